What follows belongs to an exercise in optimizing a design on an open flow for a short achievable clock period and few clock cycles; a production flow would make more cautious choices. At most, simulation tests tie the RTL to the original design; equivalence was not proved. The runs stand in the order in which they began. Some may have run side by side, so a run need not build on the results above it, and the first need not be the original design. The series may have gaps, and a smaller design here may also do less where the tests do not look. Function not checked in runs 2 to 8, 10 to 12, 15, 17, 18 and 20 to 22: the RTL went through the layout flow alone. The flow treats the clock pin as an ideal source, which a real chip does not have.

[design/flow/run.sh]
#!/bin/bash
# synth_recipe.tcl (not shown) runs the flow's synth.tcl, then flattens the netlist and writes it again
# the make line also repeats each setting of config.mk as NAME=value (left out here)
make -C /OpenROAD-flow-scripts/flow DESIGN_CONFIG=/design/flow/config.mk WORK_HOME=/design/flow/orfs CLKGATE_MAP_FILE= SYNTH_SCRIPT=/design/flow/synth_recipe.tcl finish
[design/flow/config.mk]
export PLATFORM = sky130hd
export DESIGN_NAME = cpu
export DESIGN_NICKNAME = cpu
export VERILOG_FILES = /design/flow/design.v
export SDC_FILE = /design/flow/constraint.sdc
export NUM_CORES = 4
export LEC_CHECK = 0
export CAP_MARGIN = 20
export CORE_MARGIN = 2
export CORE_UTILIZATION = 40
export PLACE_DENSITY = 0.6
export SLEW_MARGIN = 20
[design/flow/constraint.sdc]
create_clock -name core_clock -period 5.5 [get_ports {clk}]
set_input_delay 1.1000 -clock core_clock [delete_from_list [all_inputs] [get_ports {clk}]]
set_output_delay 1.1000 -clock core_clock [all_outputs]
set_load 0.01 [all_outputs]
[design/flow/design.v]
module DFFe_16(input clk, input en, input [15:0] D, output reg[15:0] Q);
  always @(posedge clk) begin
    if (en) begin
      Q <= D;
    end
  end
endmodule
module DFFe_3(input clk, input en, input [2:0] D, output reg [2:0]Q);
  always @(posedge clk) begin
    if (en) begin
      Q <= D;
    end
  end
endmodule
module DFFe_8(input clk, input en, input [7:0] D, output reg [7:0]Q);
  always @(posedge clk) begin
    if (en) begin
      Q <= D;
    end
  end
endmodule
module mux_16(input [15:0] option_1, input [15:0] option_2, input selection, output reg[15:0] out);
   always @(*) begin  
   case(selection) 
        1'b0: out <= option_2;
        1'b1: out <= option_1;
        default: out <= 16'bx;
   endcase
  end
endmodule
module mux_8(input [7:0] option_1, input [7:0] option_2, input selection, output reg[7:0] out);
   always @(*) begin  
   case(selection) 
        1'b0: out <= option_2;
        1'b1: out <= option_1;
        default: out <= 8'bx;
   endcase
  end
endmodule
module mux_writeback(input [15:0] option_1, input [15:0] option_2, input [15:0] option_3, input [15:0] option_4, input [1:0] selection, output reg [15:0] out);
 always @(*) begin  
   case(selection) 
        2'b00: out <= option_1;
        2'b01: out <= option_2;
        2'b10: out <= option_3;
        2'b11: out <= option_4;
        default: out <= 16'bx;
   endcase
  end
endmodule
module regfile(input logic clk, input logic [15:0] w_data, input logic [2:0] w_addr, input logic w_en, input logic [2:0] r_addr, output logic [15:0] r_data);
    logic [15:0] m[0:7];
    assign r_data = m[r_addr];
    always_ff @(posedge clk) if (w_en) m[w_addr] <= w_data;
endmodule
module shifter( input [15:0] shift_in, input [1:0] shift_op, output [15:0] shift_out);
  reg signed [15:0] shift_out_reg;
  reg signed [15:0] shift_in_reg;
  assign shift_out = shift_out_reg;
always_comb begin
  if (shift_op == 2'b00) begin
    shift_in_reg = shift_in;
    shift_out_reg = shift_in;
  end 
  else if (shift_op == 2'b01) begin
    shift_in_reg = shift_in;
    shift_out_reg = shift_in << 1;
  end
  else if (shift_op == 2'b10) begin
    shift_in_reg = shift_in;
    shift_out_reg = shift_in >> 1;
  end
  else if (shift_op == 2'b11) begin
    shift_in_reg = shift_in;
    shift_out_reg = shift_in_reg >>> 1;
  end
  else begin
    shift_out_reg = 16'bx;
    shift_in_reg = 16'bx;
  end
end
endmodule
module ALU(input [15:0] val_A, input [15:0] val_B, input [1:0] ALU_op, output [15:0] ALU_out, output [2:0] Z);
  reg signed [15:0] ALU_out_reg;
  reg signed [15:0] val_B_reg;
  reg signed [15:0] val_A_reg;
  reg [2:0] Z_reg;
  assign ALU_out = ALU_out_reg;
  assign Z = Z_reg;
 always_comb begin
    ALU_out_reg = 16'bx;
     val_B_reg = ~val_B + 1'b1;
  if (ALU_op == 2'b00) begin
    ALU_out_reg = val_A + val_B;
  end 
  else if (ALU_op == 2'b01) begin
    ALU_out_reg = val_A + val_B_reg;
  end
  else if (ALU_op == 2'b10) begin
   ALU_out_reg = val_A & val_B;
  end
  else if (ALU_op == 2'b11) begin
    ALU_out_reg = ~val_B;
  end
  else begin
    ALU_out_reg = 16'bx;
  end
end
always_comb begin
  Z_reg[2] = (ALU_out_reg == 16'b0);
  Z_reg[1] = ALU_out_reg[15];
  Z_reg[0] = (val_A[15] != val_B[15]) && (ALU_out_reg[15] != val_A[15]);
end
endmodule
module idecoder(input [15:0] ir, input [1:0] reg_sel,
                output [2:0] opcode, output [1:0] ALU_op, output [1:0] shift_op,
		output [15:0] sximm5, output [15:0] sximm8,
                output [2:0] r_addr, output [2:0] w_addr);
        reg [2:0] out;
        assign opcode = ir[15:13];
        assign ALU_op = ir[12:11];
        assign shift_op = (ir[15:13] == 3'b011 || ir[15:13] == 3'b100) ? 2'b00 : ir[4:3];  
        mux_3 regselmux(ir[10:8], ir[7:5], ir[2:0], reg_sel, out);
        assign r_addr = out;
        assign w_addr = out;
        assign sximm5 = {{11{ir[4]}},ir[4:0]};
        assign sximm8 = {{8{ir[7]}},ir[7:0]};
endmodule
module mux_3(input wire [2:0] Rn_in, input wire [2:0] Rd_in, input wire [2:0] Rm_in, input wire [1:0] selection_FSM, output reg [2:0] out);
  always @(*) begin  
   case(selection_FSM) 
        2'b00: out <= Rm_in;
        2'b01: out <= Rd_in;
        2'b10: out <= Rn_in;
        default: out <= 3'bx;
   endcase
  end
endmodule
module datapath(input clk, input [15:0] mdata, input [7:0] pc, input [1:0] wb_sel,
                input [2:0] w_addr, input w_en, input [2:0] r_addr, input en_A,
                input en_B, input [1:0] shift_op, input sel_A, input sel_B,
                input [1:0] ALU_op, input en_C, input en_status,
		            input [15:0] sximm8, input [15:0] sximm5,
                output [15:0] datapath_out, output [15:0] out,output Z_out, output N_out, output V_out);
  reg [15:0] w_data;
  reg [15:0] shift_in;
  reg [15:0] val_A;
  reg [15:0] val_B;
  assign out = datapath_out;
  reg [15:0] r_data;
  reg [15:0] shift_out;
  reg [15:0] ALU_out;
  reg [2:0] Z;
  wire [15:0] A_out; 
  DFFe_16 A(clk, en_A, r_data, A_out);
  DFFe_16 B(clk, en_B, r_data, shift_in);
  DFFe_16 C(clk, en_C, ALU_out, datapath_out);
  DFFe_3 status(clk, en_status, Z, {Z_out,N_out,V_out});
  mux_16 a_select(16'b0, A_out, sel_A, val_A);
  mux_16 b_select(sximm5, shift_out, sel_B, val_B);
  mux_writeback writeback(datapath_out, {8'b0,pc}, sximm8, mdata, wb_sel, w_data); 
  regfile U0(clk, w_data, w_addr, w_en, r_addr, r_data); 
  shifter U1(shift_in, shift_op, shift_out);
  ALU U2(val_A, val_B, ALU_op, ALU_out, Z);
endmodule
module controller7(input clk, input rst_n,
                  input [2:0] opcode, input [1:0] ALU_op, input [1:0] shift_op,
                  output waiting,
                  output [1:0] reg_sel, output [1:0] wb_sel, output w_en,
                  output en_A, output en_B, output en_C, output en_status,
                  output sel_A, output sel_B,
                  output load_ir, output load_addr, output sel_addr, output load_pc, output clear_pc,
                  output ram_w_en);
  localparam [4:0] S_RST     = 5'd0,
                   S_IF1     = 5'd1,    
                   S_IF2     = 5'd2,    
                   S_DEC     = 5'd3,
                   S_MOVI    = 5'd4,
                   S_LA      = 5'd5,
                   S_LB      = 5'd6,
                   S_ALU     = 5'd7,
                   S_CMP     = 5'd8,
                   S_WB      = 5'd9,
                   S_ADDR    = 5'd10,   
                   S_DAR     = 5'd11,   
                   S_LDR1    = 5'd12,   
                   S_LDR2    = 5'd13,   
                   S_STR1    = 5'd14,   
                   S_STR2    = 5'd15,   
                   S_STR3    = 5'd16,   
                   S_HALT    = 5'd17;
  reg [4:0] State;
  reg [4:0] NextState;
  wire is_movi = (opcode == 3'b110) && (ALU_op == 2'b10);
  wire is_movr = (opcode == 3'b110) && (ALU_op == 2'b00);
  wire is_alu  = (opcode == 3'b101);
  wire is_ldr  = (opcode == 3'b011);
  wire is_str  = (opcode == 3'b100);
  always @(*) begin
    case (State)
      S_RST:  NextState = S_IF1;
      S_IF1:  NextState = S_IF2;
      S_IF2:  NextState = S_DEC;
      S_DEC: begin
        if (is_movi)                              NextState = S_MOVI;
        else if (is_movr || (is_alu && ALU_op == 2'b11)) NextState = S_LB;
        else if (is_alu || is_ldr || is_str)      NextState = S_LA;
        else                                      NextState = S_HALT;
      end
      S_MOVI: NextState = S_IF1;
      S_LA:   NextState = (is_ldr || is_str) ? S_ADDR : S_LB;
      S_LB:   NextState = (is_alu && ALU_op == 2'b01) ? S_CMP : S_ALU;
      S_ALU:  NextState = S_WB;
      S_CMP:  NextState = S_IF1;
      S_WB:   NextState = S_IF1;
      S_ADDR: NextState = S_DAR;
      S_DAR:  NextState = is_ldr ? S_LDR1 : S_STR1;
      S_LDR1: NextState = S_LDR2;
      S_LDR2: NextState = S_IF1;
      S_STR1: NextState = S_STR2;
      S_STR2: NextState = S_STR3;
      S_STR3: NextState = S_IF1;
      default: NextState = S_HALT;
    endcase
  end
  always_ff @(posedge clk) begin
    if (~rst_n) State <= S_RST;
    else        State <= NextState;
  end
  assign waiting   = (State == S_HALT);
  assign reg_sel   = (State == S_MOVI || State == S_LA) ? 2'b10 :
                     (State == S_WB || State == S_LDR2 || State == S_STR1) ? 2'b01 : 2'b00;
  assign wb_sel    = (State == S_MOVI) ? 2'b10 : (State == S_LDR2) ? 2'b11 : 2'b00;
  assign w_en      = (State == S_MOVI) || (State == S_WB) || (State == S_LDR2);
  assign en_A      = (State == S_LA);
  assign en_B      = (State == S_LB) || (State == S_STR1);
  assign en_C      = (State == S_ALU) || (State == S_ADDR) || (State == S_STR2);
  assign en_status = (State == S_CMP);
  assign sel_A     = (State == S_STR2) || (State == S_ALU && (is_movr || ALU_op == 2'b11));
  assign sel_B     = (State == S_ADDR);
  assign load_ir   = (State == S_IF2);
  assign load_addr = (State == S_DAR);
  assign sel_addr  = !(State == S_LDR1 || State == S_STR3);
  assign load_pc   = (State == S_RST) || (State == S_IF1);
  assign clear_pc  = (State == S_RST);
  assign ram_w_en  = (State == S_STR3);
endmodule
module cpu(input clk, input rst_n, input [7:0] start_pc, input [15:0] ram_r_data,
           output waiting, output [15:0] out, output [15:0] ram_w_data, output N, output V, output Z, output [7:0] ram_addr, output ram_w_en);
reg [15:0] ir;
reg [1:0] reg_sel;
reg [2:0] opcode;
reg [1:0] ALU_op;
reg [15:0] sximm5;
reg [15:0] sximm8;
reg [2:0] r_addr;
reg [2:0] w_addr;
reg [1:0] shift_op;
reg [1:0] wb_sel;
reg w_en;
reg en_A;
reg en_B;
reg en_C;
reg en_status;
reg sel_A;
reg sel_B;
reg [15:0] mdata;
reg [7:0] pc;
reg load_ir;
reg sel_addr;
reg load_pc;
reg clear_pc;
reg [15:0] datapath_out;
reg load_addr;
reg [7:0] data_addr;
reg [7:0] next_pc;
reg [7:0] pc_addr;
assign ram_w_data = datapath_out;
idecoder U0(ir, reg_sel, 
            opcode, ALU_op, shift_op, sximm5, sximm8, r_addr, w_addr);
controller7 U1(clk, rst_n, opcode, ALU_op, shift_op,
              waiting, reg_sel, wb_sel, w_en, en_A, en_B, en_C, en_status, sel_A, sel_B,
              load_ir, load_addr, sel_addr, load_pc, clear_pc, ram_w_en);
datapath U2( clk, ram_r_data, pc, wb_sel, w_addr,  w_en, r_addr,  en_A, en_B, shift_op, sel_A, sel_B, ALU_op, en_C, en_status, sximm8, sximm5,
            datapath_out, out, Z, N, V);
DFFe_16 inst_reg(clk, load_ir, ram_r_data, ir);
DFFe_8 DAR(clk, load_addr, datapath_out[7:0], data_addr);
DFFe_8 PC(clk, load_pc, next_pc, pc);
mux_8 PC_control(start_pc, {pc + 1'b1}, clear_pc, next_pc);
mux_8 ram_AddrControl(pc, data_addr, sel_addr, ram_addr);
endmodule
==> results of run 1 <==
-- worst max-delay path by stage --
stage,end,slack [ps],cells after the start
detailed placement,U2.status.Q[2],420,16
global placement,U2.status.Q[2],560,16
floorplan,U2.status.Q[2],1210,19
global route,U2.status.Q[2],60,16
finish,U2.status.Q[2],400,16
CTS,U2.status.Q[2],380,16
-- flip-flops by register name, summed over array words and instances, names as in the netlist --
name,count
PC.Q,8
U1.State,5
DAR.Q,8
U2.status.Q,3
U2.C.Q,16
U2.U0.m,128
U2.B.Q,16
U2.A.Q,16
inst_reg.Q,16
-- timing repair --
item / 4_1_cts / 5_1_grt
setup buffers: 0 / 0
resized for setup: 0 / 1
hold buffers: 0 / 0
setup endpoints to repair: 0 / 1
-- worst reg2reg max path, cell delays in order, from the launching register on --
cell	delay, ps
edfxtp_1	610
or3b_1	620
a41oi_1	280
nor2_1	50
o21ai_0	410
inv_1	210
ha_1	240
o21ba_2	240
o211ai_1	120
a31oi_1	310
o31ai_2	150
a211o_1	380
and4_4	210
a311o_1	290
nor4_2	370
o2111ai_1	190
nor4b_2	240
-- final cells by class --
| type | instances | area [um^2] | share of cell area |
|---|---|---|---|
| inverter | 37 | 138.9 | 0.01022 |
| multi-input combinational | 806 | 4876 | 0.3588 |
| sequential | 216 | 6436 | 0.4737 |
| timing repair buffer | 100 | 925.9 | 0.06814 |
| clock buffer | 28 | 636.9 | 0.04687 |
| tap | 384 | 480.5 | 0.03536 |
| clock inverter | 12 | 93.84 | 0.006906 |
-- layer usage --
layer,global-route usage,vias up
li1,-,4278
met1,0.2744,4307
met2,0.3451,277
met3,0.02511,44
met4,0.04511,0
met5,0,-
-- Yosys cell counts (7+ instances only) --
master    count  area (um^2)
nand2_1     224        840.8
mux2_2       10        112.6
a21oi_1      40        200.2
o21a_1        9        67.56
a21o_1        8        60.06
o22ai_1       7        43.79
nand2b_1     10        62.56
and2_1       23        143.9
a221o_1      11        110.1
xnor2_1      11        96.34
nor3_1       23        115.1
nor2b_1      21        131.4
buf_1         8        30.03
nor2_1       48        180.2
inv_1        37        138.9
a31oi_1      14        87.58
a22oi_1      13        97.59
or3_1        10        62.56
buf_4        17        127.6
xor2_1        7        61.31
o21ai_0      64        320.3
edfxtp_1    211         6336
a211oi_1      8        60.06
ha_1         30        375.4
nand3_1      88        440.4
clkbuf_1     57        214.0
-- stage by stage --
stage	area, um^2	hold slack [ps]	setup WS [ps]	util	instances
after floorplan	11810	542.9	1215	-	1147
after global placement	12850	593.0	558.1	0.4455	1543
after detailed placement	12850	599.6	417.1	0.4455	1543
after CTS	13590	607.3	380.8	0.4708	1583
after global routing	13590	620.1	62.96	0.4709	1583
final	13590	575.0	402.4	0.4709	1583
-- cells by family after synthesis --
family | after synthesis | synth area share
AND/OR/NAND/NOR | 499 | 0.2046
AO/OA/AOI/OAI | 240 | 0.1383
flip-flops | 216 | 0.5451
buffers and inverters | 125 | 0.04684
adder cells (fa/ha/maj) | 32 | 0.03518
XOR/XNOR | 18 | 0.01335
multiplexers | 17 | 0.01653
==> results.json, run 1 <==
{
  "clock_latency_ps": 520,
  "ys_types": 87,
  "drive_above_1_share": 0.08924,
  "drt_pass1_iterations": 5,
  "worstHoldStart": "U2.C.Q[1]",
  "start_kind": "flip-flop",
  "syn2layout_area_growth_pct": 15.09,
  "fin_skew_ps": 11.46,
  "syn_area_um2": 11810,
  "h-tree-depth": 1,
  "fp.coreArea_um2": 28860,
  "ys.flop_type": "edfxtp_1",
  "die_h_um": 175.8,
  "grt_pass1_vias": 8381,
  "cpMaxStageDelayCell": "or3b_1",
  "reg2reg_to": "U2.status.Q[2]",
  "fillers": 2713,
  "fin_crit_ps": 5098,
  "synth_edf_count": 211,
  "cts_tree": "done",
  "seq_area_frac_synth": 0.5451,
  "tns_ps": 0,
  "grt_pass1_wl_um": 48490,
  "overflow": 0,
  "max_stage_delay_ps": 620,
  "num_antenna_cells": 0,
  "nNetsFinal": 1244,
  "grt_max_degree": 64,
  "wl_met2_um": 15280,
  "numClockSinks": 216,
  "hold_end": "DAR.Q[1]",
  "hold_depth": 0,
  "status": "complete, no violations",
  "io_pins": 71,
  "synth.yosys.warnings": 11,
  "rsz0062_at_grt": "no",
  "path_class": "reg2reg",
  "start_util": 0.4091,
  "cts-buffers-inserted": 25,
  "hpwl_um": 21620,
  "r2r-start": "inst_reg.Q[13]",
  "slew_viol_final": 0,
  "clk_pin_slew_ps": 60,
  "wl_met3_um": 1808,
  "hp-class": "reg2reg",
  "path_cells": "or3b_1, a41oi_1, nor2_1, o21ai_0, inv_1, ha_1, o21ba_2, o211ai_1, a31oi_1, o31ai_2, a211o_1, and4_4, a311o_1, nor4_2, o2111ai_1, nor4b_2",
  "via_per_inst": 5.626,
  "drt-wirelength-per-cell_um": 19.80,
  "die_area_um2": 30910,
  "tightest_slew_ps": 1089,
  "r2r_slack_ps": 400,
  "synth_nets": 1205,
  "synth-seq-cells": 216,
  "synth_cells": 1147,
  "cp_data_required_time_ps": 5840,
  "synth-async-reset-ratio": 0,
  "m1WireLength_um": 13680,
  "drt_iter0_drc": 841,
  "highest_layer": "met4",
  "track_usage": 0.2015,
  "via_count": 8906,
  "drc": 0,
  "worst-path-max-fanout": 14,
  "worstSetupStartpoint": "inst_reg.Q[13]",
  "wirelength_um": 31350,
  "antenna_found_initial": 0,
  "avgSynthCellArea_um2": 10.29,
  "max_cap_viol_count": 0,
  "numPortBuffers": 70,
  "end_kind": "flip-flop",
  "path_buf_inv": 1,
  "relSlewSlack": 0.2710,
  "ant_nets": 0,
  "critPathTopFamily": "compound AO/OA/AOI/OAI gates",
  "die_w_um": 175.8,
  "place_congestion": 0.9002,
  "final_common_cell": "nand2_1",
  "cts-root-buf": "clkbuf_16",
  "arrival_ps": 5440,
  "hold_viol": 0,
  "layout_common_cells": "nand2_1 (223), edfxtp_1 (211), nand3_1 (88)",
  "timing.final.crit_share": 0.9268,
  "rows": 62,
  "setup_violations": 0,
  "max_freq_mhz": 196.2,
  "r2r_cells": 16,
  "clockBufferDepth": 3
}
Testbench counts, summed over its fixed seeds: cycles 67,531.
Power of run 1 is not shown: the default activity estimate is doubtful for this run.
==> run 2: changes to the inputs <==
==> design/flow/design.v (replaced) <==
module cpu(input clk, input rst_n, input [7:0] start_pc, input [15:0] ram_r_data,
           output waiting, output [15:0] out, output [15:0] ram_w_data, output N, output V, output Z, output [7:0] ram_addr, output ram_w_en);
  localparam D = 6;                
  reg [15:0] rf [0:7];
  reg [7:0]  addr_q, pc_q;
  reg        wen_q;
  reg [15:0] wdata_q;
  reg        fetch_q;              
  reg        arr_q;                
  reg        ld1_q;                
  reg [2:0]  ld1_rd;
  reg        ld2_q;                
  reg [2:0]  ld2_rd;
  reg [15:0] q [0:D-1];            
  reg [2:0]  cnt;
  reg        ex_v, ex_wr, ex_out, ex_cmp;
  reg        ex_add, ex_and, ex_notb;    
  reg [2:0]  ex_rd;
  reg [15:0] a_q, b_q;
  reg [15:0] out_q;
  reg        z_q, n_q, v_q;
  reg        wait_q;
  assign waiting    = wait_q;
  assign out        = out_q;
  assign ram_w_data = wdata_q;
  assign ram_addr   = addr_q;
  assign ram_w_en   = wen_q;
  assign Z = z_q;
  assign N = n_q;
  assign V = v_q;
  wire [15:0] sum  = a_q + b_q;
  wire [15:0] diff = a_q - b_q;
  wire [15:0] ex_res = ex_add ? sum : ex_and ? (a_q & b_q) : ex_notb ? ~b_q : b_q;
  wire        ex_fw  = ex_v & ex_wr;
  wire [15:0] ir = q[0];
  wire        ir_v = (cnt != 3'd0);
  wire [2:0]  opc = ir[15:13];
  wire [1:0]  op  = ir[12:11];
  wire [2:0]  rn  = ir[10:8];
  wire [2:0]  rd  = ir[7:5];
  wire [1:0]  sh  = ir[4:3];
  wire [2:0]  rm  = ir[2:0];
  wire is_movi = (opc == 3'b110) & (op == 2'b10);
  wire is_mov  = (opc == 3'b110) & (op == 2'b00);
  wire is_alu  = (opc == 3'b101);
  wire is_ldr  = (opc == 3'b011);
  wire is_str  = (opc == 3'b100);
  wire is_mem  = is_ldr | is_str;
  wire is_halt = ~(is_movi | is_mov | is_alu | is_mem);
  wire reads_a = (is_alu & (op != 2'b11)) | is_mem;
  wire reads_b = is_mov | is_alu | is_str;
  wire [2:0] rb = is_str ? rd : rm;
  wire stall = (ld1_q & ((reads_a & (rn == ld1_rd)) | (reads_b & (rb == ld1_rd)))) |
               (is_mem & ex_fw & (ex_rd == rn)) |
               (is_mem & ld2_q & (ld2_rd == rn));
  wire consume = ir_v & ~is_halt & ~stall;
  wire [15:0] rf_a = rf[rn];
  wire [15:0] rf_b = rf[rb];
  wire [15:0] va = (ex_fw & (ex_rd == rn)) ? ex_res :
                   (ld2_q & (ld2_rd == rn)) ? ram_r_data : rf_a;
  wire [15:0] vb = (ex_fw & (ex_rd == rb)) ? ex_res :
                   (ld2_q & (ld2_rd == rb)) ? ram_r_data : rf_b;
  wire [1:0]  shb = is_str ? 2'b00 : sh;
  wire [15:0] vb_sh = (shb == 2'b00) ? vb :
                      (shb == 2'b01) ? {vb[14:0], 1'b0} :
                      (shb == 2'b10) ? {1'b0, vb[15:1]} : {vb[15], vb[15:1]};
  wire [15:0] sximm5 = {{11{ir[4]}}, ir[4:0]};
  wire [15:0] sximm8 = {{8{ir[7]}}, ir[7:0]};
  wire [15:0] b_d = is_movi ? sximm8 : is_ldr ? sximm5 : vb_sh;
  wire [7:0]  da = rf_a[7:0] + sximm5[7:0];
  wire [2:0] pos   = cnt - {2'b00, consume};
  wire [2:0] cnt_d = pos + {2'b00, arr_q};
  wire fetch_ok = ({1'b0, cnt_d} + {3'b000, fetch_q}) < D;
  integer i;
  always @(posedge clk) begin
    for (i = 0; i < D; i = i + 1) begin
      if (arr_q && pos == i)
        q[i] <= ram_r_data;
      else if (consume)
        q[i] <= (i == D - 1) ? q[i] : q[(i == D - 1) ? i : i + 1];
    end
  end
  always @(posedge clk) begin
    if (!rst_n) cnt <= 3'd0;
    else        cnt <= cnt_d;
  end
  always @(posedge clk) begin
    if (!rst_n) begin
      addr_q  <= start_pc;
      pc_q    <= start_pc + 8'd1;
      fetch_q <= 1'b1;
      wen_q   <= 1'b0;
      ld1_q   <= 1'b0;
      arr_q   <= 1'b0;
      ld2_q   <= 1'b0;
    end else begin
      arr_q  <= fetch_q;
      ld2_q  <= ld1_q;
      ld2_rd <= ld1_rd;
      if (consume & is_mem) begin
        addr_q  <= da;
        fetch_q <= 1'b0;
        wen_q   <= is_str;
        ld1_q   <= is_ldr;
        ld1_rd  <= rd;
      end else begin
        wen_q   <= 1'b0;
        ld1_q   <= 1'b0;
        fetch_q <= fetch_ok;
        if (fetch_ok) begin
          addr_q <= pc_q;
          pc_q   <= pc_q + 8'd1;
        end
      end
    end
    wdata_q <= vb;
  end
  always @(posedge clk) begin
    if (!rst_n) ex_v <= 1'b0;
    else        ex_v <= consume;
    a_q     <= va;
    b_q     <= b_d;
    ex_wr   <= is_movi | is_mov | (is_alu & (op != 2'b01));
    ex_out  <= is_mov | (is_alu & (op != 2'b01)) | is_mem;
    ex_cmp  <= is_alu & (op == 2'b01);
    ex_add  <= (is_alu & (op == 2'b00)) | is_ldr;
    ex_and  <= is_alu & (op == 2'b10);
    ex_notb <= is_alu & (op == 2'b11);
    ex_rd   <= is_movi ? rn : rd;
  end
  integer k;
  always @(posedge clk) begin
    for (k = 0; k < 8; k = k + 1) begin
      if (ex_fw && ex_rd == k)
        rf[k] <= ex_res;
      else if (ld2_q && ld2_rd == k)
        rf[k] <= ram_r_data;
    end
    if (ex_v & ex_out) out_q <= ex_res;
    if (ex_v & ex_cmp) begin
      z_q <= (a_q == b_q);
      n_q <= diff[15];
      v_q <= (a_q[15] != b_q[15]) & (diff[15] != a_q[15]);
    end
  end
  always @(posedge clk) begin
    if (!rst_n) wait_q <= 1'b0;
    else if (ir_v & is_halt) wait_q <= 1'b1;
  end
endmodule
==> results.json, run 2 <==
{
  "status": "complete, no violations",
  "timing.final.crit_share": 0.9065,
  "die_w_um": 219.6,
  "fin_crit_ps": 4986,
  "top_regs": "rf: 128 flops, q: 96 flops",
  "synth.yosys.warnings": 3,
  "synth_area_leaders": "edfxtp_1 (43%), mux2_2 (7.3%), dfxtp_1 (7.2%)",
  "cts_tree": "done",
  "cts_post_setup_buffers_inserted": 0,
  "seq_area_frac_synth": 0.5001,
  "dp.cells": 2411,
  "path_cells": "or3b_1, mux2i_4, xnor2_1, o41ai_1, a2111o_1, inv_1, ha_1, ha_1, inv_1, ha_1, ha_1, xor2_1, a32oi_1, nor2_1, nor2_1",
  "fillers": 4215,
  "arrival_ps": 5170,
  "drt_iter0_drc": 1691,
  "synth-seq-cells": 332,
  "relSlewSlack": 0.1508,
  "layout_common_cells": "nand2_1 (318), edfxtp_1 (265), mux2_2 (121)",
  "max_stage_delay_ps": 570,
  "die_h_um": 219.6,
  "slew_viol_final": 0,
  "via_per_inst": 5.937,
  "hold_viol": 0,
  "m1WireLength_um": 25070,
  "clockBufferDepth": 3,
  "nNetsFinal": 1921,
  "yosys.area.top_type": "edfxtp_1",
  "hpwl_um": 40800,
  "fin_skew_ps": 20.89,
  "hold_buffers": 0,
  "fin_cells": 2479,
  "tns_ps": 0,
  "ant_nets": 0,
  "cp_data_required_time_ps": 5690,
  "io_pins": 71,
  "die_area_um2": 48220,
  "top_register": "rf",
  "drive_above_1_share": 0.1554,
  "hp-class": "reg2reg",
  "start_kind": "flip-flop",
  "drt-wirelength-per-cell_um": 24.27,
  "clock_latency_ps": 570,
  "overflow": 0,
  "cts-buffers-inserted": 37,
  "max_cap_viol_count": 0,
  "place_area_um2": 20160,
  "synth_top_area_frac": 0.4280,
  "synth.most_common_cell": "nand2_1",
  "numPortBuffers": 70,
  "cpMaxStageDelayCell": "edfxtp_1",
  "synth_common_cells": "nand2_1 (319), edfxtp_1 (265), o21ai_0 (126)",
  "grt_pass1_vias": 14222,
  "synth_nets": 1868,
  "path_class": "reg2reg",
  "wl_met2_um": 27040,
  "fp.coreArea_um2": 45670,
  "antenna_found_initial": 1,
  "start_util": 0.4071,
  "highest_layer": "met4",
  "syn2layout_area_growth_pct": 14.66,
  "cts-root-buf": "clkbuf_16",
  "num_antenna_cells": 0,
  "wl_met3_um": 5787,
  "ys.flop_type": "edfxtp_1",
  "final_common_cell": "nand2_1",
  "syn_area_um2": 18590,
  "numClockSinks": 332,
  "grt_max_degree": 43,
  "rows": 78,
  "final_cell_area_um2": 21320,
  "ys_types": 78,
  "synth-async-reset-ratio": 0,
  "tightest_slew_ps": 1274,
  "max_freq_mhz": 200.6,
  "crit_top_cell": "ha_1",
  "setup_violations": 0,
  "via_count": 14719,
  "synth_edf_count": 265,
  "largest_reg_flops": 128,
  "wirelength_um": 60160,
  "track_usage": 0.2501,
  "post_cts_resized": 0,
  "clk_pin_slew_ps": 60,
  "h-tree-depth": 2,
  "end_kind": "flip-flop",
  "avgSynthCellArea_um2": 10.35,
  "drc": 0,
  "worst-path-max-fanout": 13,
  "drt_pass1_iterations": 6,
  "place_congestion": 0.9336,
  "rsz0062_at_grt": "no",
  "synth_cells": 1797,
  "grt_pass1_wl_um": 89270
}
-- run 2: cell type report --
| cell class | instances | area, um^2 | area share |
|---|---|---|---|
| inverter | 56 | 210.2 | 0.009860 |
| tap | 600 | 750.7 | 0.03522 |
| clock buffer | 41 | 940.9 | 0.04414 |
| multi-input combinational | 1275 | 8617 | 0.4042 |
| clock inverter | 27 | 214.0 | 0.01004 |
| timing repair buffer | 148 | 1286 | 0.06034 |
| sequential | 332 | 9299 | 0.4362 |
-- run 2: final timing paths --
| check | to | slack, ps | from | cells past startpoint |
|---|---|---|---|---|
| setup / recovery | pc_q[6] | 510 | q[0][13] | 15 |
| hold reg to reg | wait_q | 470 | wait_q | 1 |
| setup reg to reg | pc_q[6] | 510 | q[0][13] | 15 |
| hold / removal | wait_q | 470 | wait_q | 1 |
-- run 2: worst max-delay path: cells and delay by family (launching register included) --
family | cells | cell delay, ps
buffers and inverters | 2 | 200
flip-flops | 1 | 570
AO/OA/AOI/OAI | 3 | 810
XOR/XNOR | 2 | 280
AND/OR/NAND/NOR | 3 | 1210
adder cells (fa/ha/maj) | 4 | 1080
multiplexers | 1 | 470
-- run 2: cells by family after synthesis --
group | share of synthesized area
compound gates | 0.1432
xor+xnor | 0.02779
fa+ha+maj | 0.03109
buf+inv | 0.03943
flops | 0.5001
mux | 0.1170
simple gates | 0.1413
-- run 2: stage by stage --
stage          setup WS [ps]  utilization  hold slack [ps]
2_1_floorplan           1055            -            426.4
3_3_place_gp           637.4       0.4409            447.6
3_5_place_dp           526.0       0.4413            459.1
4_1_cts                516.4       0.4666            472.6
5_1_grt                223.2       0.4667            482.8
6_report               514.0       0.4667            467.1
-- run 2: metal layers --
layer / up-vias / GRT usage
met5: - / 0
met2: 810 / 0.3937
met3: 146 / 0.05535
met4: 0 / 0.1009
met1: 7078 / 0.3347
li1: 6685 / -
Power of run 2 is not shown: the default activity estimate is doubtful for this run.
==> run 3: changes to the inputs <==
--- a/design/flow/config.mk
+++ b/design/flow/config.mk
@@ -5,8 +5,10 @@
 export SDC_FILE = /design/flow/constraint.sdc
 export NUM_CORES = 4
 export LEC_CHECK = 0
+export ABC_CLOCK_PERIOD_IN_PS = 2000
 export CAP_MARGIN = 20
 export CORE_MARGIN = 2
 export CORE_UTILIZATION = 40
 export PLACE_DENSITY = 0.6
+export SETUP_SLACK_MARGIN = 3.4
 export SLEW_MARGIN = 20
==> results.json, run 3 <==
{
  "status": "complete, no violations",
  "syn_area_um2": 18590,
  "synth_cells": 1797,
  "ys.flop_type": "edfxtp_1",
  "tns_ps": 0,
  "die_h_um": 219.6,
  "fp.coreArea_um2": 45670,
  "start_util": 0.4071,
  "largest_reg_flops": 128,
  "cts-buffers-inserted": 38,
  "worst-path-max-fanout": 8,
  "via_per_inst": 5.972,
  "overflow": 0,
  "final_common_cell": "nand2_1",
  "cts_tree": "done",
  "rsz0062_at_grt": "yes",
  "synth-compound-area-share": 0.1432,
  "ys_types": 78,
  "end_kind": "flip-flop",
  "timing.final.crit_share": 0.7085,
  "via_count": 16185,
  "drt-wirelength-per-cell_um": 24.76,
  "die_w_um": 219.6,
  "clk_pin_slew_ps": 60,
  "synth_area_leaders": "edfxtp_1 (43%), mux2_2 (7.3%), dfxtp_1 (7.2%)",
  "wirelength_um": 67110,
  "grt_pass1_vias": 15628,
  "r2r_cells": 16,
  "fin_skew_ps": 27.62,
  "numClockSinks": 332,
  "numPortBuffers": 70,
  "fin_crit_ps": 3897,
  "h-tree-depth": 2,
  "cts-root-buf": "clkbuf_16",
  "yosys.area_share.simple": 0.1413,
  "rows": 78,
  "antenna_found_initial": 0,
  "final_cell_area_um2": 25910,
  "ant_nets": 0,
  "synth_xor_area_frac": 0.02779,
  "synth_nets": 1868,
  "hold_depth": 1,
  "cp_data_required_time_ps": 5720,
  "synth_top_family_by_area": "compound AO/OA/AOI/OAI gates",
  "clockBufferDepth": 3,
  "yosys.area.top_type": "edfxtp_1",
  "synth_top_area_frac": 0.4280,
  "avgSynthCellArea_um2": 10.35,
  "syn2layout_area_growth_pct": 39.38,
  "drc": 0,
  "top_regs": "rf: 128 flops, q: 96 flops",
  "grt_max_degree": 31,
  "grt_pass1_wl_um": 98500,
  "synth_mux_area_frac": 0.1170,
  "path_class": "reg2reg",
  "max_cap_viol_count": 0,
  "arrival_ps": 4120,
  "num_antenna_cells": 0,
  "seq_area_frac_synth": 0.5001,
  "top_register": "rf",
  "io_pins": 71,
  "synth-seq-cells": 332,
  "synth.most_common_cell": "nand2_1",
  "slew_viol_final": 0,
  "place_congestion": 0.9581,
  "hpwl_um": 41250,
  "synth_common_cells": "nand2_1 (319), edfxtp_1 (265), o21ai_0 (126)",
  "relSlewSlack": 0.2198,
  "setup_violations": 0,
  "clock_latency_ps": 560,
  "track_usage": 0.2741,
  "start_kind": "flip-flop",
  "hp-class": "reg2reg",
  "tightest_slew_ps": 1170,
  "synth_edf_count": 265,
  "layout_common_cells": "nand2_1 (276), edfxtp_1 (265), buf_4 (184)",
  "die_area_um2": 48220,
  "synth-async-reset-ratio": 0,
  "nNetsFinal": 2151,
  "synth.yosys.warnings": 3,
  "place_area_um2": 20710,
  "hold_buffers": 0,
  "synthAdderAreaFrac": 0.03109,
  "hold_viol": 0,
  "drt_iter0_drc": 2149,
  "max_freq_mhz": 256.6,
  "drive_above_1_share": 0.4289,
  "drt_pass1_iterations": 6
}
-- run 3: cells by family (layout without fill, tap and decap cells) --
logic type      count (synthesis)  in the layout
buf+inv                       190            497
mux                           181            183
xor+xnor                       59             59
compound gates                404            404
flops                         332            332
fa+ha+maj                      45             45
simple gates                  586            590
-- run 3: final timing paths --
check,startpoint,endpoint,slack (ps)
worst max-delay path,q[0][13],pc_q[1],1600
worst min-delay path,wait_q,wait_q,470
worst max register to register,q[0][13],pc_q[1],1600
worst min register to register,wait_q,wait_q,470
-- run 3: timing repair --
| item | 4_1_cts | 5_1_grt |
|---|---|---|
| pin swaps | 104 | 104 |
| cloned | 15 | 1 |
| setup buffers | 149 | 75 |
| setup endpoints to repair | 473 | 485 |
| gates resized for setup | 507 | 207 |
| hold endpoints to repair | 0 | 0 |
-- run 3: cell type report --
type	instances	area (um^2)
timing repair buffer	371	3496
fill	3713	19760
multi-input combinational	1281	10840
inverter	56	247.7
clock buffer	43	991.0
clock inverter	27	254.0
tap	600	750.7
sequential	332	9333
-- run 3: worst max-delay path: stages (launching register included) --
cell and delay [ps]:
edfxtp_1 400, or3b_4 470, mux2i_1 140, buf_4 160, xnor2_2 130, o41ai_2 360
a2111o_1 280, inv_2 70, ha_4 160, ha_4 270, inv_2 50, ha_4 230
ha_4 160, xor2_2 170, a32oi_2 190, nor2_2 90, nor2_4 240
-- run 3: routing by layer --
layer	share of wire	wire, um	up-vias	global-route usage
met4	0.048	3244	0	0.1152
li1	-	-	7171	-
met1	0.39	26290	7928	0.3514
met2	0.46	30850	889	0.4446
met5	0	0	-	0
met3	0.10	6726	197	0.06432
-- run 3: per-stage QoR --
stage | util | instances | worst slack, ps | hold slack, ps
2_1_floorplan | - | 1797 | 1695 | 426.4
3_3_place_gp | 0.4528 | 2400 | 976.3 | 448.3
3_5_place_dp | 0.4534 | 2400 | 893.1 | 462.3
4_1_cts | 0.5360 | 2634 | 1554 | 458.9
5_1_grt | 0.5674 | 2710 | 1487 | 499.0
6_report | 0.5674 | 2710 | 1603 | 468.3
Power of run 3 is not shown: the default activity estimate is doubtful for this run.
==> run 4: changes to the inputs <==
==> design/flow/design.v (replaced) <==
module cpu(input clk, input rst_n, input [7:0] start_pc, input [15:0] ram_r_data,
           output waiting, output [15:0] out, output [15:0] ram_w_data, output N, output V, output Z, output [7:0] ram_addr, output ram_w_en);
  localparam K = 4;                
  localparam KB = 2;               
  localparam FWDADD = 0;           
  reg [15:0] rf [0:7];
  reg [7:0]  addr_q, pc_q;
  reg        wen_q;
  reg [15:0] wdata_q;
  reg        fetch_q;              
  reg        arr_q;                
  reg        ld1_q;                
  reg [2:0]  ld1_rd;
  reg [7:0]  ld2_oh;               
  reg [15:0] bq [0:K-1];
  reg [KB-1:0] rp, wp;
  reg [KB:0] nb;
  reg [15:0] ir;
  reg        ir_v;
  reg        d_movi, d_ldr, d_str, d_halt, d_wr, d_add, d_out, d_cmp, d_and, d_notb;
  reg [2:0]  d_dest;
  reg [7:0]  d_rn_oh, d_rb_oh;
  reg [1:0]  d_sh;
  reg        fa_ex, fb_ex, fa_ld, fb_ld, stall_q;
  reg        ex_wr, ex_out, ex_cmp;
  reg [7:0]  ex_wr_oh;
  reg        ex_add, ex_and, ex_notb;    
  reg [15:0] a_q, b_q;
  reg [15:0] out_q;
  reg        z_q, n_q, v_q;
  reg        wait_q;
  assign waiting    = wait_q;
  assign out        = out_q;
  assign ram_w_data = wdata_q;
  assign ram_addr   = addr_q;
  assign ram_w_en   = wen_q;
  assign Z = z_q;
  assign N = n_q;
  assign V = v_q;
  wire [15:0] sum    = a_q + b_q;
  wire [15:0] diff   = a_q - b_q;
  wire [15:0] ex_lres = ex_and ? (a_q & b_q) : ex_notb ? ~b_q : b_q;
  wire [15:0] ex_res  = ex_add ? sum : ex_lres;
  wire [15:0] ex_fwd  = FWDADD ? ex_res : ex_lres;
  wire consume = ir_v & ~d_halt & ~stall_q;
  wire d_mem   = d_ldr | d_str;
  reg [15:0] rf_a, rf_b;
  integer j;
  always @(*) begin
    rf_a = 16'h0;
    rf_b = 16'h0;
    for (j = 0; j < 8; j = j + 1) begin
      rf_a = rf_a | ({16{d_rn_oh[j]}} & rf[j]);
      rf_b = rf_b | ({16{d_rb_oh[j]}} & rf[j]);
    end
  end
  wire [15:0] va = fa_ex ? ex_fwd : fa_ld ? ram_r_data : rf_a;
  wire [15:0] vb = fb_ex ? ex_fwd : fb_ld ? ram_r_data : rf_b;
  wire [15:0] vb_sh = (d_sh == 2'b00) ? vb :
                      (d_sh == 2'b01) ? {vb[14:0], 1'b0} :
                      (d_sh == 2'b10) ? {1'b0, vb[15:1]} : {vb[15], vb[15:1]};
  wire [15:0] sximm5 = {{11{ir[4]}}, ir[4:0]};
  wire [15:0] sximm8 = {{8{ir[7]}}, ir[7:0]};
  wire [15:0] b_d = d_movi ? sximm8 : d_ldr ? sximm5 : vb_sh;
  wire [7:0]  da  = rf_a[7:0] + sximm5[7:0];
  wire take = ~ir_v | consume;
  wire [15:0] bhead = bq[rp];
  wire [15:0] w  = ~take ? ir : (nb != 0) ? bhead : ram_r_data;
  wire        wv = ~take | (nb != 0) | arr_q;
  wire [2:0] opc = w[15:13];
  wire [1:0] op  = w[12:11];
  wire [2:0] rn  = w[10:8];
  wire [2:0] rd  = w[7:5];
  wire [2:0] rm  = w[2:0];
  wire w_movi = (opc == 3'b110) & (op == 2'b10);
  wire w_mov  = (opc == 3'b110) & (op == 2'b00);
  wire w_alu  = (opc == 3'b101);
  wire w_ldr  = (opc == 3'b011);
  wire w_str  = (opc == 3'b100);
  wire w_mem  = w_ldr | w_str;
  wire w_halt = ~(w_movi | w_mov | w_alu | w_mem);
  wire w_ra   = (w_alu & (op != 2'b11)) | w_mem;
  wire w_rb   = w_mov | w_alu | w_str;
  wire [2:0] rb = w_str ? rd : rm;
  wire       nx_ex_wr = consume & d_wr;
  wire       nx_ld1   = consume & d_ldr;
  wire       a_ex  = nx_ex_wr & (d_dest == rn);
  wire       b_ex  = nx_ex_wr & (d_dest == rb);
  wire       a_ld1 = nx_ld1 & (ir[7:5] == rn);
  wire       b_ld1 = nx_ld1 & (ir[7:5] == rb);
  wire       a_ld2 = ld1_q & (ld1_rd == rn);
  wire       b_ld2 = ld1_q & (ld1_rd == rb);
  wire       ex_noadd = FWDADD ? 1'b1 : ~d_add;
  wire       stall_d = (w_ra & a_ld1) | (w_rb & b_ld1) |
                       (w_mem & (a_ex | a_ld2)) |
                       (~ex_noadd & ((w_ra & a_ex) | (w_rb & b_ex)));
  always @(posedge clk) begin
    if (take) ir <= w;
    d_movi <= w_movi;
    d_ldr  <= w_ldr;
    d_str  <= w_str;
    d_halt <= w_halt;
    d_wr   <= w_movi | w_mov | (w_alu & (op != 2'b01));
    d_out  <= w_mov | (w_alu & (op != 2'b01)) | w_mem;
    d_cmp  <= w_alu & (op == 2'b01);
    d_add  <= (w_alu & (op == 2'b00)) | w_ldr;
    d_and  <= w_alu & (op == 2'b10);
    d_notb <= w_alu & (op == 2'b11);
    d_dest <= w_movi ? rn : rd;
    d_rn_oh <= 8'b1 << rn;
    d_rb_oh <= 8'b1 << rb;
    d_sh   <= w_mem ? 2'b00 : w[4:3];
    fa_ex  <= a_ex;
    fb_ex  <= b_ex;
    fa_ld  <= a_ld2 & ~a_ex;
    fb_ld  <= b_ld2 & ~b_ex;
    if (!rst_n) begin
      ir_v    <= 1'b0;
      stall_q <= 1'b0;
    end else begin
      ir_v    <= wv;
      stall_q <= stall_d;
    end
  end
  wire from_b = take & (nb != 0);
  wire to_b   = arr_q & ~(take & (nb == 0));
  always @(posedge clk) begin
    if (to_b) bq[wp] <= ram_r_data;
    if (!rst_n) begin
      rp <= 0;
      wp <= 0;
      nb <= 0;
    end else begin
      if (from_b) rp <= rp + 1'b1;
      if (to_b)   wp <= wp + 1'b1;
      nb <= nb + {{KB{1'b0}}, to_b} - {{KB{1'b0}}, from_b};
    end
  end
  wire fetch_ok = ({2'b00, nb} + {{KB+1{1'b0}}, ir_v} + {{KB+1{1'b0}}, arr_q} +
                   {{KB+1{1'b0}}, fetch_q}) <= K;
  always @(posedge clk) begin
    if (!rst_n) begin
      addr_q  <= start_pc;
      pc_q    <= start_pc + 8'd1;
      fetch_q <= 1'b1;
      wen_q   <= 1'b0;
      ld1_q   <= 1'b0;
      arr_q   <= 1'b0;
      ld2_oh  <= 8'h00;
    end else begin
      arr_q  <= fetch_q;
      ld2_oh <= ld1_q ? (8'b1 << ld1_rd) : 8'h00;
      if (consume & d_mem) begin
        addr_q  <= da;
        fetch_q <= 1'b0;
        wen_q   <= d_str;
        ld1_q   <= d_ldr;
        ld1_rd  <= ir[7:5];
      end else begin
        wen_q   <= 1'b0;
        ld1_q   <= 1'b0;
        fetch_q <= fetch_ok;
        if (fetch_ok) begin
          addr_q <= pc_q;
          pc_q   <= pc_q + 8'd1;
        end
      end
    end
    wdata_q <= vb;
  end
  always @(posedge clk) begin
    if (!rst_n) begin
      ex_wr_oh <= 8'h00;
      ex_out   <= 1'b0;
      ex_cmp   <= 1'b0;
    end else begin
      ex_wr_oh <= (consume & d_wr) ? (8'b1 << d_dest) : 8'h00;
      ex_out   <= consume & d_out;
      ex_cmp   <= consume & d_cmp;
    end
    a_q     <= va;
    b_q     <= b_d;
    ex_add  <= d_add;
    ex_and  <= d_and;
    ex_notb <= d_notb;
  end
  integer k;
  always @(posedge clk) begin
    for (k = 0; k < 8; k = k + 1) begin
      if (ex_wr_oh[k])
        rf[k] <= ex_res;
      else if (ld2_oh[k])
        rf[k] <= ram_r_data;
    end
    if (ex_out) out_q <= ex_res;
    if (ex_cmp) begin
      z_q <= (a_q == b_q);
      n_q <= diff[15];
      v_q <= (a_q[15] != b_q[15]) & (diff[15] != a_q[15]);
    end
  end
  always @(posedge clk) begin
    if (!rst_n) wait_q <= 1'b0;
    else if (ir_v & d_halt) wait_q <= 1'b1;
  end
endmodule
==> results.json, run 4 <==
{
  "status": "complete, no violations",
  "syn_area_um2": 18260,
  "multiInputGateArea_um2": 9318,
  "max_stage_delay_ps": 430,
  "synth.yosys.warnings": 2,
  "seq_area_frac_synth": 0.5363,
  "fin_crit_ps": 2834,
  "cts_tree": "done",
  "path_class": "in2reg",
  "relSlewSlack": 0.2058,
  "numClockSinks": 366,
  "via_count": 15098,
  "clockBufferDepth": 3,
  "hold_viol": 0,
  "drt_pass1_iterations": 7,
  "arrival_ps": 3310,
  "regArea_um2": 9873,
  "timing.final.crit_share": 0.5153,
  "r2r_slack_ps": 2690,
  "synth_area_leaders": "edfxtp_1 (40%), dfxtp_1 (13%), a22oi_1 (5.3%)",
  "cpMaxStageDelayCell": "clkdlybuf4s50_1",
  "cts-buffers-inserted": 42,
  "grt_pass1_wl_um": 92410,
  "avgSynthCellArea_um2": 10.90,
  "synth-seq-cells": 366,
  "h-tree-depth": 2,
  "grt_pass1_vias": 14743,
  "numPortBuffers": 70,
  "grt_max_degree": 46,
  "end_kind": "flip-flop",
  "r2r_cells": 14,
  "path_cells": "clkdlybuf4s50_1, buf_8, a221oi_4, inv_2, nand3_4, mux2_4, mux2i_1, and3_4, o2111ai_1, a31oi_1",
  "io_pins": 71,
  "clk_pin_slew_ps": 60,
  "fillers": 3760,
  "wirelength_um": 63540,
  "synth-async-reset-ratio": 0,
  "drive_above_1_share": 0.3853,
  "final_common_cell": "edfxtp_1",
  "max_cap_viol_count": 0,
  "rsz0062_at_grt": "yes",
  "r2r-start": "b_q[0]",
  "synth_common_cells": "edfxtp_1 (246), nor2_1 (157), a21oi_1 (132)",
  "yosys.area.top_type": "edfxtp_1",
  "drt_iter0_drc": 1795,
  "rows": 78,
  "ant_nets": 0,
  "hpwl_um": 38140,
  "largest_reg_flops": 128,
  "tightest_slew_ps": 1190,
  "place_congestion": 0.9151,
  "synth_nets": 1754,
  "clock_latency_ps": 580,
  "antenna_found_initial": 0,
  "die_w_um": 217.6,
  "overflow": 0,
  "start_util": 0.4040,
  "layout_common_cells": "edfxtp_1 (246), nor2_1 (138), buf_4 (131)",
  "die_h_um": 217.6,
  "start_kind": "primary input",
  "die_area_um2": 47360,
  "cp_data_required_time_ps": 5980,
  "synth_top_area_frac": 0.4047,
  "hold_depth": 0,
  "drt-wirelength-per-cell_um": 25.16,
  "track_usage": 0.2631,
  "top_register": "rf",
  "synth.most_common_cell": "edfxtp_1",
  "worstHoldStart": "d_and",
  "cts-root-buf": "clkbuf_16",
  "top_regs": "rf: 128 flops, bq: 64 flops",
  "max_freq_mhz": 352.8,
  "via_per_inst": 5.977,
  "worst-path-max-fanout": 8,
  "slew_viol_final": 0,
  "synth_cells": 1675,
  "fp.coreArea_um2": 45190,
  "nNetsFinal": 1971,
  "hp-class": "reg2reg",
  "drc": 0,
  "ys.flop_type": "edfxtp_1",
  "hold_end": "ex_and",
  "hold_buffers": 0,
  "num_antenna_cells": 0,
  "ys_types": 68,
  "reg2reg_to": "out_q[14]",
  "fin_skew_ps": 32.16,
  "syn2layout_area_growth_pct": 34.27,
  "tns_ps": 0,
  "setup_violations": 0,
  "synth_edf_count": 246
}
-- run 4: changes by cell type in the layout (fill, tap and decap cells not counted), moves of 39 or more --
cell and change:
dfxtp_1 +39, nor2_1 +64, nand2_1 -169, a22oi_1 +65, a21oi_1 +42, buf_4 -53
-- run 4: final cells by class --
class	instances	share of cell area
Sequential cell	366	0.4028
Tap cell	600	0.03063
Inverter	62	0.01149
Clock buffer	58	0.04875
Multi-Input combinational cell	1122	0.3801
Timing Repair Buffer	298	0.1200
Clock inverter	20	0.006228
-- run 4: cell families (layout without fill, tap and decap cells) --
| logic type | count (synthesis) | after routing | synth area share |
|---|---|---|---|
| adders and majority gates | 53 | 53 | 0.03838 |
| buffers and inverters | 189 | 438 | 0.03982 |
| DFF | 366 | 366 | 0.5363 |
| and+or+nand+nor | 431 | 431 | 0.1094 |
| AOI/OAI and AO/OA | 433 | 434 | 0.1513 |
| muxes | 143 | 143 | 0.09609 |
| xor gates and xnor gates | 60 | 61 | 0.02879 |
-- run 4: worst max-delay path: cells and delay by family --
kind                   cells  cell delay, ps
AND/OR/NAND/NOR            2             400
AO/OA/AOI/OAI              3             590
buffers and inverters      3             720
multiplexers               2             480
-- run 4: timing repair --
action	in CTS	in global routing
gates resized for setup	471	205
gates cloned	3	2
pin swaps	70	102
setup endpoints to repair	365	317
setup buffers	128	60
-- run 4: how the worst max path moves through the flow --
stage | cells after the start | to | start
floorplan | 8 | stall_q | ram_r_data[15]
global placement | 10 | stall_q | ram_r_data[14]
detailed placement | 10 | stall_q | ram_r_data[14]
CTS | 14 | rf[1][14] | b_q[0]
global route | 14 | out_q[14] | b_q[0]
finish | 10 | stall_q | ram_r_data[15]
-- run 4: routing by layer --
layer  track usage  part of all wire  vias to the layer above
met5             0                 0                        -
met4        0.1416             0.053                        0
met3       0.04630             0.093                      194
met2        0.4245              0.47                      872
met1        0.3371              0.39                     7405
li1              -                 -                     6627
-- run 4: metrics by stage --
stage               cells  utilization  setup slack (ps)  area (um^2)  hold WS (ps)
floorplan            1675            -              2863        18820         309.6
global placement     2255       0.4412              1929        19930         313.0
detailed placement   2255       0.4412              1909        19940         318.2
CTS                  2464       0.5139              2794        23220         332.8
global route         2526       0.5424              2553        24510         328.5
finish               2526       0.5424              2666        24510         323.1
Power of run 4 is not shown: the default activity estimate is doubtful for this run.
==> run 5: changes to the inputs <==
==> design/flow/design.v (replaced) <==
module idecoder(input [15:0] w, input [2:0] xd, input [2:0] wd,
                output movi, output ldr, output str, output halt,
                output ra, output rbu, output wr, output add, output lop_and,
                output lop_notb, output cmp, output outv,
                output [2:0] dest, output [7:0] rn_oh, output [7:0] rb_oh, output [1:0] sh,
                output rn_x, output rb_x, output rn_w, output rb_w);
  wire [2:0] opc = w[15:13];
  wire [1:0] op  = w[12:11];
  wire [2:0] rn  = w[10:8];
  wire [2:0] rd  = w[7:5];
  wire [2:0] rm  = w[2:0];
  wire mv  = (opc == 3'b110) & (op == 2'b00);
  wire alu = (opc == 3'b101);
  wire mem;
  assign movi = (opc == 3'b110) & (op == 2'b10);
  assign ldr  = (opc == 3'b011);
  assign str  = (opc == 3'b100);
  assign mem  = ldr | str;
  assign halt = ~(movi | mv | alu | mem);
  assign ra   = (alu & (op != 2'b11)) | mem;
  assign rbu  = mv | alu | str;
  assign wr   = movi | mv | (alu & (op != 2'b01)) | ldr;
  assign add  = (alu & (op == 2'b00)) | ldr;
  assign lop_and  = alu & (op == 2'b10);
  assign lop_notb = alu & (op == 2'b11);
  assign cmp  = alu & (op == 2'b01);
  assign outv = mv | (alu & (op != 2'b01)) | mem;
  wire [2:0] rb = str ? rd : rm;
  assign dest  = movi ? rn : rd;
  assign rn_oh = 8'b1 << rn;
  assign rb_oh = 8'b1 << rb;
  assign sh    = mem ? 2'b00 : w[4:3];
  assign rn_x  = (rn == xd);
  assign rb_x  = (rb == xd);
  assign rn_w  = (rn == wd);
  assign rb_w  = (rb == wd);
endmodule
module cpu(input clk, input rst_n, input [7:0] start_pc, input [15:0] ram_r_data,
           output waiting, output [15:0] out, output [15:0] ram_w_data, output N, output V, output Z, output [7:0] ram_addr, output ram_w_en);
  localparam K = 4;                
  localparam KB = 2;               
  reg [15:0] rf [0:7];
  reg [7:0]  addr_q, pc_q;
  reg        wen_q;
  reg [15:0] wdata_q;
  reg        fetch_q;              
  reg        arr_q;                
  reg [15:0] bq [0:K-1];
  reg [KB-1:0] rp, wp;
  reg [KB:0] nb;
  reg [15:0] ir;
  reg        ir_v;
  reg        d_movi, d_ldr, d_str, d_halt, d_wr, d_add, d_out, d_cmp, d_and, d_notb;
  reg [2:0]  d_dest;
  reg [7:0]  d_rn_oh, d_rb_oh;
  reg [1:0]  d_sh;
  reg        fa_ex, fb_ex, fa_wb, fb_wb, stall_q;
  reg [15:0] a_q, b_q;
  reg        ex_add, ex_and, ex_notb;    
  reg        ex_wr, ex_out, ex_cmp, ex_ldr;
  reg [2:0]  ex_dest;
  reg [15:0] wb_res;
  reg [7:0]  wb_wr_oh;
  reg        wb_ldr;
  reg [15:0] out_q;
  reg        z_q, n_q, v_q;
  reg        wait_q;
  assign waiting    = wait_q;
  assign out        = out_q;
  assign ram_w_data = wdata_q;
  assign ram_addr   = addr_q;
  assign ram_w_en   = wen_q;
  assign Z = z_q;
  assign N = n_q;
  assign V = v_q;
  wire [8:0]  lo  = {1'b0, a_q[7:0]} + {1'b0, b_q[7:0]};
  wire [7:0]  h0  = a_q[15:8] + b_q[15:8];
  wire [7:0]  h1  = a_q[15:8] - ~b_q[15:8];         
  wire [15:0] sum = {lo[8] ? h1 : h0, lo[7:0]};
  wire [8:0]  dlo = {1'b0, a_q[7:0]} - {1'b0, b_q[7:0]};
  wire [7:0]  dh0 = a_q[15:8] - b_q[15:8];
  wire [7:0]  dh1 = a_q[15:8] + ~b_q[15:8];         
  wire        dn  = dlo[8] ? dh1[7] : dh0[7];
  wire [15:0] ex_lres = ex_and ? (a_q & b_q) : ex_notb ? ~b_q : b_q;
  wire [15:0] ex_res  = ex_add ? sum : ex_lres;
  wire [15:0] wb_val  = wb_ldr ? ram_r_data : wb_res;
  wire consume = ir_v & ~d_halt & ~stall_q;
  wire d_mem   = d_ldr | d_str;
  reg [15:0] rf_a, rf_b;
  integer j;
  always @(*) begin
    rf_a = 16'h0;
    rf_b = 16'h0;
    for (j = 0; j < 8; j = j + 1) begin
      rf_a = rf_a | ({16{d_rn_oh[j]}} & rf[j]);
      rf_b = rf_b | ({16{d_rb_oh[j]}} & rf[j]);
    end
  end
  wire [15:0] va = fa_ex ? ex_lres : fa_wb ? wb_val : rf_a;
  wire [15:0] vb = fb_ex ? ex_lres : fb_wb ? wb_val : rf_b;
  wire [15:0] vb_sh = (d_sh == 2'b00) ? vb :
                      (d_sh == 2'b01) ? {vb[14:0], 1'b0} :
                      (d_sh == 2'b10) ? {1'b0, vb[15:1]} : {vb[15], vb[15:1]};
  wire [15:0] sximm5 = {{11{ir[4]}}, ir[4:0]};
  wire [15:0] sximm8 = {{8{ir[7]}}, ir[7:0]};
  wire [15:0] b_d = d_movi ? sximm8 : d_ldr ? sximm5 : vb_sh;
  wire [7:0]  base = fa_wb ? wb_res[7:0] : rf_a[7:0];
  wire [7:0]  da   = base + sximm5[7:0];
  wire take   = ~ir_v | consume;
  wire from_b = take & (nb != 3'd0);
  wire [15:0] bhead = bq[rp];
  wire cx = consume & d_wr;
  wire cw = ex_wr;
  wire i_movi, i_ldr, i_str, i_halt, i_ra, i_rbu, i_wr, i_add, i_and, i_notb, i_cmp, i_out;
  wire [2:0] i_dest; wire [7:0] i_rn, i_rb; wire [1:0] i_sh;
  wire i_rnx, i_rbx, i_rnw, i_rbw;
  idecoder DI(ir, d_dest, ex_dest, i_movi, i_ldr, i_str, i_halt, i_ra, i_rbu, i_wr, i_add,
              i_and, i_notb, i_cmp, i_out, i_dest, i_rn, i_rb, i_sh, i_rnx, i_rbx, i_rnw, i_rbw);
  wire h_movi, h_ldr, h_str, h_halt, h_ra, h_rbu, h_wr, h_add, h_and, h_notb, h_cmp, h_out;
  wire [2:0] h_dest; wire [7:0] h_rn, h_rb; wire [1:0] h_sh;
  wire h_rnx, h_rbx, h_rnw, h_rbw;
  idecoder DH(bhead, d_dest, ex_dest, h_movi, h_ldr, h_str, h_halt, h_ra, h_rbu, h_wr, h_add,
              h_and, h_notb, h_cmp, h_out, h_dest, h_rn, h_rb, h_sh, h_rnx, h_rbx, h_rnw, h_rbw);
  wire r_movi, r_ldr, r_str, r_halt, r_ra, r_rbu, r_wr, r_add, r_and, r_notb, r_cmp, r_out;
  wire [2:0] r_dest; wire [7:0] r_rn, r_rb; wire [1:0] r_sh;
  wire r_rnx, r_rbx, r_rnw, r_rbw;
  idecoder DR(ram_r_data, d_dest, ex_dest, r_movi, r_ldr, r_str, r_halt, r_ra, r_rbu, r_wr, r_add,
              r_and, r_notb, r_cmp, r_out, r_dest, r_rn, r_rb, r_sh, r_rnx, r_rbx, r_rnw, r_rbw);
  wire i_aw = cw & i_rnw;
  wire i_st = (i_ldr | i_str) & i_aw & ex_ldr;
  wire i_fa_wb = i_aw;
  wire i_fb_wb = cw & i_rbw;
  wire h_ax = cx & h_rnx, h_bx = cx & h_rbx, h_aw = cw & h_rnw, h_bw = cw & h_rbw;
  wire h_st = (d_add & ((h_ra & h_ax) | (h_rbu & h_bx))) |
              ((h_ldr | h_str) & (h_ax | (h_aw & ex_ldr)));
  wire r_ax = cx & r_rnx, r_bx = cx & r_rbx, r_aw = cw & r_rnw, r_bw = cw & r_rbw;
  wire r_st = (d_add & ((r_ra & r_ax) | (r_rbu & r_bx))) |
              ((r_ldr | r_str) & (r_ax | (r_aw & ex_ldr)));
  always @(posedge clk) begin
    if (take) ir <= from_b ? bhead : ram_r_data;
    if (!take) begin
      d_movi <= i_movi; d_ldr <= i_ldr; d_str <= i_str; d_halt <= i_halt;
      d_wr <= i_wr; d_add <= i_add; d_and <= i_and; d_notb <= i_notb;
      d_cmp <= i_cmp; d_out <= i_out; d_dest <= i_dest;
      d_rn_oh <= i_rn; d_rb_oh <= i_rb; d_sh <= i_sh;
      fa_ex <= 1'b0; fb_ex <= 1'b0; fa_wb <= i_fa_wb; fb_wb <= i_fb_wb;
    end else if (from_b) begin
      d_movi <= h_movi; d_ldr <= h_ldr; d_str <= h_str; d_halt <= h_halt;
      d_wr <= h_wr; d_add <= h_add; d_and <= h_and; d_notb <= h_notb;
      d_cmp <= h_cmp; d_out <= h_out; d_dest <= h_dest;
      d_rn_oh <= h_rn; d_rb_oh <= h_rb; d_sh <= h_sh;
      fa_ex <= h_ax; fb_ex <= h_bx; fa_wb <= h_aw & ~h_ax; fb_wb <= h_bw & ~h_bx;
    end else begin
      d_movi <= r_movi; d_ldr <= r_ldr; d_str <= r_str; d_halt <= r_halt;
      d_wr <= r_wr; d_add <= r_add; d_and <= r_and; d_notb <= r_notb;
      d_cmp <= r_cmp; d_out <= r_out; d_dest <= r_dest;
      d_rn_oh <= r_rn; d_rb_oh <= r_rb; d_sh <= r_sh;
      fa_ex <= r_ax; fb_ex <= r_bx; fa_wb <= r_aw & ~r_ax; fb_wb <= r_bw & ~r_bx;
    end
    if (!rst_n) begin
      ir_v    <= 1'b0;
      stall_q <= 1'b0;
    end else begin
      ir_v    <= ~take | (nb != 3'd0) | arr_q;
      stall_q <= ~take ? i_st : from_b ? h_st : r_st;
    end
  end
  wire to_b = arr_q & ~(take & (nb == 3'd0));
  always @(posedge clk) begin
    if (to_b) bq[wp] <= ram_r_data;
    if (!rst_n) begin
      rp <= 0;
      wp <= 0;
      nb <= 0;
    end else begin
      if (from_b) rp <= rp + 1'b1;
      if (to_b)   wp <= wp + 1'b1;
      nb <= nb + {{KB{1'b0}}, to_b} - {{KB{1'b0}}, from_b};
    end
  end
  wire fetch_ok = ({2'b00, nb} + {{KB+1{1'b0}}, ir_v} + {{KB+1{1'b0}}, arr_q} +
                   {{KB+1{1'b0}}, fetch_q}) <= K;
  always @(posedge clk) begin
    if (!rst_n) begin
      addr_q  <= start_pc;
      pc_q    <= start_pc + 8'd1;
      fetch_q <= 1'b1;
      wen_q   <= 1'b0;
      arr_q   <= 1'b0;
    end else begin
      arr_q <= fetch_q;
      if (consume & d_mem) begin
        addr_q  <= da;
        fetch_q <= 1'b0;
        wen_q   <= d_str;
      end else begin
        wen_q   <= 1'b0;
        fetch_q <= fetch_ok;
        if (fetch_ok) begin
          addr_q <= pc_q;
          pc_q   <= pc_q + 8'd1;
        end
      end
    end
    wdata_q <= vb;
  end
  always @(posedge clk) begin
    if (!rst_n) begin
      ex_wr  <= 1'b0;
      ex_out <= 1'b0;
      ex_cmp <= 1'b0;
      ex_ldr <= 1'b0;
    end else begin
      ex_wr  <= consume & d_wr;
      ex_out <= consume & d_out;
      ex_cmp <= consume & d_cmp;
      ex_ldr <= consume & d_ldr;
    end
    a_q     <= va;
    b_q     <= b_d;
    ex_add  <= d_add;
    ex_and  <= d_and;
    ex_notb <= d_notb;
    ex_dest <= d_dest;
  end
  always @(posedge clk) begin
    if (!rst_n) begin
      wb_wr_oh <= 8'h00;
      wb_ldr   <= 1'b0;
    end else begin
      wb_wr_oh <= ex_wr ? (8'b1 << ex_dest) : 8'h00;
      wb_ldr   <= ex_ldr;
    end
    wb_res <= ex_res;
    if (ex_out) out_q <= ex_res;
    if (ex_cmp) begin
      z_q <= (a_q == b_q);
      n_q <= dn;
      v_q <= (a_q[15] != b_q[15]) & (dn != a_q[15]);
    end
  end
  integer k;
  always @(posedge clk) begin
    for (k = 0; k < 8; k = k + 1)
      if (wb_wr_oh[k]) rf[k] <= wb_val;
  end
  always @(posedge clk) begin
    if (!rst_n) wait_q <= 1'b0;
    else if (ir_v & d_halt) wait_q <= 1'b1;
  end
endmodule
==> results.json, run 5 <==
{
  "r2r_slack_ps": 1970,
  "fin_skew_ps": 18.39,
  "cp_data_required_time_ps": 5790,
  "syn2layout_area_growth_pct": 25.83,
  "h-tree-depth": 2,
  "hold_depth": 0,
  "synth_cells": 1598,
  "clk_pin_slew_ps": 60,
  "fin_hold_ws_ps": 331.3,
  "worst-path-max-fanout": 5,
  "start_kind": "flip-flop",
  "hpwl_um": 34990,
  "final_util": 0.5104,
  "path_class": "reg2reg",
  "setup_violations": 0,
  "die_w_um": 215.8,
  "seq_area_frac_synth": 0.5552,
  "via_per_inst": 5.775,
  "ys.flop_type": "edfxtp_1",
  "r2r_cells": 19,
  "post-place-ws_ps": 1595,
  "final.setup.worst_slack_ps": 1971,
  "drc": 0,
  "timing.final.crit_share": 0.6416,
  "synth_top_area_frac": 0.4068,
  "grt_pass1_wl_um": 80980,
  "io_pins": 71,
  "reg2reg_to": "out_q[14]",
  "slew_viol_final": 0,
  "antenna_found_initial": 1,
  "hp-class": "reg2reg",
  "ant_nets": 0,
  "numClockSinks": 376,
  "cts-buffers-inserted": 42,
  "die_h_um": 215.8,
  "synth_area_leaders": "edfxtp_1 (41%), dfxtp_1 (15%), a22oi_1 (4.8%)",
  "hold_viol": 0,
  "via_count": 13600,
  "syn_area_um2": 17940,
  "yosys.area.top_type": "edfxtp_1",
  "layout_common_cells": "edfxtp_1 (243), nor2_1 (112), nand2_1 (111), a22oi_1 (111), buf_4 (91)",
  "cts_tree": "done",
  "tns_ps": 0,
  "end_kind": "flip-flop",
  "num_antenna_cells": 0,
  "r2r-start": "b_q[0]",
  "fp.coreArea_um2": 44220,
  "fin_crit_ps": 3529,
  "grt_pass1_vias": 13428,
  "grt_max_degree": 53,
  "clockBufferDepth": 3,
  "track_usage": 0.2296,
  "fillers": 3815,
  "synth-async-reset-ratio": 0,
  "numPortBuffers": 70,
  "top_register": "rf",
  "avgSynthCellArea_um2": 11.22,
  "top_regs": "rf: 128 flops, bq: 64 flops",
  "hold_end": "ex_notb",
  "overflow": 0,
  "regArea_um2": 10060,
  "die_area_um2": 46550,
  "multiInputGateArea_um2": 8564,
  "drt-wirelength-per-cell_um": 23.07,
  "ys_types": 71,
  "max_freq_mhz": 283.4,
  "wirelength_um": 54340,
  "synth_common_cells": "edfxtp_1 (243), dfxtp_1 (133), nand2_1 (120)",
  "rsz0062_at_grt": "yes",
  "drt_pass1_iterations": 8,
  "synth.most_common_cell": "edfxtp_1",
  "final_common_cell": "edfxtp_1",
  "synth_edf_count": 243,
  "max_cap_viol_count": 0,
  "synth-seq-cells": 376,
  "relSlewSlack": 0.2436,
  "arrival_ps": 3820,
  "rows": 77,
  "cts-root-buf": "clkbuf_16",
  "largest_reg_flops": 128,
  "place_congestion": 0.8935,
  "synth_nets": 1685,
  "drive_above_1_share": 0.2853,
  "clock_latency_ps": 570,
  "status": "complete, no violations",
  "worstHoldStart": "d_notb",
  "synth.yosys.warnings": 2,
  "nNetsFinal": 1817,
  "start_util": 0.4056,
  "drt_iter0_drc": 1433,
  "tightest_slew_ps": 1133
}
## run 5: changes by cell type after synthesis, sizes merged, moves of 23 or more
cell,delta
clkbuf,-30
mux2i,+40
mux2,-82
xnor2,+23
o21ai,-28
nor2,-40
## run 5: area by class of cell
type | count | share of cell area
clock buffers | 60 | 0.05455
clock inverters | 17 | 0.004546
inverters | 67 | 0.01186
multi-input cells | 1054 | 0.3795
flip-flops and latches | 376 | 0.4459
well taps | 592 | 0.03282
repair buffers | 189 | 0.07085
## run 5: cells by family (layout without fill, tap and decap cells)
family	after synthesis	in the layout	synth area share
AO/OA/AOI/OAI	387	388	0.1408
XOR/XNOR	85	85	0.04150
adder cells (fa/ha/maj)	61	61	0.04506
buffers and inverters	170	333	0.03704
flip-flops	376	376	0.5552
multiplexers	102	102	0.06941
AND/OR/NAND/NOR	417	418	0.1109
## run 5: how the worst max path moves through the flow
stage / startpoint / to / slack (ps) / cells past startpoint
finish: b_q[0] / out_q[14] / 1970 / 19
global route: b_q[0] / out_q[15] / 1860 / 18
CTS: b_q[0] / out_q[15] / 1970 / 17
global placement: ram_r_data[15] / stall_q / 1650 / 8
detailed placement: ram_r_data[15] / stall_q / 1590 / 8
floorplan: b_q[0] / out_q[15] / 1980 / 18
## run 5: per-layer routing
metal / part of all wire / vias to the layer above / track usage
met5: 0.00022 / - / 0
met4: 0.046 / 2 / 0.1106
met3: 0.083 / 151 / 0.04778
met2: 0.46 / 614 / 0.3554
met1: 0.42 / 6641 / 0.3080
li1: - / 6192 / -
## run 5: stage by stage
| step | instance area (um^2) | std cells |
|---|---|---|
| 6_report | 22570 | 2355 |
| 5_1_grt | 22570 | 2355 |
| 4_1_cts | 21770 | 2317 |
| 3_5_place_dp | 19360 | 2166 |
| 3_3_place_gp | 19360 | 2166 |
| 2_1_floorplan | 18410 | 1598 |
## run 5: repair_timing
| item | 4_1_cts | 5_1_grt |
|---|---|---|
| hold buffers | 0 | 0 |
| pin swaps | 55 | 54 |
| gates resized for setup | 413 | 132 |
| endpoints found under the setup margin | 365 | 178 |
| gates cloned | 4 | 0 |
| buffers inserted | 70 | 38 |
## run 5: worst max-delay path, cell delays in order (launching register included)
cell      delay [ps]
dfxtp_4          360
ha_4             130
inv_2             30
fa_2             340
o21ba_4          210
o21ai_4          130
a21oi_2           70
a221o_2          470
nand2_2          130
o21ai_4           70
buf_6            120
buf_6            100
fa_2             350
nor2b_2          140
o21ai_1           80
nand2b_1         100
a21o_1           140
a21oi_2           50
xor2_1           140
mux2i_1          100
Power of run 5 is not shown: the default activity estimate is doubtful for this run.
==> run 6: changes to the inputs <==
--- a/design/flow/design.v
+++ b/design/flow/design.v
@@ -38,16 +38,14 @@
 module cpu(input clk, input rst_n, input [7:0] start_pc, input [15:0] ram_r_data,
            output waiting, output [15:0] out, output [15:0] ram_w_data, output N, output V, output Z, output [7:0] ram_addr, output ram_w_en);
   localparam K = 4;                
-  localparam KB = 2;               
   reg [15:0] rf [0:7];
   reg [7:0]  addr_q, pc_q;
   reg        wen_q;
   reg [15:0] wdata_q;
   reg        fetch_q;              
   reg        arr_q;                
-  reg [15:0] bq [0:K-1];
-  reg [KB-1:0] rp, wp;
-  reg [KB:0] nb;
+  reg [15:0] bq [0:K-1];           
+  reg [K-1:0] bv;                  
   reg [15:0] ir;
   reg        ir_v;
   reg        d_movi, d_ldr, d_str, d_halt, d_wr, d_add, d_out, d_cmp, d_and, d_notb;
@@ -55,13 +53,17 @@
   reg [7:0]  d_rn_oh, d_rb_oh;
   reg [1:0]  d_sh;
   reg        fa_ex, fb_ex, fa_wb, fb_wb, stall_q;
+  reg        cons_q;               
   reg [15:0] a_q, b_q;
   reg        ex_add, ex_and, ex_notb;    
   reg        ex_wr, ex_out, ex_cmp, ex_ldr;
   reg [2:0]  ex_dest;
-  reg [15:0] wb_res;
+  reg [7:0]  wb_lo, wb_h0, wb_h1;
+  reg        wb_c;
+  reg [15:0] wb_l;
+  reg        wb_add, wb_ldr, wb_outadd, wb_cmp;
   reg [7:0]  wb_wr_oh;
-  reg        wb_ldr;
+  reg        wb_z, wb_db, wb_dh0, wb_dh1, wb_a15, wb_b15;
   reg [15:0] out_q;
   reg        z_q, n_q, v_q;
   reg        wait_q;
@@ -76,15 +78,15 @@
   wire [8:0]  lo  = {1'b0, a_q[7:0]} + {1'b0, b_q[7:0]};
   wire [7:0]  h0  = a_q[15:8] + b_q[15:8];
   wire [7:0]  h1  = a_q[15:8] - ~b_q[15:8];         
-  wire [15:0] sum = {lo[8] ? h1 : h0, lo[7:0]};
   wire [8:0]  dlo = {1'b0, a_q[7:0]} - {1'b0, b_q[7:0]};
   wire [7:0]  dh0 = a_q[15:8] - b_q[15:8];
   wire [7:0]  dh1 = a_q[15:8] + ~b_q[15:8];         
-  wire        dn  = dlo[8] ? dh1[7] : dh0[7];
-  wire [15:0] ex_lres = ex_and ? (a_q & b_q) : ex_notb ? ~b_q : b_q;
-  wire [15:0] ex_res  = ex_add ? sum : ex_lres;
-  wire [15:0] wb_val  = wb_ldr ? ram_r_data : wb_res;
-  wire consume = ir_v & ~d_halt & ~stall_q;
+  wire [15:0] ex_l = ex_and ? (a_q & b_q) : ex_notb ? ~b_q : b_q;
+  wire [15:0] wb_sum = {(wb_h0 & {8{~wb_c}}) | (wb_h1 & {8{wb_c}}), wb_lo};
+  wire [15:0] wb_res = wb_add ? wb_sum : wb_l;
+  wire [15:0] wb_val = wb_ldr ? ram_r_data : wb_res;
+  wire        wb_n   = (wb_dh0 & ~wb_db) | (wb_dh1 & wb_db);
+  wire consume = cons_q;
   wire d_mem   = d_ldr | d_str;
   reg [15:0] rf_a, rf_b;
   integer j;
@@ -96,19 +98,26 @@
       rf_b = rf_b | ({16{d_rb_oh[j]}} & rf[j]);
     end
   end
-  wire [15:0] va = fa_ex ? ex_lres : fa_wb ? wb_val : rf_a;
-  wire [15:0] vb = fb_ex ? ex_lres : fb_wb ? wb_val : rf_b;
+  wire [15:0] va = fa_ex ? ex_l : fa_wb ? wb_val : rf_a;
+  wire [15:0] vb = fb_ex ? ex_l : fb_wb ? wb_val : rf_b;
   wire [15:0] vb_sh = (d_sh == 2'b00) ? vb :
                       (d_sh == 2'b01) ? {vb[14:0], 1'b0} :
                       (d_sh == 2'b10) ? {1'b0, vb[15:1]} : {vb[15], vb[15:1]};
   wire [15:0] sximm5 = {{11{ir[4]}}, ir[4:0]};
   wire [15:0] sximm8 = {{8{ir[7]}}, ir[7:0]};
   wire [15:0] b_d = d_movi ? sximm8 : d_ldr ? sximm5 : vb_sh;
-  wire [7:0]  base = fa_wb ? wb_res[7:0] : rf_a[7:0];
-  wire [7:0]  da   = base + sximm5[7:0];
+  reg [7:0] da_rf;
+  integer m;
+  always @(*) begin
+    da_rf = 8'h00;
+    for (m = 0; m < 8; m = m + 1)
+      da_rf = da_rf | ({8{d_rn_oh[m]}} & (rf[m][7:0] + sximm5[7:0]));
+  end
+  wire [7:0] da_wl = wb_lo + sximm5[7:0];
+  wire [7:0] da_wo = wb_l[7:0] + sximm5[7:0];
+  wire [7:0] da = ~fa_wb ? da_rf : wb_add ? da_wl : da_wo;
   wire take   = ~ir_v | consume;
-  wire from_b = take & (nb != 3'd0);
-  wire [15:0] bhead = bq[rp];
+  wire from_b = take & bv[0];
   wire cx = consume & d_wr;
   wire cw = ex_wr;
   wire i_movi, i_ldr, i_str, i_halt, i_ra, i_rbu, i_wr, i_add, i_and, i_notb, i_cmp, i_out;
@@ -119,7 +128,7 @@
   wire h_movi, h_ldr, h_str, h_halt, h_ra, h_rbu, h_wr, h_add, h_and, h_notb, h_cmp, h_out;
   wire [2:0] h_dest; wire [7:0] h_rn, h_rb; wire [1:0] h_sh;
   wire h_rnx, h_rbx, h_rnw, h_rbw;
-  idecoder DH(bhead, d_dest, ex_dest, h_movi, h_ldr, h_str, h_halt, h_ra, h_rbu, h_wr, h_add,
+  idecoder DH(bq[0], d_dest, ex_dest, h_movi, h_ldr, h_str, h_halt, h_ra, h_rbu, h_wr, h_add,
               h_and, h_notb, h_cmp, h_out, h_dest, h_rn, h_rb, h_sh, h_rnx, h_rbx, h_rnw, h_rbw);
   wire r_movi, r_ldr, r_str, r_halt, r_ra, r_rbu, r_wr, r_add, r_and, r_notb, r_cmp, r_out;
   wire [2:0] r_dest; wire [7:0] r_rn, r_rb; wire [1:0] r_sh;
@@ -128,22 +137,21 @@
               r_and, r_notb, r_cmp, r_out, r_dest, r_rn, r_rb, r_sh, r_rnx, r_rbx, r_rnw, r_rbw);
   wire i_aw = cw & i_rnw;
   wire i_st = (i_ldr | i_str) & i_aw & ex_ldr;
-  wire i_fa_wb = i_aw;
-  wire i_fb_wb = cw & i_rbw;
   wire h_ax = cx & h_rnx, h_bx = cx & h_rbx, h_aw = cw & h_rnw, h_bw = cw & h_rbw;
   wire h_st = (d_add & ((h_ra & h_ax) | (h_rbu & h_bx))) |
               ((h_ldr | h_str) & (h_ax | (h_aw & ex_ldr)));
   wire r_ax = cx & r_rnx, r_bx = cx & r_rbx, r_aw = cw & r_rnw, r_bw = cw & r_rbw;
   wire r_st = (d_add & ((r_ra & r_ax) | (r_rbu & r_bx))) |
               ((r_ldr | r_str) & (r_ax | (r_aw & ex_ldr)));
-  always @(posedge clk) begin
-    if (take) ir <= from_b ? bhead : ram_r_data;
+  wire nx_v = ~take | bv[0] | arr_q;
+  always @(posedge clk) begin
+    if (take) ir <= from_b ? bq[0] : ram_r_data;
     if (!take) begin
       d_movi <= i_movi; d_ldr <= i_ldr; d_str <= i_str; d_halt <= i_halt;
       d_wr <= i_wr; d_add <= i_add; d_and <= i_and; d_notb <= i_notb;
       d_cmp <= i_cmp; d_out <= i_out; d_dest <= i_dest;
       d_rn_oh <= i_rn; d_rb_oh <= i_rb; d_sh <= i_sh;
-      fa_ex <= 1'b0; fb_ex <= 1'b0; fa_wb <= i_fa_wb; fb_wb <= i_fb_wb;
+      fa_ex <= 1'b0; fb_ex <= 1'b0; fa_wb <= i_aw; fb_wb <= cw & i_rbw;
     end else if (from_b) begin
       d_movi <= h_movi; d_ldr <= h_ldr; d_str <= h_str; d_halt <= h_halt;
       d_wr <= h_wr; d_add <= h_add; d_and <= h_and; d_notb <= h_notb;
@@ -160,26 +168,38 @@
     if (!rst_n) begin
       ir_v    <= 1'b0;
       stall_q <= 1'b0;
-    end else begin
-      ir_v    <= ~take | (nb != 3'd0) | arr_q;
+      cons_q  <= 1'b0;
+    end else begin
+      ir_v    <= nx_v;
       stall_q <= ~take ? i_st : from_b ? h_st : r_st;
-    end
-  end
-  wire to_b = arr_q & ~(take & (nb == 3'd0));
-  always @(posedge clk) begin
-    if (to_b) bq[wp] <= ram_r_data;
-    if (!rst_n) begin
-      rp <= 0;
-      wp <= 0;
-      nb <= 0;
-    end else begin
-      if (from_b) rp <= rp + 1'b1;
-      if (to_b)   wp <= wp + 1'b1;
-      nb <= nb + {{KB{1'b0}}, to_b} - {{KB{1'b0}}, from_b};
-    end
-  end
-  wire fetch_ok = ({2'b00, nb} + {{KB+1{1'b0}}, ir_v} + {{KB+1{1'b0}}, arr_q} +
-                   {{KB+1{1'b0}}, fetch_q}) <= K;
+      cons_q  <= ~take ? (~i_halt & ~i_st) :
+                 from_b ? (~h_halt & ~h_st) : (arr_q & ~r_halt & ~r_st);
+    end
+  end
+  wire pop  = from_b;
+  wire push = arr_q & ~(take & ~bv[0]);
+  reg [15:0] sh_q [0:K-1];
+  reg [K-1:0] sh_v;
+  integer f;
+  always @(*) begin
+    for (f = 0; f < K; f = f + 1) begin
+      sh_q[f] = (pop && f < K - 1) ? bq[(f < K - 1) ? f + 1 : f] : bq[f];
+      sh_v[f] = pop ? ((f < K - 1) ? bv[(f < K - 1) ? f + 1 : f] : 1'b0) : bv[f];
+    end
+  end
+  always @(posedge clk) begin
+    for (f = 0; f < K; f = f + 1) begin
+      if (push && !sh_v[f] && (f == 0 || sh_v[(f == 0) ? 0 : f - 1]))
+        bq[f] <= ram_r_data;
+      else
+        bq[f] <= sh_q[f];
+    end
+    if (!rst_n) bv <= {K{1'b0}};
+    else        bv <= sh_v | (push ? (sh_v + 1'b1) & ~sh_v : {K{1'b0}});
+  end
+  wire [1:0] xin = {1'b0, ir_v} + {1'b0, arr_q} + {1'b0, fetch_q};
+  wire fetch_ok = (xin == 2'd0) | ((xin == 2'd1) & ~bv[3]) |
+                  ((xin == 2'd2) & ~bv[2]) | ((xin == 2'd3) & ~bv[1]);
   always @(posedge clk) begin
     if (!rst_n) begin
       addr_q  <= start_pc;
@@ -225,18 +245,36 @@
   end
   always @(posedge clk) begin
     if (!rst_n) begin
-      wb_wr_oh <= 8'h00;
-      wb_ldr   <= 1'b0;
-    end else begin
-      wb_wr_oh <= ex_wr ? (8'b1 << ex_dest) : 8'h00;
-      wb_ldr   <= ex_ldr;
-    end
-    wb_res <= ex_res;
-    if (ex_out) out_q <= ex_res;
-    if (ex_cmp) begin
-      z_q <= (a_q == b_q);
-      n_q <= dn;
-      v_q <= (a_q[15] != b_q[15]) & (dn != a_q[15]);
+      wb_wr_oh  <= 8'h00;
+      wb_ldr    <= 1'b0;
+      wb_outadd <= 1'b0;
+      wb_cmp    <= 1'b0;
+    end else begin
+      wb_wr_oh  <= ex_wr ? (8'b1 << ex_dest) : 8'h00;
+      wb_ldr    <= ex_ldr;
+      wb_outadd <= ex_out & ex_add;
+      wb_cmp    <= ex_cmp;
+    end
+    wb_lo  <= lo[7:0];
+    wb_c   <= lo[8];
+    wb_h0  <= h0;
+    wb_h1  <= h1;
+    wb_l   <= ex_l;
+    wb_add <= ex_add;
+    wb_z   <= (a_q == b_q);
+    wb_db  <= dlo[8];
+    wb_dh0 <= dh0[7];
+    wb_dh1 <= dh1[7];
+    wb_a15 <= a_q[15];
+    wb_b15 <= b_q[15];
+  end
+  always @(posedge clk) begin
+    if (ex_out & ~ex_add) out_q <= ex_l;
+    else if (wb_outadd)   out_q <= wb_sum;
+    if (wb_cmp) begin
+      z_q <= wb_z;
+      n_q <= wb_n;
+      v_q <= (wb_a15 != wb_b15) & (wb_n != wb_a15);
     end
   end
   integer k;
@@ -246,6 +284,6 @@
   end
   always @(posedge clk) begin
     if (!rst_n) wait_q <= 1'b0;
-    else if (ir_v & d_halt) wait_q <= 1'b1;
+    else if (ir_v & d_halt & ~(ex_out & ex_add) & ~ex_cmp) wait_q <= 1'b1;
   end
 endmodule
==> results.json, run 6 <==
{
  "fin_crit_ps": 2893,
  "h-tree-depth": 2,
  "synth-async-reset-ratio": 0,
  "synth_area_leaders": "edfxtp_1 (34%), dfxtp_1 (15%), ha_1 (5.6%)",
  "synth_nets": 2189,
  "syn_area_um2": 21590,
  "ys_types": 85,
  "cts_tree": "done",
  "cp_data_required_time_ps": 5800,
  "ant_nets": 0,
  "r2r_cells": 7,
  "end_kind": "flip-flop",
  "clockBufferDepth": 3,
  "avgSynthCellArea_um2": 10.51,
  "start_util": 0.4027,
  "final_common_cell": "edfxtp_1",
  "worstSetupStartpoint": "ir[4]",
  "arrival_ps": 3190,
  "clk_pin_slew_ps": 60,
  "syn2layout_area_growth_pct": 21.47,
  "grt_max_degree": 48,
  "hold_viol": 0,
  "synth_cells": 2053,
  "fin_skew_ps": 20.19,
  "status": "complete, no violations",
  "nNetsFinal": 2287,
  "drt-wirelength-per-cell_um": 24.94,
  "tns_ps": 0,
  "numPortBuffers": 70,
  "top_regs": "rf: 128 flops, bq: 64 flops",
  "synth_top_area_frac": 0.3380,
  "worst-path-max-fanout": 12,
  "synth.most_common_cell": "edfxtp_1",
  "grt_pass1_wl_um": 104900,
  "rows": 85,
  "path_class": "reg2reg",
  "drc": 0,
  "yosys.area.top_type": "edfxtp_1",
  "drt_iter0_drc": 1910,
  "fp.coreArea_um2": 53600,
  "cts-root-buf": "clkbuf_16",
  "tightest_slew_ps": 1197,
  "max_freq_mhz": 345.7,
  "timing.final.crit_share": 0.5259,
  "r2r_slack_ps": 2610,
  "clock_latency_ps": 570,
  "slew_viol_final": 0,
  "overflow": 0,
  "synth-seq-cells": 405,
  "place_congestion": 0.8977,
  "start_kind": "flip-flop",
  "grt_pass1_vias": 16594,
  "hold_buffers": 0,
  "cts-buffers-inserted": 43,
  "ys.flop_type": "edfxtp_1",
  "seq_area_frac_synth": 0.4883,
  "layout_common_cells": "edfxtp_1 (243), nand2_1 (143), dfxtp_1 (127)",
  "numClockSinks": 405,
  "hpwl_um": 48300,
  "fillers": 4839,
  "die_w_um": 236.3,
  "die_area_um2": 55840,
  "antenna_found_initial": 1,
  "io_pins": 71,
  "largest_reg_flops": 128,
  "top_register": "rf",
  "hp-class": "reg2reg",
  "max_cap_viol_count": 0,
  "die_h_um": 236.3,
  "via_per_inst": 6.024,
  "critPathCapture": "addr_q[6]",
  "reg2reg_to": "addr_q[6]",
  "r2r-start": "ir[4]",
  "synth.yosys.warnings": 7,
  "drive_above_1_share": 0.2390,
  "via_count": 17350,
  "setup_violations": 0,
  "num_antenna_cells": 0,
  "wirelength_um": 71820,
  "track_usage": 0.2469,
  "synth_common_cells": "edfxtp_1 (243), dfxtp_1 (162), nand2_1 (151)",
  "drt_pass1_iterations": 6,
  "relSlewSlack": 0.2006,
  "rsz0062_at_grt": "yes",
  "synth_edf_count": 243
}
-- run 6: cell count changes after synthesis, moves of 29 or more --
cell and delta:
o21ai_0 +44, inv_1 +30, a221oi_1 +29, dfxtp_1 +29
ha_1 +42, nand2_1 +31, mux2_2 +60, a21oi_1 +31
-- run 6: how the worst min path moves through the flow --
| stage | startpoint | endpoint | cells after the start |
|---|---|---|---|
| final | d_notb | ex_notb | 0 |
| after detailed placement | d_notb | ex_notb | 0 |
| after global placement | d_notb | ex_notb | 0 |
| after global routing | d_notb | ex_notb | 0 |
| after CTS | d_notb | ex_notb | 0 |
| after floorplan | d_and | ex_and | 0 |
-- run 6: cell families after synthesis --
family / count (synthesis) / synth area share
AND/OR/NAND/NOR: 464 / 0.1022
multiplexers: 126 / 0.06283
buffers and inverters: 231 / 0.04521
XOR/XNOR: 111 / 0.04504
flip-flops: 405 / 0.4883
AO/OA/AOI/OAI: 606 / 0.1882
adder cells (fa/ha/maj): 110 / 0.06828
-- run 6: through the flow --
step	instances	setup slack [ps]	cell area [um^2]	util	hold slack (ps)
after CTS	2847	2655	25440	0.4746	334.2
after global placement	2713	1244	22950	0.4282	322.5
final	2880	2607	26220	0.4892	330.4
after detailed placement	2713	1490	22950	0.4282	322.0
after global routing	2880	2559	26220	0.4892	348.9
after floorplan	2053	2794	21870	-	309.6
-- run 6: final cells by class --
cell class / instances / area, um^2 / share of cell area
Tap cell: 696 / 870.8 / 0.03321
Clock inverter: 20 / 171.4 / 0.006538
Inverter: 97 / 371.6 / 0.01417
Multi-Input combinational cell: 1419 / 11110 / 0.4238
Clock buffer: 58 / 1290 / 0.04920
Timing Repair Buffer: 185 / 1805 / 0.06886
Sequential cell: 405 / 10600 / 0.4042
-- run 6: critical path, stage by stage (launching register included) --
cell and delay (ps):
edfxtp_1 490, buf_12 210, ha_4 290, mux2_2 340, a222oi_1 440, nand4_1 240, a2111oi_4 490, a2bb2oi_2 120
-- run 6: layer usage --
| layer | global-route usage | vias to the layer above | wire length (um) |
|---|---|---|---|
| met5 | 0 | - | 0 |
| met4 | 0.1013 | 0 | 2834 |
| met3 | 0.02926 | 146 | 4887 |
| met2 | 0.4001 | 817 | 33640 |
| met1 | 0.3360 | 8546 | 30470 |
| li1 | - | 7841 | - |
-- run 6: timing repair --
| item | in CTS | in global routing |
|---|---|---|
| gates resized for setup | 397 | 111 |
| setup buffers | 52 | 26 |
| endpoints found under the setup margin | 397 | 191 |
| hold endpoints to repair | 0 | 0 |
| gates cloned | 4 | 7 |
| pin swaps | 40 | 34 |
Power of run 6 is not shown: the default activity estimate is doubtful for this run.
==> run 7: changes to the inputs <==
--- a/design/flow/design.v
+++ b/design/flow/design.v
@@ -1,9 +1,9 @@
-module idecoder(input [15:0] w, input [2:0] xd, input [2:0] wd,
+module idecoder(input [15:0] w, input [2:0] xd, input [2:0] wd, input [2:0] ld,
                 output movi, output ldr, output str, output halt,
                 output ra, output rbu, output wr, output add, output lop_and,
                 output lop_notb, output cmp, output outv,
                 output [2:0] dest, output [7:0] rn_oh, output [7:0] rb_oh, output [1:0] sh,
-                output rn_x, output rb_x, output rn_w, output rb_w);
+                output rn_x, output rb_x, output rn_w, output rb_w, output rn_l, output rb_l);
   wire [2:0] opc = w[15:13];
   wire [1:0] op  = w[12:11];
   wire [2:0] rn  = w[10:8];
@@ -34,6 +34,8 @@
   assign rb_x  = (rb == xd);
   assign rn_w  = (rn == wd);
   assign rb_w  = (rb == wd);
+  assign rn_l  = (rn == ld);
+  assign rb_l  = (rb == ld);
 endmodule
 module cpu(input clk, input rst_n, input [7:0] start_pc, input [15:0] ram_r_data,
            output waiting, output [15:0] out, output [15:0] ram_w_data, output N, output V, output Z, output [7:0] ram_addr, output ram_w_en);
@@ -52,17 +54,20 @@
   reg [2:0]  d_dest;
   reg [7:0]  d_rn_oh, d_rb_oh;
   reg [1:0]  d_sh;
-  reg        fa_ex, fb_ex, fa_wb, fb_wb, stall_q;
+  reg        fa_ex, fb_ex, fa_wb, fb_wb, fa_ld, fb_ld, stall_q;
   reg        cons_q;               
   reg [15:0] a_q, b_q;
   reg        ex_add, ex_and, ex_notb;    
-  reg        ex_wr, ex_out, ex_cmp, ex_ldr;
+  reg        ex_wr, ex_out, ex_cmp, ex_ldr, ex_str;
   reg [2:0]  ex_dest;
+  reg [7:0]  ex_imm;
   reg [7:0]  wb_lo, wb_h0, wb_h1;
   reg        wb_c;
   reg [15:0] wb_l;
   reg        wb_add, wb_ldr, wb_outadd, wb_cmp;
   reg [7:0]  wb_wr_oh;
+  reg [2:0]  wb_dest;
+  reg [7:0]  w2_oh;                
   reg        wb_z, wb_db, wb_dh0, wb_dh1, wb_a15, wb_b15;
   reg [15:0] out_q;
   reg        z_q, n_q, v_q;
@@ -84,10 +89,8 @@
   wire [15:0] ex_l = ex_and ? (a_q & b_q) : ex_notb ? ~b_q : b_q;
   wire [15:0] wb_sum = {(wb_h0 & {8{~wb_c}}) | (wb_h1 & {8{wb_c}}), wb_lo};
   wire [15:0] wb_res = wb_add ? wb_sum : wb_l;
-  wire [15:0] wb_val = wb_ldr ? ram_r_data : wb_res;
   wire        wb_n   = (wb_dh0 & ~wb_db) | (wb_dh1 & wb_db);
   wire consume = cons_q;
-  wire d_mem   = d_ldr | d_str;
   reg [15:0] rf_a, rf_b;
   integer j;
   always @(*) begin
@@ -98,51 +101,44 @@
       rf_b = rf_b | ({16{d_rb_oh[j]}} & rf[j]);
     end
   end
-  wire [15:0] va = fa_ex ? ex_l : fa_wb ? wb_val : rf_a;
-  wire [15:0] vb = fb_ex ? ex_l : fb_wb ? wb_val : rf_b;
+  wire [15:0] va = fa_ex ? ex_l : fa_wb ? wb_res : fa_ld ? ram_r_data : rf_a;
+  wire [15:0] vb = fb_ex ? ex_l : fb_wb ? wb_res : fb_ld ? ram_r_data : rf_b;
   wire [15:0] vb_sh = (d_sh == 2'b00) ? vb :
                       (d_sh == 2'b01) ? {vb[14:0], 1'b0} :
                       (d_sh == 2'b10) ? {1'b0, vb[15:1]} : {vb[15], vb[15:1]};
   wire [15:0] sximm5 = {{11{ir[4]}}, ir[4:0]};
   wire [15:0] sximm8 = {{8{ir[7]}}, ir[7:0]};
   wire [15:0] b_d = d_movi ? sximm8 : d_ldr ? sximm5 : vb_sh;
-  reg [7:0] da_rf;
-  integer m;
-  always @(*) begin
-    da_rf = 8'h00;
-    for (m = 0; m < 8; m = m + 1)
-      da_rf = da_rf | ({8{d_rn_oh[m]}} & (rf[m][7:0] + sximm5[7:0]));
-  end
-  wire [7:0] da_wl = wb_lo + sximm5[7:0];
-  wire [7:0] da_wo = wb_l[7:0] + sximm5[7:0];
-  wire [7:0] da = ~fa_wb ? da_rf : wb_add ? da_wl : da_wo;
   wire take   = ~ir_v | consume;
   wire from_b = take & bv[0];
   wire cx = consume & d_wr;
   wire cw = ex_wr;
+  wire cl = wb_ldr;
   wire i_movi, i_ldr, i_str, i_halt, i_ra, i_rbu, i_wr, i_add, i_and, i_notb, i_cmp, i_out;
   wire [2:0] i_dest; wire [7:0] i_rn, i_rb; wire [1:0] i_sh;
-  wire i_rnx, i_rbx, i_rnw, i_rbw;
-  idecoder DI(ir, d_dest, ex_dest, i_movi, i_ldr, i_str, i_halt, i_ra, i_rbu, i_wr, i_add,
-              i_and, i_notb, i_cmp, i_out, i_dest, i_rn, i_rb, i_sh, i_rnx, i_rbx, i_rnw, i_rbw);
+  wire i_rnx, i_rbx, i_rnw, i_rbw, i_rnl, i_rbl;
+  idecoder DI(ir, d_dest, ex_dest, wb_dest, i_movi, i_ldr, i_str, i_halt, i_ra, i_rbu, i_wr, i_add,
+              i_and, i_notb, i_cmp, i_out, i_dest, i_rn, i_rb, i_sh, i_rnx, i_rbx, i_rnw, i_rbw, i_rnl, i_rbl);
   wire h_movi, h_ldr, h_str, h_halt, h_ra, h_rbu, h_wr, h_add, h_and, h_notb, h_cmp, h_out;
   wire [2:0] h_dest; wire [7:0] h_rn, h_rb; wire [1:0] h_sh;
-  wire h_rnx, h_rbx, h_rnw, h_rbw;
-  idecoder DH(bq[0], d_dest, ex_dest, h_movi, h_ldr, h_str, h_halt, h_ra, h_rbu, h_wr, h_add,
-              h_and, h_notb, h_cmp, h_out, h_dest, h_rn, h_rb, h_sh, h_rnx, h_rbx, h_rnw, h_rbw);
+  wire h_rnx, h_rbx, h_rnw, h_rbw, h_rnl, h_rbl;
+  idecoder DH(bq[0], d_dest, ex_dest, wb_dest, h_movi, h_ldr, h_str, h_halt, h_ra, h_rbu, h_wr, h_add,
+              h_and, h_notb, h_cmp, h_out, h_dest, h_rn, h_rb, h_sh, h_rnx, h_rbx, h_rnw, h_rbw, h_rnl, h_rbl);
   wire r_movi, r_ldr, r_str, r_halt, r_ra, r_rbu, r_wr, r_add, r_and, r_notb, r_cmp, r_out;
   wire [2:0] r_dest; wire [7:0] r_rn, r_rb; wire [1:0] r_sh;
-  wire r_rnx, r_rbx, r_rnw, r_rbw;
-  idecoder DR(ram_r_data, d_dest, ex_dest, r_movi, r_ldr, r_str, r_halt, r_ra, r_rbu, r_wr, r_add,
-              r_and, r_notb, r_cmp, r_out, r_dest, r_rn, r_rb, r_sh, r_rnx, r_rbx, r_rnw, r_rbw);
-  wire i_aw = cw & i_rnw;
-  wire i_st = (i_ldr | i_str) & i_aw & ex_ldr;
+  wire r_rnx, r_rbx, r_rnw, r_rbw, r_rnl, r_rbl;
+  idecoder DR(ram_r_data, d_dest, ex_dest, wb_dest, r_movi, r_ldr, r_str, r_halt, r_ra, r_rbu, r_wr, r_add,
+              r_and, r_notb, r_cmp, r_out, r_dest, r_rn, r_rb, r_sh, r_rnx, r_rbx, r_rnw, r_rbw, r_rnl, r_rbl);
+  wire i_aw = cw & i_rnw, i_bw = cw & i_rbw, i_al = cl & i_rnl, i_bl = cl & i_rbl;
+  wire i_st = ex_ldr & ((i_ra & i_aw) | (i_rbu & i_bw));
   wire h_ax = cx & h_rnx, h_bx = cx & h_rbx, h_aw = cw & h_rnw, h_bw = cw & h_rbw;
+  wire h_al = cl & h_rnl, h_bl = cl & h_rbl;
   wire h_st = (d_add & ((h_ra & h_ax) | (h_rbu & h_bx))) |
-              ((h_ldr | h_str) & (h_ax | (h_aw & ex_ldr)));
+              (ex_ldr & ((h_ra & h_aw) | (h_rbu & h_bw)));
   wire r_ax = cx & r_rnx, r_bx = cx & r_rbx, r_aw = cw & r_rnw, r_bw = cw & r_rbw;
+  wire r_al = cl & r_rnl, r_bl = cl & r_rbl;
   wire r_st = (d_add & ((r_ra & r_ax) | (r_rbu & r_bx))) |
-              ((r_ldr | r_str) & (r_ax | (r_aw & ex_ldr)));
+              (ex_ldr & ((r_ra & r_aw) | (r_rbu & r_bw)));
   wire nx_v = ~take | bv[0] | arr_q;
   always @(posedge clk) begin
     if (take) ir <= from_b ? bq[0] : ram_r_data;
@@ -151,19 +147,22 @@
       d_wr <= i_wr; d_add <= i_add; d_and <= i_and; d_notb <= i_notb;
       d_cmp <= i_cmp; d_out <= i_out; d_dest <= i_dest;
       d_rn_oh <= i_rn; d_rb_oh <= i_rb; d_sh <= i_sh;
-      fa_ex <= 1'b0; fb_ex <= 1'b0; fa_wb <= i_aw; fb_wb <= cw & i_rbw;
+      fa_ex <= 1'b0; fb_ex <= 1'b0; fa_wb <= i_aw; fb_wb <= i_bw;
+      fa_ld <= i_al & ~i_aw; fb_ld <= i_bl & ~i_bw;
     end else if (from_b) begin
       d_movi <= h_movi; d_ldr <= h_ldr; d_str <= h_str; d_halt <= h_halt;
       d_wr <= h_wr; d_add <= h_add; d_and <= h_and; d_notb <= h_notb;
       d_cmp <= h_cmp; d_out <= h_out; d_dest <= h_dest;
       d_rn_oh <= h_rn; d_rb_oh <= h_rb; d_sh <= h_sh;
       fa_ex <= h_ax; fb_ex <= h_bx; fa_wb <= h_aw & ~h_ax; fb_wb <= h_bw & ~h_bx;
+      fa_ld <= h_al & ~h_aw & ~h_ax; fb_ld <= h_bl & ~h_bw & ~h_bx;
     end else begin
       d_movi <= r_movi; d_ldr <= r_ldr; d_str <= r_str; d_halt <= r_halt;
       d_wr <= r_wr; d_add <= r_add; d_and <= r_and; d_notb <= r_notb;
       d_cmp <= r_cmp; d_out <= r_out; d_dest <= r_dest;
       d_rn_oh <= r_rn; d_rb_oh <= r_rb; d_sh <= r_sh;
       fa_ex <= r_ax; fb_ex <= r_bx; fa_wb <= r_aw & ~r_ax; fb_wb <= r_bw & ~r_bx;
+      fa_ld <= r_al & ~r_aw & ~r_ax; fb_ld <= r_bl & ~r_bw & ~r_bx;
     end
     if (!rst_n) begin
       ir_v    <= 1'b0;
@@ -209,10 +208,10 @@
       arr_q   <= 1'b0;
     end else begin
       arr_q <= fetch_q;
-      if (consume & d_mem) begin
-        addr_q  <= da;
+      if (ex_ldr | ex_str) begin
+        addr_q  <= a_q[7:0] + ex_imm;
         fetch_q <= 1'b0;
-        wen_q   <= d_str;
+        wen_q   <= ex_str;
       end else begin
         wen_q   <= 1'b0;
         fetch_q <= fetch_ok;
@@ -222,7 +221,7 @@
         end
       end
     end
-    wdata_q <= vb;
+    wdata_q <= b_q;
   end
   always @(posedge clk) begin
     if (!rst_n) begin
@@ -230,11 +229,13 @@
       ex_out <= 1'b0;
       ex_cmp <= 1'b0;
       ex_ldr <= 1'b0;
+      ex_str <= 1'b0;
     end else begin
       ex_wr  <= consume & d_wr;
       ex_out <= consume & d_out;
       ex_cmp <= consume & d_cmp;
       ex_ldr <= consume & d_ldr;
+      ex_str <= consume & d_str;
     end
     a_q     <= va;
     b_q     <= b_d;
@@ -242,19 +243,23 @@
     ex_and  <= d_and;
     ex_notb <= d_notb;
     ex_dest <= d_dest;
+    ex_imm  <= sximm5[7:0];
   end
   always @(posedge clk) begin
     if (!rst_n) begin
       wb_wr_oh  <= 8'h00;
+      w2_oh     <= 8'h00;
       wb_ldr    <= 1'b0;
       wb_outadd <= 1'b0;
       wb_cmp    <= 1'b0;
     end else begin
-      wb_wr_oh  <= ex_wr ? (8'b1 << ex_dest) : 8'h00;
+      wb_wr_oh  <= (ex_wr & ~ex_ldr) ? (8'b1 << ex_dest) : 8'h00;
+      w2_oh     <= wb_ldr ? (8'b1 << wb_dest) : 8'h00;
       wb_ldr    <= ex_ldr;
       wb_outadd <= ex_out & ex_add;
       wb_cmp    <= ex_cmp;
     end
+    wb_dest <= ex_dest;
     wb_lo  <= lo[7:0];
     wb_c   <= lo[8];
     wb_h0  <= h0;
@@ -280,10 +285,11 @@
   integer k;
   always @(posedge clk) begin
     for (k = 0; k < 8; k = k + 1)
-      if (wb_wr_oh[k]) rf[k] <= wb_val;
+      if (wb_wr_oh[k])   rf[k] <= wb_res;
+      else if (w2_oh[k]) rf[k] <= ram_r_data;
   end
   always @(posedge clk) begin
     if (!rst_n) wait_q <= 1'b0;
-    else if (ir_v & d_halt & ~(ex_out & ex_add) & ~ex_cmp) wait_q <= 1'b1;
+    else if (ir_v & d_halt & ~(ex_out & ex_add) & ~ex_cmp & ~ex_str) wait_q <= 1'b1;
   end
 endmodule
==> results.json, run 7 <==
{
  "rows": 83,
  "status": "complete, no violations",
  "fp.coreArea_um2": 51510,
  "cp_data_required_time_ps": 5980,
  "timing.final.crit_share": 0.4750,
  "grt_pass1_vias": 16345,
  "setup_violations": 0,
  "synth_common_cells": "edfxtp_1 (243), nor2_1 (204), a21oi_1 (187)",
  "layout_common_cells": "edfxtp_1 (243), nor2_1 (191), a21oi_1 (170)",
  "track_usage": 0.2487,
  "die_area_um2": 54170,
  "grt_max_degree": 38,
  "relSlewSlack": 0.2346,
  "start_util": 0.4063,
  "syn2layout_area_growth_pct": 24.15,
  "top_register": "rf",
  "synth_top_area_frac": 0.3487,
  "tns_ps": 0,
  "drc": 0,
  "synth_nets": 2098,
  "numClockSinks": 423,
  "slew_viol_final": 0,
  "max_cap_viol_count": 0,
  "r2r-start": "bq[0][1]",
  "cts-root-buf": "clkbuf_16",
  "overflow": 0,
  "nNetsFinal": 2222,
  "synth_area_leaders": "edfxtp_1 (35%), dfxtp_1 (17%), mux2_2 (6.0%)",
  "drive_above_1_share": 0.2690,
  "arrival_ps": 3090,
  "via_per_inst": 5.898,
  "synth_cells": 2026,
  "cts_tree": "done",
  "yosys.area.top_type": "edfxtp_1",
  "synth-seq-cells": 423,
  "top_regs": "rf: 128 flops, bq: 64 flops",
  "avgSynthCellArea_um2": 10.33,
  "largest_reg_flops": 128,
  "ys_types": 67,
  "synth-async-reset-ratio": 0,
  "end_kind": "flip-flop",
  "worst-path-max-fanout": 4,
  "place_congestion": 0.9151,
  "antenna_found_initial": 0,
  "path_class": "in2reg",
  "num_antenna_cells": 0,
  "drt_iter0_drc": 1949,
  "h-tree-depth": 2,
  "cts-buffers-inserted": 46,
  "hold_viol": 0,
  "hold_end": "ex_and",
  "synth_edf_count": 243,
  "hpwl_um": 42330,
  "drt-wirelength-per-cell_um": 24.02,
  "ys.flop_type": "edfxtp_1",
  "seq_area_frac_synth": 0.5209,
  "start_kind": "primary input",
  "synth.most_common_cell": "edfxtp_1",
  "fillers": 4611,
  "r2r_slack_ps": 3150,
  "grt_pass1_wl_um": 101100,
  "numPortBuffers": 70,
  "clockBufferDepth": 3,
  "max_freq_mhz": 382.8,
  "hp-class": "reg2reg",
  "hold_buffers": 0,
  "worstHoldStart": "d_and",
  "die_w_um": 232.7,
  "multiInputGateArea_um2": 9990,
  "wirelength_um": 68850,
  "hold_depth": 0,
  "ant_nets": 0,
  "fin_skew_ps": 19.98,
  "clk_pin_slew_ps": 70,
  "final_common_cell": "edfxtp_1",
  "r2r_cells": 6,
  "reg2reg_to": "fb_wb",
  "synth.yosys.warnings": 7,
  "io_pins": 71,
  "regArea_um2": 10960,
  "via_count": 16903,
  "clock_latency_ps": 590,
  "tightest_slew_ps": 1147,
  "die_h_um": 232.7,
  "drt_pass1_iterations": 8,
  "fin_crit_ps": 2612,
  "rsz0062_at_grt": "yes",
  "syn_area_um2": 20930
}
run 7: cell types whose count changed in the layout (fill, tap and decap cells not counted), moves of 27 or more:
cell,delta
nor2_1,+69
inv_1,-32
nand2_1,-30
buf_4,+36
a22oi_1,-27
ha_1,-38
a21oi_1,+47
mux2_2,+48
run 7: worst max path at each step:
stage,start,endpoint,slack [ps],depth (start not counted)
finish,ram_r_data[14],fb_wb,2890,10
global route,ram_r_data[14],fb_wb,2820,10
CTS,ram_r_data[14],fb_wb,2920,10
detailed placement,ram_r_data[13],fb_wb,1540,9
global placement,ram_r_data[13],fb_wb,1600,9
floorplan,ram_r_data[13],fb_wb,2450,7
run 7: metal layers:
metal / wire length [um] / track usage / vias to the layer above
met1: 27800 / 0.3275 / 8111
met2: 30960 / 0.3912 / 927
met4: 3196 / 0.1071 / 4
met5: 140 / 0 / -
met3: 6750 / 0.05821 / 241
li1: - / - / 7620
run 7: cell families (layout without fill, tap and decap cells):
group	after synthesis	count (layout)	share of synthesized area
buf+inv	235	395	0.04269
xor+xnor	97	97	0.04060
compound gates	543	543	0.1627
flops	423	423	0.5209
fa+ha+maj	46	46	0.02930
mux	171	171	0.08920
simple gates	511	511	0.1146
run 7: repair_timing:
action                                  4_1_cts  5_1_grt
buffers inserted                             65       47
endpoints found under the setup margin      300      192
gates cloned                                  8        2
pin swaps                                    34       68
gates resized for setup                     379      171
run 7: layout make-up:
| class | instances | area share |
|---|---|---|
| Sequential cell | 423 | 0.4219 |
| Multi-Input combinational cell | 1368 | 0.3845 |
| Timing Repair Buffer | 242 | 0.09260 |
| Clock buffer | 59 | 0.04897 |
| Tap cell | 680 | 0.03275 |
| Inverter | 69 | 0.01108 |
| Clock inverter | 25 | 0.008186 |
run 7: metrics by stage:
step                      std cells  hold slack [ps]  setup slack, ps  area (um^2)    util
after global routing           2866            330.4             2820        25980  0.5044
after detailed placement       2660            314.3             1536        22370  0.4343
after CTS                      2817            328.8             2916        24990  0.4852
after floorplan                2026            309.6             2450        21190       -
final                          2866            327.8             2888        25980  0.5044
after global placement         2660            320.2             1601        22370  0.4343
run 7: critical path: stages:
cell and delay [ps]:
buf_8 100, buf_12 110, nor3b_4 180, buf_6 170
mux2i_4 280, xnor2_2 110, or3_4 400, o21a_1 180
and3_1 150, or3_1 300
Power of run 7 is not shown: the default activity estimate is doubtful for this run.
==> run 8: changes to the inputs <==
--- a/design/flow/design.v
+++ b/design/flow/design.v
@@ -31,15 +31,15 @@
   assign rb_oh = 8'b1 << rb;
   assign sh    = mem ? 2'b00 : w[4:3];
   assign rn_x  = (rn == xd);
-  assign rb_x  = (rb == xd);
+  assign rb_x  = str ? (rd == xd) : (rm == xd);
   assign rn_w  = (rn == wd);
-  assign rb_w  = (rb == wd);
+  assign rb_w  = str ? (rd == wd) : (rm == wd);
   assign rn_l  = (rn == ld);
-  assign rb_l  = (rb == ld);
+  assign rb_l  = str ? (rd == ld) : (rm == ld);
 endmodule
 module cpu(input clk, input rst_n, input [7:0] start_pc, input [15:0] ram_r_data,
            output waiting, output [15:0] out, output [15:0] ram_w_data, output N, output V, output Z, output [7:0] ram_addr, output ram_w_en);
-  localparam K = 4;                
+  localparam K = 6;                
   reg [15:0] rf [0:7];
   reg [7:0]  addr_q, pc_q;
   reg        wen_q;
@@ -197,8 +197,8 @@
     else        bv <= sh_v | (push ? (sh_v + 1'b1) & ~sh_v : {K{1'b0}});
   end
   wire [1:0] xin = {1'b0, ir_v} + {1'b0, arr_q} + {1'b0, fetch_q};
-  wire fetch_ok = (xin == 2'd0) | ((xin == 2'd1) & ~bv[3]) |
-                  ((xin == 2'd2) & ~bv[2]) | ((xin == 2'd3) & ~bv[1]);
+  wire fetch_ok = (xin == 2'd0) | ((xin == 2'd1) & ~bv[K-1]) |
+                  ((xin == 2'd2) & ~bv[K-2]) | ((xin == 2'd3) & ~bv[K-3]);
   always @(posedge clk) begin
     if (!rst_n) begin
       addr_q  <= start_pc;
==> results.json, run 8 <==
{
  "status": "complete, no violations",
  "cpMaxStageDelayCell": "a21oi_2",
  "wirelength_um": 72500,
  "synth_nets": 2217,
  "synth.most_common_cell": "edfxtp_1",
  "cp_data_required_time_ps": 6020,
  "reg2reg_to": "cons_q",
  "synth_top_area_frac": 0.3709,
  "via_per_inst": 5.914,
  "drt-wirelength-per-cell_um": 23.77,
  "seq_area_frac_synth": 0.5345,
  "nNetsFinal": 2332,
  "final_common_cell": "edfxtp_1",
  "ys.flop_type": "edfxtp_1",
  "synth_area_leaders": "edfxtp_1 (37%), dfxtp_1 (16%), mux2_2 (4.8%)",
  "numPortBuffers": 70,
  "path_cells": "buf_4, buf_12, nor3b_4, buf_6, mux2i_4, buf_4, buf_6, mux2i_1, nor2_1, a21oi_2, buf_4, nand2b_4, nor2_1",
  "start_util": 0.4041,
  "worstSetupStartpoint": "ram_r_data[15]",
  "track_usage": 0.2449,
  "timing.final.crit_share": 0.4449,
  "grt_max_degree": 37,
  "hpwl_um": 44830,
  "rsz0062_at_grt": "yes",
  "cts_tree": "done",
  "overflow": 0,
  "num_antenna_cells": 0,
  "fin_skew_ps": 14.51,
  "die_area_um2": 57570,
  "antenna_found_initial": 1,
  "top_register": "rf",
  "clockBufferDepth": 3,
  "slew_viol_final": 0,
  "relSlewSlack": 0.3717,
  "hp-class": "reg2reg",
  "worst-path-max-fanout": 5,
  "r2r_slack_ps": 3160,
  "place_congestion": 0.8903,
  "ys_types": 73,
  "critPathTopFamily": "buffers and inverters",
  "largest_reg_flops": 128,
  "drc": 0,
  "start_kind": "primary input",
  "numClockSinks": 457,
  "cts-buffers-inserted": 50,
  "max_stage_delay_ps": 250,
  "end_kind": "flip-flop",
  "arrival_ps": 2970,
  "die_h_um": 239.9,
  "ant_nets": 0,
  "r2r-start": "bq[0][15]",
  "synth_common_cells": "edfxtp_1 (275), nand2_1 (192), nor2_1 (192)",
  "critPathCapture": "d_rb_oh[1]",
  "synth_cells": 2145,
  "path_depth": 13,
  "setup_violations": 0,
  "synth_edf_count": 275,
  "drt_pass1_iterations": 6,
  "io_pins": 71,
  "top_regs": "rf: 128 flops, bq: 96 flops",
  "fp.coreArea_um2": 55090,
  "synth-seq-cells": 457,
  "final_util": 0.4958,
  "grt_pass1_vias": 17168,
  "drive_above_1_share": 0.2572,
  "max_cap_viol_count": 0,
  "hold_viol": 0,
  "avgSynthCellArea_um2": 10.38,
  "max_freq_mhz": 408.6,
  "path_buf_inv": 6,
  "syn2layout_area_growth_pct": 22.69,
  "drt_iter0_drc": 2205,
  "die_w_um": 239.9,
  "synth-async-reset-ratio": 0,
  "layout_common_cells": "edfxtp_1 (275), nor2_1 (189), nand2_1 (184)",
  "synth.yosys.warnings": 7,
  "h-tree-depth": 2,
  "rows": 86,
  "syn_area_um2": 22270,
  "cts-root-buf": "clkbuf_16",
  "yosys.area.top_type": "edfxtp_1",
  "tns_ps": 0,
  "clock_latency_ps": 590,
  "via_count": 18037,
  "grt_pass1_wl_um": 106200,
  "fin_crit_ps": 2447,
  "crit_top_cell": "buf_4",
  "r2r_cells": 8,
  "path_class": "in2reg",
  "tightest_slew_ps": 935.2,
  "clk_pin_slew_ps": 70
}
## run 8: cell types whose count changed in the layout (fill, tap and decap cells not counted), sizes merged, moves of 9 or more
cell / delta
buf: -15
a22oi: +11
mux2: -20
edfxtp: +32
clkbuf: +12
o21ai: +28
nand3: +10
a221oi: -9
nor2: -11
nand2: +73
and3: -10
## run 8: cells by family (layout without fill, tap and decap cells)
logic type                 count (synthesis)  in the layout  share of synthesized area
buffers and inverters                    242            394                    0.04350
adders and majority gates                 46             46                    0.02754
AOI/OAI and AO/OA                        584            584                     0.1644
muxes                                    154            154                    0.07575
xor gates and xnor gates                  95             95                    0.03737
DFF                                      457            457                     0.5345
and+or+nand+nor                          567            572                     0.1169
## run 8: cell type report
type                            count  area (um^2)
Fill cell                        4966        27780
Sequential cell                   457        11970
Multi-Input combinational cell   1451        10250
Timing Repair Buffer              228         2093
Clock buffer                       70         1505
Tap cell                          748        935.9
Inverter                           72        299.0
Clock inverter                     24        260.3
## run 8: worst min path at each step
| stage | cells after the start | start | slack (ps) | to |
|---|---|---|---|---|
| 2_1_floorplan | 0 | d_and | 310 | ex_and |
| 3_3_place_gp | 0 | d_and | 320 | ex_and |
| 3_5_place_dp | 0 | d_and | 310 | ex_and |
| 4_1_cts | 0 | d_and | 320 | ex_and |
| 5_1_grt | 0 | d_notb | 330 | ex_notb |
| 6_report | 0 | d_and | 320 | ex_and |
## run 8: repair_timing
item,in CTS,in global routing
setup buffers,62,47
endpoints found under the setup margin,394,279
resized for setup,392,113
hold buffers,0,0
pin swaps,37,48
gates cloned,10,2
## run 8: through the flow
stage | cells | area [um^2] | setup WS, ps | hold WS [ps]
4_1_cts | 3001 | 26530 | 3163 | 324.0
5_1_grt | 3050 | 27320 | 3014 | 328.9
2_1_floorplan | 2145 | 22530 | 2717 | 309.6
3_5_place_dp | 2835 | 23640 | 1783 | 312.1
6_report | 3050 | 27320 | 3053 | 322.3
3_3_place_gp | 2835 | 23640 | 1831 | 315.4
## run 8: worst reg2reg max path, delay by kind of cell, from the launching register on
family          cells  cell delay (ps)
simple gates        2              520
mux                 1              380
buf+inv             1              210
flops               1              510
xor+xnor            1              130
compound gates      3              480
## run 8: layer usage
layer	vias to the layer above	part of all wire	track usage	routed length [um]
met3	237	0.098	0.03995	7082
met1	8737	0.39	0.3253	28560
met5	-	0	0	0
met4	0	0.049	0.1105	3527
met2	1030	0.46	0.3937	33330
li1	8033	-	-	-
Power of run 8 is not shown: the default activity estimate is doubtful for this run.
==> run 9: changes to the inputs <==
--- a/design/flow/design.v
+++ b/design/flow/design.v
@@ -124,24 +124,15 @@
   wire h_rnx, h_rbx, h_rnw, h_rbw, h_rnl, h_rbl;
   idecoder DH(bq[0], d_dest, ex_dest, wb_dest, h_movi, h_ldr, h_str, h_halt, h_ra, h_rbu, h_wr, h_add,
               h_and, h_notb, h_cmp, h_out, h_dest, h_rn, h_rb, h_sh, h_rnx, h_rbx, h_rnw, h_rbw, h_rnl, h_rbl);
-  wire r_movi, r_ldr, r_str, r_halt, r_ra, r_rbu, r_wr, r_add, r_and, r_notb, r_cmp, r_out;
-  wire [2:0] r_dest; wire [7:0] r_rn, r_rb; wire [1:0] r_sh;
-  wire r_rnx, r_rbx, r_rnw, r_rbw, r_rnl, r_rbl;
-  idecoder DR(ram_r_data, d_dest, ex_dest, wb_dest, r_movi, r_ldr, r_str, r_halt, r_ra, r_rbu, r_wr, r_add,
-              r_and, r_notb, r_cmp, r_out, r_dest, r_rn, r_rb, r_sh, r_rnx, r_rbx, r_rnw, r_rbw, r_rnl, r_rbl);
   wire i_aw = cw & i_rnw, i_bw = cw & i_rbw, i_al = cl & i_rnl, i_bl = cl & i_rbl;
   wire i_st = ex_ldr & ((i_ra & i_aw) | (i_rbu & i_bw));
   wire h_ax = cx & h_rnx, h_bx = cx & h_rbx, h_aw = cw & h_rnw, h_bw = cw & h_rbw;
   wire h_al = cl & h_rnl, h_bl = cl & h_rbl;
   wire h_st = (d_add & ((h_ra & h_ax) | (h_rbu & h_bx))) |
               (ex_ldr & ((h_ra & h_aw) | (h_rbu & h_bw)));
-  wire r_ax = cx & r_rnx, r_bx = cx & r_rbx, r_aw = cw & r_rnw, r_bw = cw & r_rbw;
-  wire r_al = cl & r_rnl, r_bl = cl & r_rbl;
-  wire r_st = (d_add & ((r_ra & r_ax) | (r_rbu & r_bx))) |
-              (ex_ldr & ((r_ra & r_aw) | (r_rbu & r_bw)));
-  wire nx_v = ~take | bv[0] | arr_q;
-  always @(posedge clk) begin
-    if (take) ir <= from_b ? bq[0] : ram_r_data;
+  wire nx_v = ~take | bv[0];
+  always @(posedge clk) begin
+    if (take) ir <= bq[0];
     if (!take) begin
       d_movi <= i_movi; d_ldr <= i_ldr; d_str <= i_str; d_halt <= i_halt;
       d_wr <= i_wr; d_add <= i_add; d_and <= i_and; d_notb <= i_notb;
@@ -149,20 +140,13 @@
       d_rn_oh <= i_rn; d_rb_oh <= i_rb; d_sh <= i_sh;
       fa_ex <= 1'b0; fb_ex <= 1'b0; fa_wb <= i_aw; fb_wb <= i_bw;
       fa_ld <= i_al & ~i_aw; fb_ld <= i_bl & ~i_bw;
-    end else if (from_b) begin
+    end else begin
       d_movi <= h_movi; d_ldr <= h_ldr; d_str <= h_str; d_halt <= h_halt;
       d_wr <= h_wr; d_add <= h_add; d_and <= h_and; d_notb <= h_notb;
       d_cmp <= h_cmp; d_out <= h_out; d_dest <= h_dest;
       d_rn_oh <= h_rn; d_rb_oh <= h_rb; d_sh <= h_sh;
       fa_ex <= h_ax; fb_ex <= h_bx; fa_wb <= h_aw & ~h_ax; fb_wb <= h_bw & ~h_bx;
       fa_ld <= h_al & ~h_aw & ~h_ax; fb_ld <= h_bl & ~h_bw & ~h_bx;
-    end else begin
-      d_movi <= r_movi; d_ldr <= r_ldr; d_str <= r_str; d_halt <= r_halt;
-      d_wr <= r_wr; d_add <= r_add; d_and <= r_and; d_notb <= r_notb;
-      d_cmp <= r_cmp; d_out <= r_out; d_dest <= r_dest;
-      d_rn_oh <= r_rn; d_rb_oh <= r_rb; d_sh <= r_sh;
-      fa_ex <= r_ax; fb_ex <= r_bx; fa_wb <= r_aw & ~r_ax; fb_wb <= r_bw & ~r_bx;
-      fa_ld <= r_al & ~r_aw & ~r_ax; fb_ld <= r_bl & ~r_bw & ~r_bx;
     end
     if (!rst_n) begin
       ir_v    <= 1'b0;
@@ -170,13 +154,12 @@
       cons_q  <= 1'b0;
     end else begin
       ir_v    <= nx_v;
-      stall_q <= ~take ? i_st : from_b ? h_st : r_st;
-      cons_q  <= ~take ? (~i_halt & ~i_st) :
-                 from_b ? (~h_halt & ~h_st) : (arr_q & ~r_halt & ~r_st);
+      stall_q <= ~take ? i_st : h_st;
+      cons_q  <= ~take ? (~i_halt & ~i_st) : (from_b & ~h_halt & ~h_st);
     end
   end
   wire pop  = from_b;
-  wire push = arr_q & ~(take & ~bv[0]);
+  wire push = arr_q;
   reg [15:0] sh_q [0:K-1];
   reg [K-1:0] sh_v;
   integer f;
==> results.json, run 9 <==
{
  "grt_max_degree": 34,
  "start_kind": "flip-flop",
  "synth_nets": 1952,
  "yosys.area.top_type": "edfxtp_1",
  "critPathTopFamily": "flip-flops",
  "fin_skew_ps": 23.35,
  "worst-path-max-fanout": 1,
  "max_freq_mhz": 451.0,
  "nNetsFinal": 2058,
  "wirelength_um": 62620,
  "hpwl_um": 39490,
  "die_area_um2": 55460,
  "drt_pass1_iterations": 6,
  "grt_pass1_wl_um": 92460,
  "relSlewSlack": 0.2432,
  "path_class": "reg2out",
  "ys.flop_type": "edfxtp_1",
  "synth_top_area_frac": 0.3852,
  "synth.most_common_cell": "edfxtp_1",
  "synth.yosys.warnings": 7,
  "max_stage_delay_ps": 380,
  "rsz0062_at_grt": "yes",
  "grt_pass1_vias": 15195,
  "slew_viol_final": 0,
  "clockBufferDepth": 3,
  "avgSynthCellArea_um2": 11.40,
  "tightest_slew_ps": 1134,
  "timing.final.crit_share": 0.4031,
  "die_w_um": 235.5,
  "antenna_found_initial": 0,
  "drt-wirelength-per-cell_um": 23.06,
  "clock_latency_ps": 600,
  "max_cap_viol_count": 0,
  "largest_reg_flops": 128,
  "cts_tree": "done",
  "cts-root-buf": "clkbuf_16",
  "clk_pin_slew_ps": 60,
  "numPortBuffers": 70,
  "ant_nets": 0,
  "setup_violations": 0,
  "path_buf_inv": 1,
  "synth-seq-cells": 457,
  "start_util": 0.4063,
  "syn_area_um2": 21440,
  "r2r-start": "bq[0][13]",
  "rows": 84,
  "cpMaxStageDelayCell": "edfxtp_1",
  "layout_common_cells": "edfxtp_1 (275), nor2_1 (161), dfxtp_1 (161)",
  "die_h_um": 235.5,
  "synth-async-reset-ratio": 0,
  "r2r_cells": 7,
  "cp_data_required_time_ps": 4400,
  "fillers": 4682,
  "critPathCapture": "ram_addr[7]",
  "drt_iter0_drc": 1894,
  "via_count": 15831,
  "fin_crit_ps": 2217,
  "end_kind": "output pin",
  "arrival_ps": 1120,
  "path_cells": "buf_2",
  "synth_cells": 1880,
  "status": "complete, no violations",
  "place_congestion": 0.8680,
  "worstHoldStart": "d_notb",
  "hold_buffers": 0,
  "final_common_cell": "edfxtp_1",
  "hp-class": "reg2reg",
  "numClockSinks": 457,
  "tns_ps": 0,
  "path_depth": 1,
  "synth_common_cells": "edfxtp_1 (275), dfxtp_1 (182), nor2_1 (164)",
  "top_register": "rf",
  "hold_viol": 0,
  "track_usage": 0.2166,
  "worstSetupStartpoint": "addr_q[7]",
  "cts-buffers-inserted": 49,
  "seq_area_frac_synth": 0.5552,
  "syn2layout_area_growth_pct": 21.04,
  "synth_area_leaders": "edfxtp_1 (39%), dfxtp_1 (17%), mux2_2 (8.1%)",
  "io_pins": 71,
  "drc": 0,
  "r2r_slack_ps": 3300,
  "ys_types": 75,
  "fp.coreArea_um2": 52760,
  "drive_above_1_share": 0.2704,
  "synth_edf_count": 275,
  "overflow": 0,
  "reg2reg_to": "fb_ld",
  "top_regs": "rf: 128 flops, bq: 96 flops",
  "h-tree-depth": 2,
  "via_per_inst": 5.829
}
-- run 9: per-stage QoR --
stage	cell area, um^2	hold WS (ps)	setup WS [ps]	instances	util
floorplan	21550	309.6	3247	1880	-
global placement	22760	324.2	2337	2530	0.4313
detailed placement	22760	319.9	2248	2530	0.4313
CTS	25130	334.3	3239	2660	0.4764
global route	25950	339.8	3230	2715	0.4918
finish	25950	331.1	3283	2716	0.4918
-- run 9: kinds of logic (layout without fill, tap and decap cells) --
| kind of cell | after synthesis | in the layout | synth area share |
|---|---|---|---|
| XOR/XNOR | 80 | 80 | 0.03268 |
| AO/OA/AOI/OAI | 455 | 455 | 0.1393 |
| adder cells (fa/ha/maj) | 46 | 46 | 0.02860 |
| multiplexers | 220 | 220 | 0.1122 |
| other | 0 | 1 | 0 |
| buffers and inverters | 202 | 348 | 0.03759 |
| flip-flops | 457 | 457 | 0.5552 |
| AND/OR/NAND/NOR | 420 | 421 | 0.09443 |
-- run 9: area by class of cell --
cell class | instances | area [um^2] | area share
clock inverters | 29 | 239.0 | 0.009210
diodes | 1 | 2.502 | 0.00009644
multi-input cells | 1222 | 9397 | 0.3621
clock buffers | 63 | 1445 | 0.05569
inverters | 59 | 234.0 | 0.009017
well taps | 688 | 860.8 | 0.03317
repair buffers | 197 | 1833 | 0.07064
flip-flops and latches | 457 | 11940 | 0.4601
-- run 9: per-layer routing --
layer | vias to the layer above | GRT usage | part of all wire
met5 | - | 0 | 0
met4 | 0 | 0.08550 | 0.038
met3 | 179 | 0.03928 | 0.086
met2 | 836 | 0.3512 | 0.46
met1 | 7635 | 0.2876 | 0.42
li1 | 7181 | - | -
-- run 9: repair_timing --
| action | 4_1_cts | 5_1_grt |
|---|---|---|
| gates cloned | 4 | 5 |
| setup endpoints to repair | 301 | 180 |
| resized for setup | 305 | 88 |
| pin swaps | 17 | 26 |
| hold endpoints to repair | 0 | 0 |
| buffers inserted | 34 | 50 |
-- run 9: how the worst min path moves through the flow --
stage               endpoint  slack [ps]  depth (start not counted)
floorplan             ex_and         310                          0
global placement     ex_notb         320                          0
detailed placement   ex_notb         320                          0
CTS                  ex_notb         330                          0
global route         ex_notb         340                          0
finish               ex_notb         330                          0
Testbench counts for the RTL of run 9, summed over its fixed seeds: cycles 13,981.
Power of run 9 is not shown: the default activity estimate is doubtful for this run.
==> run 10: changes to the inputs <==
--- a/design/flow/design.v
+++ b/design/flow/design.v
@@ -1,9 +1,10 @@
 module idecoder(input [15:0] w, input [2:0] xd, input [2:0] wd, input [2:0] ld,
                 output movi, output ldr, output str, output halt,
-                output ra, output rbu, output wr, output add, output lop_and,
+                output ra, output rbu, output rcu, output wr, output add, output lop_and,
                 output lop_notb, output cmp, output outv,
-                output [2:0] dest, output [7:0] rn_oh, output [7:0] rb_oh, output [1:0] sh,
-                output rn_x, output rb_x, output rn_w, output rb_w, output rn_l, output rb_l);
+                output [2:0] dest, output [7:0] rn_oh, output [7:0] rm_oh, output [7:0] rd_oh,
+                output [1:0] sh,
+                output [2:0] x, output [2:0] wb, output [2:0] l);
   wire [2:0] opc = w[15:13];
   wire [1:0] op  = w[12:11];
   wire [2:0] rn  = w[10:8];
@@ -18,24 +19,22 @@
   assign mem  = ldr | str;
   assign halt = ~(movi | mv | alu | mem);
   assign ra   = (alu & (op != 2'b11)) | mem;
-  assign rbu  = mv | alu | str;
+  assign rbu  = mv | alu;
+  assign rcu  = str;
   assign wr   = movi | mv | (alu & (op != 2'b01)) | ldr;
   assign add  = (alu & (op == 2'b00)) | ldr;
   assign lop_and  = alu & (op == 2'b10);
   assign lop_notb = alu & (op == 2'b11);
   assign cmp  = alu & (op == 2'b01);
   assign outv = mv | (alu & (op != 2'b01)) | mem;
-  wire [2:0] rb = str ? rd : rm;
   assign dest  = movi ? rn : rd;
   assign rn_oh = 8'b1 << rn;
-  assign rb_oh = 8'b1 << rb;
+  assign rm_oh = 8'b1 << rm;
+  assign rd_oh = 8'b1 << rd;
   assign sh    = mem ? 2'b00 : w[4:3];
-  assign rn_x  = (rn == xd);
-  assign rb_x  = str ? (rd == xd) : (rm == xd);
-  assign rn_w  = (rn == wd);
-  assign rb_w  = str ? (rd == wd) : (rm == wd);
-  assign rn_l  = (rn == ld);
-  assign rb_l  = str ? (rd == ld) : (rm == ld);
+  assign x  = {rn == xd, rm == xd, rd == xd};
+  assign wb = {rn == wd, rm == wd, rd == wd};
+  assign l  = {rn == ld, rm == ld, rd == ld};
 endmodule
 module cpu(input clk, input rst_n, input [7:0] start_pc, input [15:0] ram_r_data,
            output waiting, output [15:0] out, output [15:0] ram_w_data, output N, output V, output Z, output [7:0] ram_addr, output ram_w_en);
@@ -52,9 +51,10 @@
   reg        ir_v;
   reg        d_movi, d_ldr, d_str, d_halt, d_wr, d_add, d_out, d_cmp, d_and, d_notb;
   reg [2:0]  d_dest;
-  reg [7:0]  d_rn_oh, d_rb_oh;
+  reg [7:0]  d_rn_oh, d_rm_oh, d_rd_oh;
   reg [1:0]  d_sh;
-  reg        fa_ex, fb_ex, fa_wb, fb_wb, fa_ld, fb_ld, stall_q;
+  reg [2:0]  f_ex, f_wb, f_ld;
+  reg        stall_q;
   reg        cons_q;               
   reg [15:0] a_q, b_q;
   reg        ex_add, ex_and, ex_notb;    
@@ -91,62 +91,80 @@
   wire [15:0] wb_res = wb_add ? wb_sum : wb_l;
   wire        wb_n   = (wb_dh0 & ~wb_db) | (wb_dh1 & wb_db);
   wire consume = cons_q;
-  reg [15:0] rf_a, rf_b;
+  reg [15:0] rf_a, rf_b, rf_c;
   integer j;
   always @(*) begin
     rf_a = 16'h0;
     rf_b = 16'h0;
+    rf_c = 16'h0;
     for (j = 0; j < 8; j = j + 1) begin
       rf_a = rf_a | ({16{d_rn_oh[j]}} & rf[j]);
-      rf_b = rf_b | ({16{d_rb_oh[j]}} & rf[j]);
-    end
-  end
-  wire [15:0] va = fa_ex ? ex_l : fa_wb ? wb_res : fa_ld ? ram_r_data : rf_a;
-  wire [15:0] vb = fb_ex ? ex_l : fb_wb ? wb_res : fb_ld ? ram_r_data : rf_b;
+      rf_b = rf_b | ({16{d_rm_oh[j]}} & rf[j]);
+      rf_c = rf_c | ({16{d_rd_oh[j]}} & rf[j]);
+    end
+  end
+  wire [15:0] va = f_ex[2] ? ex_l : f_wb[2] ? wb_res : f_ld[2] ? ram_r_data : rf_a;
+  wire [15:0] vb = f_ex[1] ? ex_l : f_wb[1] ? wb_res : f_ld[1] ? ram_r_data : rf_b;
+  wire [15:0] vc = f_ex[0] ? ex_l : f_wb[0] ? wb_res : f_ld[0] ? ram_r_data : rf_c;
   wire [15:0] vb_sh = (d_sh == 2'b00) ? vb :
                       (d_sh == 2'b01) ? {vb[14:0], 1'b0} :
                       (d_sh == 2'b10) ? {1'b0, vb[15:1]} : {vb[15], vb[15:1]};
   wire [15:0] sximm5 = {{11{ir[4]}}, ir[4:0]};
   wire [15:0] sximm8 = {{8{ir[7]}}, ir[7:0]};
-  wire [15:0] b_d = d_movi ? sximm8 : d_ldr ? sximm5 : vb_sh;
+  wire [15:0] b_d = d_movi ? sximm8 : d_ldr ? sximm5 : d_str ? vc : vb_sh;
   wire take   = ~ir_v | consume;
   wire from_b = take & bv[0];
   wire cx = consume & d_wr;
   wire cw = ex_wr;
   wire cl = wb_ldr;
-  wire i_movi, i_ldr, i_str, i_halt, i_ra, i_rbu, i_wr, i_add, i_and, i_notb, i_cmp, i_out;
-  wire [2:0] i_dest; wire [7:0] i_rn, i_rb; wire [1:0] i_sh;
-  wire i_rnx, i_rbx, i_rnw, i_rbw, i_rnl, i_rbl;
-  idecoder DI(ir, d_dest, ex_dest, wb_dest, i_movi, i_ldr, i_str, i_halt, i_ra, i_rbu, i_wr, i_add,
-              i_and, i_notb, i_cmp, i_out, i_dest, i_rn, i_rb, i_sh, i_rnx, i_rbx, i_rnw, i_rbw, i_rnl, i_rbl);
-  wire h_movi, h_ldr, h_str, h_halt, h_ra, h_rbu, h_wr, h_add, h_and, h_notb, h_cmp, h_out;
-  wire [2:0] h_dest; wire [7:0] h_rn, h_rb; wire [1:0] h_sh;
-  wire h_rnx, h_rbx, h_rnw, h_rbw, h_rnl, h_rbl;
-  idecoder DH(bq[0], d_dest, ex_dest, wb_dest, h_movi, h_ldr, h_str, h_halt, h_ra, h_rbu, h_wr, h_add,
-              h_and, h_notb, h_cmp, h_out, h_dest, h_rn, h_rb, h_sh, h_rnx, h_rbx, h_rnw, h_rbw, h_rnl, h_rbl);
-  wire i_aw = cw & i_rnw, i_bw = cw & i_rbw, i_al = cl & i_rnl, i_bl = cl & i_rbl;
-  wire i_st = ex_ldr & ((i_ra & i_aw) | (i_rbu & i_bw));
-  wire h_ax = cx & h_rnx, h_bx = cx & h_rbx, h_aw = cw & h_rnw, h_bw = cw & h_rbw;
-  wire h_al = cl & h_rnl, h_bl = cl & h_rbl;
-  wire h_st = (d_add & ((h_ra & h_ax) | (h_rbu & h_bx))) |
-              (ex_ldr & ((h_ra & h_aw) | (h_rbu & h_bw)));
-  wire nx_v = ~take | bv[0];
-  always @(posedge clk) begin
-    if (take) ir <= bq[0];
+  wire i_movi, i_ldr, i_str, i_halt, i_ra, i_rbu, i_rcu, i_wr, i_add, i_and, i_notb, i_cmp, i_out;
+  wire [2:0] i_dest; wire [7:0] i_rn, i_rm, i_rd; wire [1:0] i_sh;
+  wire [2:0] i_x, i_w, i_l;
+  idecoder DI(ir, d_dest, ex_dest, wb_dest, i_movi, i_ldr, i_str, i_halt, i_ra, i_rbu, i_rcu,
+              i_wr, i_add, i_and, i_notb, i_cmp, i_out, i_dest, i_rn, i_rm, i_rd, i_sh,
+              i_x, i_w, i_l);
+  wire h_movi, h_ldr, h_str, h_halt, h_ra, h_rbu, h_rcu, h_wr, h_add, h_and, h_notb, h_cmp, h_out;
+  wire [2:0] h_dest; wire [7:0] h_rn, h_rm, h_rd; wire [1:0] h_sh;
+  wire [2:0] h_x, h_w, h_l;
+  idecoder DH(bq[0], d_dest, ex_dest, wb_dest, h_movi, h_ldr, h_str, h_halt, h_ra, h_rbu, h_rcu,
+              h_wr, h_add, h_and, h_notb, h_cmp, h_out, h_dest, h_rn, h_rm, h_rd, h_sh,
+              h_x, h_w, h_l);
+  wire r_movi, r_ldr, r_str, r_halt, r_ra, r_rbu, r_rcu, r_wr, r_add, r_and, r_notb, r_cmp, r_out;
+  wire [2:0] r_dest; wire [7:0] r_rn, r_rm, r_rd; wire [1:0] r_sh;
+  wire [2:0] r_x, r_w, r_l;
+  idecoder DR(ram_r_data, d_dest, ex_dest, wb_dest, r_movi, r_ldr, r_str, r_halt, r_ra, r_rbu, r_rcu,
+              r_wr, r_add, r_and, r_notb, r_cmp, r_out, r_dest, r_rn, r_rm, r_rd, r_sh,
+              r_x, r_w, r_l);
+  wire [2:0] i_fw = {3{cw}} & i_w, i_fl = {3{cl}} & i_l;
+  wire [2:0] i_use = {i_ra, i_rbu, i_rcu};
+  wire i_st = ex_ldr & |(i_use & i_fw);
+  wire [2:0] h_fx = {3{cx}} & h_x, h_fw = {3{cw}} & h_w, h_fl = {3{cl}} & h_l;
+  wire [2:0] h_use = {h_ra, h_rbu, h_rcu};
+  wire h_st = (d_add & |(h_use & h_fx)) | (ex_ldr & |(h_use & h_fw));
+  wire [2:0] r_fx = {3{cx}} & r_x, r_fw = {3{cw}} & r_w, r_fl = {3{cl}} & r_l;
+  wire [2:0] r_use = {r_ra, r_rbu, r_rcu};
+  wire r_st = (d_add & |(r_use & r_fx)) | (ex_ldr & |(r_use & r_fw));
+  wire nx_v = ~take | bv[0] | arr_q;
+  always @(posedge clk) begin
+    if (take) ir <= from_b ? bq[0] : ram_r_data;
     if (!take) begin
       d_movi <= i_movi; d_ldr <= i_ldr; d_str <= i_str; d_halt <= i_halt;
       d_wr <= i_wr; d_add <= i_add; d_and <= i_and; d_notb <= i_notb;
       d_cmp <= i_cmp; d_out <= i_out; d_dest <= i_dest;
-      d_rn_oh <= i_rn; d_rb_oh <= i_rb; d_sh <= i_sh;
-      fa_ex <= 1'b0; fb_ex <= 1'b0; fa_wb <= i_aw; fb_wb <= i_bw;
-      fa_ld <= i_al & ~i_aw; fb_ld <= i_bl & ~i_bw;
-    end else begin
+      d_rn_oh <= i_rn; d_rm_oh <= i_rm; d_rd_oh <= i_rd; d_sh <= i_sh;
+      f_ex <= 3'b000; f_wb <= i_fw; f_ld <= i_fl & ~i_fw;
+    end else if (from_b) begin
       d_movi <= h_movi; d_ldr <= h_ldr; d_str <= h_str; d_halt <= h_halt;
       d_wr <= h_wr; d_add <= h_add; d_and <= h_and; d_notb <= h_notb;
       d_cmp <= h_cmp; d_out <= h_out; d_dest <= h_dest;
-      d_rn_oh <= h_rn; d_rb_oh <= h_rb; d_sh <= h_sh;
-      fa_ex <= h_ax; fb_ex <= h_bx; fa_wb <= h_aw & ~h_ax; fb_wb <= h_bw & ~h_bx;
-      fa_ld <= h_al & ~h_aw & ~h_ax; fb_ld <= h_bl & ~h_bw & ~h_bx;
+      d_rn_oh <= h_rn; d_rm_oh <= h_rm; d_rd_oh <= h_rd; d_sh <= h_sh;
+      f_ex <= h_fx; f_wb <= h_fw & ~h_fx; f_ld <= h_fl & ~h_fw & ~h_fx;
+    end else begin
+      d_movi <= r_movi; d_ldr <= r_ldr; d_str <= r_str; d_halt <= r_halt;
+      d_wr <= r_wr; d_add <= r_add; d_and <= r_and; d_notb <= r_notb;
+      d_cmp <= r_cmp; d_out <= r_out; d_dest <= r_dest;
+      d_rn_oh <= r_rn; d_rm_oh <= r_rm; d_rd_oh <= r_rd; d_sh <= r_sh;
+      f_ex <= r_fx; f_wb <= r_fw & ~r_fx; f_ld <= r_fl & ~r_fw & ~r_fx;
     end
     if (!rst_n) begin
       ir_v    <= 1'b0;
@@ -154,12 +172,13 @@
       cons_q  <= 1'b0;
     end else begin
       ir_v    <= nx_v;
-      stall_q <= ~take ? i_st : h_st;
-      cons_q  <= ~take ? (~i_halt & ~i_st) : (from_b & ~h_halt & ~h_st);
+      stall_q <= ~take ? i_st : from_b ? h_st : r_st;
+      cons_q  <= ~take ? (~i_halt & ~i_st) :
+                 from_b ? (~h_halt & ~h_st) : (arr_q & ~r_halt & ~r_st);
     end
   end
   wire pop  = from_b;
-  wire push = arr_q;
+  wire push = arr_q & ~(take & ~bv[0]);
   reg [15:0] sh_q [0:K-1];
   reg [K-1:0] sh_v;
   integer f;
==> results.json, run 10 <==
{
  "status": "complete, no violations",
  "layout_common_cells": "edfxtp_1 (275), nor2_1 (232), a21oi_1 (221)",
  "synth_xor_area_frac": 0.04331,
  "ys.flop_type": "edfxtp_1",
  "max_stage_delay_ps": 460,
  "regArea_um2": 12200,
  "synth-async-reset-ratio": 0,
  "drc": 0,
  "syn2layout_area_growth_pct": 17.91,
  "hp-class": "reg2reg",
  "final_common_cell": "edfxtp_1",
  "numClockSinks": 468,
  "fp.coreArea_um2": 59240,
  "place_congestion": 0.9518,
  "clk_pin_slew_ps": 60,
  "hold_viol": 0,
  "synth_top_area_frac": 0.3431,
  "numPortBuffers": 70,
  "top_register": "rf",
  "io_pins": 71,
  "synth-seq-cells": 468,
  "top_regs": "rf: 128 flops, bq: 96 flops",
  "num_antenna_cells": 0,
  "synth_area_leaders": "edfxtp_1 (34%), dfxtp_1 (16%), a21oi_1 (4.9%)",
  "cpMaxStageDelayCell": "or3_4",
  "clock_latency_ps": 620,
  "synth_common_cells": "edfxtp_1 (275), a21oi_1 (238), nor2_1 (235)",
  "max_cap_viol_count": 0,
  "critPathTopFamily": "compound AO/OA/AOI/OAI gates",
  "fin_cells": 3266,
  "ys_types": 71,
  "timing.final.crit_share": 0.4260,
  "die_w_um": 249.3,
  "arrival_ps": 2840,
  "synth.most_common_cell": "edfxtp_1",
  "drt-wirelength-per-cell_um": 25.11,
  "tns_ps": 0,
  "via_per_inst": 6.129,
  "slew_viol_final": 0,
  "synth_mux_area_frac": 0.06644,
  "fillers": 5443,
  "antenna_found_initial": 0,
  "cts-buffers-inserted": 51,
  "drive_above_1_share": 0.1837,
  "seq_area_frac_synth": 0.5037,
  "syn_area_um2": 24070,
  "avgSynthCellArea_um2": 9.875,
  "grt_max_degree": 58,
  "synth_nets": 2509,
  "grt_pass1_wl_um": 122100,
  "synth-compound-area-share": 0.1883,
  "die_area_um2": 62140,
  "drt_iter0_drc": 2952,
  "wirelength_um": 82020,
  "hpwl_um": 52930,
  "nNetsFinal": 2523,
  "die_h_um": 249.3,
  "h-tree-depth": 2,
  "synth_top_family_by_area": "compound AO/OA/AOI/OAI gates",
  "ant_nets": 0,
  "rows": 89,
  "synth_cells": 2437,
  "path_buf_inv": 2,
  "yosys.area.top_type": "edfxtp_1",
  "grt_pass1_vias": 19001,
  "cp_data_required_time_ps": 5990,
  "largest_reg_flops": 128,
  "via_count": 20017,
  "overflow": 0,
  "start_kind": "flip-flop",
  "setup_violations": 0,
  "max_freq_mhz": 426.8,
  "fin_crit_ps": 2343,
  "drt_pass1_iterations": 10,
  "synth_edf_count": 275,
  "relSlewSlack": 0.2829,
  "rsz0062_at_grt": "yes",
  "end_kind": "flip-flop",
  "fin_skew_ps": 22.60,
  "dp.cells": 3108,
  "start_util": 0.4062,
  "track_usage": 0.2567,
  "worst-path-max-fanout": 6,
  "path_class": "reg2reg",
  "yosys.area_share.simple": 0.1225,
  "tightest_slew_ps": 1074,
  "path_cells": "buf_12, or3_4, buf_6, a221oi_2, and3_4, a211o_1, mux2_4, o21ai_2, a221o_1",
  "multiInputGateArea_um2": 11350,
  "synth.yosys.warnings": 7,
  "cts-root-buf": "clkbuf_16",
  "cts_tree": "done",
  "clockBufferDepth": 3,
  "synthAdderAreaFrac": 0.02548
}
## run 10: worst reg2reg max path: cells and delay by family, from the launching register on
kind,cells,cell delay [ps]
AOI/OAI and AO/OA,4,730
and+or+nand+nor,2,710
DFF,1,350
buffers and inverters,2,270
muxes,1,160
## run 10: worst paths after layout
| kind | endpoint | slack [ps] | startpoint | depth (start not counted) |
|---|---|---|---|---|
| max | b_q[7] | 3160 | f_ex[1] | 9 |
| min | ex_notb | 320 | d_notb | 0 |
| max reg2reg | b_q[7] | 3160 | f_ex[1] | 9 |
| min reg2reg | ex_notb | 320 | d_notb | 0 |
## run 10: logic make-up (layout without fill, tap and decap cells)
family | count (synthesis) | after routing
AOI/OAI and AO/OA | 710 | 710
and+or+nand+nor | 636 | 637
DFF | 468 | 468
buffers and inverters | 309 | 364
muxes | 149 | 149
xor gates and xnor gates | 119 | 119
adders and majority gates | 46 | 46
## run 10: layer usage
layer / share of wire / track usage / routed length (um)
met1: 0.41 / 0.3481 / 33400
met2: 0.44 / 0.3916 / 35880
met3: 0.12 / 0.06991 / 9524
met4: 0.039 / 0.09501 / 3218
met5: 0 / 0 / 0
## run 10: final cells by class
class                           count  area share
Sequential cell                   468      0.4300
Timing Repair Buffer              189     0.06327
Clock inverter                     27     0.01058
Clock buffer                       68     0.05084
Tap cell                          773     0.03408
Multi-Input combinational cell   1661      0.3998
Inverter                           80     0.01142
## run 10: what timing repair did
item,CTS,global route
gates cloned,6,0
setup endpoints to repair,408,152
setup buffers,45,12
hold buffers,0,0
gates resized for setup,365,98
pin swaps,31,33
hold endpoints to repair,0,0
## run 10: through the flow
stage	util	worst slack, ps	area [um^2]	hold slack, ps
6_report	0.4790	3157	28380	324.6
5_1_grt	0.4790	3086	28380	331.4
4_1_cts	0.4714	3149	27930	326.7
3_5_place_dp	0.4286	1893	25390	316.1
3_3_place_gp	0.4285	1987	25380	316.2
2_1_floorplan	-	3232	24320	309.6
Power of run 10 is not shown: the default activity estimate is doubtful for this run.
==> run 11: changes to the inputs <==
--- a/design/flow/design.v
+++ b/design/flow/design.v
@@ -69,8 +69,8 @@
   reg [2:0]  wb_dest;
   reg [7:0]  w2_oh;                
   reg        wb_z, wb_db, wb_dh0, wb_dh1, wb_a15, wb_b15;
-  reg [15:0] out_q;
-  reg        z_q, n_q, v_q;
+  reg [15:0] out_q, out_s;
+  reg        z_q, n_q, v_q, z_s, n_s, v_s;
   reg        wait_q;
   assign waiting    = wait_q;
   assign out        = out_q;
@@ -215,12 +215,10 @@
         fetch_q <= 1'b0;
         wen_q   <= ex_str;
       end else begin
+        addr_q  <= pc_q;
         wen_q   <= 1'b0;
         fetch_q <= fetch_ok;
-        if (fetch_ok) begin
-          addr_q <= pc_q;
-          pc_q   <= pc_q + 8'd1;
-        end
+        if (fetch_ok) pc_q <= pc_q + 8'd1;
       end
     end
     wdata_q <= b_q;
@@ -275,13 +273,20 @@
     wb_a15 <= a_q[15];
     wb_b15 <= b_q[15];
   end
-  always @(posedge clk) begin
-    if (ex_out & ~ex_add) out_q <= ex_l;
-    else if (wb_outadd)   out_q <= wb_sum;
+  wire [15:0] out_d = (ex_out & ~ex_add) ? ex_l : wb_outadd ? wb_sum : out_s;
+  wire        z_d = wb_cmp ? wb_z : z_s;
+  wire        n_d = wb_cmp ? wb_n : n_s;
+  wire        v_d = wb_cmp ? ((wb_a15 != wb_b15) & (wb_n != wb_a15)) : v_s;
+  always @(posedge clk) begin
+    out_q <= out_d;
+    z_q   <= z_d;
+    n_q   <= n_d;
+    v_q   <= v_d;
+    if ((ex_out & ~ex_add) | wb_outadd) out_s <= out_d;
     if (wb_cmp) begin
-      z_q <= wb_z;
-      n_q <= wb_n;
-      v_q <= (wb_a15 != wb_b15) & (wb_n != wb_a15);
+      z_s <= z_d;
+      n_s <= n_d;
+      v_s <= v_d;
     end
   end
   integer k;
==> results.json, run 11 <==
{
  "status": "complete, no violations",
  "synth_mux_area_frac": 0.07012,
  "largest_reg_flops": 128,
  "overflow": 0,
  "path_cells": "buf_12, or3_4, a221o_1, a221oi_2, a221oi_2, mux2i_1, o21ai_1, a221o_1",
  "synth_top_family_by_area": "compound AO/OA/AOI/OAI gates",
  "arrival_ps": 2850,
  "synth.yosys.warnings": 7,
  "synth.most_common_cell": "edfxtp_1",
  "antenna_found_initial": 2,
  "drive_above_1_share": 0.1771,
  "synth-async-reset-ratio": 0,
  "fin_crit_ps": 2352,
  "grt_max_degree": 49,
  "clockBufferDepth": 3,
  "cp_data_required_time_ps": 5990,
  "synth_edf_count": 267,
  "rows": 90,
  "cts_tree": "done",
  "layout_common_cells": "edfxtp_1 (267), nor2_1 (224), a21oi_1 (215)",
  "nNetsFinal": 2531,
  "grt_pass1_wl_um": 124400,
  "synth_nets": 2537,
  "max_cap_viol_count": 0,
  "avgSynthCellArea_um2": 9.924,
  "top_register": "rf",
  "clk_pin_slew_ps": 60,
  "synth-seq-cells": 487,
  "worst-path-max-fanout": 17,
  "max_freq_mhz": 425.2,
  "io_pins": 71,
  "synth_common_cells": "edfxtp_1 (267), a21oi_1 (231), nor2_1 (226)",
  "die_h_um": 251.3,
  "numPortBuffers": 70,
  "track_usage": 0.2602,
  "setup_violations": 0,
  "numClockSinks": 487,
  "hpwl_um": 53960,
  "synth_xor_area_frac": 0.04260,
  "tns_ps": 0,
  "worstSetupStartpoint": "f_ex[1]",
  "hp-class": "reg2reg",
  "ys_types": 72,
  "syn_area_um2": 24460,
  "drt-wirelength-per-cell_um": 25.54,
  "tightest_slew_ps": 960.0,
  "yosys.area.top_type": "edfxtp_1",
  "end_kind": "flip-flop",
  "slew_viol_final": 0,
  "synth_cells": 2465,
  "clock_latency_ps": 620,
  "drt_pass1_iterations": 9,
  "via_count": 20193,
  "num_antenna_cells": 0,
  "seq_area_frac_synth": 0.5078,
  "cts-buffers-inserted": 52,
  "relSlewSlack": 0.3600,
  "fp.coreArea_um2": 60360,
  "place_congestion": 0.9233,
  "synthAdderAreaFrac": 0.02506,
  "die_area_um2": 63150,
  "worstHoldStart": "d_notb",
  "path_class": "reg2reg",
  "drt_iter0_drc": 2873,
  "fin_skew_ps": 20.23,
  "h-tree-depth": 2,
  "top_regs": "rf: 128 flops, bq: 96 flops",
  "cts-root-buf": "clkbuf_16",
  "synth_top_area_frac": 0.3277,
  "ant_nets": 0,
  "final_common_cell": "edfxtp_1",
  "rsz0062_at_grt": "yes",
  "hold_viol": 0,
  "final_util": 0.4756,
  "die_w_um": 251.3,
  "path_buf_inv": 1,
  "start_util": 0.4053,
  "drc": 0,
  "via_per_inst": 6.149,
  "yosys.area_share.simple": 0.1203,
  "synth-compound-area-share": 0.1847,
  "grt_pass1_vias": 19188,
  "timing.final.crit_share": 0.4276,
  "max_stage_delay_ps": 450,
  "wirelength_um": 83880,
  "r2r-start": "f_ex[1]",
  "critPathTopFamily": "compound AO/OA/AOI/OAI gates",
  "start_kind": "flip-flop",
  "cpMaxStageDelayCell": "or3_4",
  "syn2layout_area_growth_pct": 17.35,
  "synth_area_leaders": "edfxtp_1 (33%), dfxtp_1 (18%), a21oi_1 (4.7%)",
  "ys.flop_type": "edfxtp_1"
}
run 11: logic make-up after synthesis:
logic type	count (synthesis)
XOR/XNOR	119
adder cells (fa/ha/maj)	46
multiplexers	159
buffers and inverters	311
flip-flops	487
AND/OR/NAND/NOR	638
AO/OA/AOI/OAI	705
run 11: area by class of cell:
| class | count | area (um^2) |
|---|---|---|
| fillers | 5521 | 31650 |
| flip-flops and latches | 487 | 12540 |
| multi-input cells | 1670 | 11450 |
| repair buffers | 173 | 1719 |
| clock buffers | 72 | 1458 |
| well taps | 782 | 978.4 |
| inverters | 75 | 300.3 |
| clock inverters | 25 | 257.7 |
run 11: what timing repair did:
item                                    4_1_cts  5_1_grt
cloned                                       10        1
endpoints found under the hold margin         0        0
endpoints found under the setup margin      376      197
buffers inserted                             34        7
gates resized for setup                     392       96
pin swaps                                    24       21
hold buffers                                  0        0
run 11: metrics by stage:
step	std cells	area, um^2	hold WS, ps	worst slack [ps]
CTS	3276	28350	326.5	3197
global placement	3135	25740	315.7	2058
detailed placement	3135	25740	314.7	2027
finish	3284	28710	324.0	3148
global route	3284	28710	331.7	3109
floorplan	2465	24730	309.6	3230
run 11: path summary, 6_finish.rpt:
path | endpoint | slack, ps | depth (start not counted)
worst max-delay path | b_q[2] | 3150 | 8
worst min-delay path | ex_notb | 320 | 0
worst max register to register | b_q[2] | 3150 | 8
worst min register to register | ex_notb | 320 | 0
run 11: worst register-to-register path, cell delays in order, from the launching register on:
cell      delay (ps)
dfxtp_4          360
buf_12           150
or3_4            460
a221o_1          310
a221oi_2         280
a221oi_2         130
mux2i_1          160
o21ai_1           80
a221o_1          310
run 11: metal layers:
layer	vias up	part of all wire	global-route usage
met5	-	0.00032	0
met4	4	0.042	0.1075
met3	249	0.11	0.05250
met2	1216	0.43	0.3896
met1	9713	0.42	0.3667
li1	9011	-	-
Power of run 11 is not shown: the default activity estimate is doubtful for this run.
==> run 12: changes to the inputs <==
--- a/design/flow/design.v
+++ b/design/flow/design.v
@@ -3,7 +3,7 @@
                 output ra, output rbu, output rcu, output wr, output add, output lop_and,
                 output lop_notb, output cmp, output outv,
                 output [2:0] dest, output [7:0] rn_oh, output [7:0] rm_oh, output [7:0] rd_oh,
-                output [1:0] sh,
+                output [6:0] bsel,
                 output [2:0] x, output [2:0] wb, output [2:0] l);
   wire [2:0] opc = w[15:13];
   wire [1:0] op  = w[12:11];
@@ -31,7 +31,9 @@
   assign rn_oh = 8'b1 << rn;
   assign rm_oh = 8'b1 << rm;
   assign rd_oh = 8'b1 << rd;
-  assign sh    = mem ? 2'b00 : w[4:3];
+  wire sb = mv | alu;
+  assign bsel  = {movi, ldr, str, sb & (w[4:3] == 2'b00), sb & (w[4:3] == 2'b01),
+                  sb & (w[4:3] == 2'b10), sb & (w[4:3] == 2'b11)};
   assign x  = {rn == xd, rm == xd, rd == xd};
   assign wb = {rn == wd, rm == wd, rd == wd};
   assign l  = {rn == ld, rm == ld, rd == ld};
@@ -52,8 +54,8 @@
   reg        d_movi, d_ldr, d_str, d_halt, d_wr, d_add, d_out, d_cmp, d_and, d_notb;
   reg [2:0]  d_dest;
   reg [7:0]  d_rn_oh, d_rm_oh, d_rd_oh;
-  reg [1:0]  d_sh;
-  reg [2:0]  f_ex, f_wb, f_ld;
+  reg [6:0]  d_bsel;               
+  reg [2:0]  f_ex, f_wb, f_ld, f_rf;   
   reg        stall_q;
   reg        cons_q;               
   reg [15:0] a_q, b_q;
@@ -103,68 +105,57 @@
       rf_c = rf_c | ({16{d_rd_oh[j]}} & rf[j]);
     end
   end
-  wire [15:0] va = f_ex[2] ? ex_l : f_wb[2] ? wb_res : f_ld[2] ? ram_r_data : rf_a;
-  wire [15:0] vb = f_ex[1] ? ex_l : f_wb[1] ? wb_res : f_ld[1] ? ram_r_data : rf_b;
-  wire [15:0] vc = f_ex[0] ? ex_l : f_wb[0] ? wb_res : f_ld[0] ? ram_r_data : rf_c;
-  wire [15:0] vb_sh = (d_sh == 2'b00) ? vb :
-                      (d_sh == 2'b01) ? {vb[14:0], 1'b0} :
-                      (d_sh == 2'b10) ? {1'b0, vb[15:1]} : {vb[15], vb[15:1]};
+  wire [15:0] va = ({16{f_ex[2]}} & ex_l) | ({16{f_wb[2]}} & wb_res) |
+                   ({16{f_ld[2]}} & ram_r_data) | ({16{f_rf[2]}} & rf_a);
+  wire [15:0] vb = ({16{f_ex[1]}} & ex_l) | ({16{f_wb[1]}} & wb_res) |
+                   ({16{f_ld[1]}} & ram_r_data) | ({16{f_rf[1]}} & rf_b);
+  wire [15:0] vc = ({16{f_ex[0]}} & ex_l) | ({16{f_wb[0]}} & wb_res) |
+                   ({16{f_ld[0]}} & ram_r_data) | ({16{f_rf[0]}} & rf_c);
   wire [15:0] sximm5 = {{11{ir[4]}}, ir[4:0]};
   wire [15:0] sximm8 = {{8{ir[7]}}, ir[7:0]};
-  wire [15:0] b_d = d_movi ? sximm8 : d_ldr ? sximm5 : d_str ? vc : vb_sh;
+  wire [15:0] b_d = ({16{d_bsel[6]}} & sximm8) | ({16{d_bsel[5]}} & sximm5) |
+                    ({16{d_bsel[4]}} & vc) | ({16{d_bsel[3]}} & vb) |
+                    ({16{d_bsel[2]}} & {vb[14:0], 1'b0}) |
+                    ({16{d_bsel[1] | d_bsel[0]}} & {d_bsel[0] & vb[15], vb[15:1]});
   wire take   = ~ir_v | consume;
   wire from_b = take & bv[0];
   wire cx = consume & d_wr;
   wire cw = ex_wr;
   wire cl = wb_ldr;
   wire i_movi, i_ldr, i_str, i_halt, i_ra, i_rbu, i_rcu, i_wr, i_add, i_and, i_notb, i_cmp, i_out;
-  wire [2:0] i_dest; wire [7:0] i_rn, i_rm, i_rd; wire [1:0] i_sh;
+  wire [2:0] i_dest; wire [7:0] i_rn, i_rm, i_rd; wire [6:0] i_bs;
   wire [2:0] i_x, i_w, i_l;
   idecoder DI(ir, d_dest, ex_dest, wb_dest, i_movi, i_ldr, i_str, i_halt, i_ra, i_rbu, i_rcu,
-              i_wr, i_add, i_and, i_notb, i_cmp, i_out, i_dest, i_rn, i_rm, i_rd, i_sh,
+              i_wr, i_add, i_and, i_notb, i_cmp, i_out, i_dest, i_rn, i_rm, i_rd, i_bs,
               i_x, i_w, i_l);
   wire h_movi, h_ldr, h_str, h_halt, h_ra, h_rbu, h_rcu, h_wr, h_add, h_and, h_notb, h_cmp, h_out;
-  wire [2:0] h_dest; wire [7:0] h_rn, h_rm, h_rd; wire [1:0] h_sh;
+  wire [2:0] h_dest; wire [7:0] h_rn, h_rm, h_rd; wire [6:0] h_bs;
   wire [2:0] h_x, h_w, h_l;
   idecoder DH(bq[0], d_dest, ex_dest, wb_dest, h_movi, h_ldr, h_str, h_halt, h_ra, h_rbu, h_rcu,
-              h_wr, h_add, h_and, h_notb, h_cmp, h_out, h_dest, h_rn, h_rm, h_rd, h_sh,
+              h_wr, h_add, h_and, h_notb, h_cmp, h_out, h_dest, h_rn, h_rm, h_rd, h_bs,
               h_x, h_w, h_l);
-  wire r_movi, r_ldr, r_str, r_halt, r_ra, r_rbu, r_rcu, r_wr, r_add, r_and, r_notb, r_cmp, r_out;
-  wire [2:0] r_dest; wire [7:0] r_rn, r_rm, r_rd; wire [1:0] r_sh;
-  wire [2:0] r_x, r_w, r_l;
-  idecoder DR(ram_r_data, d_dest, ex_dest, wb_dest, r_movi, r_ldr, r_str, r_halt, r_ra, r_rbu, r_rcu,
-              r_wr, r_add, r_and, r_notb, r_cmp, r_out, r_dest, r_rn, r_rm, r_rd, r_sh,
-              r_x, r_w, r_l);
   wire [2:0] i_fw = {3{cw}} & i_w, i_fl = {3{cl}} & i_l;
   wire [2:0] i_use = {i_ra, i_rbu, i_rcu};
   wire i_st = ex_ldr & |(i_use & i_fw);
   wire [2:0] h_fx = {3{cx}} & h_x, h_fw = {3{cw}} & h_w, h_fl = {3{cl}} & h_l;
   wire [2:0] h_use = {h_ra, h_rbu, h_rcu};
   wire h_st = (d_add & |(h_use & h_fx)) | (ex_ldr & |(h_use & h_fw));
-  wire [2:0] r_fx = {3{cx}} & r_x, r_fw = {3{cw}} & r_w, r_fl = {3{cl}} & r_l;
-  wire [2:0] r_use = {r_ra, r_rbu, r_rcu};
-  wire r_st = (d_add & |(r_use & r_fx)) | (ex_ldr & |(r_use & r_fw));
-  wire nx_v = ~take | bv[0] | arr_q;
-  always @(posedge clk) begin
-    if (take) ir <= from_b ? bq[0] : ram_r_data;
+  wire nx_v = ~take | bv[0];
+  always @(posedge clk) begin
+    if (take) ir <= bq[0];
     if (!take) begin
       d_movi <= i_movi; d_ldr <= i_ldr; d_str <= i_str; d_halt <= i_halt;
       d_wr <= i_wr; d_add <= i_add; d_and <= i_and; d_notb <= i_notb;
       d_cmp <= i_cmp; d_out <= i_out; d_dest <= i_dest;
-      d_rn_oh <= i_rn; d_rm_oh <= i_rm; d_rd_oh <= i_rd; d_sh <= i_sh;
-      f_ex <= 3'b000; f_wb <= i_fw; f_ld <= i_fl & ~i_fw;
-    end else if (from_b) begin
+      d_rn_oh <= i_rn; d_rm_oh <= i_rm; d_rd_oh <= i_rd; d_bsel <= i_bs;
+      f_ex <= 3'b000; f_wb <= i_fw; f_ld <= i_fl & ~i_fw; f_rf <= ~(i_fw | i_fl);
+    end else begin
       d_movi <= h_movi; d_ldr <= h_ldr; d_str <= h_str; d_halt <= h_halt;
       d_wr <= h_wr; d_add <= h_add; d_and <= h_and; d_notb <= h_notb;
       d_cmp <= h_cmp; d_out <= h_out; d_dest <= h_dest;
-      d_rn_oh <= h_rn; d_rm_oh <= h_rm; d_rd_oh <= h_rd; d_sh <= h_sh;
+      d_rn_oh <= h_rn; d_rm_oh <= h_rm; d_rd_oh <= h_rd; d_bsel <= h_bs;
       f_ex <= h_fx; f_wb <= h_fw & ~h_fx; f_ld <= h_fl & ~h_fw & ~h_fx;
-    end else begin
-      d_movi <= r_movi; d_ldr <= r_ldr; d_str <= r_str; d_halt <= r_halt;
-      d_wr <= r_wr; d_add <= r_add; d_and <= r_and; d_notb <= r_notb;
-      d_cmp <= r_cmp; d_out <= r_out; d_dest <= r_dest;
-      d_rn_oh <= r_rn; d_rm_oh <= r_rm; d_rd_oh <= r_rd; d_sh <= r_sh;
-      f_ex <= r_fx; f_wb <= r_fw & ~r_fx; f_ld <= r_fl & ~r_fw & ~r_fx;
+      f_rf <= ~(h_fx | h_fw | h_fl);
     end
     if (!rst_n) begin
       ir_v    <= 1'b0;
@@ -172,13 +163,12 @@
       cons_q  <= 1'b0;
     end else begin
       ir_v    <= nx_v;
-      stall_q <= ~take ? i_st : from_b ? h_st : r_st;
-      cons_q  <= ~take ? (~i_halt & ~i_st) :
-                 from_b ? (~h_halt & ~h_st) : (arr_q & ~r_halt & ~r_st);
+      stall_q <= ~take ? i_st : h_st;
+      cons_q  <= ~take ? (~i_halt & ~i_st) : (from_b & ~h_halt & ~h_st);
     end
   end
   wire pop  = from_b;
-  wire push = arr_q & ~(take & ~bv[0]);
+  wire push = arr_q;
   reg [15:0] sh_q [0:K-1];
   reg [K-1:0] sh_v;
   integer f;
==> results.json, run 12 <==
{
  "via_per_inst": 6.120,
  "wirelength_um": 75120,
  "final_common_cell": "edfxtp_1",
  "clockBufferDepth": 3,
  "numClockSinks": 492,
  "cts-root-buf": "clkbuf_16",
  "track_usage": 0.2382,
  "avgSynthCellArea_um2": 10.87,
  "path_class": "reg2out",
  "io_pins": 71,
  "top_regs": "rf: 128 flops, bq: 96 flops",
  "drt_pass1_iterations": 8,
  "synth_nets": 2236,
  "worst-path-max-fanout": 3,
  "nNetsFinal": 2286,
  "max_stage_delay_ps": 350,
  "arrival_ps": 1060,
  "die_area_um2": 60790,
  "synth.most_common_cell": "edfxtp_1",
  "rows": 88,
  "overflow": 0,
  "hp-class": "reg2reg",
  "hold_buffers": 0,
  "start_kind": "flip-flop",
  "fillers": 5196,
  "synth_top_area_frac": 0.3407,
  "cts_tree": "done",
  "antenna_found_initial": 0,
  "die_w_um": 246.6,
  "status": "complete, no violations",
  "rsz0062_at_grt": "yes",
  "top_register": "rf",
  "ant_nets": 0,
  "synth_edf_count": 267,
  "hold_viol": 0,
  "grt_pass1_wl_um": 110000,
  "cpMaxStageDelayCell": "dfxtp_2",
  "path_buf_inv": 1,
  "num_antenna_cells": 0,
  "max_cap_viol_count": 0,
  "via_count": 18481,
  "clk_pin_slew_ps": 60,
  "drive_above_1_share": 0.2359,
  "setup_violations": 0,
  "fin_skew_ps": 13.89,
  "tightest_slew_ps": 1169,
  "synth-async-reset-ratio": 0,
  "synth-seq-cells": 492,
  "timing.final.crit_share": 0.3923,
  "ys.flop_type": "edfxtp_1",
  "relSlewSlack": 0.2193,
  "grt_pass1_vias": 17837,
  "clock_latency_ps": 620,
  "syn_area_um2": 23530,
  "critPathTopFamily": "flip-flops",
  "tns_ps": 0,
  "place_congestion": 0.9421,
  "fin_crit_ps": 2158,
  "drt-wirelength-per-cell_um": 24.87,
  "layout_common_cells": "edfxtp_1 (267), a22oi_1 (235), dfxtp_1 (178)",
  "seq_area_frac_synth": 0.5321,
  "hpwl_um": 47700,
  "regArea_um2": 12610,
  "die_h_um": 246.6,
  "slew_viol_final": 0,
  "h-tree-depth": 2,
  "fp.coreArea_um2": 57920,
  "synth_common_cells": "edfxtp_1 (267), a22oi_1 (239), dfxtp_1 (225)",
  "drt_iter0_drc": 3021,
  "numPortBuffers": 70,
  "synth_cells": 2164,
  "grt_max_degree": 55,
  "syn2layout_area_growth_pct": 17.92,
  "start_util": 0.4063,
  "max_freq_mhz": 463.4,
  "yosys.area.top_type": "edfxtp_1",
  "ys_types": 68,
  "largest_reg_flops": 128,
  "cp_data_required_time_ps": 4400,
  "path_cells": "buf_6",
  "multiInputGateArea_um2": 10320,
  "drc": 0,
  "end_kind": "output pin",
  "cts-buffers-inserted": 54,
  "synth_area_leaders": "edfxtp_1 (34%), dfxtp_1 (19%), mux2_2 (7.7%)",
  "synth.yosys.warnings": 7
}
-- run 12: changes by cell type after synthesis, sizes merged, moves of 22 or more --
cell,previous run,this run
a22oi,135,239
o21ai,146,49
a21oi,231,153
mux2,96,161
nor2,226,170
clkbuf,194,151
nand2,191,156
a221oi,31,2
xnor2,89,64
mux2i,63,39
a222oi,16,38
-- run 12: final timing paths --
kind | startpoint | cells after the start | slack [ps] | endpoint
worst max-delay path | wb_b15 | 1 | 3340 | ram_w_data[15]
worst min-delay path | d_notb | 0 | 330 | ex_notb
worst max register to register | d_rm_oh[5] | 8 | 3400 | b_q[13]
worst min register to register | d_notb | 0 | 330 | ex_notb
-- run 12: routing by layer --
layer | GRT usage | wire, um
met5 | 0 | 0
met2 | 0.3794 | 34110
met3 | 0.06264 | 8303
met4 | 0.09072 | 2601
met1 | 0.3096 | 30100
-- run 12: repair_timing --
action                                 4_1_cts  5_1_grt
pin swaps                                   17       36
gates resized for setup                    270       98
setup endpoints to repair                  325      193
endpoints found under the hold margin        0        0
gates cloned                                 0        3
buffers inserted                            25       63
-- run 12: area by class of cell --
cell class	count	share of cell area
clock buffers	74	0.05862
inverters	56	0.007891
repair buffers	186	0.06295
clock inverters	23	0.009604
multi-input cells	1424	0.3720
well taps	765	0.03449
flip-flops and latches	492	0.4545
-- run 12: logic make-up after synthesis --
family,share of synthesized area
AO/OA/AOI/OAI,0.1706
AND/OR/NAND/NOR,0.1019
flip-flops,0.5321
buffers and inverters,0.04222
multiplexers,0.09363
XOR/XNOR,0.03350
adder cells (fa/ha/maj),0.02605
-- run 12: through the flow --
step             util  cell area, um^2  hold slack [ps]  setup slack, ps  std cells
3_3_place_gp   0.4253            24630            319.8             2387       2832
5_1_grt        0.4791            27750            342.1             3314       3020
3_5_place_dp   0.4253            24630            325.7             2262       2832
6_report       0.4791            27750            327.7             3342       3020
2_1_floorplan       -            23580            309.6             3257       2164
4_1_cts        0.4633            26830            335.5             3309       2954
Power of run 12 is not shown: the default activity estimate is doubtful for this run.
==> run 13: changes to the inputs <==
--- a/design/flow/design.v
+++ b/design/flow/design.v
@@ -134,28 +134,44 @@
   idecoder DH(bq[0], d_dest, ex_dest, wb_dest, h_movi, h_ldr, h_str, h_halt, h_ra, h_rbu, h_rcu,
               h_wr, h_add, h_and, h_notb, h_cmp, h_out, h_dest, h_rn, h_rm, h_rd, h_bs,
               h_x, h_w, h_l);
+  wire r_movi, r_ldr, r_str, r_halt, r_ra, r_rbu, r_rcu, r_wr, r_add, r_and, r_notb, r_cmp, r_out;
+  wire [2:0] r_dest; wire [7:0] r_rn, r_rm, r_rd; wire [6:0] r_bs;
+  wire [2:0] r_x, r_w, r_l;
+  idecoder DR(ram_r_data, d_dest, ex_dest, wb_dest, r_movi, r_ldr, r_str, r_halt, r_ra, r_rbu, r_rcu,
+              r_wr, r_add, r_and, r_notb, r_cmp, r_out, r_dest, r_rn, r_rm, r_rd, r_bs,
+              r_x, r_w, r_l);
   wire [2:0] i_fw = {3{cw}} & i_w, i_fl = {3{cl}} & i_l;
   wire [2:0] i_use = {i_ra, i_rbu, i_rcu};
   wire i_st = ex_ldr & |(i_use & i_fw);
   wire [2:0] h_fx = {3{cx}} & h_x, h_fw = {3{cw}} & h_w, h_fl = {3{cl}} & h_l;
   wire [2:0] h_use = {h_ra, h_rbu, h_rcu};
   wire h_st = (d_add & |(h_use & h_fx)) | (ex_ldr & |(h_use & h_fw));
-  wire nx_v = ~take | bv[0];
+  wire [2:0] r_fx = {3{cx}} & r_x, r_fw = {3{cw}} & r_w, r_fl = {3{cl}} & r_l;
+  wire [2:0] r_use = {r_ra, r_rbu, r_rcu};
+  wire r_st = (d_add & |(r_use & r_fx)) | (ex_ldr & |(r_use & r_fw));
+  wire nx_v = ~take | bv[0] | arr_q;
   always @(posedge clk) begin
-    if (take) ir <= bq[0];
+    if (take) ir <= from_b ? bq[0] : ram_r_data;
     if (!take) begin
       d_movi <= i_movi; d_ldr <= i_ldr; d_str <= i_str; d_halt <= i_halt;
       d_wr <= i_wr; d_add <= i_add; d_and <= i_and; d_notb <= i_notb;
       d_cmp <= i_cmp; d_out <= i_out; d_dest <= i_dest;
       d_rn_oh <= i_rn; d_rm_oh <= i_rm; d_rd_oh <= i_rd; d_bsel <= i_bs;
       f_ex <= 3'b000; f_wb <= i_fw; f_ld <= i_fl & ~i_fw; f_rf <= ~(i_fw | i_fl);
-    end else begin
+    end else if (from_b) begin
       d_movi <= h_movi; d_ldr <= h_ldr; d_str <= h_str; d_halt <= h_halt;
       d_wr <= h_wr; d_add <= h_add; d_and <= h_and; d_notb <= h_notb;
       d_cmp <= h_cmp; d_out <= h_out; d_dest <= h_dest;
       d_rn_oh <= h_rn; d_rm_oh <= h_rm; d_rd_oh <= h_rd; d_bsel <= h_bs;
       f_ex <= h_fx; f_wb <= h_fw & ~h_fx; f_ld <= h_fl & ~h_fw & ~h_fx;
       f_rf <= ~(h_fx | h_fw | h_fl);
+    end else begin
+      d_movi <= r_movi; d_ldr <= r_ldr; d_str <= r_str; d_halt <= r_halt;
+      d_wr <= r_wr; d_add <= r_add; d_and <= r_and; d_notb <= r_notb;
+      d_cmp <= r_cmp; d_out <= r_out; d_dest <= r_dest;
+      d_rn_oh <= r_rn; d_rm_oh <= r_rm; d_rd_oh <= r_rd; d_bsel <= r_bs;
+      f_ex <= r_fx; f_wb <= r_fw & ~r_fx; f_ld <= r_fl & ~r_fw & ~r_fx;
+      f_rf <= ~(r_fx | r_fw | r_fl);
     end
     if (!rst_n) begin
       ir_v    <= 1'b0;
@@ -163,12 +179,13 @@
       cons_q  <= 1'b0;
     end else begin
       ir_v    <= nx_v;
-      stall_q <= ~take ? i_st : h_st;
-      cons_q  <= ~take ? (~i_halt & ~i_st) : (from_b & ~h_halt & ~h_st);
+      stall_q <= ~take ? i_st : from_b ? h_st : r_st;
+      cons_q  <= ~take ? (~i_halt & ~i_st) :
+                 from_b ? (~h_halt & ~h_st) : (arr_q & ~r_halt & ~r_st);
     end
   end
   wire pop  = from_b;
-  wire push = arr_q;
+  wire push = arr_q & ~(take & ~bv[0]);
   reg [15:0] sh_q [0:K-1];
   reg [K-1:0] sh_v;
   integer f;
==> results.json, run 13 <==
{
  "top_regs": "rf: 128 flops, bq: 96 flops",
  "h-tree-depth": 2,
  "rsz0062_at_grt": "yes",
  "synth_mux_area_frac": 0.08838,
  "path_class": "reg2reg",
  "wirelength_um": 84650,
  "start_kind": "flip-flop",
  "synth_common_cells": "edfxtp_1 (267), a22oi_1 (250), dfxtp_1 (225)",
  "via_count": 20079,
  "numPortBuffers": 70,
  "synth_cells": 2357,
  "synth.most_common_cell": "edfxtp_1",
  "start_util": 0.4050,
  "clk_pin_slew_ps": 60,
  "nNetsFinal": 2475,
  "clock_latency_ps": 620,
  "numClockSinks": 492,
  "fin_crit_ps": 2169,
  "seq_area_frac_synth": 0.5113,
  "grt_pass1_vias": 19443,
  "cts_tree": "done",
  "cts-buffers-inserted": 51,
  "synth_top_area_frac": 0.3274,
  "drt_iter0_drc": 3075,
  "overflow": 0,
  "max_freq_mhz": 461.1,
  "drt_pass1_iterations": 11,
  "hold_viol": 0,
  "grt_max_degree": 53,
  "layout_common_cells": "edfxtp_1 (267), a22oi_1 (243), nand2_1 (193)",
  "synth-async-reset-ratio": 0,
  "grt_pass1_wl_um": 124300,
  "syn2layout_area_growth_pct": 18.57,
  "synth_edf_count": 267,
  "top_register": "rf",
  "ant_nets": 0,
  "rows": 90,
  "fin_skew_ps": 25.10,
  "fin_hold_ws_ps": 322.2,
  "synth_nets": 2429,
  "drc": 0,
  "tightest_slew_ps": 1227,
  "track_usage": 0.2611,
  "synth-compound-area-share": 0.1692,
  "tns_ps": 0,
  "num_antenna_cells": 0,
  "max_stage_delay_ps": 430,
  "cp_data_required_time_ps": 5980,
  "die_h_um": 251.4,
  "relSlewSlack": 0.1809,
  "max_cap_viol_count": 0,
  "fillers": 5398,
  "fp.coreArea_um2": 60470,
  "yosys.area_share.simple": 0.1165,
  "synth-seq-cells": 492,
  "synth.yosys.warnings": 7,
  "final_common_cell": "edfxtp_1",
  "die_area_um2": 63220,
  "dp.cells": 3029,
  "antenna_found_initial": 0,
  "arrival_ps": 2650,
  "slew_viol_final": 0,
  "synth_area_leaders": "edfxtp_1 (33%), dfxtp_1 (18%), a22oi_1 (7.7%)",
  "clockBufferDepth": 3,
  "end_kind": "flip-flop",
  "timing.final.crit_share": 0.3943,
  "cpMaxStageDelayCell": "a222oi_1",
  "critPathTopFamily": "compound AO/OA/AOI/OAI gates",
  "path_buf_inv": 1,
  "status": "complete, no violations",
  "io_pins": 71,
  "avgSynthCellArea_um2": 10.39,
  "drt-wirelength-per-cell_um": 26.22,
  "worst-path-max-fanout": 16,
  "hp-class": "reg2reg",
  "hold_buffers": 0,
  "synthAdderAreaFrac": 0.02503,
  "fin_cells": 3228,
  "syn_area_um2": 24490,
  "via_per_inst": 6.220,
  "drive_above_1_share": 0.2363,
  "setup_violations": 0,
  "cts-root-buf": "clkbuf_16",
  "hpwl_um": 51650,
  "path_cells": "buf_4, a22oi_1, nand4_1, a222oi_1, nand2_1, a222oi_1, nand2_1",
  "place_congestion": 0.9124,
  "synth_top_family_by_area": "compound AO/OA/AOI/OAI gates",
  "die_w_um": 251.4,
  "largest_reg_flops": 128,
  "ys_types": 74,
  "synth_xor_area_frac": 0.04256,
  "yosys.area.top_type": "edfxtp_1",
  "ys.flop_type": "edfxtp_1"
}
==> run 13: path summary, 6_finish.rpt <==
kind | from | end | slack [ps] | cells past startpoint
setup / recovery | d_rd_oh[2] | b_q[5] | 3330 | 7
setup reg to reg | d_rd_oh[2] | b_q[5] | 3330 | 7
hold / removal | d_notb | ex_notb | 320 | 0
hold reg to reg | d_notb | ex_notb | 320 | 0
==> run 13: worst register-to-register path: cells and delay by family, from the launching register on <==
family                 cells  cell delay [ps]
AO/OA/AOI/OAI              3              970
AND/OR/NAND/NOR            3              530
flip-flops                 1              300
buffers and inverters      1              230
==> run 13: cell type report <==
cell class                 instances  area (um^2)  area share
multi-input combinational       1579        11280      0.3885
sequential                       492        12620      0.4347
clock inverter                    22        182.7    0.006291
clock buffer                      74         1460     0.05028
tap                              782        978.4     0.03370
inverter                          62        239.0    0.008230
timing repair buffer             217         2275     0.07834
==> run 13: metal layers <==
metal  GRT usage  wire length, um  up-vias
met3     0.05406             8965      297
met2      0.4119            38170     1278
li1            -                -     8830
met4      0.1267             4353        0
met5           0                0        -
met1      0.3429            33150     9674
==> run 13: logic make-up after synthesis <==
kind of cell / Yosys count
AO/OA/AOI/OAI: 614
XOR/XNOR: 119
flip-flops: 492
adder cells (fa/ha/maj): 46
multiplexers: 197
AND/OR/NAND/NOR: 603
buffers and inverters: 286
==> run 13: repair_timing <==
action | 4_1_cts | 5_1_grt
gates resized for setup | 365 | 136
endpoints found under the setup margin | 409 | 148
gates cloned | 11 | 2
buffers inserted | 38 | 52
pin swaps | 17 | 33
endpoints found under the hold margin | 0 | 0
==> run 13: stage by stage <==
stage / utilization / setup slack (ps) / cell area, um^2
finish: 0.4802 / 3331 / 29040
global placement: 0.4240 / 1880 / 25640
detailed placement: 0.4240 / 1860 / 25640
CTS: 0.4654 / 3321 / 28150
global route: 0.4802 / 3272 / 29040
floorplan: - / 3158 / 24710
Testbench counts for the RTL of run 13, summed over its fixed seeds: cycles 13,816.
Power of run 13 is not shown: the default activity estimate is doubtful for this run.
==> run 14: changes to the inputs <==
--- a/design/flow/config.mk
+++ b/design/flow/config.mk
@@ -9,6 +9,8 @@
 export CAP_MARGIN = 20
 export CORE_MARGIN = 2
 export CORE_UTILIZATION = 40
+export CTS_CLUSTER_DIAMETER = 100
+export CTS_CLUSTER_SIZE = 24
 export PLACE_DENSITY = 0.6
 export SETUP_SLACK_MARGIN = 3.4
 export SLEW_MARGIN = 20
==> results.json, run 14 <==
{
  "status": "complete, no violations",
  "synth.most_common_cell": "edfxtp_1",
  "synth_common_cells": "edfxtp_1 (267), a22oi_1 (250), dfxtp_1 (225)",
  "track_usage": 0.2546,
  "wl_met3_um": 8305,
  "fin_crit_ps": 2149,
  "rsz0062_at_grt": "yes",
  "cpMaxStageDelayCell": "dfxtp_2",
  "tns_ps": 0,
  "top_register": "rf",
  "cts_tree": "done",
  "die_w_um": 251.4,
  "hpwl_um": 51650,
  "drive_above_1_share": 0.2107,
  "grt_max_degree": 53,
  "numClockSinks": 492,
  "synth_cells": 2357,
  "hold_buffers": 0,
  "yosys.area.top_type": "edfxtp_1",
  "drc": 0,
  "clockBufferDepth": 3,
  "path_class": "reg2out",
  "ant_nets": 0,
  "max_cap_viol_count": 0,
  "layout_common_cells": "edfxtp_1 (267), a22oi_1 (244), nand2_1 (193)",
  "top_regs": "rf: 128 flops, bq: 96 flops",
  "fin_hold_ws_ps": 336.7,
  "synth_edf_count": 267,
  "worstSetupStartpoint": "out_q[2]",
  "synth_top_area_frac": 0.3274,
  "wirelength_um": 83020,
  "synth.yosys.warnings": 7,
  "drt-wirelength-per-cell_um": 26.27,
  "synth-async-reset-ratio": 0,
  "start_util": 0.4050,
  "nNetsFinal": 2432,
  "cp_data_required_time_ps": 4400,
  "rows": 90,
  "seq_area_frac_synth": 0.5113,
  "grt_pass1_vias": 19083,
  "worstHoldStart": "d_notb",
  "fin_skew_ps": 20.39,
  "num_antenna_cells": 0,
  "synth-seq-cells": 492,
  "hold_viol": 0,
  "die_area_um2": 63220,
  "place_congestion": 0.9124,
  "die_h_um": 251.4,
  "clock_latency_ps": 600,
  "slew_viol_final": 0,
  "overflow": 0,
  "final_common_cell": "edfxtp_1",
  "critPathTopFamily": "flip-flops",
  "via_per_inst": 6.222,
  "r2r-start": "bq[0][12]",
  "worst-path-max-fanout": 1,
  "ys.flop_type": "edfxtp_1",
  "max_freq_mhz": 465.3,
  "largest_reg_flops": 128,
  "clk_pin_slew_ps": 100,
  "path_buf_inv": 1,
  "cts-root-buf": "clkbuf_16",
  "setup_violations": 0,
  "syn2layout_area_growth_pct": 14.39,
  "relSlewSlack": 0.1880,
  "tightest_slew_ps": 1216,
  "drt_pass1_iterations": 19,
  "arrival_ps": 1050,
  "synth_area_leaders": "edfxtp_1 (33%), dfxtp_1 (18%), a22oi_1 (7.7%)",
  "fp.coreArea_um2": 60470,
  "synth_nets": 2429,
  "m1WireLength_um": 32510,
  "max_stage_delay_ps": 340,
  "avgSynthCellArea_um2": 10.39,
  "antenna_found_initial": 1,
  "hp-class": "reg2reg",
  "syn_area_um2": 24490,
  "io_pins": 71,
  "ys_types": 74,
  "highest_layer": "met5",
  "start_kind": "flip-flop",
  "via_count": 19662,
  "path_cells": "buf_6",
  "timing.final.crit_share": 0.3908,
  "cts-buffers-inserted": 24,
  "drt_iter0_drc": 2680,
  "fillers": 5516,
  "end_kind": "output pin",
  "grt_pass1_wl_um": 122100,
  "wl_met2_um": 38220,
  "h-tree-depth": 1,
  "numPortBuffers": 70
}
[run 14: changes by cell type in the layout (fill, tap and decap cells not counted), sizes merged]
| cell | delta |
|---|---|
| clkdlybuf4s15 | -1 |
| bufinv | -1 |
| buf | -22 |
| clkinv | -14 |
| clkinvlp | -5 |
| clkbuf | -26 |
| or2 | +1 |
[run 14: layout make-up]
| cell class | instances | area (um^2) | share of cell area |
|---|---|---|---|
| flip-flops and latches | 492 | 12620 | 0.4504 |
| multi-input cells | 1580 | 11290 | 0.4029 |
| repair buffers | 200 | 2186 | 0.07802 |
| well taps | 782 | 978.4 | 0.03492 |
| clock buffers | 42 | 689.4 | 0.02461 |
| inverters | 62 | 239.0 | 0.008530 |
| clock inverters | 2 | 16.27 | 0.0005806 |
[run 14: layer usage]
layer	global-route usage	up-vias
met1	0.3343	9514
met3	0.04467	237
met5	0.01467	-
li1	-	8701
met4	0.1126	2
met2	0.4112	1208
[run 14: worst paths after layout]
check,endpoint,slack [ps],cells after the start
worst max-delay path,out[2],3350,1
worst min-delay path,ex_notb,340,0
worst max register to register,cons_q,3390,6
worst min register to register,ex_notb,340,0
[run 14: metrics by stage]
step | setup slack [ps] | utilization | instance area [um^2] | instances
final | 3351 | 0.4633 | 28020 | 3160
after detailed placement | 1860 | 0.4240 | 25640 | 3029
after global placement | 1880 | 0.4240 | 25640 | 3029
after CTS | 3173 | 0.4474 | 27050 | 3104
after global routing | 3288 | 0.4633 | 28020 | 3160
after floorplan | 3158 | - | 24710 | 2357
[run 14: repair_timing]
action / 4_1_cts / 5_1_grt
gates resized for setup: 329 / 160
gates cloned: 12 / 2
setup endpoints to repair: 414 / 208
setup buffers: 19 / 54
pin swaps: 18 / 38
[run 14: kinds of logic (layout without fill, tap and decap cells)]
logic type	count (synthesis)	after routing	synth area share
xor+xnor	119	119	0.04256
simple gates	603	604	0.1165
fa+ha+maj	46	46	0.02503
flops	492	492	0.5113
compound gates	614	614	0.1692
mux	197	197	0.08838
buf+inv	286	306	0.04700
Power of run 14 is not shown: the default activity estimate is doubtful for this run.
==> run 15: changes to the inputs <==
--- a/design/flow/design.v
+++ b/design/flow/design.v
@@ -55,7 +55,7 @@
   reg [2:0]  d_dest;
   reg [7:0]  d_rn_oh, d_rm_oh, d_rd_oh;
   reg [6:0]  d_bsel;               
-  reg [2:0]  f_ex, f_wb, f_ld, f_rf;   
+  reg [2:0]  f_ex, f_wb, f_rf;       
   reg        stall_q;
   reg        cons_q;               
   reg [15:0] a_q, b_q;
@@ -106,11 +106,11 @@
     end
   end
   wire [15:0] va = ({16{f_ex[2]}} & ex_l) | ({16{f_wb[2]}} & wb_res) |
-                   ({16{f_ld[2]}} & ram_r_data) | ({16{f_rf[2]}} & rf_a);
+                   ({16{f_rf[2]}} & rf_a);
   wire [15:0] vb = ({16{f_ex[1]}} & ex_l) | ({16{f_wb[1]}} & wb_res) |
-                   ({16{f_ld[1]}} & ram_r_data) | ({16{f_rf[1]}} & rf_b);
+                   ({16{f_rf[1]}} & rf_b);
   wire [15:0] vc = ({16{f_ex[0]}} & ex_l) | ({16{f_wb[0]}} & wb_res) |
-                   ({16{f_ld[0]}} & ram_r_data) | ({16{f_rf[0]}} & rf_c);
+                   ({16{f_rf[0]}} & rf_c);
   wire [15:0] sximm5 = {{11{ir[4]}}, ir[4:0]};
   wire [15:0] sximm8 = {{8{ir[7]}}, ir[7:0]};
   wire [15:0] b_d = ({16{d_bsel[6]}} & sximm8) | ({16{d_bsel[5]}} & sximm5) |
@@ -134,44 +134,28 @@
   idecoder DH(bq[0], d_dest, ex_dest, wb_dest, h_movi, h_ldr, h_str, h_halt, h_ra, h_rbu, h_rcu,
               h_wr, h_add, h_and, h_notb, h_cmp, h_out, h_dest, h_rn, h_rm, h_rd, h_bs,
               h_x, h_w, h_l);
-  wire r_movi, r_ldr, r_str, r_halt, r_ra, r_rbu, r_rcu, r_wr, r_add, r_and, r_notb, r_cmp, r_out;
-  wire [2:0] r_dest; wire [7:0] r_rn, r_rm, r_rd; wire [6:0] r_bs;
-  wire [2:0] r_x, r_w, r_l;
-  idecoder DR(ram_r_data, d_dest, ex_dest, wb_dest, r_movi, r_ldr, r_str, r_halt, r_ra, r_rbu, r_rcu,
-              r_wr, r_add, r_and, r_notb, r_cmp, r_out, r_dest, r_rn, r_rm, r_rd, r_bs,
-              r_x, r_w, r_l);
   wire [2:0] i_fw = {3{cw}} & i_w, i_fl = {3{cl}} & i_l;
   wire [2:0] i_use = {i_ra, i_rbu, i_rcu};
-  wire i_st = ex_ldr & |(i_use & i_fw);
+  wire i_st = (ex_ldr & |(i_use & i_fw)) | |(i_use & i_fl & ~i_fw);
   wire [2:0] h_fx = {3{cx}} & h_x, h_fw = {3{cw}} & h_w, h_fl = {3{cl}} & h_l;
   wire [2:0] h_use = {h_ra, h_rbu, h_rcu};
-  wire h_st = (d_add & |(h_use & h_fx)) | (ex_ldr & |(h_use & h_fw));
-  wire [2:0] r_fx = {3{cx}} & r_x, r_fw = {3{cw}} & r_w, r_fl = {3{cl}} & r_l;
-  wire [2:0] r_use = {r_ra, r_rbu, r_rcu};
-  wire r_st = (d_add & |(r_use & r_fx)) | (ex_ldr & |(r_use & r_fw));
-  wire nx_v = ~take | bv[0] | arr_q;
+  wire h_st = (d_add & |(h_use & h_fx)) | (ex_ldr & |(h_use & h_fw)) |
+              |(h_use & h_fl & ~h_fw & ~h_fx);
+  wire nx_v = ~take | bv[0];
   always @(posedge clk) begin
-    if (take) ir <= from_b ? bq[0] : ram_r_data;
+    if (take) ir <= bq[0];
     if (!take) begin
       d_movi <= i_movi; d_ldr <= i_ldr; d_str <= i_str; d_halt <= i_halt;
       d_wr <= i_wr; d_add <= i_add; d_and <= i_and; d_notb <= i_notb;
       d_cmp <= i_cmp; d_out <= i_out; d_dest <= i_dest;
       d_rn_oh <= i_rn; d_rm_oh <= i_rm; d_rd_oh <= i_rd; d_bsel <= i_bs;
-      f_ex <= 3'b000; f_wb <= i_fw; f_ld <= i_fl & ~i_fw; f_rf <= ~(i_fw | i_fl);
-    end else if (from_b) begin
+      f_ex <= 3'b000; f_wb <= i_fw; f_rf <= ~i_fw;
+    end else begin
       d_movi <= h_movi; d_ldr <= h_ldr; d_str <= h_str; d_halt <= h_halt;
       d_wr <= h_wr; d_add <= h_add; d_and <= h_and; d_notb <= h_notb;
       d_cmp <= h_cmp; d_out <= h_out; d_dest <= h_dest;
       d_rn_oh <= h_rn; d_rm_oh <= h_rm; d_rd_oh <= h_rd; d_bsel <= h_bs;
-      f_ex <= h_fx; f_wb <= h_fw & ~h_fx; f_ld <= h_fl & ~h_fw & ~h_fx;
-      f_rf <= ~(h_fx | h_fw | h_fl);
-    end else begin
-      d_movi <= r_movi; d_ldr <= r_ldr; d_str <= r_str; d_halt <= r_halt;
-      d_wr <= r_wr; d_add <= r_add; d_and <= r_and; d_notb <= r_notb;
-      d_cmp <= r_cmp; d_out <= r_out; d_dest <= r_dest;
-      d_rn_oh <= r_rn; d_rm_oh <= r_rm; d_rd_oh <= r_rd; d_bsel <= r_bs;
-      f_ex <= r_fx; f_wb <= r_fw & ~r_fx; f_ld <= r_fl & ~r_fw & ~r_fx;
-      f_rf <= ~(r_fx | r_fw | r_fl);
+      f_ex <= h_fx; f_wb <= h_fw & ~h_fx; f_rf <= ~(h_fx | h_fw);
     end
     if (!rst_n) begin
       ir_v    <= 1'b0;
@@ -179,13 +163,12 @@
       cons_q  <= 1'b0;
     end else begin
       ir_v    <= nx_v;
-      stall_q <= ~take ? i_st : from_b ? h_st : r_st;
-      cons_q  <= ~take ? (~i_halt & ~i_st) :
-                 from_b ? (~h_halt & ~h_st) : (arr_q & ~r_halt & ~r_st);
+      stall_q <= ~take ? i_st : h_st;
+      cons_q  <= ~take ? (~i_halt & ~i_st) : (from_b & ~h_halt & ~h_st);
     end
   end
   wire pop  = from_b;
-  wire push = arr_q & ~(take & ~bv[0]);
+  wire push = arr_q;
   reg [15:0] sh_q [0:K-1];
   reg [K-1:0] sh_v;
   integer f;
==> results.json, run 15 <==
{
  "top_register": "rf",
  "drt_pass1_iterations": 7,
  "ys.flop_type": "edfxtp_1",
  "critPathTopFamily": "flip-flops",
  "synth_nets": 2179,
  "io_pins": 71,
  "yosys.area.top_type": "edfxtp_1",
  "syn2layout_area_growth_pct": 10.35,
  "numClockSinks": 489,
  "path_buf_inv": 1,
  "clock_latency_ps": 600,
  "drt-wirelength-per-cell_um": 24.68,
  "avgSynthCellArea_um2": 11.09,
  "cts_tree": "done",
  "wirelength_um": 70360,
  "ys_types": 82,
  "drc": 0,
  "synth_common_cells": "edfxtp_1 (267), dfxtp_1 (222), a22oi_1 (209)",
  "hold_buffers": 0,
  "cpMaxStageDelayCell": "dfxtp_2",
  "arrival_ps": 1040,
  "rsz0062_at_grt": "yes",
  "clk_pin_slew_ps": 90,
  "max_freq_mhz": 468.1,
  "numPortBuffers": 70,
  "overflow": 0,
  "synth_edf_count": 267,
  "cts-buffers-inserted": 24,
  "track_usage": 0.2248,
  "grt_pass1_wl_um": 104000,
  "grt_max_degree": 65,
  "fillers": 5254,
  "synth-async-reset-ratio": 0,
  "cp_data_required_time_ps": 4400,
  "slew_viol_final": 0,
  "tightest_slew_ps": 1195,
  "h-tree-depth": 1,
  "syn_area_um2": 23380,
  "top_regs": "rf: 128 flops, bq: 96 flops",
  "antenna_found_initial": 0,
  "clockBufferDepth": 3,
  "num_antenna_cells": 0,
  "drive_above_1_share": 0.1975,
  "hold_viol": 0,
  "final_common_cell": "edfxtp_1",
  "rows": 88,
  "synth.yosys.warnings": 7,
  "tns_ps": 0,
  "path_class": "reg2out",
  "ant_nets": 0,
  "start_kind": "flip-flop",
  "largest_reg_flops": 128,
  "path_cells": "buf_6",
  "via_per_inst": 6.095,
  "max_stage_delay_ps": 340,
  "place_congestion": 0.8974,
  "max_cap_viol_count": 0,
  "relSlewSlack": 0.2025,
  "timing.final.crit_share": 0.3884,
  "grt_pass1_vias": 16767,
  "synth_top_area_frac": 0.3430,
  "end_kind": "output pin",
  "synth_cells": 2107,
  "status": "complete, no violations",
  "via_count": 17377,
  "setup_violations": 0,
  "hpwl_um": 45540,
  "worst-path-max-fanout": 2,
  "start_util": 0.4052,
  "seq_area_frac_synth": 0.5331,
  "drt_iter0_drc": 2379,
  "cts-root-buf": "clkbuf_16",
  "fin_skew_ps": 26.26,
  "layout_common_cells": "edfxtp_1 (267), a22oi_1 (208), dfxtp_1 (166)",
  "synth.most_common_cell": "edfxtp_1",
  "fp.coreArea_um2": 57700,
  "nNetsFinal": 2141,
  "synth_area_leaders": "edfxtp_1 (34%), dfxtp_1 (19%), a22oi_1 (6.7%)",
  "die_w_um": 245.7,
  "fin_crit_ps": 2136,
  "die_area_um2": 60390,
  "die_h_um": 245.7,
  "synth-seq-cells": 489,
  "hp-class": "reg2reg"
}
[run 15: changes by cell type in the layout (fill, tap and decap cells not counted), moves of 22 or more]
| cell | before | now |
|---|---|---|
| a21oi_1 | 149 | 113 |
| a22oi_1 | 244 | 208 |
| buf_12 | 27 | 5 |
| buf_4 | 85 | 46 |
| nand2_1 | 193 | 131 |
| nand4_1 | 69 | 43 |
| nor2_1 | 172 | 146 |
| xnor2_1 | 91 | 55 |
[run 15: logic make-up after synthesis]
| kind of cell | synth area share |
|---|---|
| compound gates | 0.1622 |
| flops | 0.5331 |
| simple gates | 0.09966 |
| buf+inv | 0.05005 |
| mux | 0.09426 |
| xor+xnor | 0.03447 |
| fa+ha+maj | 0.02623 |
[run 15: per-stage QoR]
step | setup WS, ps | hold slack, ps | utilization | instances | area (um^2)
2_1_floorplan | 3260 | 309.6 | - | 2107 | 23410
3_3_place_gp | 2242 | 311.0 | 0.4200 | 2764 | 24230
3_5_place_dp | 2146 | 319.1 | 0.4201 | 2764 | 24240
4_1_cts | 3338 | 346.4 | 0.4357 | 2818 | 25140
5_1_grt | 3323 | 346.3 | 0.4471 | 2851 | 25800
6_report | 3364 | 342.3 | 0.4471 | 2851 | 25800
[run 15: cell type report]
| class | instances | area, um^2 | share of cell area |
|---|---|---|---|
| well taps | 765 | 957.2 | 0.03711 |
| inverters | 65 | 274.0 | 0.01062 |
| repair inverters | 2 | 22.52 | 0.0008731 |
| clock buffers | 40 | 660.6 | 0.02561 |
| flip-flops and latches | 489 | 12560 | 0.4869 |
| multi-input cells | 1362 | 10120 | 0.3922 |
| clock inverters | 3 | 37.54 | 0.001455 |
| repair buffers | 125 | 1167 | 0.04525 |
[run 15: final timing paths]
kind                            slack (ps)  startpoint  cells after the start  endpoint
worst max-delay path                  3360      wait_q                      1   waiting
worst min-delay path                   340       d_and                      0    ex_and
worst max register to register        3410       bv[1]                      5  bq[1][8]
worst min register to register         340       d_and                      0    ex_and
[run 15: timing repair]
item | in CTS | in global routing
gates resized for setup | 271 | 88
gates cloned | 1 | 4
buffers inserted | 10 | 29
pin swaps | 6 | 17
endpoints found under the setup margin | 333 | 153
[run 15: layer usage]
layer | global-route usage | vias to the layer above | wire, um | part of all wire
met4 | 0.08645 | 0 | 2633 | 0.037
met1 | 0.2991 | 8436 | 28630 | 0.41
met2 | 0.3601 | 988 | 32610 | 0.46
met3 | 0.04518 | 209 | 6478 | 0.092
met5 | 0 | - | 0 | 0
li1 | - | 7744 | - | -
Power of run 15 is not shown: the default activity estimate is doubtful for this run.
==> run 16: changes to the inputs <==
==> design/flow/design.v: back to that of run 13 <==
--- a/design/flow/config.mk
+++ b/design/flow/config.mk
@@ -8,9 +8,7 @@
 export ABC_CLOCK_PERIOD_IN_PS = 2000
 export CAP_MARGIN = 20
 export CORE_MARGIN = 2
-export CORE_UTILIZATION = 40
-export CTS_CLUSTER_DIAMETER = 100
-export CTS_CLUSTER_SIZE = 24
-export PLACE_DENSITY = 0.6
+export CORE_UTILIZATION = 55
+export PLACE_DENSITY = 0.7
 export SETUP_SLACK_MARGIN = 3.4
 export SLEW_MARGIN = 20
==> results.json, run 16 <==
{
  "status": "complete, no violations",
  "setup_violations": 0,
  "avgSynthCellArea_um2": 10.39,
  "drt_iter0_drc": 3608,
  "ys_types": 74,
  "top_regs": "rf: 128 flops, bq: 96 flops",
  "yosys.area.top_type": "edfxtp_1",
  "drive_above_1_share": 0.2310,
  "regArea_um2": 12590,
  "hp-class": "reg2reg",
  "fin_skew_ps": 23.61,
  "synth-compound-area-share": 0.1692,
  "timing.final.crit_share": 0.4325,
  "nNetsFinal": 2454,
  "synth_xor_area_frac": 0.04256,
  "final_util": 0.6503,
  "wirelength_um": 83280,
  "synth-seq-cells": 492,
  "syn_area_um2": 24490,
  "rows": 77,
  "end_kind": "flip-flop",
  "slew_viol_final": 0,
  "hpwl_um": 49800,
  "synth_area_leaders": "edfxtp_1 (33%), dfxtp_1 (18%), a22oi_1 (7.7%)",
  "cts-root-buf": "clkbuf_16",
  "multiInputGateArea_um2": 11410,
  "cts-buffers-inserted": 52,
  "r2r_slack_ps": 3120,
  "h-tree-depth": 2,
  "hold_end": "ex_and",
  "grt_pass1_wl_um": 121600,
  "synth_nets": 2429,
  "synth_cells": 2357,
  "largest_reg_flops": 128,
  "cts_tree": "done",
  "fin_hold_ws_ps": 346.3,
  "synth_top_family_by_area": "compound AO/OA/AOI/OAI gates",
  "synthAdderAreaFrac": 0.02503,
  "synth_common_cells": "edfxtp_1 (267), a22oi_1 (250), dfxtp_1 (225)",
  "final_common_cell": "edfxtp_1",
  "synth_mux_area_frac": 0.08838,
  "synth.yosys.warnings": 7,
  "die_area_um2": 46230,
  "drc": 0,
  "max_freq_mhz": 420.4,
  "yosys.area_share.simple": 0.1165,
  "hold_depth": 0,
  "clk_pin_slew_ps": 60,
  "grt_pass1_vias": 19640,
  "ant_nets": 0,
  "start_util": 0.5550,
  "tns_ps": 0,
  "layout_common_cells": "edfxtp_1 (267), a22oi_1 (239), nand2_1 (193)",
  "top_register": "rf",
  "track_usage": 0.3472,
  "overflow": 0,
  "r2r-start": "d_rm_oh[3]",
  "hold_buffers": 0,
  "io_pins": 71,
  "tightest_slew_ps": 1142,
  "rsz0062_at_grt": "yes",
  "die_h_um": 215.0,
  "start_kind": "flip-flop",
  "r2r_cells": 8,
  "cp_data_required_time_ps": 5980,
  "drt-wirelength-per-cell_um": 27.60,
  "path_class": "reg2reg",
  "max_cap_viol_count": 0,
  "clock_latency_ps": 610,
  "seq_area_frac_synth": 0.5113,
  "fp.coreArea_um2": 44120,
  "grt_max_degree": 59,
  "numClockSinks": 492,
  "numPortBuffers": 70,
  "hold_viol": 0,
  "via_per_inst": 6.780,
  "worstHoldStart": "d_and",
  "via_count": 20463,
  "synth-async-reset-ratio": 0,
  "arrival_ps": 2860,
  "synth.most_common_cell": "edfxtp_1",
  "reg2reg_to": "b_q[3]",
  "die_w_um": 215.0,
  "synth_top_area_frac": 0.3274,
  "fin_crit_ps": 2379,
  "clockBufferDepth": 3,
  "dp.cells": 2839,
  "relSlewSlack": 0.2375,
  "worst-path-max-fanout": 11,
  "synth_edf_count": 267,
  "antenna_found_initial": 3,
  "syn2layout_area_growth_pct": 17.17,
  "place_congestion": 0.9784,
  "ys.flop_type": "edfxtp_1",
  "drt_pass1_iterations": 14,
  "fin_cells": 3018,
  "fillers": 3392
}
run 16: cell count changes after synthesis, moves of 13 or more:
cell / delta
nand2_1: +62
a22oi_1: +41
clkbuf_1: +40
a21oi_1: +39
xnor2_1: +37
nand4_1: +26
nor2_1: +25
a41oi_1: -14
a221o_1: -13
a222oi_1: +13
run 16: worst max-delay path by stage:
stage,start,end,slack [ps],depth (start not counted)
2_1_floorplan,ram_r_data[0],cons_q,3160,7
3_3_place_gp,ram_r_data[13],cons_q,2040,8
3_5_place_dp,ram_r_data[13],cons_q,1990,8
4_1_cts,wait_q,waiting,3340,1
5_1_grt,d_rm_oh[3],b_q[3],3050,8
6_report,d_rm_oh[3],b_q[3],3120,8
run 16: repair_timing:
action	in CTS	in global routing
endpoints found under the setup margin	369	252
resized for setup	373	128
pin swaps	26	43
cloned	9	7
setup buffers	34	31
run 16: layer usage:
layer | part of all wire | vias up | GRT usage | routed length, um
li1 | - | 8794 | - | -
met2 | 0.44 | 1526 | 0.5422 | 36830
met4 | 0.069 | 2 | 0.1860 | 5730
met1 | 0.36 | 9685 | 0.4400 | 29930
met3 | 0.13 | 456 | 0.09667 | 10780
met5 | 0.00018 | - | 0 | 15
run 16: area by class of cell:
type | instances | area share
well taps | 592 | 0.02581
multi-input cells | 1584 | 0.3977
inverters | 62 | 0.008285
clock buffers | 73 | 0.05302
diodes | 2 | 0.0001744
flip-flops and latches | 492 | 0.4389
clock inverters | 23 | 0.005886
repair buffers | 190 | 0.07024
run 16: worst max-delay path, stage by stage (launching register included):
cell,delay (ps)
dfxtp_2,340
buf_12,130
buf_4,210
a22oi_2,170
nand4_1,390
a222oi_1,410
nand2_1,150
a222oi_1,370
nand2_1,80
run 16: cells by family (layout without fill, tap and decap cells):
family,Yosys count,count (layout)
buffers and inverters,286,348
other,0,2
xor gates and xnor gates,119,119
AOI/OAI and AO/OA,614,614
muxes,197,197
DFF,492,492
adders and majority gates,46,46
and+or+nand+nor,603,608
run 16: per-stage QoR:
| stage | setup slack, ps | instance area (um^2) |
|---|---|---|
| 6_report | 3121 | 28700 |
| 2_1_floorplan | 3158 | 24710 |
| 5_1_grt | 3045 | 28690 |
| 3_5_place_dp | 1992 | 25410 |
| 4_1_cts | 3340 | 27960 |
| 3_3_place_gp | 2036 | 25400 |
Testbench counts for the RTL of run 16, summed over its fixed seeds: cycles 13,816.
Power of run 16 is not shown: the default activity estimate is doubtful for this run.
==> run 17: changes to the inputs <==
==> design/flow/design.v: back to that of run 12 <==
==> design/flow/flow/run.sh (new file) <==
#!/bin/bash
# Layout flow: the standard flow, except for the clock tree.
#  1. standard synthesis, unchanged (bash standard.sh synth);
#  2. the rest of the standard flow, with flow/hand_cts.tcl run as ORFS's
#     PRE_CTS hook: it builds a two-level clock tree (root buffer, then one
#     leaf buffer per balanced group of registers). TritonCTS is then limited
#     to the clock port's net, which drives only the root buffer, so it adds
#     nothing; timing repair, routing and finishing are ORFS's own.
# Each step's make output goes to its own log here; ORFS's per-step logs are
# under orfs/logs.
set -euo pipefail
here=$(pwd)
bash standard.sh synth > synth.log 2>&1
bash standard.sh PRE_CTS_TCL="$here/flow/hand_cts.tcl" "CTS_ARGS=-clk_nets clk" finish > layout.log 2>&1
==> design/flow/flow/hand_cts.tcl (new file) <==
# Clock tree built by hand: the clock port drives one root buffer at the
# middle of the sinks, which drives one leaf buffer per group of registers;
# the groups are balanced (same number of registers each) and compact
# (registers sorted into columns by x, then each column into rows by y).
# TritonCTS is then told to leave these nets alone (CTS_ARGS -clk_nets clk).
proc hand_cts { ncols nrows } {
  set db [ord::get_db]
  set block [ord::get_db_block]
  set clknet [$block findNet clk]
  set bufm [$db findMaster sky130_fd_sc_hd__clkbuf_16]
  set pts {}
  foreach it [$clknet getITerms] {
    set l [[$it getInst] getLocation]
    lappend pts [list [lindex $l 0] [lindex $l 1] $it]
  }
  set n [llength $pts]
  set groups {}
  set bycol [lsort -integer -index 0 $pts]
  for {set c 0} {$c < $ncols} {incr c} {
    set a [expr {($n * $c) / $ncols}]
    set b [expr {($n * ($c + 1)) / $ncols - 1}]
    set col [lsort -integer -index 1 [lrange $bycol $a $b]]
    set m [llength $col]
    for {set r 0} {$r < $nrows} {incr r} {
      set a2 [expr {($m * $r) / $nrows}]
      set b2 [expr {($m * ($r + 1)) / $nrows - 1}]
      lappend groups [lrange $col $a2 $b2]
    }
  }
  foreach p $pts { [lindex $p 2] disconnect }
  set rootnet [odb::dbNet_create $block clk_root]
  $rootnet setSigType CLOCK
  set k 0
  set sx 0
  set sy 0
  foreach g $groups {
    set gx 0
    set gy 0
    foreach p $g { incr gx [lindex $p 0]; incr gy [lindex $p 1] }
    set gx [expr {$gx / [llength $g]}]
    set gy [expr {$gy / [llength $g]}]
    incr sx $gx
    incr sy $gy
    set lb [odb::dbInst_create $block $bufm clkleaf_$k]
    $lb setLocation $gx $gy
    $lb setPlacementStatus PLACED
    set ln [odb::dbNet_create $block clk_leaf_$k]
    $ln setSigType CLOCK
    [$lb findITerm A] connect $rootnet
    [$lb findITerm X] connect $ln
    foreach p $g { [lindex $p 2] connect $ln }
    incr k
  }
  set root [odb::dbInst_create $block $bufm clkroot]
  $root setLocation [expr {$sx / $k}] [expr {$sy / $k}]
  $root setPlacementStatus PLACED
  [$root findITerm A] connect $clknet
  [$root findITerm X] connect $rootnet
  puts "hand_cts: $n registers, $k leaf buffers"
  detailed_placement
}
hand_cts 4 6
==> design/flow/standard.sh (new file) <==
#!/bin/bash
# synth_recipe.tcl (not shown) runs the flow's synth.tcl, then flattens the netlist and writes it again
# the make line also repeats each setting of config.mk as NAME=value (left out here)
make -C /OpenROAD-flow-scripts/flow DESIGN_CONFIG=/design/flow/config.mk WORK_HOME=/design/flow/orfs CLKGATE_MAP_FILE= SYNTH_SCRIPT=/design/flow/synth_recipe.tcl "${@:-finish}"
--- a/design/flow/config.mk
+++ b/design/flow/config.mk
@@ -8,7 +8,7 @@
 export ABC_CLOCK_PERIOD_IN_PS = 2000
 export CAP_MARGIN = 20
 export CORE_MARGIN = 2
-export CORE_UTILIZATION = 55
-export PLACE_DENSITY = 0.7
-export SETUP_SLACK_MARGIN = 3.4
+export CORE_UTILIZATION = 40
+export PLACE_DENSITY = 0.6
+export SETUP_SLACK_MARGIN = 3.6
 export SLEW_MARGIN = 20
removed: design/flow/run.sh
==> results.json, run 17 <==
{
  "layout_common_cells": "edfxtp_1 (267), a22oi_1 (216), dfxtp_1 (176)",
  "status": "complete, no violations",
  "setup_violations": 0,
  "synth_top_area_frac": 0.3407,
  "ant_nets": 0,
  "drt_iter0_drc": 3063,
  "synth_edf_count": 267,
  "die_w_um": 246.6,
  "synth-async-reset-ratio": 0,
  "ys.flop_type": "edfxtp_1",
  "synth_cells": 2164,
  "top_register": "rf",
  "max_cap_viol_count": 0,
  "syn_area_um2": 23530,
  "syn2layout_area_growth_pct": 24.61,
  "cpMaxStageDelayCell": "dfxtp_2",
  "worstHoldStart": "d_notb",
  "antenna_found_initial": 1,
  "worst-path-max-fanout": 3,
  "end_kind": "output pin",
  "track_usage": 0.2444,
  "place_area_um2": 24680,
  "nNetsFinal": 2386,
  "cp_data_required_time_ps": 4400,
  "clock_latency_ps": 630,
  "grt_max_degree": 35,
  "r2r_cells": 6,
  "place_congestion": 0.9468,
  "rows": 88,
  "seq_area_frac_synth": 0.5321,
  "path_cells": "buf_6",
  "relSlewSlack": 0.2267,
  "max_freq_mhz": 459.0,
  "final_cell_area_um2": 29320,
  "numPortBuffers": 70,
  "tightest_slew_ps": 1158,
  "drc": 0,
  "synth.most_common_cell": "edfxtp_1",
  "synth_area_leaders": "edfxtp_1 (34%), dfxtp_1 (19%), mux2_2 (7.7%)",
  "via_count": 19173,
  "overflow": 0,
  "timing.final.crit_share": 0.3961,
  "die_h_um": 246.6,
  "hp-class": "reg2reg",
  "final_common_cell": "edfxtp_1",
  "reg2reg_to": "b_q[7]",
  "drt_pass1_iterations": 9,
  "clk_pin_slew_ps": 90,
  "ys_types": 68,
  "hold_depth": 0,
  "largest_reg_flops": 128,
  "path_class": "reg2out",
  "synth_nets": 2236,
  "path_buf_inv": 1,
  "via_per_inst": 6.231,
  "grt_pass1_wl_um": 113500,
  "wirelength_um": 79820,
  "r2r_slack_ps": 3400,
  "synth.yosys.warnings": 7,
  "fin_skew_ps": 15.61,
  "fp.coreArea_um2": 57920,
  "start_kind": "flip-flop",
  "synth_common_cells": "edfxtp_1 (267), a22oi_1 (239), dfxtp_1 (225)",
  "fin_crit_ps": 2179,
  "slew_viol_final": 0,
  "hold_end": "ex_notb",
  "arrival_ps": 1080,
  "max_stage_delay_ps": 360,
  "hold_buffers": 0,
  "io_pins": 71,
  "drive_above_1_share": 0.3296,
  "avgSynthCellArea_um2": 10.87,
  "yosys.area.top_type": "edfxtp_1",
  "tns_ps": 0,
  "hold_viol": 0,
  "top_regs": "rf: 128 flops, bq: 96 flops",
  "drt-wirelength-per-cell_um": 25.94,
  "fillers": 5052,
  "post-place-ws_ps": 2404,
  "critPathTopFamily": "flip-flops",
  "rsz0062_at_grt": "yes",
  "die_area_um2": 60790,
  "r2r-start": "rf[0][7]",
  "num_antenna_cells": 0,
  "hpwl_um": 48000,
  "synth-seq-cells": 492,
  "start_util": 0.4063,
  "final.setup.worst_slack_ps": 3321,
  "grt_pass1_vias": 17958
}
-- run 17: cell type report --
type | instances | area (um^2) | share of cell area
plain buffers | 25 | 625.6 | 0.02133
inverters | 56 | 226.5 | 0.007723
multi-input cells | 1430 | 11500 | 0.3921
flip-flops and latches | 492 | 12650 | 0.4313
well taps | 765 | 957.2 | 0.03264
repair buffers | 309 | 3367 | 0.1148
-- run 17: kinds of logic (layout without fill, tap and decap cells) --
| kind of cell | after synthesis | count (layout) | share of synthesized area |
|---|---|---|---|
| muxes | 200 | 200 | 0.09363 |
| and+or+nand+nor | 504 | 510 | 0.1019 |
| buffers and inverters | 248 | 390 | 0.04222 |
| adders and majority gates | 46 | 46 | 0.02605 |
| DFF | 492 | 492 | 0.5321 |
| AOI/OAI and AO/OA | 584 | 584 | 0.1706 |
| xor gates and xnor gates | 90 | 90 | 0.03350 |
-- run 17: worst max-delay path by stage --
stage,from,end,slack [ps],depth (start not counted)
floorplan,rst_n,pc_q[7],3260,6
global placement,ram_r_data[9],b_q[8],2500,5
detailed placement,ram_r_data[7],b_q[7],2400,5
CTS,ram_r_data[5],b_q[5],3050,7
global route,wb_b15,ram_w_data[15],3300,1
finish,wb_b15,ram_w_data[15],3320,1
-- run 17: metal layers --
metal  track usage  wire length, um  up-vias
li1              -                -     8364
met1        0.3303            31130     9297
met2        0.3956            36570     1240
met3       0.04804             8661      272
met4       0.07406             3451        0
met5             0                0        -
-- run 17: through the flow --
stage / hold slack [ps] / instances / utilization
floorplan: 309.6 / 2164 / -
global route: 343.5 / 3077 / 0.5063
global placement: 315.1 / 2829 / 0.4261
detailed placement: 320.6 / 2829 / 0.4261
CTS: 320.6 / 2955 / 0.4749
finish: 338.6 / 3077 / 0.5063
-- run 17: repair_timing --
item | in CTS | in global routing
buffers inserted | 82 | 114
pin swaps | 103 | 96
resized for setup | 449 | 354
endpoints found under the setup margin | 496 | 344
gates cloned | 19 | 8
Power of run 17 is not shown: the default activity estimate is doubtful for this run.
==> run 18: changes to the inputs <==
==> design/flow/design.v: back to that of run 15 <==
==> results.json, run 18 <==
{
  "path_class": "reg2out",
  "num_antenna_cells": 0,
  "path_buf_inv": 1,
  "rsz0062_at_grt": "yes",
  "synth_top_area_frac": 0.3430,
  "syn_area_um2": 23380,
  "hpwl_um": 45450,
  "wirelength_um": 74150,
  "synth.yosys.warnings": 7,
  "numPortBuffers": 70,
  "avgSynthCellArea_um2": 11.09,
  "clk_pin_slew_ps": 90,
  "setup_violations": 0,
  "hp-class": "reg2reg",
  "ys_types": 82,
  "end_kind": "output pin",
  "grt_pass1_vias": 17141,
  "cpMaxStageDelayCell": "dfxtp_2",
  "gr-usage-met2": 0.3707,
  "place_congestion": 0.9090,
  "relSlewSlack": 0.2675,
  "io_pins": 71,
  "ys.flop_type": "edfxtp_1",
  "hold_buffers": 0,
  "drt_iter0_drc": 2702,
  "start_kind": "flip-flop",
  "fillers": 5122,
  "synth.most_common_cell": "edfxtp_1",
  "via_per_inst": 6.144,
  "die_w_um": 245.7,
  "synth_common_cells": "edfxtp_1 (267), dfxtp_1 (222), a22oi_1 (209)",
  "synth-async-reset-ratio": 0,
  "nNetsFinal": 2252,
  "die_area_um2": 60390,
  "max_stage_delay_ps": 340,
  "via_count": 18081,
  "start_util": 0.4052,
  "fp.coreArea_um2": 57700,
  "track_usage": 0.2257,
  "max_freq_mhz": 465.0,
  "timing.final.crit_share": 0.3910,
  "drc": 0,
  "arrival_ps": 1050,
  "critPathTopFamily": "flip-flops",
  "tightest_slew_ps": 1097,
  "drt_pass1_iterations": 10,
  "status": "complete, no violations",
  "hold_viol": 0,
  "grt_max_degree": 33,
  "cp_data_required_time_ps": 4400,
  "fin_crit_ps": 2151,
  "overflow": 0,
  "synth_edf_count": 267,
  "worst-path-max-fanout": 2,
  "seq_area_frac_synth": 0.5331,
  "drive_above_1_share": 0.2984,
  "path_cells": "buf_6",
  "grt_use_met3": 0.03296,
  "tns_ps": 0,
  "yosys.area.top_type": "edfxtp_1",
  "synth-seq-cells": 489,
  "grt_pass1_wl_um": 105500,
  "synth_cells": 2107,
  "synth_nets": 2179,
  "grt-busiest-layer": "met2",
  "largest_reg_flops": 128,
  "slew_viol_final": 0,
  "final_common_cell": "edfxtp_1",
  "max_cap_viol_count": 0,
  "top_register": "rf",
  "ant_nets": 0,
  "rows": 88,
  "grt_use_met1": 0.3025,
  "layout_common_cells": "edfxtp_1 (267), a22oi_1 (191), dfxtp_1 (158)",
  "syn2layout_area_growth_pct": 18.63,
  "top_regs": "rf: 128 flops, bq: 96 flops",
  "clock_latency_ps": 610,
  "synth_area_leaders": "edfxtp_1 (34%), dfxtp_1 (19%), a22oi_1 (6.7%)",
  "fin_skew_ps": 17.29,
  "drt-wirelength-per-cell_um": 25.20,
  "antenna_found_initial": 0,
  "die_h_um": 245.7
}
==> run 18: cell count changes after synthesis, moves of 13 or more <==
cell,change
nand3_1,+13
a21oi_1,-31
nand2_1,-16
nor2_1,-23
clkbuf_1,-20
a22oi_1,-30
o21ai_0,+23
mux2_2,-25
a221o_1,+14
==> run 18: cells by family (layout without fill, tap and decap cells) <==
| family | count (synthesis) | in the layout | synth area share |
|---|---|---|---|
| AO/OA/AOI/OAI | 553 | 553 | 0.1622 |
| XOR/XNOR | 92 | 92 | 0.03447 |
| AND/OR/NAND/NOR | 474 | 477 | 0.09966 |
| adder cells (fa/ha/maj) | 46 | 46 | 0.02623 |
| flip-flops | 489 | 489 | 0.5331 |
| multiplexers | 197 | 197 | 0.09426 |
| buffers and inverters | 256 | 324 | 0.05005 |
==> run 18: path summary, 6_finish.rpt <==
| kind | from | depth (start not counted) | to | slack (ps) |
|---|---|---|---|---|
| max reg2reg | wb_c | 7 | b_q[11] | 3440 |
| max | wait_q | 1 | waiting | 3350 |
| min | d_notb | 0 | ex_notb | 340 |
| min reg2reg | d_notb | 0 | ex_notb | 340 |
==> run 18: final cells by class <==
| class | instances | area (um^2) | share of cell area |
|---|---|---|---|
| Timing Repair inverter | 2 | 20.02 | 0.0007219 |
| Buffer | 25 | 625.6 | 0.02256 |
| Inverter | 65 | 277.8 | 0.01002 |
| Sequential cell | 489 | 12600 | 0.4544 |
| Tap cell | 765 | 957.2 | 0.03452 |
| Timing Repair Buffer | 232 | 2291 | 0.08261 |
| Multi-Input combinational cell | 1365 | 10960 | 0.3951 |
==> run 18: metal layers <==
metal  vias to the layer above  routed length, um
met5                         -                  0
met4                         0               3480
met3                       251               7010
met2                      1150              34080
met1                      8744              29590
li1                       7936                  -
==> run 18: per-stage QoR <==
step | cells | instance area (um^2) | hold slack, ps | worst slack, ps | util
after CTS | 2858 | 26240 | 311.8 | 3198 | 0.4547
after global routing | 2943 | 27730 | 334.0 | 3321 | 0.4807
after global placement | 2763 | 24250 | 313.9 | 2426 | 0.4203
after detailed placement | 2763 | 24250 | 312.1 | 2303 | 0.4203
final | 2943 | 27730 | 335.2 | 3349 | 0.4807
after floorplan | 2107 | 23460 | 309.6 | 3280 | -
==> run 18: timing repair <==
| item | 4_1_cts | 5_1_grt |
|---|---|---|
| setup buffers | 63 | 77 |
| pin swaps | 50 | 69 |
| gates cloned | 7 | 8 |
| setup endpoints to repair | 497 | 232 |
| hold endpoints to repair | 0 | 0 |
| gates resized for setup | 338 | 346 |
Power of run 18 is not shown: the default activity estimate is doubtful for this run.
==> run 19: changes to the inputs <==
==> design/flow/design.v: back to that of run 13 <==
==> design/flow/run.sh (new file) <==
#!/bin/bash
# synth_recipe.tcl (not shown) runs the flow's synth.tcl, then flattens the netlist and writes it again
# the make line also repeats each setting of config.mk as NAME=value (left out here)
make -C /OpenROAD-flow-scripts/flow DESIGN_CONFIG=/design/flow/config.mk WORK_HOME=/design/flow/orfs CLKGATE_MAP_FILE= SYNTH_SCRIPT=/design/flow/synth_recipe.tcl finish
removed: design/flow/flow/run.sh
removed: design/flow/flow/hand_cts.tcl
removed: design/flow/standard.sh
==> results.json, run 19 <==
{
  "wirelength_um": 85090,
  "slew_viol_final": 0,
  "tns_ps": 0,
  "rows": 90,
  "r2r_slack_ps": 3410,
  "hold_viol": 0,
  "ys.flop_type": "edfxtp_1",
  "start_util": 0.4050,
  "max_cap_viol_count": 0,
  "h-tree-depth": 2,
  "clockBufferDepth": 3,
  "largest_reg_flops": 128,
  "synth_area_leaders": "edfxtp_1 (33%), dfxtp_1 (18%), a22oi_1 (7.7%)",
  "synth_edf_count": 267,
  "synth_common_cells": "edfxtp_1 (267), a22oi_1 (250), dfxtp_1 (225)",
  "synth.yosys.warnings": 7,
  "relSlewSlack": 0.2481,
  "setup_violations": 0,
  "path_cells": "buf_6",
  "fp.coreArea_um2": 60470,
  "max_stage_delay_ps": 330,
  "worst-path-max-fanout": 3,
  "seq_area_frac_synth": 0.5113,
  "hold_end": "ex_and",
  "num_antenna_cells": 0,
  "antenna_found_initial": 0,
  "ant_nets": 0,
  "worstHoldStart": "d_and",
  "synth_cells": 2357,
  "grt_pass1_vias": 19577,
  "place_congestion": 0.9253,
  "tightest_slew_ps": 1126,
  "synth-seq-cells": 492,
  "drive_above_1_share": 0.3123,
  "end_kind": "output pin",
  "cts-buffers-inserted": 51,
  "via_count": 20441,
  "clock_latency_ps": 620,
  "die_w_um": 251.4,
  "nNetsFinal": 2533,
  "synth_top_area_frac": 0.3274,
  "top_register": "rf",
  "io_pins": 71,
  "synth.most_common_cell": "edfxtp_1",
  "via_per_inst": 6.226,
  "cp_data_required_time_ps": 4400,
  "path_buf_inv": 1,
  "rsz0062_at_grt": "yes",
  "fillers": 5157,
  "drc": 0,
  "hp-class": "reg2reg",
  "cpMaxStageDelayCell": "dfxtp_2",
  "arrival_ps": 1050,
  "ys_types": 74,
  "layout_common_cells": "edfxtp_1 (267), a22oi_1 (205), nand2_1 (184)",
  "r2r_cells": 6,
  "yosys.area.top_type": "edfxtp_1",
  "cts-root-buf": "clkbuf_16",
  "start_kind": "flip-flop",
  "synth-async-reset-ratio": 0,
  "timing.final.crit_share": 0.3912,
  "critPathTopFamily": "flip-flops",
  "hpwl_um": 50890,
  "top_regs": "rf: 128 flops, bq: 96 flops",
  "max_freq_mhz": 464.8,
  "avgSynthCellArea_um2": 10.39,
  "path_class": "reg2out",
  "grt_pass1_wl_um": 121900,
  "final_common_cell": "edfxtp_1",
  "fin_crit_ps": 2152,
  "status": "complete, no violations",
  "r2r-start": "rf[3][2]",
  "die_area_um2": 63220,
  "drt_pass1_iterations": 15,
  "overflow": 0,
  "hold_buffers": 0,
  "path_depth": 1,
  "track_usage": 0.2540,
  "syn_area_um2": 24490,
  "cts_tree": "done",
  "fin_skew_ps": 21.61,
  "reg2reg_to": "b_q[2]",
  "syn2layout_area_growth_pct": 26.02,
  "drt-wirelength-per-cell_um": 25.92,
  "drt_iter0_drc": 2835,
  "synth_nets": 2429,
  "clk_pin_slew_ps": 60,
  "numClockSinks": 492,
  "die_h_um": 251.4,
  "grt_max_degree": 64,
  "hold_depth": 0,
  "numPortBuffers": 70
}
-- run 19: changes by cell type after synthesis, sizes merged, moves of 26 or more --
| cell | delta |
|---|---|
| nand2 | +60 |
| clkbuf | +41 |
| a22oi | +40 |
| a21oi | +39 |
| xnor2 | +37 |
| nand4 | +26 |
| nor2 | +26 |
-- run 19: stage by stage --
stage / setup slack [ps] / util / cells / hold WS [ps] / area, um^2
floorplan: 3158 / - / 2357 / 309.6 / 25110
global placement: 2038 / 0.4242 / 3020 / 333.3 / 25650
detailed placement: 2010 / 0.4243 / 3020 / 337.3 / 25660
CTS: 3324 / 0.4854 / 3220 / 352.3 / 29350
global route: 3300 / 0.5104 / 3283 / 353.9 / 30860
finish: 3348 / 0.5104 / 3283 / 353.8 / 30860
-- run 19: cell families (layout without fill, tap and decap cells) --
| family | after synthesis | after routing | synth area share |
|---|---|---|---|
| buffers and inverters | 286 | 429 | 0.04700 |
| flip-flops | 492 | 492 | 0.5113 |
| AND/OR/NAND/NOR | 603 | 604 | 0.1165 |
| AO/OA/AOI/OAI | 614 | 614 | 0.1692 |
| adder cells (fa/ha/maj) | 46 | 46 | 0.02503 |
| XOR/XNOR | 119 | 119 | 0.04256 |
| multiplexers | 197 | 197 | 0.08838 |
-- run 19: cell type report --
type                    instances  area (um^2)  share of cell area
clock buffers                  65         1370             0.04439
clock inverters                28        371.6             0.01204
inverters                      62        249.0            0.008067
multi-input cells            1580        12200              0.3953
flip-flops and latches        492        12670              0.4105
well taps                     782        978.4             0.03170
repair buffers                274         3023             0.09794
-- run 19: how the worst max path moves through the flow --
| stage | start | endpoint | slack (ps) |
|---|---|---|---|
| after floorplan | ram_r_data[0] | cons_q | 3160 |
| after global placement | ram_r_data[14] | cons_q | 2040 |
| after detailed placement | ram_r_data[14] | cons_q | 2010 |
| after CTS | wdata_q[0] | ram_w_data[0] | 3320 |
| after global routing | ram_r_data[13] | cons_q | 3300 |
| final | wb_b15 | ram_w_data[15] | 3350 |
-- run 19: timing repair --
action | 4_1_cts | 5_1_grt
pin swaps | 62 | 109
gates cloned | 13 | 6
buffers inserted | 94 | 57
gates resized for setup | 517 | 255
endpoints found under the setup margin | 510 | 279
-- run 19: metal layers --
layer | wire [um] | up-vias | global-route usage
li1 | - | 8926 | -
met4 | 4861 | 0 | 0.1330
met1 | 31970 | 9873 | 0.3157
met2 | 39420 | 1324 | 0.4150
met5 | 0 | - | 0
met3 | 8834 | 318 | 0.05592
Testbench counts for the RTL of run 19, summed over its fixed seeds: cycles 13,816.
Power of run 19 is not shown: the default activity estimate is doubtful for this run.
==> run 20: changes to the inputs <==
--- a/design/flow/design.v
+++ b/design/flow/design.v
@@ -55,7 +55,7 @@
   reg [2:0]  d_dest;
   reg [7:0]  d_rn_oh, d_rm_oh, d_rd_oh;
   reg [6:0]  d_bsel;               
-  reg [2:0]  f_ex, f_wb, f_ld, f_rf;   
+  reg [2:0]  f_ex, f_wb, f_rf;       
   reg        stall_q;
   reg        cons_q;               
   reg [15:0] a_q, b_q;
@@ -106,11 +106,11 @@
     end
   end
   wire [15:0] va = ({16{f_ex[2]}} & ex_l) | ({16{f_wb[2]}} & wb_res) |
-                   ({16{f_ld[2]}} & ram_r_data) | ({16{f_rf[2]}} & rf_a);
+                   ({16{f_rf[2]}} & rf_a);
   wire [15:0] vb = ({16{f_ex[1]}} & ex_l) | ({16{f_wb[1]}} & wb_res) |
-                   ({16{f_ld[1]}} & ram_r_data) | ({16{f_rf[1]}} & rf_b);
+                   ({16{f_rf[1]}} & rf_b);
   wire [15:0] vc = ({16{f_ex[0]}} & ex_l) | ({16{f_wb[0]}} & wb_res) |
-                   ({16{f_ld[0]}} & ram_r_data) | ({16{f_rf[0]}} & rf_c);
+                   ({16{f_rf[0]}} & rf_c);
   wire [15:0] sximm5 = {{11{ir[4]}}, ir[4:0]};
   wire [15:0] sximm8 = {{8{ir[7]}}, ir[7:0]};
   wire [15:0] b_d = ({16{d_bsel[6]}} & sximm8) | ({16{d_bsel[5]}} & sximm5) |
@@ -142,13 +142,15 @@
               r_x, r_w, r_l);
   wire [2:0] i_fw = {3{cw}} & i_w, i_fl = {3{cl}} & i_l;
   wire [2:0] i_use = {i_ra, i_rbu, i_rcu};
-  wire i_st = ex_ldr & |(i_use & i_fw);
+  wire i_st = (ex_ldr & |(i_use & i_fw)) | |(i_use & i_fl & ~i_fw);
   wire [2:0] h_fx = {3{cx}} & h_x, h_fw = {3{cw}} & h_w, h_fl = {3{cl}} & h_l;
   wire [2:0] h_use = {h_ra, h_rbu, h_rcu};
-  wire h_st = (d_add & |(h_use & h_fx)) | (ex_ldr & |(h_use & h_fw));
+  wire h_st = (d_add & |(h_use & h_fx)) | (ex_ldr & |(h_use & h_fw)) |
+              |(h_use & h_fl & ~h_fw & ~h_fx);
   wire [2:0] r_fx = {3{cx}} & r_x, r_fw = {3{cw}} & r_w, r_fl = {3{cl}} & r_l;
   wire [2:0] r_use = {r_ra, r_rbu, r_rcu};
-  wire r_st = (d_add & |(r_use & r_fx)) | (ex_ldr & |(r_use & r_fw));
+  wire r_st = (d_add & |(r_use & r_fx)) | (ex_ldr & |(r_use & r_fw)) |
+              |(r_use & r_fl & ~r_fw & ~r_fx);
   wire nx_v = ~take | bv[0] | arr_q;
   always @(posedge clk) begin
     if (take) ir <= from_b ? bq[0] : ram_r_data;
@@ -157,21 +159,19 @@
       d_wr <= i_wr; d_add <= i_add; d_and <= i_and; d_notb <= i_notb;
       d_cmp <= i_cmp; d_out <= i_out; d_dest <= i_dest;
       d_rn_oh <= i_rn; d_rm_oh <= i_rm; d_rd_oh <= i_rd; d_bsel <= i_bs;
-      f_ex <= 3'b000; f_wb <= i_fw; f_ld <= i_fl & ~i_fw; f_rf <= ~(i_fw | i_fl);
+      f_ex <= 3'b000; f_wb <= i_fw; f_rf <= ~i_fw;
     end else if (from_b) begin
       d_movi <= h_movi; d_ldr <= h_ldr; d_str <= h_str; d_halt <= h_halt;
       d_wr <= h_wr; d_add <= h_add; d_and <= h_and; d_notb <= h_notb;
       d_cmp <= h_cmp; d_out <= h_out; d_dest <= h_dest;
       d_rn_oh <= h_rn; d_rm_oh <= h_rm; d_rd_oh <= h_rd; d_bsel <= h_bs;
-      f_ex <= h_fx; f_wb <= h_fw & ~h_fx; f_ld <= h_fl & ~h_fw & ~h_fx;
-      f_rf <= ~(h_fx | h_fw | h_fl);
+      f_ex <= h_fx; f_wb <= h_fw & ~h_fx; f_rf <= ~(h_fx | h_fw);
     end else begin
       d_movi <= r_movi; d_ldr <= r_ldr; d_str <= r_str; d_halt <= r_halt;
       d_wr <= r_wr; d_add <= r_add; d_and <= r_and; d_notb <= r_notb;
       d_cmp <= r_cmp; d_out <= r_out; d_dest <= r_dest;
       d_rn_oh <= r_rn; d_rm_oh <= r_rm; d_rd_oh <= r_rd; d_bsel <= r_bs;
-      f_ex <= r_fx; f_wb <= r_fw & ~r_fx; f_ld <= r_fl & ~r_fw & ~r_fx;
-      f_rf <= ~(r_fx | r_fw | r_fl);
+      f_ex <= r_fx; f_wb <= r_fw & ~r_fx; f_rf <= ~(r_fx | r_fw);
     end
     if (!rst_n) begin
       ir_v    <= 1'b0;
--- a/design/flow/config.mk
+++ b/design/flow/config.mk
@@ -10,5 +10,5 @@
 export CORE_MARGIN = 2
 export CORE_UTILIZATION = 40
 export PLACE_DENSITY = 0.6
-export SETUP_SLACK_MARGIN = 3.6
+export SETUP_SLACK_MARGIN = 3.4
 export SLEW_MARGIN = 20
==> results.json, run 20 <==
{
  "timing.final.crit_share": 0.3990,
  "rows": 89,
  "seq_area_frac_synth": 0.5170,
  "synth_edf_count": 267,
  "fin_cells": 3125,
  "synth-seq-cells": 489,
  "grt_use_met3": 0.05757,
  "grt-busiest-layer": "met2",
  "fin_skew_ps": 23.01,
  "drt_iter0_drc": 2842,
  "avgSynthCellArea_um2": 10.56,
  "hpwl_um": 50590,
  "tns_ps": 0,
  "clockBufferDepth": 3,
  "place_area_um2": 25180,
  "final_cell_area_um2": 28340,
  "place_congestion": 0.8963,
  "cts-buffers-inserted": 52,
  "layout_common_cells": "edfxtp_1 (267), a22oi_1 (205), dfxtp_1 (171)",
  "worst-path-max-fanout": 3,
  "fin_crit_ps": 2194,
  "critPathTopFamily": "flip-flops",
  "yosys.area.top_type": "edfxtp_1",
  "max_cap_viol_count": 0,
  "max_stage_delay_ps": 360,
  "grt_pass1_vias": 18370,
  "cts-root-buf": "clkbuf_16",
  "via_count": 19322,
  "drc": 0,
  "post-place-ws_ps": 1805,
  "drt-wirelength-per-cell_um": 25.47,
  "gr-usage-met2": 0.3682,
  "synth-compound-area-share": 0.1620,
  "via_per_inst": 6.183,
  "overflow": 0,
  "synth_common_cells": "edfxtp_1 (267), dfxtp_1 (222), a22oi_1 (216)",
  "max_freq_mhz": 455.7,
  "top_regs": "rf: 128 flops, bq: 96 flops",
  "cts_tree": "done",
  "start_kind": "flip-flop",
  "synthAdderAreaFrac": 0.02543,
  "r2r_cells": 8,
  "grt_max_degree": 45,
  "die_area_um2": 62240,
  "dp.cells": 2943,
  "relSlewSlack": 0.2204,
  "drt_pass1_iterations": 8,
  "numClockSinks": 489,
  "ant_nets": 0,
  "r2r-start": "ir[13]",
  "synth_cells": 2282,
  "synth_top_area_frac": 0.3326,
  "reg2reg_to": "cons_q",
  "rsz0062_at_grt": "yes",
  "synth_top_family_by_area": "compound AO/OA/AOI/OAI gates",
  "antenna_found_initial": 2,
  "hp-class": "reg2reg",
  "syn2layout_area_growth_pct": 17.55,
  "numPortBuffers": 70,
  "track_usage": 0.2454,
  "ys_types": 73,
  "synth_nets": 2354,
  "end_kind": "output pin",
  "path_buf_inv": 1,
  "path_cells": "buf_6",
  "ys.flop_type": "edfxtp_1",
  "clock_latency_ps": 610,
  "slew_viol_final": 0,
  "synth_area_leaders": "edfxtp_1 (33%), dfxtp_1 (18%), a22oi_1 (6.7%)",
  "worstHoldStart": "a_q[15]",
  "cpMaxStageDelayCell": "dfxtp_4",
  "largest_reg_flops": 128,
  "path_class": "reg2out",
  "synth_mux_area_frac": 0.08954,
  "hold_depth": 0,
  "tightest_slew_ps": 1168,
  "hold_viol": 0,
  "yosys.area_share.simple": 0.1161,
  "die_h_um": 249.5,
  "synth_xor_area_frac": 0.04324,
  "hold_end": "wb_a15",
  "fp.coreArea_um2": 59350,
  "final.setup.worst_slack_ps": 3306,
  "start_util": 0.4061,
  "grt_pass1_wl_um": 116700,
  "die_w_um": 249.5,
  "h-tree-depth": 2,
  "top_register": "rf",
  "cp_data_required_time_ps": 4400,
  "synth.most_common_cell": "edfxtp_1",
  "synth.yosys.warnings": 7,
  "arrival_ps": 1090,
  "syn_area_um2": 24110,
  "nNetsFinal": 2380,
  "wirelength_um": 79600,
  "clk_pin_slew_ps": 60,
  "drive_above_1_share": 0.2199,
  "synth-async-reset-ratio": 0,
  "status": "complete, no violations",
  "setup_violations": 0,
  "r2r_slack_ps": 3350,
  "final_common_cell": "edfxtp_1",
  "grt_use_met1": 0.3403,
  "io_pins": 71
}
[run 20: cell type report]
cell class,instances,area [um^2]
inverter,67,262.8
multi-input combinational,1525,11130
sequential,489,12580
clock buffer,64,1408
fill,5307,31020
tap,773,967.2
clock inverter,33,357.8
timing repair buffer,173,1633
antenna,1,2.502
[run 20: cells by family after synthesis]
| kind of cell | count (synthesis) |
|---|---|
| fa+ha+maj | 46 |
| buf+inv | 274 |
| simple gates | 581 |
| compound gates | 577 |
| flops | 489 |
| xor+xnor | 119 |
| mux | 196 |
[run 20: per-stage QoR]
stage | utilization | hold slack [ps]
after floorplan | - | 309.6
after global placement | 0.4242 | 370.3
after detailed placement | 0.4242 | 363.8
after CTS | 0.4618 | 371.3
after global routing | 0.4774 | 385.1
final | 0.4774 | 376.3
[run 20: timing repair]
action	CTS	global route
pin swaps	9	31
hold buffers	0	0
cloned	9	0
resized for setup	350	120
endpoints found under the setup margin	383	154
hold endpoints to repair	0	0
buffers inserted	23	52
[run 20: worst max path at each step]
stage                         startpoint             end  slack, ps  cells after the start
after floorplan           ram_r_data[13]       d_dest[1]       3260                      6
after global placement    ram_r_data[11]           d_add       1900                      8
after detailed placement  ram_r_data[13]          cons_q       1800                      8
after CTS                         wb_b15  ram_w_data[15]       3280                      1
after global routing              ir[13]          cons_q       3250                      8
final                             wb_b15  ram_w_data[15]       3310                      1
[run 20: per-layer routing]
layer	vias to the layer above	wire, um
met5	-	0
met4	0	3421
met3	287	8682
met2	1258	34460
met1	9263	33040
li1	8514	-
Power of run 20 is not shown: the default activity estimate is doubtful for this run.
==> run 21: changes to the inputs <==
--- a/design/flow/design.v
+++ b/design/flow/design.v
@@ -40,7 +40,7 @@
 endmodule
 module cpu(input clk, input rst_n, input [7:0] start_pc, input [15:0] ram_r_data,
            output waiting, output [15:0] out, output [15:0] ram_w_data, output N, output V, output Z, output [7:0] ram_addr, output ram_w_en);
-  localparam K = 6;                
+  localparam K = 4;                
   reg [15:0] rf [0:7];
   reg [7:0]  addr_q, pc_q;
   reg        wen_q;
@@ -55,7 +55,7 @@
   reg [2:0]  d_dest;
   reg [7:0]  d_rn_oh, d_rm_oh, d_rd_oh;
   reg [6:0]  d_bsel;               
-  reg [2:0]  f_ex, f_wb, f_rf;       
+  reg [2:0]  f_ex, f_wb, f_ld, f_rf;   
   reg        stall_q;
   reg        cons_q;               
   reg [15:0] a_q, b_q;
@@ -106,11 +106,11 @@
     end
   end
   wire [15:0] va = ({16{f_ex[2]}} & ex_l) | ({16{f_wb[2]}} & wb_res) |
-                   ({16{f_rf[2]}} & rf_a);
+                   ({16{f_ld[2]}} & ram_r_data) | ({16{f_rf[2]}} & rf_a);
   wire [15:0] vb = ({16{f_ex[1]}} & ex_l) | ({16{f_wb[1]}} & wb_res) |
-                   ({16{f_rf[1]}} & rf_b);
+                   ({16{f_ld[1]}} & ram_r_data) | ({16{f_rf[1]}} & rf_b);
   wire [15:0] vc = ({16{f_ex[0]}} & ex_l) | ({16{f_wb[0]}} & wb_res) |
-                   ({16{f_rf[0]}} & rf_c);
+                   ({16{f_ld[0]}} & ram_r_data) | ({16{f_rf[0]}} & rf_c);
   wire [15:0] sximm5 = {{11{ir[4]}}, ir[4:0]};
   wire [15:0] sximm8 = {{8{ir[7]}}, ir[7:0]};
   wire [15:0] b_d = ({16{d_bsel[6]}} & sximm8) | ({16{d_bsel[5]}} & sximm5) |
@@ -142,15 +142,13 @@
               r_x, r_w, r_l);
   wire [2:0] i_fw = {3{cw}} & i_w, i_fl = {3{cl}} & i_l;
   wire [2:0] i_use = {i_ra, i_rbu, i_rcu};
-  wire i_st = (ex_ldr & |(i_use & i_fw)) | |(i_use & i_fl & ~i_fw);
+  wire i_st = ex_ldr & |(i_use & i_fw);
   wire [2:0] h_fx = {3{cx}} & h_x, h_fw = {3{cw}} & h_w, h_fl = {3{cl}} & h_l;
   wire [2:0] h_use = {h_ra, h_rbu, h_rcu};
-  wire h_st = (d_add & |(h_use & h_fx)) | (ex_ldr & |(h_use & h_fw)) |
-              |(h_use & h_fl & ~h_fw & ~h_fx);
+  wire h_st = (d_add & |(h_use & h_fx)) | (ex_ldr & |(h_use & h_fw));
   wire [2:0] r_fx = {3{cx}} & r_x, r_fw = {3{cw}} & r_w, r_fl = {3{cl}} & r_l;
   wire [2:0] r_use = {r_ra, r_rbu, r_rcu};
-  wire r_st = (d_add & |(r_use & r_fx)) | (ex_ldr & |(r_use & r_fw)) |
-              |(r_use & r_fl & ~r_fw & ~r_fx);
+  wire r_st = (d_add & |(r_use & r_fx)) | (ex_ldr & |(r_use & r_fw));
   wire nx_v = ~take | bv[0] | arr_q;
   always @(posedge clk) begin
     if (take) ir <= from_b ? bq[0] : ram_r_data;
@@ -159,19 +157,21 @@
       d_wr <= i_wr; d_add <= i_add; d_and <= i_and; d_notb <= i_notb;
       d_cmp <= i_cmp; d_out <= i_out; d_dest <= i_dest;
       d_rn_oh <= i_rn; d_rm_oh <= i_rm; d_rd_oh <= i_rd; d_bsel <= i_bs;
-      f_ex <= 3'b000; f_wb <= i_fw; f_rf <= ~i_fw;
+      f_ex <= 3'b000; f_wb <= i_fw; f_ld <= i_fl & ~i_fw; f_rf <= ~(i_fw | i_fl);
     end else if (from_b) begin
       d_movi <= h_movi; d_ldr <= h_ldr; d_str <= h_str; d_halt <= h_halt;
       d_wr <= h_wr; d_add <= h_add; d_and <= h_and; d_notb <= h_notb;
       d_cmp <= h_cmp; d_out <= h_out; d_dest <= h_dest;
       d_rn_oh <= h_rn; d_rm_oh <= h_rm; d_rd_oh <= h_rd; d_bsel <= h_bs;
-      f_ex <= h_fx; f_wb <= h_fw & ~h_fx; f_rf <= ~(h_fx | h_fw);
+      f_ex <= h_fx; f_wb <= h_fw & ~h_fx; f_ld <= h_fl & ~h_fw & ~h_fx;
+      f_rf <= ~(h_fx | h_fw | h_fl);
     end else begin
       d_movi <= r_movi; d_ldr <= r_ldr; d_str <= r_str; d_halt <= r_halt;
       d_wr <= r_wr; d_add <= r_add; d_and <= r_and; d_notb <= r_notb;
       d_cmp <= r_cmp; d_out <= r_out; d_dest <= r_dest;
       d_rn_oh <= r_rn; d_rm_oh <= r_rm; d_rd_oh <= r_rd; d_bsel <= r_bs;
-      f_ex <= r_fx; f_wb <= r_fw & ~r_fx; f_rf <= ~(r_fx | r_fw);
+      f_ex <= r_fx; f_wb <= r_fw & ~r_fx; f_ld <= r_fl & ~r_fw & ~r_fx;
+      f_rf <= ~(r_fx | r_fw | r_fl);
     end
     if (!rst_n) begin
       ir_v    <= 1'b0;
==> results.json, run 21 <==
{
  "cts_tree": "done",
  "path_cells": "buf_12, clkbuf_16, buf_4, a22oi_1, nand4_1, a22oi_1, nand2_1, a222oi_1, nand2_1",
  "synth.yosys.warnings": 7,
  "drt-wirelength-per-cell_um": 26.27,
  "hp-class": "reg2reg",
  "synth_area_leaders": "edfxtp_1 (31%), dfxtp_1 (19%), a22oi_1 (8.0%)",
  "fp.coreArea_um2": 57370,
  "largest_reg_flops": 128,
  "worst-path-max-fanout": 4,
  "nNetsFinal": 2392,
  "synth_cells": 2250,
  "post-place-ws_ps": 1805,
  "cp_data_required_time_ps": 5960,
  "top_register": "rf",
  "grt_pass1_vias": 18629,
  "r2r-start": "d_rm_oh[7]",
  "hpwl_um": 49830,
  "slew_viol_final": 0,
  "io_pins": 71,
  "tns_ps": 0,
  "grt_pass1_wl_um": 119700,
  "end_kind": "flip-flop",
  "final_common_cell": "edfxtp_1",
  "worstSetupStartpoint": "d_rm_oh[7]",
  "avgSynthCellArea_um2": 10.27,
  "r2r_slack_ps": 3260,
  "critPathCapture": "b_q[9]",
  "critPathTopFamily": "compound AO/OA/AOI/OAI gates",
  "yosys.area_share.simple": 0.1244,
  "hold_viol": 0,
  "fin_crit_ps": 2238,
  "syn_area_um2": 23100,
  "relSlewSlack": 0.1720,
  "path_class": "reg2reg",
  "r2r_cells": 9,
  "numClockSinks": 458,
  "track_usage": 0.2672,
  "synth-async-reset-ratio": 0,
  "grt_max_degree": 47,
  "final.setup.worst_slack_ps": 3262,
  "die_w_um": 244.3,
  "max_stage_delay_ps": 360,
  "via_per_inst": 6.224,
  "setup_violations": 0,
  "cpMaxStageDelayCell": "dfxtp_4",
  "fin_skew_ps": 22.88,
  "cts-root-buf": "clkbuf_16",
  "path_depth": 9,
  "layout_common_cells": "edfxtp_1 (235), a22oi_1 (219), nor2_1 (195)",
  "ys_types": 73,
  "timing.final.crit_share": 0.4068,
  "drt_iter0_drc": 3056,
  "synth_nets": 2322,
  "drive_above_1_share": 0.2498,
  "drt_pass1_iterations": 10,
  "synth_edf_count": 235,
  "syn2layout_area_growth_pct": 21.02,
  "place_congestion": 0.9250,
  "synthAdderAreaFrac": 0.02654,
  "hold_buffers": 0,
  "synth_xor_area_frac": 0.04626,
  "rows": 88,
  "path_buf_inv": 3,
  "max_cap_viol_count": 0,
  "drc": 0,
  "top_regs": "rf: 128 flops, bq: 64 flops",
  "clockBufferDepth": 3,
  "start_kind": "flip-flop",
  "die_area_um2": 59680,
  "wirelength_um": 82140,
  "num_antenna_cells": 0,
  "synth.most_common_cell": "a22oi_1",
  "die_h_um": 244.3,
  "yosys.area.top_type": "edfxtp_1",
  "ys.flop_type": "edfxtp_1",
  "clock_latency_ps": 600,
  "antenna_found_initial": 3,
  "status": "complete, no violations",
  "synth_common_cells": "a22oi_1 (247), edfxtp_1 (235), dfxtp_1 (223)",
  "arrival_ps": 2690,
  "via_count": 19461,
  "h-tree-depth": 2,
  "worstHoldStart": "d_notb",
  "synth_top_area_frac": 0.3055,
  "ant_nets": 0,
  "fillers": 5097,
  "clk_pin_slew_ps": 70,
  "seq_area_frac_synth": 0.4988,
  "overflow": 0,
  "tightest_slew_ps": 1207,
  "max_freq_mhz": 446.9,
  "reg2reg_to": "b_q[9]",
  "synth_mux_area_frac": 0.08434,
  "synth-compound-area-share": 0.1713,
  "numPortBuffers": 70,
  "synth_top_family_by_area": "compound AO/OA/AOI/OAI gates",
  "start_util": 0.4026,
  "rsz0062_at_grt": "yes",
  "synth-seq-cells": 458,
  "cts-buffers-inserted": 50
}
[run 21: cell types whose count changed after synthesis, sizes merged, moves of 11 or more]
cell    change
inv        -14
a22oi      +31
nor2b      -11
o21ai      -36
nand3      -12
mux2       -16
a21oi      +27
edfxtp     -32
nand4      +15
a221o      -16
a41oi      -14
nor2       +25
[run 21: cells by family (layout without fill, tap and decap cells)]
kind of cell             after synthesis  count (layout)
buffers and inverters                264             374
AO/OA/AOI/OAI                        583             583
multiplexers                         177             177
XOR/XNOR                             119             119
AND/OR/NAND/NOR                      603             605
adder cells (fa/ha/maj)               46              46
flip-flops                           458             458
[run 21: timing repair]
action,4_1_cts,5_1_grt
cloned,8,3
setup endpoints to repair,318,179
pin swaps,20,65
gates resized for setup,388,113
buffers inserted,61,44
[run 21: final cells by class]
cell class              count  area (um^2)  share of cell area
inverters                  53        205.2            0.007341
clock buffers              70         1513             0.05412
flip-flops and latches    458        11610              0.4152
clock inverters            24        315.3             0.01128
well taps                 765        957.2             0.03424
multi-input cells        1530        10960              0.3920
repair buffers            227         2399             0.08581
[run 21: per-layer routing]
metal | vias up | track usage | part of all wire
li1 | 8482 | - | -
met5 | - | 0 | 0.00021
met1 | 9324 | 0.3368 | 0.38
met2 | 1310 | 0.4242 | 0.45
met4 | 2 | 0.1320 | 0.054
met3 | 343 | 0.07057 | 0.11
[run 21: metrics by stage]
step             util  hold WS (ps)  cells  area (um^2)
6_report       0.4873         321.3   3127        27950
5_1_grt        0.4873         329.9   3127        27950
3_5_place_dp   0.4225         312.1   2917        24230
4_1_cts        0.4723         323.6   3080        27090
2_1_floorplan       -         309.6   2250        23280
3_3_place_gp   0.4224         317.6   2916        24230
[run 21: how the worst min path moves through the flow]
stage	slack (ps)	cells past startpoint	endpoint
global placement	320	0	ex_and
global route	330	0	ex_notb
finish	320	0	ex_notb
detailed placement	310	0	ex_notb
floorplan	310	0	ex_and
CTS	320	0	ex_notb
Power of run 21 is not shown: the default activity estimate is doubtful for this run.
==> run 22: changes to the inputs <==
--- a/design/flow/design.v
+++ b/design/flow/design.v
@@ -40,7 +40,7 @@
 endmodule
 module cpu(input clk, input rst_n, input [7:0] start_pc, input [15:0] ram_r_data,
            output waiting, output [15:0] out, output [15:0] ram_w_data, output N, output V, output Z, output [7:0] ram_addr, output ram_w_en);
-  localparam K = 4;                
+  localparam K = 6;                
   reg [15:0] rf [0:7];
   reg [7:0]  addr_q, pc_q;
   reg        wen_q;
@@ -140,15 +140,22 @@
   idecoder DR(ram_r_data, d_dest, ex_dest, wb_dest, r_movi, r_ldr, r_str, r_halt, r_ra, r_rbu, r_rcu,
               r_wr, r_add, r_and, r_notb, r_cmp, r_out, r_dest, r_rn, r_rm, r_rd, r_bs,
               r_x, r_w, r_l);
-  wire [2:0] i_fw = {3{cw}} & i_w, i_fl = {3{cl}} & i_l;
-  wire [2:0] i_use = {i_ra, i_rbu, i_rcu};
-  wire i_st = ex_ldr & |(i_use & i_fw);
-  wire [2:0] h_fx = {3{cx}} & h_x, h_fw = {3{cw}} & h_w, h_fl = {3{cl}} & h_l;
-  wire [2:0] h_use = {h_ra, h_rbu, h_rcu};
-  wire h_st = (d_add & |(h_use & h_fx)) | (ex_ldr & |(h_use & h_fw));
-  wire [2:0] r_fx = {3{cx}} & r_x, r_fw = {3{cw}} & r_w, r_fl = {3{cl}} & r_l;
-  wire [2:0] r_use = {r_ra, r_rbu, r_rcu};
-  wire r_st = (d_add & |(r_use & r_fx)) | (ex_ldr & |(r_use & r_fw));
+  wire [7:0] mx = cx ? (8'b1 << d_dest) : 8'h00;       
+  wire [7:0] mw = cw ? (8'b1 << ex_dest) : 8'h00;      
+  wire [7:0] ml = cl ? (8'b1 << wb_dest) : 8'h00;      
+  wire [7:0] ms = (d_add ? mx : 8'h00) | (ex_ldr ? mw : 8'h00);   
+  wire [7:0] mi = ex_ldr ? mw : 8'h00;                  
+  wire [2:0] i_fw = {|(i_rn & mw), |(i_rm & mw), |(i_rd & mw)};
+  wire [2:0] i_fl = {|(i_rn & ml), |(i_rm & ml), |(i_rd & ml)};
+  wire i_st = (i_ra & |(i_rn & mi)) | (i_rbu & |(i_rm & mi)) | (i_rcu & |(i_rd & mi));
+  wire [2:0] h_fx = {|(h_rn & mx), |(h_rm & mx), |(h_rd & mx)};
+  wire [2:0] h_fw = {|(h_rn & mw), |(h_rm & mw), |(h_rd & mw)};
+  wire [2:0] h_fl = {|(h_rn & ml), |(h_rm & ml), |(h_rd & ml)};
+  wire h_st = (h_ra & |(h_rn & ms)) | (h_rbu & |(h_rm & ms)) | (h_rcu & |(h_rd & ms));
+  wire [2:0] r_fx = {|(r_rn & mx), |(r_rm & mx), |(r_rd & mx)};
+  wire [2:0] r_fw = {|(r_rn & mw), |(r_rm & mw), |(r_rd & mw)};
+  wire [2:0] r_fl = {|(r_rn & ml), |(r_rm & ml), |(r_rd & ml)};
+  wire r_st = (r_ra & |(r_rn & ms)) | (r_rbu & |(r_rm & ms)) | (r_rcu & |(r_rd & ms));
   wire nx_v = ~take | bv[0] | arr_q;
   always @(posedge clk) begin
     if (take) ir <= from_b ? bq[0] : ram_r_data;
==> results.json, run 22 <==
{
  "status": "complete, no violations",
  "end_kind": "output pin",
  "tns_ps": 0,
  "ys_types": 80,
  "drt_iter0_drc": 3836,
  "setup_violations": 0,
  "seq_area_frac_synth": 0.4937,
  "syn2layout_area_growth_pct": 19.90,
  "fin_crit_ps": 2181,
  "grt_pass1_vias": 20665,
  "cts-buffers-inserted": 54,
  "max_cap_viol_count": 0,
  "final.setup.worst_slack_ps": 3319,
  "timing.final.crit_share": 0.3966,
  "layout_common_cells": "edfxtp_1 (267), nand2_1 (259), a22oi_1 (240)",
  "numClockSinks": 492,
  "drt-wirelength-per-cell_um": 27.16,
  "drive_above_1_share": 0.2365,
  "io_pins": 71,
  "place_area_um2": 26590,
  "place_congestion": 0.9071,
  "worst-path-max-fanout": 3,
  "wirelength_um": 93950,
  "final_common_cell": "edfxtp_1",
  "synth_cells": 2534,
  "top_regs": "rf: 128 flops, bq: 96 flops",
  "ant_nets": 0,
  "synth_edf_count": 267,
  "yosys.area.top_type": "edfxtp_1",
  "cts-root-buf": "clkbuf_16",
  "critPathTopFamily": "flip-flops",
  "final_cell_area_um2": 30410,
  "path_cells": "buf_6",
  "top_register": "rf",
  "synth-seq-cells": 492,
  "cts_tree": "done",
  "clockBufferDepth": 3,
  "max_stage_delay_ps": 330,
  "avgSynthCellArea_um2": 10.01,
  "die_w_um": 255.8,
  "tightest_slew_ps": 1255,
  "synth-async-reset-ratio": 0,
  "die_area_um2": 65430,
  "max_freq_mhz": 458.4,
  "rsz0062_at_grt": "yes",
  "via_count": 21882,
  "synth_top_area_frac": 0.3161,
  "hpwl_um": 59050,
  "clock_latency_ps": 650,
  "synth.most_common_cell": "edfxtp_1",
  "path_class": "reg2out",
  "synth.yosys.warnings": 7,
  "numPortBuffers": 70,
  "drt_pass1_iterations": 9,
  "num_antenna_cells": 0,
  "fin_skew_ps": 52.37,
  "post-place-ws_ps": 1980,
  "drc": 0,
  "clk_pin_slew_ps": 60,
  "track_usage": 0.2721,
  "antenna_found_initial": 0,
  "ys.flop_type": "edfxtp_1",
  "arrival_ps": 1080,
  "synth_common_cells": "edfxtp_1 (267), nand2_1 (263), a22oi_1 (251)",
  "syn_area_um2": 25360,
  "fin_hold_ws_ps": 329.6,
  "cpMaxStageDelayCell": "dfxtp_2",
  "grt_pass1_wl_um": 135200,
  "fp.coreArea_um2": 62850,
  "hold_buffers": 0,
  "grt_max_degree": 66,
  "cp_data_required_time_ps": 4400,
  "rows": 92,
  "path_buf_inv": 1,
  "relSlewSlack": 0.1624,
  "hp-class": "reg2reg",
  "start_util": 0.4035,
  "largest_reg_flops": 128,
  "h-tree-depth": 2,
  "synth_area_leaders": "edfxtp_1 (32%), dfxtp_1 (18%), a22oi_1 (7.4%)",
  "die_h_um": 255.8,
  "hold_viol": 0,
  "synth_nets": 2606,
  "via_per_inst": 6.326,
  "start_kind": "flip-flop",
  "overflow": 0,
  "nNetsFinal": 2639,
  "fillers": 5708,
  "slew_viol_final": 0
}
## run 22: cell types whose count changed after synthesis, sizes merged, moves of 17 or more
cell,delta
o21ai,+45
nand2,+90
edfxtp,+32
buf,-17
nand3,+19
clkbuf,+56
nor2,-26
o22ai,+31
## run 22: path summary, 6_finish.rpt
| check | start | endpoint | slack [ps] | cells after the start |
|---|---|---|---|---|
| max | wb_b15 | ram_w_data[15] | 3320 | 1 |
| min reg2reg | d_notb | ex_notb | 330 | 0 |
| max reg2reg | cons_q | cons_q | 3390 | 8 |
| min | d_notb | ex_notb | 330 | 0 |
## run 22: cell families (layout without fill, tap and decap cells)
| family | after synthesis | count (layout) | share of synthesized area |
|---|---|---|---|
| AOI/OAI and AO/OA | 687 | 687 | 0.1834 |
| xor gates and xnor gates | 113 | 113 | 0.03902 |
| adders and majority gates | 46 | 46 | 0.02417 |
| buffers and inverters | 305 | 379 | 0.04741 |
| DFF | 492 | 492 | 0.4937 |
| muxes | 178 | 178 | 0.07829 |
| and+or+nand+nor | 713 | 718 | 0.1339 |
## run 22: metal layers
| metal | global-route usage | up-vias | routed length (um) | share of wire |
|---|---|---|---|---|
| met5 | 0 | - | 0 | 0 |
| met4 | 0.1105 | 0 | 4198 | 0.045 |
| met3 | 0.06090 | 332 | 10310 | 0.11 |
| met2 | 0.4219 | 1522 | 42070 | 0.45 |
| met1 | 0.3681 | 10557 | 37370 | 0.40 |
| li1 | - | 9471 | - | - |
## run 22: stage by stage
| step | std cells | util |
|---|---|---|
| after CTS | 3396 | 0.4658 |
| after global routing | 3459 | 0.4838 |
| final | 3459 | 0.4838 |
| after detailed placement | 3248 | 0.4231 |
| after floorplan | 2534 | - |
| after global placement | 3247 | 0.4230 |
## run 22: area by class of cell
type,count,area [um^2],share of cell area
flip-flops and latches,492,12660,0.4164
well taps,846,1059,0.03481
inverters,55,224.0,0.007365
clock inverters,23,316.6,0.01041
multi-input cells,1742,12250,0.4029
repair buffers,222,2188,0.07197
clock buffers,79,1707,0.05612
## run 22: what timing repair did
| item | CTS | global route |
|---|---|---|
| buffers inserted | 37 | 57 |
| setup endpoints to repair | 409 | 231 |
| gates cloned | 9 | 6 |
| pin swaps | 14 | 46 |
| endpoints found under the hold margin | 0 | 0 |
| gates resized for setup | 381 | 144 |
Power of run 22 is not shown: the default activity estimate is doubtful for this run.

[afterwards: timing with drivers on the ports]
No port has a modelled driver above. Below, the same layouts with a new extraction and two added sets of constraints.
Step 1, drivers: a clkbuf_16 drives clk and a buf_2 each remaining input, both assumed.
Step 2 also shifts input and output timing later by t, the mid clock arrival at the registers, as if the neighbouring blocks saw the same clock.
a / b / c = ideal ports / drivers / drivers and shift; a / b = the first two.
run	shift t [ns]	setup WS [ns]	hold slack, ns	worst setup path at the end	slew at the worst register clock pin (ns)
run 1	0.563	0.402 / 0.402 / 0.402	0.575 / 0.575 / 0.575	register to register	0.06 / 0.06
run 2	0.615	0.514 / 0.514 / 0.514	0.467 / 0.467 / 0.467	register to register	0.07 / 0.07
run 3	0.603	1.603 / 1.603 / 1.603	0.468 / 0.468 / 0.468	register to register	0.07 / 0.07
run 4	0.622	2.666 / 2.684 / 2.062	0.323 / 0.323 / 0.323	input to register	0.07 / 0.07
run 5	0.613	1.971 / 1.971 / 1.971	0.331 / 0.331 / 0.331	register to register	0.06 / 0.06
run 6	0.621	2.607 / 2.607 / 2.326	0.330 / 0.330 / 0.330	input to register	0.07 / 0.07
run 7	0.639	2.888 / 2.908 / 2.269	0.328 / 0.328 / 0.328	input to register	0.07 / 0.07
run 8	0.644	3.053 / 3.089 / 2.445	0.322 / 0.322 / 0.322	input to register	0.07 / 0.07
run 9	0.647	3.283 / 3.224 / 2.818	0.331 / 0.331 / 0.331	input to register	0.07 / 0.07
run 10	0.669	3.157 / 3.157 / 2.578	0.325 / 0.325 / 0.325	input to register	0.07 / 0.07
run 11	0.675	3.148 / 3.148 / 2.610	0.324 / 0.324 / 0.324	input to register	0.07 / 0.07
run 12	0.665	3.342 / 3.285 / 2.721	0.328 / 0.328 / 0.328	input to register	0.07 / 0.07
run 13	0.669	3.331 / 3.293 / 2.778	0.322 / 0.322 / 0.322	input to register	0.07 / 0.07
run 14	0.648	3.351 / 3.290 / 2.745	0.337 / 0.337 / 0.337	input to register	0.11 / 0.11
run 15	0.639	3.364 / 3.308 / 2.864	0.342 / 0.342 / 0.342	input to register	0.11 / 0.11
run 16	0.655	3.121 / 3.121 / 2.833	0.346 / 0.346 / 0.346	input to register	0.06 / 0.06
run 17	0.679	3.321 / 3.259 / 3.019	0.339 / 0.339 / 0.339	input to register	0.10 / 0.10
run 18	0.654	3.349 / 3.297 / 3.115	0.335 / 0.335 / 0.335	input to register	0.10 / 0.10
run 19	0.663	3.348 / 3.291 / 2.755	0.354 / 0.354 / 0.354	input to register	0.07 / 0.07
run 20	0.661	3.306 / 3.246 / 2.788	0.376 / 0.376 / 0.376	input to register	0.07 / 0.07
run 21	0.653	3.262 / 3.262 / 2.753	0.321 / 0.321 / 0.321	input to register	0.07 / 0.07
run 22	0.692	3.319 / 3.250 / 2.748	0.330 / 0.330 / 0.330	input to register	0.07 / 0.07
After both steps every run listed still meets setup and hold. For run 12, which loses most, drivers alone change the setup slack by -0.057 ns; drivers and shift together by -0.621 ns.
